Source: an optimization exercise on an open RTL-to-GDS flow (aim: small area and a short achievable clock period). Production flows keep margins and buffers that such runs may drop.
Where RTL was checked, it was by simulation tests only, not by an equivalence proof against the original.
The runs stand in the order in which they began. Some may have run side by side, so a run need not build on the results above it, and the first need not be the original design.
Not every run is shown, and edits may drop behaviour that the tests do not exercise.
No functional check of the RTL was part of runs 1, 2, 13 and 14.

File: flow/design.v
module pic_core(
    input            clk,
    input            rst,
    input[31:0]      irq,
    output           exi,
    output[4:0]      exi_code,
    input            mgmt_req,
    input[31:0]      mgmt_adr,
    output reg       mgmt_ack,
    input            mgmt_rwn,
    input[1:0]       mgmt_wen,
    input[31:0]      mgmt_txd,
    output reg       mgmt_rxe,
    output[31:0]     mgmt_rxd
);
localparam LAT = 15;     
reg mgmt_fin, busy, issue;
always @(posedge clk or posedge rst)
begin
    if(rst)
    begin
        busy     <= 0;
        issue    <= 0;
        mgmt_fin <= 0;
    end else
    begin
        busy     <= !mgmt_fin && mgmt_req;
        issue    <= !busy     && mgmt_req;
        mgmt_fin <= issue;
    end
end
reg       rwn, wen, hit;
reg[4:0]  cfg_adr, cfg_din;
always @(posedge clk)
begin
    rwn     <= mgmt_rwn;
    wen     <= mgmt_wen[0];
    hit     <= mgmt_adr[15:5] == 11'd1;
    cfg_adr <= mgmt_adr[4:0];
    cfg_din <= mgmt_txd[4:0];
end
wire vld = issue && hit;
always @(posedge clk or posedge rst)
begin
    if(rst)
    begin
        mgmt_ack <= 0;
        mgmt_rxe <= 0;
    end else
    begin
        mgmt_ack <= vld;
        mgmt_rxe <= vld && rwn;
    end
end
reg[159:0] pri;
reg[4:0]   rd_adr;
reg[4:0]   rxd;
always @(posedge clk)
begin
    if(vld) rd_adr <= cfg_adr;
    rxd <= pri[rd_adr*5+:5];
end
genvar i;
generate
for(i = 0; i < 32; i = i + 1)
begin: g_pri
always @(posedge clk)
    if(vld && wen && cfg_adr == i) pri[i*5+:5] <= cfg_din;
end
endgenerate
assign mgmt_rxd = {27'd0, rxd};
reg[31:0]  nvld;         
reg[159:0] cnt;
generate
for(i = 0; i < 32; i = i + 1)
begin: g_line
always @(posedge clk)
    nvld[i] <= !irq[i];
always @(posedge clk or posedge rst)
begin
    if(rst) cnt[i*5+:5] <= 0;
    else    cnt[i*5+:5] <= cnt[i*5+:5] + (nvld[i] && irq[i] ? 5'd1 : 5'd0);
end
end
endgenerate
wire[10:0] key[0:31];
generate
for(i = 0; i < 32; i = i + 1)
begin: g_key
assign key[i] = {nvld[i], pri[i*5+:5], cnt[i*5+:5]};
end
endgenerate
reg[10:0] k1[0:7];
reg[1:0]  x1[0:7];
generate
for(i = 0; i < 8; i = i + 1)
begin: g_s1
wire[10:0] a = key[4*i], b = key[4*i+1], c = key[4*i+2], d = key[4*i+3];
wire ab = a <= b, ac = a <= c, ad = a <= d;
wire bc = b <= c, bd = b <= d, cd = c <= d;
wire wa = ab & ac & ad;
wire wb = !ab & bc & bd;
wire wc = !ac & !bc & cd;
wire wd = !ad & !bd & !cd;
always @(posedge clk)
begin
    k1[i] <= ({11{wa}} & a) | ({11{wb}} & b) | ({11{wc}} & c) | ({11{wd}} & d);
    x1[i] <= {wc | wd, wb | wd};
end
end
endgenerate
reg[10:0] k2[0:1];
reg[3:0]  x2[0:1];
generate
for(i = 0; i < 2; i = i + 1)
begin: g_s2
wire[10:0] a = k1[4*i], b = k1[4*i+1], c = k1[4*i+2], d = k1[4*i+3];
wire ab = a <= b, ac = a <= c, ad = a <= d;
wire bc = b <= c, bd = b <= d, cd = c <= d;
wire wa = ab & ac & ad;
wire wb = !ab & bc & bd;
wire wc = !ac & !bc & cd;
wire wd = !ad & !bd & !cd;
always @(posedge clk)
begin
    k2[i] <= ({11{wa}} & a) | ({11{wb}} & b) | ({11{wc}} & c) | ({11{wd}} & d);
    x2[i] <= {wc | wd, wb | wd,
              ({2{wa}} & x1[4*i]) | ({2{wb}} & x1[4*i+1]) |
              ({2{wc}} & x1[4*i+2]) | ({2{wd}} & x1[4*i+3])};
end
end
endgenerate
wire w0 = k2[0] <= k2[1];
wire[5:0] res = w0 ? {!k2[0][10], 1'b0, x2[0]} : {!k2[1][10], 1'b1, x2[1]};
reg[5:0] dly[3:LAT];
integer s;
always @(posedge clk)
begin
    dly[3] <= res;
    for(s = 4; s <= LAT; s = s + 1)
        dly[s] <= dly[s-1];
end
assign exi      = dly[LAT][5];
assign exi_code = dly[LAT][4:0];
endmodule
File: flow/run.sh
#!/bin/bash
# synth_recipe.tcl (not shown) runs the flow's synth.tcl, then flattens the netlist and writes it again
# the make line also repeats each setting of config.mk as NAME=value (left out here)
make -C /OpenROAD-flow-scripts/flow DESIGN_CONFIG=/design/flow/config.mk WORK_HOME=/design/flow/orfs CLKGATE_MAP_FILE= SYNTH_SCRIPT=/design/flow/synth_recipe.tcl finish
File: flow/config.mk
export PLATFORM = sky130hd
export DESIGN_NAME = pic_core
export DESIGN_NICKNAME = pic_core
export VERILOG_FILES = /design/flow/design.v
export SDC_FILE = /design/flow/constraint.sdc
export NUM_CORES = 4
export LEC_CHECK = 0
export CAP_MARGIN = 20
export CORE_MARGIN = 2
export CORE_UTILIZATION = 40
export SLEW_MARGIN = 20
File: flow/constraint.sdc
create_clock -name core_clock -period 5.0 [get_ports {clk}]
set_input_delay 1.0000 -clock core_clock [delete_from_list [all_inputs] [get_ports {clk}]]
set_output_delay 1.0000 -clock core_clock [all_outputs]
set_load 0.01 [all_outputs]
==> results of run 1 <==
==> per-layer routing <==
metal	up-vias	track usage [%]	part of all wire (%)
met2	841	34.1	45
met1	13419	30.5	47
met4	0	5.93	2.3
met5	-	0	0
li1	13564	-	-
met3	135	3.03	6.0
==> worst paths after layout <==
check,startpoint,to,slack (ns),cells past startpoint
setup / recovery,pri[22],k1[1][10],1.90,7
hold / removal,dly[13][1],dly[14][1],0.31,0
setup reg to reg,pri[22],k1[1][10],1.90,7
hold reg to reg,dly[13][1],dly[14][1],0.31,0
max in group asynchronous,rst,cnt[28],3.47,3
min in group asynchronous,rst,cnt[131],0.72,2
==> metrics by stage <==
stage / hold WS [ns] / util [%] / cells / setup slack (ns) / area (um2)
after floorplan: 0.310 / - / 3578 / 1.90 / 37500
after global placement: 0.312 / 42.5 / 4817 / 1.95 / 39500
after detailed placement: 0.312 / 42.5 / 4817 / 1.92 / 39500
after global routing: 0.325 / 45.1 / 4946 / 1.73 / 41900
final: 0.313 / 45.1 / 4946 / 1.90 / 41900
after CTS: 0.315 / 45.0 / 4945 / 1.91 / 41800
==> registers in the layout, summed over array words and instances (netlist names), 5 cells and up <==
register  cells
cfg_adr       5
cfg_din       5
k2           22
k1           88
rd_adr        5
x2            8
nvld         32
dly          78
cnt         160
rxd           5
pri         160
x1           16
==> logic make-up (layout without fill, tap and decap cells) <==
kind of cell	after synthesis	in the layout	share of synthesized area, %
and+or+nand+nor	677	677	10.1
muxes	60	60	3.31
xor gates and xnor gates	96	96	2.25
AOI/OAI and AO/OA	858	858	15.7
adders and majority gates	735	735	24.6
buffers and inverters	533	647	5.72
other	1	27	0.0100
DFF	592	592	38.3
==> Yosys cell counts, types with 51 or more instances <==
cell type / number
ha_1: 735
inv_1: 419
dfxtp_1: 262
a21oi_1: 247
nand3_1: 208
dfrtp_1: 165
edfxtp_1: 165
o21ai_0: 138
a221o_1: 113
o32ai_1: 113
nor2_1: 109
a21o_1: 96
nand2_1: 74
nand3b_1: 67
xnor2_1: 64
a211oi_1: 58
clkbuf_1: 57
nor4_1: 55
o22ai_1: 55
nor4b_1: 51
==> area by class of cell <==
class / instances / area [um2]
clock buffers: 91 / 1980
clock inverters: 37 / 369
fillers: 8749 / 51000
inverters: 419 / 1580
multi-input cells: 2453 / 21100
flip-flops and latches: 592 / 14300
well taps: 1254 / 1570
repair buffers: 100 / 951
==> placed cells by master, fill, tap and decap left out, types with 39 or more instances in the layout <==
cell | Yosys | layout
a221o_1 | 113 | 113
nand2_1 | 74 | 74
mux4_2 | 50 | 50
a21oi_1 | 247 | 247
inv_1 | 419 | 418
nand3_1 | 208 | 208
clkdlybuf4s50_1 | 0 | 70
a211oi_1 | 58 | 58
nor2_1 | 109 | 109
nand4_1 | 39 | 39
nand3b_1 | 67 | 67
nor4_1 | 55 | 55
edfxtp_1 | 165 | 165
o22ai_1 | 55 | 51
a21o_1 | 96 | 96
xnor2_1 | 64 | 64
clkbuf_16 | 0 | 74
o32ai_1 | 113 | 113
nor4b_1 | 51 | 44
ha_1 | 735 | 735
o21ai_0 | 138 | 138
dfxtp_1 | 262 | 262
dfrtp_1 | 165 | 165
==> results.yml, run 1 <==
die:
  rows: 112
  ios: 142
  dieArea_mm2: 0.0959
  core_mm2: 0.0929
  chipHeight_um: 310
  initial_core_util_pct: 40.2
  die_w_um: 310
final_layout:
  layout-drive-gt1-share_pct: 6.55
  fin_nets: 4473
  areaGrowthSynthToFinish_pct: 12.0
  diodes: 0
synth:
  synth_area_leaders: "ha_1 25%, dfxtp_1 14%, edfxtp_1 13%, dfrtp_1 11%, inv_1 4.2%"
  ys_seq_area_share_pct: 38.3
  synth_area_per_cell_um2: 10.5
  async_reset_ff_share_pct: 27.9
  synth-main-ff-cell: "dfxtp_1"
  yosysWarnings: 6
  synth_cell_types: 47
  yosysTopAreaCell: "ha_1"
  synth_top_area_share_pct: 24.6
  synth-seq-cells: 592
  synthCells: 3552
  syn_area_mm2: 0.0374
  synth_edf_count: 165
worst_setup_path:
  cp_max_fo: 11
  path_cells: "ha_1, nand3_1, a211oi_1, nor4b_1, o22ai_1, o32ai_1, a221o_1"
  crit_slowest_cell: "o22ai_1"
  crit_required_ns: 5.47
  cp-end-kind: "flip-flop"
  critPathTopFamily: "compound AO/OA/AOI/OAI gates"
  crit_arrival_ns: 3.57
  cp-start-kind: "flip-flop"
  slowest_delay_ns: 0.91
  path_buf_inv: 0
  crit_type: "flip-flop to flip-flop"
global_route:
  grt_pass1_vias: 27566
  grt_max_degree: 77
  antenna_found_initial: 2
  overflow: 0
  grt_pass1_wl_um: 160000
  grt_use_total_pct: 21.5
clock_network:
  cts_setup_buffers: 0
  cts-root-buf: "clkbuf_16"
  htreeDepth: 3
  cts.sinks: 592
  cts_resized: 0
  path_clk_slew_ns: 0.06
  cts-buffers-inserted: 70
  worstSkewPairLatency_ns: 0.63
  cts_tree: "built"
  clock_path_buffers: 3
  postCtsHoldBufs: 0
routing:
  routed_wl_um: 103000
  viasPerCell: 5.65
  avgRoutedWirePerCell_um: 20.8
  drtIter0Drc: 2188
  first_pass_iters: 8
  vias: 27959
  ant_nets: 0
  drc: 0
sta:
  fin_skew_ns: 0.0358
  fin_tns_setup_ns: 0
  slew_viol_final: 0
  tightest_slew_ns: 1.18
  fmax_mhz: 322
  setup_violations: 0
  final_hold_viol_count: 0
  rsz0062_at_grt: "no"
  min_period_over_period_pct: 62.1
  fin_crit_ns: 3.10
  relSlewSlack_pct: 21.6
placed_design:
  globalplace.congestion: 0.938
  dp_hpwl_um: 79200
  portBuffers: 70
worst_hold_path:
  hold_path.class: "flip-flop to flip-flop"
status:
  status: "complete, no violations"
job:
  cap_violations: 0
Power of run 1 is not shown: the default activity estimate is doubtful for this run.
==> inputs of run 2 (changes only) <==
--- a/flow/design.v
+++ b/flow/design.v
@@ -16,2 +16,22 @@
 localparam LAT = 15;     
+function le11(input[10:0] a, input[10:0] b);
+    reg[15:0] l, ng;
+    integer j, w;
+    begin
+        l  = 0;
+        ng = 16'hffff;
+        for(j = 0; j < 11; j = j + 1)
+        begin
+            l[j]  = !a[j] & b[j];
+            ng[j] = !a[j] | b[j];
+        end
+        for(w = 8; w >= 1; w = w / 2)
+            for(j = 0; j < w; j = j + 1)
+            begin
+                l[j]  = l[2*j+1] | (ng[2*j+1] & l[2*j]);
+                ng[j] = l[2*j+1] | (ng[2*j+1] & ng[2*j]);
+            end
+        le11 = ng[0];
+    end
+endfunction
 reg mgmt_fin, busy, issue;
@@ -98,4 +118,4 @@
 wire[10:0] a = key[4*i], b = key[4*i+1], c = key[4*i+2], d = key[4*i+3];
-wire ab = a <= b, ac = a <= c, ad = a <= d;
-wire bc = b <= c, bd = b <= d, cd = c <= d;
+wire ab = le11(a, b), ac = le11(a, c), ad = le11(a, d);
+wire bc = le11(b, c), bd = le11(b, d), cd = le11(c, d);
 wire wa = ab & ac & ad;
@@ -117,4 +137,4 @@
 wire[10:0] a = k1[4*i], b = k1[4*i+1], c = k1[4*i+2], d = k1[4*i+3];
-wire ab = a <= b, ac = a <= c, ad = a <= d;
-wire bc = b <= c, bd = b <= d, cd = c <= d;
+wire ab = le11(a, b), ac = le11(a, c), ad = le11(a, d);
+wire bc = le11(b, c), bd = le11(b, d), cd = le11(c, d);
 wire wa = ab & ac & ad;
@@ -132,3 +152,3 @@
 endgenerate
-wire w0 = k2[0] <= k2[1];
+wire w0 = le11(k2[0], k2[1]);
 wire[5:0] res = w0 ? {!k2[0][10], 1'b0, x2[0]} : {!k2[1][10], 1'b1, x2[1]};
--- a/flow/config.mk
+++ b/flow/config.mk
@@ -7,5 +7,7 @@
 export LEC_CHECK = 0
+export ABC_CLOCK_PERIOD_IN_PS = 1800
 export CAP_MARGIN = 20
 export CORE_MARGIN = 2
-export CORE_UTILIZATION = 40
+export CORE_UTILIZATION = 60
+export SETUP_SLACK_MARGIN = 3.2
 export SLEW_MARGIN = 20
==> run 2 against run 1 <==
Effect of this change: still clean on timing, DRC and antenna; sequential cell count is the same; clock-buffer cell count fell by 5; global-route usage is 16 points higher; cell area grew 5.5%; clock skew down 0.014 ns; worst hold slack better by 0.010 ns; critical path depth grew 5; routed wire length increased by 13%; cell count is 6.0% lower; synthesized area decreased by 10%; maximum frequency grew 1.6%; critical path type unchanged; critical endpoint is now k1[5][8]; highest routed layer is now met5.
==> results.yml, run 2 <==
status:
  status: "complete, no violations"
routing:
  drtIter0Drc: 4233
  routed_wl_um: 116000
  drc: 0
  first_pass_iters: 8
  avgRoutedWirePerCell_um: 24.9
  ant_nets: 0
  viasPerCell: 6.77
  vias: 31440
synth:
  synthCells: 3497
  synth_area_leaders: "dfxtp_1 16%, edfxtp_1 15%, dfrtp_1 12%, maj3_1 6.1%, inv_1 4.1%"
  yosysTopAreaCell: "dfxtp_1"
  synth_top_area_share_pct: 15.6
  synth_edf_count: 165
  syn_area_mm2: 0.0336
  yosys.area_share.simple_pct: 13.8
  synth_xor_area_share_pct: 2.50
  synth-main-ff-cell: "dfxtp_1"
  synth_cell_types: 101
  async_reset_ff_share_pct: 27.9
  synth_compound_area_share_pct: 21.0
  yosysWarnings: 6
  synth-seq-cells: 592
  ys_seq_area_share_pct: 42.7
  synthAdderAreaFrac_pct: 9.00
  synth_top_family_by_area: "compound AO/OA/AOI/OAI gates"
  synth.top_cells.by_count: "370 x inv_1, 262 x dfxtp_1, 204 x maj3_1"
  synth_area_per_cell_um2: 9.60
  synth.area.mux_share_pct: 3.95
  synth.most_common_cell: "inv_1"
die:
  rows: 86
  ios: 142
  chipHeight_um: 241
  dieArea_mm2: 0.0579
  die_w_um: 241
  core_mm2: 0.0552
  initial_core_util_pct: 60.8
final_layout:
  layout-drive-gt1-share_pct: 34.5
  final_cell_mix: "330 x inv_1, 306 x buf_4, 204 x dfxtp_1"
  top_regs: "cnt x160, pri x160, k1 x88"
  diodes: 0
  fin_nets: 4013
  final_common_cell: "inv_1"
  areaGrowthSynthToFinish_pct: 31.4
  num-fill-cells: 3265
clock_network:
  cts_tree: "built"
  cts-buffers-inserted: 66
  cts.sinks: 592
  clock_path_buffers: 3
  path_clk_slew_ns: 0.06
  worstSkewPairLatency_ns: 0.61
  cts-root-buf: "clkbuf_16"
  htreeDepth: 3
  postCtsHoldBufs: 0
global_route:
  antenna_found_initial: 7
  overflow: 0
  grt_pass1_wl_um: 169000
  grt_use_total_pct: 37.7
  grt_pass1_vias: 29736
  grt_max_degree: 91
worst_setup_path:
  critPathMostFrequentCell: "buf_4"
  path_buf_inv: 3
  crit_required_ns: 5.50
  r2r-end: "k1[5][8]"
  crit_type: "flip-flop to flip-flop"
  cp-end-kind: "flip-flop"
  ff2ff_path_depth: 12
  crit_cells: 12
  slowest_delay_ns: 0.53
  crit_path_end: "k1[5][8]"
  cp_max_fo: 7
  r2r_start: "pri[113]"
  r2r_setup_slack_ns: 1.94
  path_cells: "buf_4, nor2b_4, maj3_2, or4b_4, a21oi_4, nor3_2, o21a_1, a2111oi_4, buf_4, buf_12, a222oi_1, o21ai_1"
  crit_slowest_cell: "edfxtp_1"
  startpoint: "pri[113]"
  cp-start-kind: "flip-flop"
  critPathTopFamily: "compound AO/OA/AOI/OAI gates"
  crit_arrival_ns: 3.55
placed_design:
  dp_hpwl_um: 71900
  portBuffers: 70
  globalplace.congestion: 0.996
sta:
  fin_tns_setup_ns: 0
  final_hold_viol_count: 0
  relSlewSlack_pct: 37.8
  fmax_mhz: 327
  fin_skew_ns: 0.0218
  min_period_over_period_pct: 61.1
  fin_crit_ns: 3.06
  setup_violations: 0
  tightest_slew_ns: 0.933
  rsz0062_at_grt: "yes"
  slew_viol_final: 0
job:
  cap_violations: 0
worst_hold_path:
  hold_path.class: "flip-flop to flip-flop"
run 2: final cells by class:
cell class                 instances  area, um2  area share (%)
tap                              748        936            2.12
clock buffer                      86       1870            4.25
timing repair buffer             459       4260            9.66
clock inverter                    34        392           0.887
inverter                         371       1400            3.17
timing repair inverter             1       5.00          0.0113
sequential                       592      14500            32.9
multi-input combinational       2356      20700            47.0
run 2: per-stage QoR:
stage | instances | hold WS, ns | util (%) | worst slack [ns] | instance area [um2]
floorplan | 3523 | 0.310 | - | 1.90 | 34800
global placement | 4137 | 0.310 | 63.8 | 1.59 | 35200
detailed placement | 4138 | 0.312 | 63.8 | 1.47 | 35200
CTS | 4545 | 0.323 | 76.0 | 2.07 | 42000
global route | 4647 | 0.327 | 80.0 | 1.83 | 44100
finish | 4647 | 0.323 | 80.0 | 1.94 | 44100
run 2: kinds of logic (layout without fill, tap and decap cells):
family / Yosys count / after routing
other cells: 1 / 27
mux: 69 / 69
buf+inv: 587 / 951
simple gates: 915 / 924
fa+ha+maj: 284 / 284
xor+xnor: 96 / 96
flops: 592 / 592
compound gates: 953 / 956
run 2: worst min path at each step:
stage	to	depth (start not counted)	slack (ns)	from
6_report	dly[5][0]	0	0.32	dly[4][0]
5_1_grt	dly[5][1]	0	0.33	dly[4][1]
4_1_cts	dly[5][1]	0	0.32	dly[4][1]
3_5_place_dp	dly[5][1]	0	0.31	dly[4][1]
3_3_place_gp	dly[7][3]	0	0.31	dly[6][3]
2_1_floorplan	dly[10][0]	0	0.31	dly[9][0]
run 2: metal layers:
metal / vias up / track usage (%) / part of all wire (%)
met5: - / 0 / 0.054
met4: 10 / 15.9 / 4.4
met3: 447 / 9.56 / 11
met2: 2138 / 58.5 / 45
met1: 15207 / 50.5 / 39
li1: 13638 / - / -
run 2: timing repair:
action	in CTS	in global routing
endpoints found under the setup margin	392	455
resized for setup	611	298
pin swaps	179	149
cloned	23	3
setup buffers	264	99
Power of run 2 is not shown: the default activity estimate is doubtful for this run.
==> inputs of run 3 (changes only) <==
--- a/flow/design.v
+++ b/flow/design.v
@@ -112,45 +112,49 @@
 endgenerate
-reg[10:0] k1[0:7];
-reg[1:0]  x1[0:7];
+wire[32*11-1:0] lv0;
 generate
-for(i = 0; i < 8; i = i + 1)
-begin: g_s1
-wire[10:0] a = key[4*i], b = key[4*i+1], c = key[4*i+2], d = key[4*i+3];
-wire ab = le11(a, b), ac = le11(a, c), ad = le11(a, d);
-wire bc = le11(b, c), bd = le11(b, d), cd = le11(c, d);
-wire wa = ab & ac & ad;
-wire wb = !ab & bc & bd;
-wire wc = !ac & !bc & cd;
-wire wd = !ad & !bd & !cd;
-always @(posedge clk)
-begin
-    k1[i] <= ({11{wa}} & a) | ({11{wb}} & b) | ({11{wc}} & c) | ({11{wd}} & d);
-    x1[i] <= {wc | wd, wb | wd};
-end
+for(i = 0; i < 32; i = i + 1)
+begin: g_lv0
+assign lv0[i*11+:11] = key[i];
 end
 endgenerate
-reg[10:0] k2[0:1];
-reg[3:0]  x2[0:1];
+reg[16*12-1:0] lv1;
+reg[8*13-1:0]  lv2;
+reg[4*14-1:0]  lv3;
+reg[2*15-1:0]  lv4;
+reg[5:0]       lv5;
 generate
+for(i = 0; i < 16; i = i + 1)
+begin: g_l1
+    wire[10:0] a = lv0[(2*i)*11+:11], b = lv0[(2*i+1)*11+:11];
+    wire w = le11(a, b);
+    always @(posedge clk)
+        lv1[i*12+:12] <= w ? {a, 1'b0} : {b, 1'b1};
+end
+for(i = 0; i < 8; i = i + 1)
+begin: g_l2
+    wire[11:0] a = lv1[(2*i)*12+:12], b = lv1[(2*i+1)*12+:12];
+    wire w = le11(a[11:1], b[11:1]);
+    always @(posedge clk)
+        lv2[i*13+:13] <= w ? {a[11:1], 1'b0, a[0:0]} : {b[11:1], 1'b1, b[0:0]};
+end
+for(i = 0; i < 4; i = i + 1)
+begin: g_l3
+    wire[12:0] a = lv2[(2*i)*13+:13], b = lv2[(2*i+1)*13+:13];
+    wire w = le11(a[12:2], b[12:2]);
+    always @(posedge clk)
+        lv3[i*14+:14] <= w ? {a[12:2], 1'b0, a[1:0]} : {b[12:2], 1'b1, b[1:0]};
+end
 for(i = 0; i < 2; i = i + 1)
-begin: g_s2
-wire[10:0] a = k1[4*i], b = k1[4*i+1], c = k1[4*i+2], d = k1[4*i+3];
-wire ab = le11(a, b), ac = le11(a, c), ad = le11(a, d);
-wire bc = le11(b, c), bd = le11(b, d), cd = le11(c, d);
-wire wa = ab & ac & ad;
-wire wb = !ab & bc & bd;
-wire wc = !ac & !bc & cd;
-wire wd = !ad & !bd & !cd;
-always @(posedge clk)
-begin
-    k2[i] <= ({11{wa}} & a) | ({11{wb}} & b) | ({11{wc}} & c) | ({11{wd}} & d);
-    x2[i] <= {wc | wd, wb | wd,
-              ({2{wa}} & x1[4*i]) | ({2{wb}} & x1[4*i+1]) |
-              ({2{wc}} & x1[4*i+2]) | ({2{wd}} & x1[4*i+3])};
-end
+begin: g_l4
+    wire[13:0] a = lv3[(2*i)*14+:14], b = lv3[(2*i+1)*14+:14];
+    wire w = le11(a[13:3], b[13:3]);
+    always @(posedge clk)
+        lv4[i*15+:15] <= w ? {a[13:3], 1'b0, a[2:0]} : {b[13:3], 1'b1, b[2:0]};
 end
 endgenerate
-wire w0 = le11(k2[0], k2[1]);
-wire[5:0] res = w0 ? {!k2[0][10], 1'b0, x2[0]} : {!k2[1][10], 1'b1, x2[1]};
-reg[5:0] dly[3:LAT];
+wire[14:0] fa = lv4[14:0], fb = lv4[29:15];
+wire fw = le11(fa[14:4], fb[14:4]);
+always @(posedge clk)
+    lv5 <= fw ? {!fa[14], 1'b0, fa[3:0]} : {!fb[14], 1'b1, fb[3:0]};
+reg[5:0] dly[6:LAT];
 integer s;
@@ -158,4 +162,4 @@
 begin
-    dly[3] <= res;
-    for(s = 4; s <= LAT; s = s + 1)
+    dly[6] <= lv5;
+    for(s = 7; s <= LAT; s = s + 1)
         dly[s] <= dly[s-1];
==> run 3 against run 2 <==
Effect of this change: worst hold slack better by 0.0028 ns; first-iteration DRC count is 63% lower; utilization is 2.9 points lower; routed wire length is 33% lower; cell count is 14% lower; critical path depth is 7 lower; synthesized area is 0.87% higher; sequential share of layout area is 12 points higher; register-to-register slack better by 0.84 ns; sequential cell count is 236 higher; maximum frequency is 38% higher; critical path type unchanged.
==> results.yml, run 3 <==
status:
  status: "complete, no violations"
routing:
  ant_nets: 0
  routed_wl_um: 78000
  first_pass_iters: 6
  avgRoutedWirePerCell_um: 19.6
  drc: 0
  viasPerCell: 5.46
  drtIter0Drc: 1562
  vias: 21716
worst_setup_path:
  crit_type: "flip-flop to flip-flop"
  cp-end-kind: "flip-flop"
  cp_max_fo: 5
  crit_required_ns: 5.51
  crit_arrival_ns: 2.73
  cp-start-kind: "flip-flop"
synth:
  syn_area_mm2: 0.0339
  async_reset_ff_share_pct: 19.9
  ys_seq_area_share_pct: 56.2
  synthCells: 2743
  yosysWarnings: 2
  synth_edf_count: 165
  synth-seq-cells: 828
  yosysTopAreaCell: "dfxtp_1"
  synth_top_area_share_pct: 29.4
  synth.top_cells.by_count: "498 x dfxtp_1, 314 x inv_1, 260 x mux2_2"
  synth_cell_types: 53
  synth_area_leaders: "dfxtp_1 29%, edfxtp_1 15%, dfrtp_1 12%, mux2_2 8.6%, maj3_1 3.7%"
  synth.most_common_cell: "dfxtp_1"
  synth-main-ff-cell: "dfxtp_1"
  synth_area_per_cell_um2: 12.4
placed_design:
  portBuffers: 70
  dp_hpwl_um: 51400
  dp.cells: 3545
  globalplace.congestion: 0.851
  pre_cts_ws_ns: 2.30
sta:
  rsz0062_at_grt: "yes"
  fin_crit_ns: 2.22
  setup_violations: 0
  fin_skew_ns: 0.0198
  min_period_over_period_pct: 44.3
  slew_viol_final: 0
  fmax_mhz: 451
  final_hold_viol_count: 0
  relSlewSlack_pct: 38.4
  fin_tns_setup_ns: 0
  tightest_slew_ns: 0.923
  finalWorstSetupSlack_ns: 2.78
die:
  core_mm2: 0.0561
  ios: 142
  initial_core_util_pct: 60.4
  die_w_um: 242
  rows: 87
  dieArea_mm2: 0.0584
  chipHeight_um: 242
final_layout:
  top_regs: "lv1 x192, cnt x160, pri x160"
  final_cell_mix: "416 x dfxtp_1, 291 x mux2_4, 282 x inv_1"
  layout-drive-gt1-share_pct: 35.7
  final_cells: 3974
  areaGrowthSynthToFinish_pct: 27.5
  fin_nets: 3307
  largest_register_ffs: 192
  top_register: "lv1"
  final_common_cell: "dfxtp_1"
clock_network:
  worstSkewPairLatency_ns: 0.64
  cts-root-buf: "clkbuf_16"
  htreeDepth: 3
  postCtsHoldBufs: 0
  path_clk_slew_ns: 0.06
  cts_tree: "built"
  cts.sinks: 828
  clock_path_buffers: 3
  cts-buffers-inserted: 86
global_route:
  grt_max_degree: 166
  grt_pass1_wl_um: 119000
  overflow: 0
  grt_pass1_vias: 21931
  grt_use_total_pct: 26.0
  antenna_found_initial: 4
worst_hold_path:
  hold_path.class: "flip-flop to flip-flop"
job:
  cap_violations: 0
[run 3: logic make-up after synthesis]
logic type	synth area share, %
AO/OA/AOI/OAI	6.22
XOR/XNOR	2.48
adder cells (fa/ha/maj)	6.13
buffers and inverters	4.99
flip-flops	56.2
AND/OR/NAND/NOR	9.68
multiplexers	14.3
other	0.0111
[run 3: final timing paths]
kind | startpoint | to | slack, ns | depth (start not counted)
min reg2reg | dly[8][5] | dly[9][5] | 0.33 | 0
min | dly[8][5] | dly[9][5] | 0.33 | 0
max in group asynchronous | rst | cnt[84] | 3.52 | 3
max reg2reg | rd_adr[0] | rxd[3] | 2.78 | 5
max | rd_adr[0] | rxd[3] | 2.78 | 5
min in group asynchronous | rst | cnt[69] | 0.90 | 3
[run 3: final cells by class]
class                      instances  area [um2]
antenna                            4        10.0
clock buffer                     127        2640
clock inverter                    34         310
fill                            3490       12900
inverter                         314        1180
multi-input combinational       1557       15500
sequential                       828       19200
tap                              756         946
timing repair buffer             354        3450
[run 3: through the flow]
| step | hold WS (ns) | instance area, um2 | utilization, % |
|---|---|---|---|
| floorplan | 0.310 | 35200 | - |
| global placement | 0.313 | 36400 | 64.9 |
| detailed placement | 0.312 | 36400 | 64.9 |
| CTS | 0.326 | 42100 | 75.2 |
| global route | 0.335 | 43200 | 77.0 |
| finish | 0.325 | 43200 | 77.0 |
[run 3: worst max-delay path, cell delays in order, from the launching register on]
cell       delay [ns]
edfxtp_1         0.37
buf_6            0.16
clkbuf_16        0.18
mux4_2           0.56
mux4_2           0.49
mux2_2           0.31
[run 3: repair_timing]
action                                  4_1_cts  5_1_grt
resized for setup                           385      169
endpoints found under the setup margin      534      661
pin swaps                                    79       61
setup buffers                               185       62
gates cloned                                 15        2
hold endpoints to repair                      0        0
[run 3: per-layer routing]
metal / GRT usage, % / vias up / wire length, um
met2: 42.6 / 536 / 37000
met3: 3.95 / 151 / 3420
li1: - / 10350 / -
met4: 8.44 / 0 / 2310
met1: 35.7 / 10679 / 35300
met5: 0 / - / 0
Power of run 3 is not shown: the default activity estimate is doubtful for this run.
==> inputs of run 4 (changes only) <==
--- a/flow/design.v
+++ b/flow/design.v
@@ -34,2 +34,22 @@
         le11 = ng[0];
+    end
+endfunction
+function le_key(input[5:0] a, input[4:0] ca, input[5:0] b, input[4:0] cb, input z);
+    reg[7:0] l, ng;
+    integer j, w;
+    begin
+        l  = 0;
+        ng = 8'hff;
+        for(j = 0; j < 6; j = j + 1)
+        begin
+            l[j]  = !a[j] & b[j];
+            ng[j] = !a[j] | b[j];
+        end
+        for(w = 4; w >= 1; w = w / 2)
+            for(j = 0; j < w; j = j + 1)
+            begin
+                l[j]  = l[2*j+1] | (ng[2*j+1] & l[2*j]);
+                ng[j] = l[2*j+1] | (ng[2*j+1] & ng[2*j]);
+            end
+        le_key = l[0] | (ng[0] & (z | le11({6'd0, ca}, {6'd0, cb})));
     end
@@ -91,4 +111,10 @@
 assign mgmt_rxd = {27'd0, rxd};
+reg        rclr;
 reg[31:0]  nvld;         
 reg[159:0] cnt;
+always @(posedge clk or posedge rst)
+begin
+    if(rst) rclr <= 1;
+    else    rclr <= 0;
+end
 generate
@@ -97,7 +123,5 @@
 always @(posedge clk)
-    nvld[i] <= !irq[i];
-always @(posedge clk or posedge rst)
 begin
-    if(rst) cnt[i*5+:5] <= 0;
-    else    cnt[i*5+:5] <= cnt[i*5+:5] + (nvld[i] && irq[i] ? 5'd1 : 5'd0);
+    nvld[i]      <= !irq[i];
+    cnt[i*5+:5]  <= (rclr ? 5'd0 : cnt[i*5+:5]) + (nvld[i] && irq[i] ? 5'd1 : 5'd0);
 end
@@ -105,17 +129,4 @@
 endgenerate
-wire[10:0] key[0:31];
-generate
-for(i = 0; i < 32; i = i + 1)
-begin: g_key
-assign key[i] = {nvld[i], pri[i*5+:5], cnt[i*5+:5]};
-end
-endgenerate
-wire[32*11-1:0] lv0;
-generate
-for(i = 0; i < 32; i = i + 1)
-begin: g_lv0
-assign lv0[i*11+:11] = key[i];
-end
-endgenerate
-reg[16*12-1:0] lv1;
+reg[15:0]  v1, w1;
+reg[79:0]  p1;
 reg[8*13-1:0]  lv2;
@@ -127,6 +138,11 @@
 begin: g_l1
-    wire[10:0] a = lv0[(2*i)*11+:11], b = lv0[(2*i+1)*11+:11];
-    wire w = le11(a, b);
+    wire[5:0] a = {nvld[2*i], pri[(2*i)*5+:5]}, b = {nvld[2*i+1], pri[(2*i+1)*5+:5]};
+    wire[4:0] ca = cnt[(2*i)*5+:5], cb = cnt[(2*i+1)*5+:5];
+    wire w = !le_key(a, ca, b, cb, rclr);
     always @(posedge clk)
-        lv1[i*12+:12] <= w ? {a, 1'b0} : {b, 1'b1};
+    begin
+        v1[i] <= !(a[5] && b[5]);
+        w1[i] <= w;
+        p1[i*5+:5] <= w ? b[4:0] : a[4:0];
+    end
 end
@@ -134,3 +150,6 @@
 begin: g_l2
-    wire[11:0] a = lv1[(2*i)*12+:12], b = lv1[(2*i+1)*12+:12];
+    wire[4:0] ca = w1[2*i]   ? cnt[(4*i+1)*5+:5] : cnt[(4*i)*5+:5];
+    wire[4:0] cb = w1[2*i+1] ? cnt[(4*i+3)*5+:5] : cnt[(4*i+2)*5+:5];
+    wire[11:0] a = {!v1[2*i],   p1[(2*i)*5+:5],   ca, w1[2*i]};
+    wire[11:0] b = {!v1[2*i+1], p1[(2*i+1)*5+:5], cb, w1[2*i+1]};
     wire w = le11(a[11:1], b[11:1]);
==> run 4 against run 3 <==
Effect of this change: critical endpoint is now lv2[34]; via count is 4.3% higher; worst hold slack better by 0.00058 ns; clock-buffer cell count fell by 18; sequential cell count decreased by 79; cell count is 1.0% higher; synthesized area is 4.9% lower; sequential share of layout area shrank 5.7 points; routed wire length increased by 8.7%; non-clock buffer count down 5.
==> results.yml, run 4 <==
sta:
  fin_crit_ns: 2.52
  setup_violations: 0
  relSlewSlack_pct: 39.6
  tightest_slew_ns: 0.906
  final_hold_viol_count: 0
  fmax_mhz: 397
  rsz0062_at_grt: "yes"
  fin_skew_ns: 0.0221
  slew_viol_final: 0
  fin_tns_setup_ns: 0
  min_period_over_period_pct: 50.3
final_layout:
  diodes: 0
  layout-drive-gt1-share_pct: 38.9
  multiInputGateArea_mm2: 0.0180
  num-fill-cells: 2862
  top_regs: "cnt x160, pri x160, lv2 x104"
  fin_util_pct: 82.2
  final_cell_mix: "509 x dfxtp_1, 277 x inv_1, 165 x edfxtp_1"
  regArea_mm2: 0.0168
  final_common_cell: "dfxtp_1"
  fin_nets: 3430
  areaGrowthSynthToFinish_pct: 35.0
routing:
  viasPerCell: 5.64
  avgRoutedWirePerCell_um: 21.1
  routed_wl_um: 84800
  first_pass_iters: 5
  vias: 22655
  ant_nets: 0
  drtIter0Drc: 1522
  drc: 0
worst_setup_path:
  cp_max_fo: 5
  startpoint: "w1[4]"
  crit_type: "flip-flop to flip-flop"
  cp-start-kind: "flip-flop"
  r2r_start: "w1[4]"
  crit_arrival_ns: 3.01
  crit_required_ns: 5.50
  cp-end-kind: "flip-flop"
die:
  die_w_um: 236
  chipHeight_um: 236
  rows: 84
  dieArea_mm2: 0.0555
  initial_core_util_pct: 60.9
  ios: 142
  core_mm2: 0.0529
global_route:
  grt_pass1_wl_um: 126000
  grt_use_total_pct: 29.2
  overflow: 0
  antenna_found_initial: 1
  grt_max_degree: 33
  grt_pass1_vias: 23048
synth:
  synth.most_common_cell: "dfxtp_1"
  yosysTopAreaCell: "dfxtp_1"
  synth_top_area_share_pct: 35.9
  synth-main-ff-cell: "dfxtp_1"
  synth-seq-cells: 749
  synth_edf_count: 165
  synth.top_cells.by_count: "578 x dfxtp_1, 315 x inv_1, 223 x nor2_1"
  synth_cell_types: 75
  async_reset_ff_share_pct: 0.801
  syn_area_mm2: 0.0322
  ys_seq_area_share_pct: 51.8
  synth_area_leaders: "dfxtp_1 36%, edfxtp_1 15%, maj3_1 5.2%, mux2_2 3.9%, inv_1 3.7%"
  yosysWarnings: 2
  synth_area_per_cell_um2: 11.1
  synthCells: 2900
clock_network:
  cts.sinks: 749
  path_clk_slew_ns: 0.06
  cts_tree: "built"
  cts-root-buf: "clkbuf_16"
  clock_path_buffers: 3
  cts-buffers-inserted: 76
  htreeDepth: 3
  worstSkewPairLatency_ns: 0.62
placed_design:
  dp_hpwl_um: 53000
  globalplace.congestion: 0.863
  portBuffers: 70
worst_hold_path:
  hold_path.class: "flip-flop to flip-flop"
  holdCritStartpoint: "dly[6][5]"
status:
  status: "complete, no violations"
job:
  cap_violations: 0
## run 4: path summary, 6_finish.rpt
| path | endpoint | slack [ns] | cells after the start |
|---|---|---|---|
| max | lv2[34] | 2.48 | 9 |
| min | dly[7][5] | 0.33 | 0 |
| max reg2reg | lv2[34] | 2.48 | 9 |
| min reg2reg | dly[7][5] | 0.33 | 0 |
| max in group asynchronous | rclr | 4.15 | 2 |
| min in group asynchronous | mgmt_ack | 0.60 | 2 |
## run 4: stage by stage
step	area [um2]	instances	hold WS, ns	worst slack [ns]
after floorplan	34400	2927	0.310	2.61
after global routing	43500	4015	0.328	2.39
after global placement	35300	3605	0.312	2.00
after CTS	41700	3948	0.325	2.43
final	43500	4015	0.326	2.48
after detailed placement	35300	3606	0.312	1.95
## run 4: per-layer routing
metal / track usage [%] / vias to the layer above / routed length, um
met2: 50.1 / 635 / 41500
met1: 38.8 / 11187 / 36800
met5: 0 / - / 0
met3: 3.99 / 155 / 4000
met4: 8.18 / 0 / 2500
li1: - / 10678 / -
## run 4: layout make-up
class	instances	share of cell area, %
well taps	688	1.98
clock inverters	32	0.832
flip-flops and latches	749	38.7
inverters	315	3.02
multi-input cells	1773	41.4
repair buffers	349	9.06
clock buffers	109	4.97
## run 4: cells by family (layout without fill, tap and decap cells)
family          count (synthesis)  after routing  synth area share [%]
flops                         749            749                  51.8
mux                           336            336                  13.4
buf+inv                       409            805                  5.45
other cells                     1             28                0.0116
fa+ha+maj                     265            266                  8.86
xor+xnor                       96             96                  2.61
simple gates                  729            731                  11.1
compound gates                315            316                  6.78
## run 4: critical path: stages (launching register included)
cell,delay [ns]
dfxtp_4,0.38
mux2i_2,0.24
inv_1,0.09
maj3_2,0.34
maj3_2,0.33
maj3_2,0.33
nor3_4,0.15
nor2_4,0.09
buf_6,0.16
mux2_4,0.29
## run 4: repair_timing
item                       CTS  global route
gates cloned                16             2
gates resized for setup    567           247
pin swaps                  168           146
hold buffers                 0             0
setup buffers              185            65
setup endpoints to repair  590           567
Power of run 4 is not shown: the default activity estimate is doubtful for this run.
==> inputs of run 5 (changes only) <==
==> flow/design.v: back to that of run 3 <==
--- a/flow/config.mk
+++ b/flow/config.mk
@@ -7,7 +7,8 @@
 export LEC_CHECK = 0
-export ABC_CLOCK_PERIOD_IN_PS = 1800
 export CAP_MARGIN = 20
 export CORE_MARGIN = 2
-export CORE_UTILIZATION = 60
-export SETUP_SLACK_MARGIN = 3.2
+export CORE_UTILIZATION = 70
+export CTS_CLUSTER_DIAMETER = 60
+export CTS_CLUSTER_SIZE = 24
+export SETUP_SLACK_MARGIN = 3.4
 export SLEW_MARGIN = 20
==> run 5 against run 4 <==
Effect of this change: non-clock buffer count rose by 57; still clean on timing, DRC and antenna; global-route usage rose by 3.3 points; critical path depth fell by 2; worst hold slack improved by 0.0052 ns.
==> results.yml, run 5 <==
final_layout:
  final_cell_mix: "416 x dfxtp_1, 294 x mux2_4, 277 x inv_1"
  largest_register_ffs: 192
  top_regs: "lv1 x192, cnt x160, pri x160"
  design_area_mm2: 0.0431
  areaGrowthSynthToFinish_pct: 27.1
  fin_nets: 3321
  final_common_cell: "dfxtp_1"
  diodes: 0
  top_register: "lv1"
  layout-drive-gt1-share_pct: 39.0
sta:
  final_hold_viol_count: 0
  fin_skew_ns: 0.0297
  setup_violations: 0
  fin_crit_ns: 2.40
  tightest_slew_ns: 0.719
  fmax_mhz: 416
  rsz0062_at_grt: "yes"
  fin_tns_setup_ns: 0
  min_period_over_period_pct: 48.1
  slew_viol_final: 0
  relSlewSlack_pct: 51.9
worst_setup_path:
  critPathTopFamily: "simple AND/OR/NAND/NOR gates"
  path_cells: "inv_1, nand3_1, o21ai_0, or3_4, o211ai_1, buf_4, mux2_4"
  path_buf_inv: 2
  cp_max_fo: 6
  cp-end-kind: "flip-flop"
  slowest_delay_ns: 0.47
  crit_required_ns: 5.52
  cp-start-kind: "flip-flop"
  crit_arrival_ns: 2.93
  crit_type: "flip-flop to flip-flop"
  crit_slowest_cell: "edfxtp_1"
clock_network:
  cts-buffers-inserted: 48
  cts.sinks: 828
  postCtsHoldBufs: 0
  cts_tree: "built"
  htreeDepth: 2
  path_clk_slew_ns: 0.09
  cts-root-buf: "clkbuf_16"
  worstSkewPairLatency_ns: 0.64
  clock_path_buffers: 3
synth:
  synth_top_area_share_pct: 29.4
  synth.most_common_cell: "dfxtp_1"
  synth_cell_types: 53
  yosysWarnings: 2
  synth_area_per_cell_um2: 12.4
  synth-seq-cells: 828
  synth-main-ff-cell: "dfxtp_1"
  async_reset_ff_share_pct: 19.9
  synth_edf_count: 165
  yosysTopAreaCell: "dfxtp_1"
  syn_area_mm2: 0.0339
  synthCells: 2743
  synth_area_leaders: "dfxtp_1 29%, edfxtp_1 15%, dfrtp_1 12%, mux2_2 8.6%, maj3_1 3.7%"
  ys_seq_area_share_pct: 56.2
  synth.top_cells.by_count: "498 x dfxtp_1, 314 x inv_1, 260 x mux2_2"
global_route:
  grt_pass1_vias: 23003
  grt_max_degree: 84
  overflow: 0
  grt_pass1_wl_um: 126000
  antenna_found_initial: 8
  grt_use_total_pct: 32.5
die:
  ios: 142
  die_w_um: 224
  chipHeight_um: 224
  rows: 80
  initial_core_util_pct: 71.0
  core_mm2: 0.0477
  dieArea_mm2: 0.0502
status:
  status: "complete, no violations"
placed_design:
  globalplace.congestion: 0.872
  dp_hpwl_um: 51300
  postPlaceCellArea_mm2: 0.0369
  portBuffers: 70
routing:
  avgRoutedWirePerCell_um: 24.5
  viasPerCell: 6.23
  drtIter0Drc: 2343
  drc: 0
  ant_nets: 0
  routed_wl_um: 93400
  first_pass_iters: 5
  vias: 23693
worst_hold_path:
  hold_path.class: "flip-flop to flip-flop"
job:
  cap_violations: 0
-- run 5: cell count changes after synthesis, moves of 30 or more --
cell	delta
nor2_1	-156
o211ai_1	+32
nor2b_1	-32
mux2i_1	-87
and2_1	+42
nand2_1	-135
maj3_2	-30
mux2_2	+149
maj3_1	-44
dfrtp_1	+160
dfxtp_1	-80
-- run 5: stage by stage --
step / setup slack [ns] / utilization (%) / hold slack (ns) / cells
final: 2.60 / 90.2 / 0.331 / 3806
after global placement: 2.43 / 77.3 / 0.313 / 3407
after CTS: 2.80 / 87.3 / 0.333 / 3700
after floorplan: 1.90 / - / 0.310 / 2769
after detailed placement: 2.38 / 77.3 / 0.312 / 3407
after global routing: 2.57 / 90.2 / 0.341 / 3806
-- run 5: what timing repair did --
action	4_1_cts	5_1_grt
setup endpoints to repair	742	544
setup buffers	193	101
gates resized for setup	479	164
gates cloned	14	5
pin swaps	96	81
-- run 5: kinds of logic (layout without fill, tap and decap cells) --
family          after synthesis  after routing  share of synthesized area (%)
other cells                   1             27                         0.0111
compound gates              307            307                           6.22
fa+ha+maj                   191            191                           6.13
mux                         381            381                           14.3
simple gates                554            555                           9.68
xor+xnor                     96             96                           2.48
flops                       828            828                           56.2
buf+inv                     385            806                           4.99
-- run 5: worst reg2reg max path, delay by kind of cell, from the launching register on --
kind / cells / cell delay, ns
buf+inv: 2 / 0.38
mux: 1 / 0.32
flops: 1 / 0.47
compound gates: 2 / 0.54
simple gates: 2 / 0.60
-- run 5: final timing paths --
check                      startpoint          to  slack (ns)  cells past startpoint
setup / recovery              pri[46]     lv1[56]        2.60                      7
min in group asynchronous         rst    cnt[159]        0.79                      3
hold reg to reg            dly[12][2]  dly[13][2]        0.33                      0
max in group asynchronous         rst    cnt[139]        3.56                      3
hold / removal             dly[12][2]  dly[13][2]        0.33                      0
setup reg to reg              pri[46]     lv1[56]        2.60                      7
-- run 5: area by class of cell --
class | count | area, um2
Sequential cell | 828 | 19200
Multi-Input combinational cell | 1557 | 16400
Fill cell | 1883 | 4670
Timing Repair Buffer | 406 | 3870
Clock buffer | 64 | 1370
Inverter | 314 | 1180
Tap cell | 615 | 769
Clock inverter | 22 | 285
-- run 5: routing by layer --
metal | part of all wire (%) | vias to the layer above | track usage, %
met2 | 49 | 1178 | 55.0
met4 | 5.3 | 10 | 12.3
met5 | 0.073 | - | 0
li1 | - | 10352 | -
met3 | 7.5 | 356 | 5.02
met1 | 38 | 11797 | 42.5
Power of run 5 is not shown: the default activity estimate is doubtful for this run.
==> inputs of run 6 (changes only) <==
--- a/flow/config.mk
+++ b/flow/config.mk
@@ -9,6 +9,7 @@
 export CORE_MARGIN = 2
-export CORE_UTILIZATION = 70
-export CTS_CLUSTER_DIAMETER = 60
-export CTS_CLUSTER_SIZE = 24
-export SETUP_SLACK_MARGIN = 3.4
+export CORE_UTILIZATION = 60
+export CTS_BUF_LIST = sky130_fd_sc_hd__clkbuf_8 sky130_fd_sc_hd__clkbuf_16
+export CTS_CLUSTER_DIAMETER = 100
+export CTS_CLUSTER_SIZE = 30
+export SETUP_SLACK_MARGIN = 3.2
 export SLEW_MARGIN = 20
==> run 6 against run 5 <==
Effect of this change: sequential share of layout area grew 1.6 points; synthesized area is the same; clock-buffer cell count decreased by 26; via count is 9.7% lower; global-route usage fell by 6.9 points; maximum frequency up 4.6%; first-iteration DRC count decreased by 38%; cell area is 3.4% lower; clock skew shrank 0.0057 ns; synthesized cell count unchanged; register-to-register slack better by 0.11 ns; die area grew 16%.
==> results.yml, run 6 <==
clock_network:
  worstSkewPairLatency_ns: 0.60
  clock_path_buffers: 3
  cts-buffers-inserted: 35
  cts_tree: "built"
  htreeDepth: 2
  cts-root-buf: "clkbuf_16"
  path_clk_slew_ns: 0.11
  cts.sinks: 828
  postCtsHoldBufs: 0
final_layout:
  fin_nets: 3273
  final_cell_mix: "410 x dfxtp_1, 294 x inv_1, 292 x mux2_4"
  top_regs: "lv1 x192, cnt x160, pri x160"
  fin_util_pct: 74.2
  regArea_mm2: 0.0192
  final_common_cell: "dfxtp_1"
  areaGrowthSynthToFinish_pct: 22.8
  largest_register_ffs: 192
  multiInputGateArea_mm2: 0.0155
  top_register: "lv1"
  layout-drive-gt1-share_pct: 34.8
  num-fill-cells: 3746
die:
  core_mm2: 0.0561
  ios: 142
  initial_core_util_pct: 60.4
  dieArea_mm2: 0.0584
  rows: 87
  chipHeight_um: 242
  die_w_um: 242
global_route:
  grt_pass1_wl_um: 117000
  grt_pass1_vias: 21460
  grt_use_total_pct: 25.6
  overflow: 0
  antenna_found_initial: 1
  grt_max_degree: 166
routing:
  top_layer: "met4"
  ant_nets: 0
  vias: 21400
  wl_met2_um: 36700
  drtIter0Drc: 1461
  routed_wl_um: 76800
  first_pass_iters: 5
  viasPerCell: 5.50
  routedLengthMet1_um: 35200
  met3WireLength_um: 3210
  drc: 0
  avgRoutedWirePerCell_um: 19.8
synth:
  synth.top_cells.by_count: "498 x dfxtp_1, 314 x inv_1, 260 x mux2_2"
  async_reset_ff_share_pct: 19.9
  synth-main-ff-cell: "dfxtp_1"
  synth_cell_types: 53
  synth.most_common_cell: "dfxtp_1"
  synthCells: 2743
  ys_seq_area_share_pct: 56.2
  synth_top_area_share_pct: 29.4
  synth-seq-cells: 828
  synth_edf_count: 165
  yosysWarnings: 2
  yosysTopAreaCell: "dfxtp_1"
  synth_area_per_cell_um2: 12.4
  synth_area_leaders: "dfxtp_1 29%, edfxtp_1 15%, dfrtp_1 12%, mux2_2 8.6%, maj3_1 3.7%"
  syn_area_mm2: 0.0339
sta:
  fmax_mhz: 435
  rsz0062_at_grt: "yes"
  fin_tns_setup_ns: 0
  min_period_over_period_pct: 46.0
  relSlewSlack_pct: 40.8
  fin_skew_ns: 0.0240
  slew_viol_final: 0
  whs_ns: 0.327
  setup_violations: 0
  tightest_slew_ns: 0.887
  final_hold_viol_count: 0
  fin_crit_ns: 2.30
placed_design:
  globalplace.congestion: 0.851
  portBuffers: 70
  dp_hpwl_um: 51400
worst_setup_path:
  cp-start-kind: "flip-flop"
  r2r_start: "rd_adr[0]"
  cp-end-kind: "flip-flop"
  crit_arrival_ns: 2.78
  cp_max_fo: 5
  crit_required_ns: 5.48
  ff2ff_path_depth: 5
  r2r_setup_slack_ns: 2.70
  r2r-end: "rxd[0]"
  crit_type: "flip-flop to flip-flop"
worst_hold_path:
  holdCritStartpoint: "dly[12][2]"
  hold_path.class: "flip-flop to flip-flop"
  whs_endpoint: "dly[13][2]"
  hold-path-cell-count: 0
job:
  cap_violations: 0
status:
  status: "complete, no violations"
==> run 6: cell counts after synthesis <==
No cell type changed its count.
==> run 6: stage by stage <==
step / area, um2 / std cells / worst slack, ns
final: 41600 / 3889 / 2.70
after global routing: 41600 / 3887 / 2.70
after CTS: 40500 / 3817 / 2.78
after detailed placement: 36400 / 3545 / 2.30
after global placement: 36400 / 3545 / 2.40
after floorplan: 35200 / 2769 / 1.90
==> run 6: what timing repair did <==
| action | CTS | global route |
|---|---|---|
| pin swaps | 75 | 65 |
| setup endpoints to repair | 535 | 587 |
| gates resized for setup | 398 | 197 |
| gates cloned | 19 | 1 |
| setup buffers | 192 | 69 |
==> run 6: cell type report <==
| type | count | area share, % |
|---|---|---|
| multi-input cells | 1557 | 37.3 |
| repair buffers | 371 | 8.74 |
| diodes | 2 | 0.0120 |
| flip-flops and latches | 828 | 46.2 |
| inverters | 314 | 2.84 |
| clock buffers | 38 | 2.29 |
| well taps | 756 | 2.27 |
| clock inverters | 23 | 0.343 |
==> run 6: cell families after synthesis <==
| group | Yosys count | share of synthesized area, % |
|---|---|---|
| other cells | 1 | 0.0111 |
| simple gates | 554 | 9.68 |
| flops | 828 | 56.2 |
| fa+ha+maj | 191 | 6.13 |
| buf+inv | 385 | 4.99 |
| mux | 381 | 14.3 |
| compound gates | 307 | 6.22 |
| xor+xnor | 96 | 2.48 |
==> run 6: how the worst max path moves through the flow <==
stage               startpoint       end  cells past startpoint
floorplan                  rst      busy                      1
global placement     rd_adr[0]    rxd[0]                      4
detailed placement     pri[83]  lv1[103]                      7
CTS                  rd_adr[0]    rxd[0]                      5
global route         rd_adr[0]    rxd[0]                      5
finish               rd_adr[0]    rxd[0]                      5
==> run 6: routing by layer <==
layer / vias up / GRT usage, %
li1: 10218 / -
met1: 10590 / 35.9
met2: 475 / 42.8
met3: 117 / 3.20
met4: 0 / 6.08
met5: - / 0
==> run 6: worst max-delay path, stage by stage (launching register included) <==
cell      delay [ns]
edfxtp_1        0.44
buf_6           0.16
buf_12          0.15
mux4_2          0.58
mux4_2          0.52
mux2_4          0.32
Power of run 6 is not shown: the default activity estimate is doubtful for this run.
==> inputs of run 7 (changes only) <==
--- a/flow/config.mk
+++ b/flow/config.mk
@@ -12,4 +12,5 @@
 export CTS_CLUSTER_DIAMETER = 100
-export CTS_CLUSTER_SIZE = 30
+export CTS_CLUSTER_SIZE = 24
 export SETUP_SLACK_MARGIN = 3.2
 export SLEW_MARGIN = 20
+export TNS_END_PERCENT = 10
==> run 7 against run 6 <==
Effect of this change: synthesized cell count did not move; critical endpoint unchanged; cell count is 3.7% lower; critical path type unchanged; clock skew is 0.0049 ns lower; cell area decreased by 7.1%; sequential share of layout area rose by 3.3 points; utilization down 5.2 points.
==> results.yml, run 7 <==
clock_network:
  cts-root-buf: "clkbuf_16"
  postCtsHoldBufs: 0
  cts-buffers-inserted: 40
  cts.sinks: 828
  htreeDepth: 2
  worstSkewPairLatency_ns: 0.60
  clock_path_buffers: 3
  cts_tree: "built"
  path_clk_slew_ns: 0.09
worst_hold_path:
  hold-path-cell-count: 0
  hold_path.class: "flip-flop to flip-flop"
synth:
  synthAdderAreaFrac_pct: 6.13
  synthCells: 2743
  synth-seq-cells: 828
  yosysWarnings: 2
  syn_area_mm2: 0.0339
  ys_seq_area_share_pct: 56.2
  synth_top_area_share_pct: 29.4
  synth_edf_count: 165
  yosys.area_share.simple_pct: 9.68
  synth_area_per_cell_um2: 12.4
  synth_top_family_by_area: "multiplexers"
  synth_area_leaders: "dfxtp_1 29%, edfxtp_1 15%, dfrtp_1 12%, mux2_2 8.6%, maj3_1 3.7%"
  yosysTopAreaCell: "dfxtp_1"
  synth.top_cells.by_count: "498 x dfxtp_1, 314 x inv_1, 260 x mux2_2"
  synth.most_common_cell: "dfxtp_1"
  synth_cell_types: 53
  synth_xor_area_share_pct: 2.48
  synth.area.mux_share_pct: 14.3
  synth_compound_area_share_pct: 6.22
  synth-main-ff-cell: "dfxtp_1"
  async_reset_ff_share_pct: 19.9
final_layout:
  top_regs: "lv1 x192, cnt x160, pri x160"
  final_common_cell: "dfxtp_1"
  largest_register_ffs: 192
  fin_nets: 3125
  diodes: 0
  top_register: "lv1"
  layout-drive-gt1-share_pct: 22.5
  final_cell_mix: "453 x dfxtp_1, 343 x inv_1, 165 x edfxtp_1"
  areaGrowthSynthToFinish_pct: 14.1
  num-fill-cells: 4130
routing:
  drc: 0
  drtIter0Drc: 1315
  avgRoutedWirePerCell_um: 19.3
  vias: 20636
  viasPerCell: 5.51
  ant_nets: 0
  first_pass_iters: 5
  routed_wl_um: 72400
die:
  ios: 142
  core_mm2: 0.0561
  rows: 87
  die_w_um: 242
  chipHeight_um: 242
  dieArea_mm2: 0.0584
  initial_core_util_pct: 60.4
global_route:
  grt_use_total_pct: 24.1
  overflow: 0
  grt_pass1_vias: 20525
  grt_max_degree: 99
  grt_pass1_wl_um: 111000
  antenna_found_initial: 2
sta:
  final_hold_viol_count: 0
  tightest_slew_ns: 0.992
  fin_crit_ns: 2.31
  fin_skew_ns: 0.0191
  finalWorstSetupSlack_ns: 2.69
  fmax_mhz: 433
  setup_violations: 0
  min_period_over_period_pct: 46.2
  slew_viol_final: 0
  rsz0062_at_grt: "yes"
  relSlewSlack_pct: 33.9
  fin_tns_setup_ns: 0
worst_setup_path:
  cp-start-kind: "flip-flop"
  cp_max_fo: 7
  crit_required_ns: 5.48
  cp-end-kind: "flip-flop"
  crit_type: "flip-flop to flip-flop"
  ff2ff_path_depth: 5
  crit_arrival_ns: 2.78
job:
  cap_violations: 0
placed_design:
  globalplace.congestion: 0.879
  portBuffers: 70
  pre_cts_ws_ns: 2.22
  dp_hpwl_um: 49900
status:
  status: "complete, no violations"
## run 7: changes by cell type in the layout (fill, tap and decap cells not counted), sizes merged, moves of 2 or more
| cell | previous run | this run |
|---|---|---|
| inv | 334 | 343 |
| clkbuf | 41 | 45 |
| buf | 311 | 140 |
| clkdlybuf4s50 | 49 | 57 |
| o211ai | 59 | 64 |
| dlymetal6s2s | 7 | 0 |
| dlygate4sd2 | 1 | 13 |
| diode | 2 | 0 |
## run 7: kinds of logic after synthesis
| kind of cell | after synthesis |
|---|---|
| buf+inv | 385 |
| flops | 828 |
| mux | 381 |
| simple gates | 554 |
| fa+ha+maj | 191 |
| xor+xnor | 96 |
| other cells | 1 |
| compound gates | 307 |
## run 7: critical path: stages, from the launching register on
cell,delay (ns)
edfxtp_1,0.39
buf_12,0.18
clkbuf_16,0.20
mux4_2,0.56
mux4_2,0.52
mux2_4,0.32
## run 7: stage by stage
| stage | area (um2) | hold WS, ns | utilization, % | instances |
|---|---|---|---|---|
| after floorplan | 34000 | 0.310 | - | 2769 |
| after global placement | 35200 | 0.310 | 62.7 | 3529 |
| after detailed placement | 35200 | 0.312 | 62.8 | 3531 |
| after CTS | 37400 | 0.322 | 66.8 | 3687 |
| after global routing | 38700 | 0.329 | 69.0 | 3745 |
| final | 38700 | 0.326 | 69.0 | 3745 |
## run 7: area by class of cell
class	count	area (um2)	area share [%]
Sequential cell	828	19100	49.5
Multi-Input combinational cell	1561	14200	36.7
Timing Repair Buffer	214	2030	5.25
Inverter	314	1180	3.06
Clock buffer	41	1030	2.65
Tap cell	756	946	2.45
Clock inverter	31	129	0.333
## run 7: worst paths after layout
path | slack [ns] | from | to
max in group asynchronous | 3.26 | rst | cnt[94]
min in group asynchronous | 0.84 | rst | cnt[130]
setup / recovery | 2.69 | rd_adr[0] | rxd[0]
hold / removal | 0.33 | dly[12][5] | dly[13][5]
setup reg to reg | 2.69 | rd_adr[0] | rxd[0]
hold reg to reg | 0.33 | dly[12][5] | dly[13][5]
## run 7: timing repair
item	in CTS	in global routing
endpoints found under the setup margin	534	610
gates cloned	3	10
pin swaps	42	47
gates resized for setup	125	205
setup buffers	81	48
## run 7: per-layer routing
layer / track usage (%) / vias up / wire (um)
li1: - / 9940 / -
met1: 34.7 / 10114 / 33400
met2: 38.9 / 458 / 33800
met3: 2.82 / 122 / 3290
met4: 6.85 / 2 / 1900
met5: 0 / - / 12
Power of run 7 is not shown: the default activity estimate is doubtful for this run.
==> inputs of run 8 (changes only) <==
--- a/flow/config.mk
+++ b/flow/config.mk
@@ -13,4 +13,4 @@
 export CTS_CLUSTER_SIZE = 24
-export SETUP_SLACK_MARGIN = 3.2
+export SETUP_SLACK_MARGIN = 3.5
 export SLEW_MARGIN = 20
-export TNS_END_PERCENT = 10
+export TNS_END_PERCENT = 3
==> run 8 against run 7 <==
Effect of this change: still clean on timing, DRC and antenna; sequential cell count unchanged; first-iteration DRC count up 3.0%; sequential share of layout area up 1.3 points; global-route usage down 0.15 points; via count down 1.6%; die area unchanged; clock skew up 0.0023 ns; largest cell class unchanged.
==> results.yml, run 8 <==
synth:
  synth.top_cells.by_count: "498 x dfxtp_1, 314 x inv_1, 260 x mux2_2"
  synth-seq-cells: 828
  synth.most_common_cell: "dfxtp_1"
  yosysTopAreaCell: "dfxtp_1"
  synth_area_per_cell_um2: 12.4
  synth_cell_types: 53
  synth-main-ff-cell: "dfxtp_1"
  synth_edf_count: 165
  yosysWarnings: 2
  synth_area_leaders: "dfxtp_1 29%, edfxtp_1 15%, dfrtp_1 12%, mux2_2 8.6%, maj3_1 3.7%"
  ys_seq_area_share_pct: 56.2
  syn_area_mm2: 0.0339
  async_reset_ff_share_pct: 19.9
  synth_top_area_share_pct: 29.4
  synthCells: 2743
sta:
  relSlewSlack_pct: 34.7
  final_hold_viol_count: 0
  fin_skew_ns: 0.0213
  fin_crit_ns: 2.32
  min_period_over_period_pct: 46.5
  rsz0062_at_grt: "yes"
  slew_viol_final: 0
  setup_violations: 0
  fmax_mhz: 430
  fin_tns_setup_ns: 0
  tightest_slew_ns: 0.980
routing:
  first_pass_iters: 5
  ant_nets: 0
  drtIter0Drc: 1355
  routed_wl_um: 70700
  vias: 20312
  viasPerCell: 5.51
  avgRoutedWirePerCell_um: 19.2
  drc: 0
global_route:
  antenna_found_initial: 2
  grt_pass1_wl_um: 111000
  grt_max_degree: 99
  grt_pass1_vias: 20410
  grt_use_total_pct: 24.0
  overflow: 0
worst_setup_path:
  crit_arrival_ns: 2.79
  cp_max_fo: 7
  crit_required_ns: 5.47
  crit_type: "flip-flop to flip-flop"
  cp-end-kind: "flip-flop"
  cp-start-kind: "flip-flop"
final_layout:
  multiInputGateArea_mm2: 0.0137
  top_regs: "lv1 x192, cnt x160, pri x160"
  top_register: "lv1"
  num-fill-cells: 4246
  fin_nets: 3065
  largest_register_ffs: 192
  regArea_mm2: 0.0191
  layout-drive-gt1-share_pct: 17.7
  final_common_cell: "dfxtp_1"
  areaGrowthSynthToFinish_pct: 10.9
  diodes: 0
  final_cell_mix: "484 x dfxtp_1, 343 x inv_1, 217 x mux2_2"
worst_hold_path:
  hold_path.class: "flip-flop to flip-flop"
die:
  core_mm2: 0.0561
  dieArea_mm2: 0.0584
  die_w_um: 242
  rows: 87
  chipHeight_um: 242
  ios: 142
  initial_core_util_pct: 60.4
clock_network:
  path_clk_slew_ns: 0.09
  htreeDepth: 2
  cts_tree: "built"
  cts-buffers-inserted: 40
  worstSkewPairLatency_ns: 0.60
  postCtsHoldBufs: 0
  cts.sinks: 828
  cts-root-buf: "clkbuf_16"
  clock_path_buffers: 3
placed_design:
  globalplace.congestion: 0.879
  dp_hpwl_um: 49900
  portBuffers: 70
status:
  status: "complete, no violations"
job:
  cap_violations: 0
==> run 8: logic make-up (layout without fill, tap and decap cells) <==
family	count (synthesis)	after routing	share of synthesized area (%)
xor gates and xnor gates	96	96	2.48
adders and majority gates	191	191	6.13
muxes	381	381	14.3
DFF	828	828	56.2
and+or+nand+nor	554	554	9.68
buffers and inverters	385	542	4.99
other	1	27	0.0111
AOI/OAI and AO/OA	307	310	6.22
==> run 8: through the flow <==
step	hold WS, ns	setup WS [ns]	std cells	utilization, %	cell area, um2
final	0.324	2.68	3685	67.0	37600
after global routing	0.329	2.67	3685	67.0	37600
after CTS	0.322	2.70	3662	66.1	37100
after detailed placement	0.312	2.22	3531	62.8	35200
after global placement	0.310	2.25	3529	62.7	35200
after floorplan	0.310	1.90	2769	-	34000
==> run 8: what timing repair did <==
item | 4_1_cts | 5_1_grt
setup endpoints to repair | 708 | 731
pin swaps | 24 | 16
buffers inserted | 56 | 17
resized for setup | 70 | 70
gates cloned | 3 | 6
==> run 8: cell type report <==
class | instances | share of cell area [%]
Sequential cell | 828 | 50.8
Multi-Input combinational cell | 1559 | 36.5
Timing Repair Buffer | 156 | 4.02
Inverter | 314 | 3.15
Clock buffer | 41 | 2.73
Tap cell | 756 | 2.52
Clock inverter | 31 | 0.343
==> run 8: path summary, 6_finish.rpt <==
kind	from	to	slack (ns)	cells after the start
max	rd_adr[0]	rxd[0]	2.68	5
min	dly[12][5]	dly[13][5]	0.32	0
max reg2reg	rd_adr[0]	rxd[0]	2.68	5
min reg2reg	dly[12][5]	dly[13][5]	0.32	0
max in group asynchronous	rst	cnt[94]	3.26	3
min in group asynchronous	rst	cnt[130]	0.84	3
==> run 8: critical path, cell delays in order, from the launching register on <==
cell and delay (ns):
edfxtp_1 0.39, buf_12 0.18, clkbuf_16 0.20, mux4_2 0.57
mux4_2 0.52, mux2_2 0.34
==> run 8: layer usage <==
layer | track usage, % | part of all wire, % | wire length, um | vias to the layer above
met1 | 34.5 | 47 | 33100 | 9943
met4 | 6.89 | 2.5 | 1760 | 2
met2 | 38.5 | 46 | 32700 | 444
met3 | 2.86 | 4.4 | 3110 | 108
li1 | - | - | - | 9815
met5 | 0 | 0.017 | 12 | -
Power of run 8 is not shown: the default activity estimate is doubtful for this run.
==> inputs of run 9 (changes only) <==
--- a/flow/config.mk
+++ b/flow/config.mk
@@ -13,4 +13,4 @@
 export CTS_CLUSTER_SIZE = 24
-export SETUP_SLACK_MARGIN = 3.5
+export SETUP_SLACK_MARGIN = 4.0
 export SLEW_MARGIN = 20
-export TNS_END_PERCENT = 3
+export TNS_END_PERCENT = 1
==> run 9 against run 8 <==
Effect of this change: worst hold slack improved by 0.0016 ns; critical endpoint unchanged; non-clock buffer count down 2; critical path type unchanged; die area did not move; still clean.
==> results.yml, run 9 <==
synth:
  syn_area_mm2: 0.0339
  synth-main-ff-cell: "dfxtp_1"
  synth_top_area_share_pct: 29.4
  synth.top_cells.by_count: "498 x dfxtp_1, 314 x inv_1, 260 x mux2_2"
  synthCells: 2743
  async_reset_ff_share_pct: 19.9
  synth_area_leaders: "dfxtp_1 29%, edfxtp_1 15%, dfrtp_1 12%, mux2_2 8.6%, maj3_1 3.7%"
  synth_area_per_cell_um2: 12.4
  synth_cell_types: 53
  yosysWarnings: 2
  synth.most_common_cell: "dfxtp_1"
  synth_edf_count: 165
  yosysTopAreaCell: "dfxtp_1"
  ys_seq_area_share_pct: 56.2
  synth-seq-cells: 828
global_route:
  grt_pass1_vias: 20375
  overflow: 0
  grt_use_total_pct: 23.9
  grt_pass1_wl_um: 110000
  antenna_found_initial: 2
  grt_max_degree: 99
final_layout:
  largest_register_ffs: 192
  top_regs: "lv1 x192, cnt x160, pri x160"
  design_area_mm2: 0.0375
  layout-drive-gt1-share_pct: 17.6
  fin_nets: 3063
  top_register: "lv1"
  num-fill-cells: 4248
  final_cell_mix: "484 x dfxtp_1, 343 x inv_1, 239 x mux2_2"
  areaGrowthSynthToFinish_pct: 10.6
  diodes: 0
  final_common_cell: "dfxtp_1"
clock_network:
  htreeDepth: 2
  worstSkewPairLatency_ns: 0.60
  postCtsHoldBufs: 0
  cts-root-buf: "clkbuf_16"
  cts.sinks: 828
  path_clk_slew_ns: 0.09
  clock_path_buffers: 3
  cts_tree: "built"
  cts-buffers-inserted: 40
status:
  status: "complete, no violations"
worst_setup_path:
  crit_arrival_ns: 2.80
  cp-start-kind: "flip-flop"
  crit_required_ns: 5.47
  crit_path_end: "rxd[0]"
  startpoint: "rd_adr[0]"
  ff2ff_path_depth: 5
  crit_type: "flip-flop to flip-flop"
  cp-end-kind: "flip-flop"
  cp_max_fo: 7
  r2r-end: "rxd[0]"
  r2r_setup_slack_ns: 2.67
  r2r_start: "rd_adr[0]"
placed_design:
  globalplace.congestion: 0.879
  portBuffers: 70
  dp_hpwl_um: 49900
  postPlaceCellArea_mm2: 0.0352
sta:
  relSlewSlack_pct: 32.6
  fmax_mhz: 429
  final_hold_viol_count: 0
  fin_crit_ns: 2.33
  min_period_over_period_pct: 46.6
  fin_skew_ns: 0.0200
  rsz0062_at_grt: "yes"
  slew_viol_final: 0
  tightest_slew_ns: 1.01
  fin_tns_setup_ns: 0
  setup_violations: 0
routing:
  first_pass_iters: 5
  vias: 20264
  avgRoutedWirePerCell_um: 19.1
  viasPerCell: 5.50
  drtIter0Drc: 1264
  drc: 0
  ant_nets: 0
  routed_wl_um: 70500
job:
  cap_violations: 0
die:
  core_mm2: 0.0561
  dieArea_mm2: 0.0584
  chipHeight_um: 242
  rows: 87
  ios: 142
  die_w_um: 242
  initial_core_util_pct: 60.4
worst_hold_path:
  hold_path.class: "flip-flop to flip-flop"
## run 9: changes by cell type in the layout (fill, tap and decap cells not counted)
cell,previous run,this run
buf_6,3,2
mux2_4,48,25
buf_4,73,72
mux2_2,217,239
mux2_1,36,37
o211ai_2,1,2
o211ai_4,15,14
## run 9: how the worst min path moves through the flow
stage	to	start	cells after the start
2_1_floorplan	dly[10][0]	dly[9][0]	0
3_3_place_gp	dly[9][2]	dly[8][2]	0
3_5_place_dp	dly[9][2]	dly[8][2]	0
4_1_cts	dly[10][5]	dly[9][5]	0
5_1_grt	dly[13][5]	dly[12][5]	0
6_report	dly[13][5]	dly[12][5]	0
## run 9: critical path, stage by stage (launching register included)
cell and delay (ns):
edfxtp_1 0.39, buf_12 0.18, clkbuf_16 0.20, mux4_2 0.57
mux4_2 0.52, mux2_2 0.34
## run 9: final cells by class
type | count | area, um2 | area share [%]
well taps | 756 | 946 | 2.53
flip-flops and latches | 828 | 19100 | 50.9
clock buffers | 41 | 1030 | 2.74
inverters | 314 | 1180 | 3.16
multi-input cells | 1559 | 13600 | 36.3
repair buffers | 154 | 1490 | 3.98
clock inverters | 31 | 129 | 0.344
## run 9: stage by stage
stage	util (%)	hold slack [ns]	instances	setup WS, ns
2_1_floorplan	-	0.310	2769	1.90
3_3_place_gp	62.7	0.310	3529	2.25
3_5_place_dp	62.8	0.312	3531	2.22
4_1_cts	66.0	0.322	3661	2.70
5_1_grt	66.8	0.329	3683	2.67
6_report	66.8	0.326	3683	2.67
## run 9: layer usage
metal	vias up	wire length, um	GRT usage [%]	share of wire (%)
met2	431	32600	38.4	46
met5	-	12	0	0.017
li1	9812	-	-	-
met3	113	3080	2.87	4.4
met4	2	1740	6.91	2.5
met1	9906	33100	34.5	47
## run 9: cell families after synthesis
family	synth area share (%)
muxes	14.3
xor gates and xnor gates	2.48
and+or+nand+nor	9.68
buffers and inverters	4.99
other	0.0111
adders and majority gates	6.13
AOI/OAI and AO/OA	6.22
DFF	56.2
## run 9: what timing repair did
action / in CTS / in global routing
hold endpoints to repair: 0 / 0
cloned: 3 / 6
setup endpoints to repair: 999 / 1053
gates resized for setup: 58 / 57
setup buffers: 55 / 16
pin swaps: 24 / 16
Power of run 9 is not shown: the default activity estimate is doubtful for this run.
==> inputs of run 10 (changes only) <==
--- a/flow/config.mk
+++ b/flow/config.mk
@@ -13,4 +13,4 @@
 export CTS_CLUSTER_SIZE = 24
-export SETUP_SLACK_MARGIN = 4.0
+export SETUP_SLACK_MARGIN = 3.5
 export SLEW_MARGIN = 20
-export TNS_END_PERCENT = 1
+export TNS_END_PERCENT = 0
==> run 10 against run 9 <==
Effect of this change: first-iteration DRC count shrank 2.1%; non-clock buffer count shrank 21; die area is the same; critical endpoint unchanged; synthesized cell count is the same; register-to-register slack is essentially flat; still clean on timing, DRC and antenna; cell count shrank 0.65%; largest cell class unchanged; critical path depth is the same.
==> results.yml, run 10 <==
worst_hold_path:
  hold_path.class: "flip-flop to flip-flop"
sta:
  relSlewSlack_pct: 36.2
  slew_viol_final: 0
  fmax_mhz: 431
  fin_tns_setup_ns: 0
  setup_violations: 0
  fin_skew_ns: 0.0210
  final_hold_viol_count: 0
  finalWorstSetupSlack_ns: 2.68
  rsz0062_at_grt: "yes"
  min_period_over_period_pct: 46.4
  tightest_slew_ns: 0.958
  fin_crit_ns: 2.32
routing:
  drc: 0
  first_pass_iters: 5
  vias: 20205
  routed_wl_um: 69800
  viasPerCell: 5.52
  drtIter0Drc: 1238
  avgRoutedWirePerCell_um: 19.1
  ant_nets: 0
synth:
  synth_area_leaders: "dfxtp_1 29%, edfxtp_1 15%, dfrtp_1 12%, mux2_2 8.6%, maj3_1 3.7%"
  async_reset_ff_share_pct: 19.9
  synth-main-ff-cell: "dfxtp_1"
  synth-seq-cells: 828
  synthCells: 2743
  synth_edf_count: 165
  synth_cell_types: 53
  yosysWarnings: 2
  synth.top_cells.by_count: "498 x dfxtp_1, 314 x inv_1, 260 x mux2_2"
  synth.most_common_cell: "dfxtp_1"
  synth_area_per_cell_um2: 12.4
  synth_top_area_share_pct: 29.4
  ys_seq_area_share_pct: 56.2
  syn_area_mm2: 0.0339
  yosysTopAreaCell: "dfxtp_1"
die:
  rows: 87
  initial_core_util_pct: 60.4
  dieArea_mm2: 0.0584
  core_mm2: 0.0561
  chipHeight_um: 242
  ios: 142
  die_w_um: 242
worst_setup_path:
  cp-end-kind: "flip-flop"
  crit_type: "flip-flop to flip-flop"
  r2r_setup_slack_ns: 2.68
  crit_required_ns: 5.47
  cp-start-kind: "flip-flop"
  cp_max_fo: 7
  crit_arrival_ns: 2.79
clock_network:
  path_clk_slew_ns: 0.09
  cts-buffers-inserted: 40
  cts-root-buf: "clkbuf_16"
  postCtsHoldBufs: 0
  htreeDepth: 2
  clock_path_buffers: 3
  cts_tree: "built"
  worstSkewPairLatency_ns: 0.60
  cts.sinks: 828
status:
  status: "complete, no violations"
global_route:
  grt_pass1_vias: 20277
  grt_max_degree: 99
  antenna_found_initial: 2
  grt_pass1_wl_um: 110000
  grt_use_total_pct: 23.8
  overflow: 0
final_layout:
  fin_nets: 3039
  final_cells: 3659
  diodes: 0
  largest_register_ffs: 192
  top_register: "lv1"
  final_common_cell: "dfxtp_1"
  layout-drive-gt1-share_pct: 15.7
  final_cell_mix: "494 x dfxtp_1, 343 x inv_1, 256 x mux2_2"
  design_area_mm2: 0.0370
  areaGrowthSynthToFinish_pct: 9.35
  top_regs: "lv1 x192, cnt x160, pri x160"
job:
  cap_violations: 0
placed_design:
  dp_hpwl_um: 49900
  pre_cts_ws_ns: 2.22
  postPlaceCellArea_mm2: 0.0352
  portBuffers: 70
  globalplace.congestion: 0.879
  dp.cells: 3531
run 10: changes by cell type in the layout (fill, tap and decap cells not counted), sizes merged:
cell,delta
buf,-21
o211ai,-3
run 10: worst paths after layout:
kind | start | to | depth (start not counted)
worst max-delay path | rd_adr[0] | rxd[0] | 5
worst min-delay path | dly[12][5] | dly[13][5] | 0
worst max register to register | rd_adr[0] | rxd[0] | 5
worst min register to register | dly[12][5] | dly[13][5] | 0
max in group asynchronous | rst | cnt[7] | 3
min in group asynchronous | rst | cnt[130] | 3
run 10: cell families (layout without fill, tap and decap cells):
kind of cell / Yosys count / after routing / synth area share (%)
muxes: 381 / 381 / 14.3
DFF: 828 / 828 / 56.2
AOI/OAI and AO/OA: 307 / 307 / 6.22
other: 1 / 27 / 0.0111
adders and majority gates: 191 / 191 / 6.13
xor gates and xnor gates: 96 / 96 / 2.48
buffers and inverters: 385 / 519 / 4.99
and+or+nand+nor: 554 / 554 / 9.68
run 10: layout make-up:
cell class	instances	area (um2)
inverters	314	1180
repair buffers	133	1340
clock inverters	31	129
fillers	4289	19000
flip-flops and latches	828	19100
multi-input cells	1556	13400
well taps	756	946
clock buffers	41	1030
run 10: repair_timing:
| item | CTS | global route |
|---|---|---|
| buffers inserted | 35 | 15 |
| gates resized for setup | 34 | 13 |
| cloned | 3 | 3 |
| pin swaps | 16 | 2 |
| endpoints found under the setup margin | 708 | 731 |
run 10: metal layers:
metal,up-vias,GRT usage [%],part of all wire (%)
met2,469,38.1,46
li1,9755,-,-
met1,9871,34.4,47
met4,2,6.81,2.5
met5,-,0,0.017
met3,108,2.86,4.6
run 10: critical path: stages (launching register included):
cell	delay (ns)
edfxtp_1	0.39
buf_12	0.18
clkbuf_16	0.20
mux4_2	0.57
mux4_2	0.52
mux2_2	0.33
run 10: metrics by stage:
stage / hold WS (ns) / util, %
global route: 0.329 / 66.1
floorplan: 0.310 / -
CTS: 0.322 / 65.6
global placement: 0.310 / 62.7
detailed placement: 0.312 / 62.8
finish: 0.323 / 66.1
Power of run 10 is not shown: the default activity estimate is doubtful for this run.
==> inputs of run 11 (changes only) <==
==> flow/design.v: back to that of run 4 <==
==> run 11 against run 10 <==
Effect of this change: still clean; sequential cell count fell by 79; cell count rose by 1.3%; cell area fell by 4.5%; critical endpoint is now rxd[4].
==> results.yml, run 11 <==
synth:
  synthCells: 2900
  async_reset_ff_share_pct: 0.801
  synth_top_area_share_pct: 35.9
  synth_edf_count: 165
  synth_area_per_cell_um2: 11.1
  synth_compound_area_share_pct: 6.78
  synth-seq-cells: 749
  synth.most_common_cell: "dfxtp_1"
  yosysTopAreaCell: "dfxtp_1"
  synth.top_cells.by_count: "578 x dfxtp_1, 315 x inv_1, 223 x nor2_1"
  synth_area_leaders: "dfxtp_1 36%, edfxtp_1 15%, maj3_1 5.2%, mux2_2 3.9%, inv_1 3.7%"
  yosysWarnings: 2
  yosys.area_share.simple_pct: 11.1
  synth.area.mux_share_pct: 13.4
  synth_xor_area_share_pct: 2.61
  syn_area_mm2: 0.0322
  synth_top_family_by_area: "multiplexers"
  synthAdderAreaFrac_pct: 8.86
  ys_seq_area_share_pct: 51.8
  synth-main-ff-cell: "dfxtp_1"
  synth_cell_types: 75
worst_setup_path:
  r2r_setup_slack_ns: 2.42
  cp_max_fo: 30
  crit_required_ns: 5.47
  cp-end-kind: "flip-flop"
  r2r_start: "rd_adr[1]"
  crit_type: "flip-flop to flip-flop"
  r2r-end: "rxd[4]"
  slowest_delay_ns: 0.73
  startpoint: "rd_adr[1]"
  crit_slowest_cell: "edfxtp_1"
  crit_path_end: "rxd[4]"
  crit_arrival_ns: 3.05
  critPathMostFrequentCell: "mux4_2"
  path_cells: "buf_6, mux4_2, mux4_2, mux2_2"
  cp-start-kind: "flip-flop"
  ff2ff_path_depth: 4
final_layout:
  layout-drive-gt1-share_pct: 14.1
  diodes: 0
  multiInputGateArea_mm2: 0.0143
  areaGrowthSynthToFinish_pct: 9.86
  num-fill-cells: 4055
  final_common_cell: "dfxtp_1"
  regArea_mm2: 0.0167
  final_cell_mix: "559 x dfxtp_1, 333 x inv_1, 216 x nor2_1"
  top_regs: "cnt x160, pri x160, lv2 x104"
  fin_nets: 3162
global_route:
  met1_usage_pct: 31.3
  grtUsageMet2_pct: 42.8
  grt_max_degree: 61
  busiest_layer: "met2"
  antenna_found_initial: 1
  overflow: 0
  grt_use_total_pct: 24.3
  grt_pass1_vias: 20446
  grtUsageMet3_pct: 2.56
  grt_pass1_wl_um: 107000
clock_network:
  cts-root-buf: "clkbuf_16"
  path_clk_slew_ns: 0.09
  htreeDepth: 2
  cts.sinks: 749
  cts_tree: "built"
  postCtsHoldBufs: 0
  cts-buffers-inserted: 37
  worstSkewPairLatency_ns: 0.59
  clock_path_buffers: 3
status:
  status: "complete, no violations"
die:
  die_w_um: 236
  core_mm2: 0.0529
  rows: 84
  chipHeight_um: 236
  ios: 142
  dieArea_mm2: 0.0555
  initial_core_util_pct: 60.9
placed_design:
  globalplace.congestion: 0.854
  portBuffers: 70
  dp_hpwl_um: 50100
sta:
  relSlewSlack_pct: 42.1
  min_period_over_period_pct: 51.5
  fin_skew_ns: 0.0223
  fmax_mhz: 388
  slew_viol_final: 0
  fin_tns_setup_ns: 0
  rsz0062_at_grt: "yes"
  tightest_slew_ns: 0.868
  fin_crit_ns: 2.58
  final_hold_viol_count: 0
  setup_violations: 0
routing:
  vias: 20456
  drc: 0
  routed_wl_um: 68700
  first_pass_iters: 5
  avgRoutedWirePerCell_um: 18.5
  viasPerCell: 5.52
  ant_nets: 0
  drtIter0Drc: 1091
worst_hold_path:
  hold_path.class: "flip-flop to flip-flop"
job:
  cap_violations: 0
==> run 11: cell count changes after synthesis, moves of 29 or more <==
cell | before | now
and2_1 | 62 | 20
mux2_2 | 260 | 111
or3_1 | 29 | 0
maj3_2 | 3 | 33
mux2i_1 | 30 | 117
nand2_1 | 11 | 146
dfxtp_1 | 498 | 578
o211ai_1 | 46 | 14
nor2b_1 | 127 | 159
dfrtp_1 | 165 | 5
maj3_1 | 124 | 168
mux2_4 | 4 | 33
nor2_1 | 67 | 223
==> run 11: worst min path at each step <==
stage          slack [ns]  depth (start not counted)         end       start
2_1_floorplan        0.31                          0  dly[10][0]   dly[9][0]
3_3_place_gp         0.31                          0   dly[6][5]      lv5[5]
3_5_place_dp         0.31                          0  dly[14][2]  dly[13][2]
4_1_cts              0.33                          0  dly[12][3]  dly[11][3]
5_1_grt              0.34                          0   dly[7][2]   dly[6][2]
6_report             0.33                          0  dly[12][3]  dly[11][3]
==> run 11: layout make-up <==
class                   instances  share of cell area, %
clock buffers                  39                   2.76
multi-input cells            1770                   40.4
clock inverters                21                  0.283
inverters                     315                   3.35
repair buffers                123                   3.51
flip-flops and latches        749                   47.3
well taps                     688                   2.43
==> run 11: what timing repair did <==
| item | in CTS | in global routing |
|---|---|---|
| endpoints found under the setup margin | 605 | 606 |
| gates cloned | 1 | 1 |
| gates resized for setup | 47 | 78 |
| pin swaps | 11 | 32 |
| setup buffers | 26 | 14 |
==> run 11: logic make-up after synthesis <==
group                    Yosys count
flip-flops                       749
buffers and inverters            409
other                              1
AO/OA/AOI/OAI                    315
AND/OR/NAND/NOR                  729
multiplexers                     336
XOR/XNOR                          96
adder cells (fa/ha/maj)          265
==> run 11: routing by layer <==
layer  routed length [um]  share of wire, %
met3                 2350               3.4
met5                    0                 0
met1                30400                44
met4                 1890               2.8
met2                34000                50
==> run 11: through the flow <==
| stage | hold WS, ns | utilization [%] | cells | setup WS, ns | cell area, um2 |
|---|---|---|---|---|---|
| finish | 0.331 | 66.9 | 3705 | 2.42 | 35400 |
| global route | 0.339 | 66.9 | 3705 | 2.41 | 35400 |
| CTS | 0.327 | 66.1 | 3689 | 2.45 | 34900 |
| detailed placement | 0.312 | 63.2 | 3602 | 1.88 | 33400 |
| global placement | 0.311 | 63.2 | 3602 | 1.94 | 33400 |
| floorplan | 0.310 | - | 2927 | 2.60 | 32300 |
==> run 11: worst max-delay path: cells and delay by family (launching register included) <==
kind | cells | cell delay [ns]
buffers and inverters | 1 | 0.40
multiplexers | 3 | 1.30
flip-flops | 1 | 0.73
Power of run 11 is not shown: the default activity estimate is doubtful for this run.
==> inputs of run 12 (changes only) <==
==> flow/design.v: back to that of run 3 <==
==> flow/flow/run.sh (new file) <==
#!/bin/bash
# The standard layout, with plain buffers on the ports instead of the
# delay cells buffer_ports picks by default. Each ORFS step also keeps its
# own log under orfs/logs; make's output is kept in flow_make.log.
set -euo pipefail
bash standard.sh BUFFER_PORTS_ARGS="-buffer_cell sky130_fd_sc_hd__buf_2" finish > flow_make.log 2>&1
==> flow/standard.sh (new file) <==
#!/bin/bash
# synth_recipe.tcl (not shown) runs the flow's synth.tcl, then flattens the netlist and writes it again
# the make line also repeats each setting of config.mk as NAME=value (left out here)
make -C /OpenROAD-flow-scripts/flow DESIGN_CONFIG=/design/flow/config.mk WORK_HOME=/design/flow/orfs CLKGATE_MAP_FILE= SYNTH_SCRIPT=/design/flow/synth_recipe.tcl "${@:-finish}"
removed: flow/run.sh
==> run 12 against run 11 <==
Effect of this change: register-to-register slack gained 0.27 ns; synthesized area grew 5.2%; synthesized cell count is 5.4% lower; sequential share of layout area rose by 4.7 points; worst setup slack improved by 0.27 ns; utilization is 1.4 points lower; worst hold slack got worse by 0.0060 ns; critical path depth rose by 1; critical path type unchanged.
==> results.yml, run 12 <==
final_layout:
  largest_register_ffs: 192
  final_cell_mix: "494 x dfxtp_1, 342 x inv_1, 257 x mux2_2"
  fin_nets: 3045
  top_regs: "lv1 x192, cnt x160, pri x160"
  final_common_cell: "dfxtp_1"
  areaGrowthSynthToFinish_pct: 8.36
  design_area_mm2: 0.0367
  top_register: "lv1"
  layout-drive-gt1-share_pct: 18.4
  diodes: 0
die:
  dieArea_mm2: 0.0584
  core_mm2: 0.0561
  rows: 87
  chipHeight_um: 242
  die_w_um: 242
  ios: 142
  initial_core_util_pct: 60.4
clock_network:
  cts-root-buf: "clkbuf_16"
  worstSkewPairLatency_ns: 0.60
  clock_path_buffers: 3
  cts-buffers-inserted: 40
  cts_tree: "built"
  cts.sinks: 828
  path_clk_slew_ns: 0.10
  htreeDepth: 2
synth:
  synth-main-ff-cell: "dfxtp_1"
  yosysTopAreaCell: "dfxtp_1"
  synth_area_leaders: "dfxtp_1 29%, edfxtp_1 15%, dfrtp_1 12%, mux2_2 8.6%, maj3_1 3.7%"
  ys_seq_area_share_pct: 56.2
  synth_cell_types: 53
  syn_area_mm2: 0.0339
  synth.top_cells.by_count: "498 x dfxtp_1, 314 x inv_1, 260 x mux2_2"
  synth_edf_count: 165
  synth_top_area_share_pct: 29.4
  async_reset_ff_share_pct: 19.9
  synth_area_per_cell_um2: 12.4
  synthCells: 2743
  synth-seq-cells: 828
  yosysWarnings: 2
  synth.most_common_cell: "dfxtp_1"
routing:
  drc: 0
  first_pass_iters: 5
  routed_wl_um: 70100
  ant_nets: 0
  vias: 20155
  drtIter0Drc: 1277
  viasPerCell: 5.50
  avgRoutedWirePerCell_um: 19.1
worst_setup_path:
  cp_max_fo: 5
  crit_type: "flip-flop to flip-flop"
  path_buf_inv: 2
  slowest_delay_ns: 0.57
  crit_slowest_cell: "mux4_2"
  critPathTopFamily: "multiplexers"
  crit_required_ns: 5.47
  crit_arrival_ns: 2.78
  critPathMostFrequentCell: "mux4_2"
  cp-start-kind: "flip-flop"
  cp-end-kind: "flip-flop"
  path_cells: "buf_6, clkbuf_16, mux4_2, mux4_2, mux2_4"
sta:
  relSlewSlack_pct: 31.1
  rsz0062_at_grt: "yes"
  fin_skew_ns: 0.0197
  fmax_mhz: 434
  tightest_slew_ns: 1.03
  final_hold_viol_count: 0
  slew_viol_final: 0
  min_period_over_period_pct: 46.1
  fin_crit_ns: 2.31
  fin_tns_setup_ns: 0
  setup_violations: 0
worst_hold_path:
  hold_path.class: "flip-flop to flip-flop"
placed_design:
  portBuffers: 70
  globalplace.congestion: 0.864
  dp_hpwl_um: 49700
  postPlaceCellArea_mm2: 0.0348
global_route:
  antenna_found_initial: 4
  grt_pass1_vias: 20286
  grt_pass1_wl_um: 109000
  overflow: 0
  grt_max_degree: 99
  grt_use_total_pct: 23.7
job:
  cap_violations: 0
status:
  status: "complete, no violations"
## run 12: cell families after synthesis
family          count (synthesis)  synth area share [%]
buf+inv                       385                  4.99
xor+xnor                       96                  2.48
flops                         828                  56.2
mux                           381                  14.3
other cells                     1                0.0111
compound gates                307                  6.22
fa+ha+maj                     191                  6.13
simple gates                  554                  9.68
## run 12: worst reg2reg max path: cells and delay by family, from the launching register on
kind | cells | cell delay [ns]
buf+inv | 2 | 0.38
flops | 1 | 0.38
mux | 3 | 1.43
## run 12: final timing paths
path                                start         to  slack (ns)  cells past startpoint
worst min-delay path            dly[7][5]  dly[8][5]        0.32                      0
min in group asynchronous             rst   cnt[130]        0.49                      3
max in group asynchronous             rst     cnt[3]        3.64                      3
worst max register to register  rd_adr[0]     rxd[1]        2.69                      5
worst min register to register  dly[7][5]  dly[8][5]        0.32                      0
worst max-delay path            rd_adr[0]     rxd[1]        2.69                      5
## run 12: through the flow
step / cells / utilization, % / hold WS (ns) / setup slack [ns]
after global placement: 3529 / 62.1 / 0.310 / 2.26
after global routing: 3664 / 65.5 / 0.336 / 2.67
final: 3664 / 65.5 / 0.325 / 2.69
after detailed placement: 3532 / 62.2 / 0.312 / 2.21
after floorplan: 2769 / - / 0.310 / 1.90
after CTS: 3636 / 64.8 / 0.330 / 2.69
## run 12: area by class of cell
cell class              instances  area (um2)
clock inverters                30         120
multi-input cells            1559       13400
fillers                      4312       19300
clock buffers                  41        1030
inverters                     314        1180
repair buffers                136         973
well taps                     756         946
flip-flops and latches        828       19100
## run 12: repair_timing
action,CTS,global route
buffers inserted,32,21
endpoints found under the setup margin,535,546
gates cloned,1,7
pin swaps,16,4
hold buffers,0,0
gates resized for setup,15,18
## run 12: per-layer routing
layer  track usage [%]  routed length (um)  share of wire (%)
met1              34.4               33300                 47
met2              38.1               32200                 46
met5                 0                   0                  0
met3              2.45                2970                4.2
met4              6.39                1700                2.4
Power of run 12 is not shown: the default activity estimate is doubtful for this run.
==> inputs of run 13 (changes only) <==
--- a/flow/design.v
+++ b/flow/design.v
@@ -80,3 +80,11 @@
     if(vld) rd_adr <= cfg_adr;
-    rxd <= pri[rd_adr*5+:5];
+    rxd <= rd_data;
+end
+reg[4:0] rd_data;
+integer r;
+always @(*)
+begin
+    rd_data = 0;
+    for(r = 0; r < 32; r = r + 1)
+        rd_data = rd_data | ({5{rd_adr == r}} & pri[r*5+:5]);
 end
==> run 13 against run 12 <==
Effect of this change: still clean; maximum frequency rose by 1.6%; clock-buffer cell count is 1 higher; worst hold slack improved by 0.0015 ns; register-to-register slack improved by 0.04 ns; critical endpoint is now rxd[0].
==> results.yml, run 13 <==
status:
  status: "complete, no violations"
final_layout:
  fin_nets: 3162
  layout-drive-gt1-share_pct: 20.6
  largest_register_ffs: 192
  top_regs: "lv1 x192, cnt x160, pri x160"
  final_cell_mix: "493 x dfxtp_1, 309 x inv_1, 193 x mux2_2"
  diodes: 0
  areaGrowthSynthToFinish_pct: 12.6
  top_register: "lv1"
  final_common_cell: "dfxtp_1"
  final_cells: 3776
worst_hold_path:
  hold_path.class: "flip-flop to flip-flop"
  hold-path-cell-count: 0
worst_setup_path:
  cp-start-kind: "flip-flop"
  crit_required_ns: 5.48
  crit_type: "flip-flop to flip-flop"
  cp-end-kind: "flip-flop"
  cp_max_fo: 4
  ff2ff_path_depth: 6
  crit_arrival_ns: 2.75
synth:
  synth_edf_count: 165
  synth-seq-cells: 828
  ys_seq_area_share_pct: 56.8
  synth-main-ff-cell: "dfxtp_1"
  yosysWarnings: 2
  synth.most_common_cell: "dfxtp_1"
  synth_area_leaders: "dfxtp_1 30%, edfxtp_1 15%, dfrtp_1 12%, mux2_2 7.0%, inv_1 3.2%"
  synth.top_cells.by_count: "498 x dfxtp_1, 282 x inv_1, 208 x mux2_2"
  synth_top_area_share_pct: 29.7
  synth_cell_types: 67
  yosysTopAreaCell: "dfxtp_1"
  synthCells: 2791
  synth_area_per_cell_um2: 12.0
  async_reset_ff_share_pct: 19.9
  syn_area_mm2: 0.0335
die:
  die_w_um: 240
  chipHeight_um: 240
  core_mm2: 0.0552
  initial_core_util_pct: 60.8
  rows: 86
  dieArea_mm2: 0.0578
  ios: 142
routing:
  viasPerCell: 5.78
  drtIter0Drc: 1637
  vias: 21819
  drc: 0
  routed_wl_um: 83500
  routedLengthMet1_um: 35700
  avgRoutedWirePerCell_um: 22.1
  first_pass_iters: 5
  ant_nets: 0
  wl_met2_um: 40400
  top_layer: "met4"
  met3WireLength_um: 5180
global_route:
  grt_use_total_pct: 29.2
  grt_max_degree: 166
  grt_pass1_vias: 21868
  overflow: 0
  antenna_found_initial: 2
  grt_pass1_wl_um: 127000
clock_network:
  cts-root-buf: "clkbuf_16"
  path_clk_slew_ns: 0.10
  cts.sinks: 828
  cts_tree: "built"
  worstSkewPairLatency_ns: 0.61
  clock_path_buffers: 3
  postCtsHoldBufs: 0
  htreeDepth: 2
  cts-buffers-inserted: 40
sta:
  fin_skew_ns: 0.0244
  slew_viol_final: 0
  final_hold_viol_count: 0
  setup_violations: 0
  min_period_over_period_pct: 45.4
  fin_crit_ns: 2.27
  whs_ns: 0.326
  fin_tns_setup_ns: 0
  rsz0062_at_grt: "yes"
  relSlewSlack_pct: 36.9
  fmax_mhz: 441
  tightest_slew_ns: 0.947
job:
  cap_violations: 0
placed_design:
  portBuffers: 70
  globalplace.congestion: 0.939
  dp_hpwl_um: 60500
  dp.cells: 3583
-- run 13: changes by cell type after synthesis, moves of 38 or more --
cell      delta
a22oi_1     +48
maj3_1      -44
maj3_2      +38
mux2_1      +53
mux2_2      -52
mux4_2      -49
nand2_1     +84
o211ai_1    -45
o21ai_0     -49
o22ai_1     +66
-- run 13: metal layers --
layer  GRT usage, %  up-vias
met5              0        -
met4           8.19        0
met3           4.14      128
met2           49.6      634
met1           39.0    10895
li1               -    10162
-- run 13: cell type report --
cell class	instances	area [um2]
sequential	828	19100
fill	4077	17400
multi-input combinational	1638	13700
timing repair buffer	205	1800
inverter	283	1070
clock buffer	42	1040
tap	748	936
clock inverter	32	138
-- run 13: critical path, cell delays in order, from the launching register on --
cell	delay [ns]
edfxtp_1	0.54
buf_4	0.24
mux2i_1	0.35
o21ai_0	0.20
and3_1	0.26
a2111oi_4	0.42
nand4_1	0.15
-- run 13: timing repair --
| item | CTS | global route |
|---|---|---|
| cloned | 4 | 0 |
| setup buffers | 111 | 4 |
| gates resized for setup | 138 | 22 |
| pin swaps | 52 | 10 |
| endpoints found under the setup margin | 535 | 602 |
-- run 13: final timing paths --
path                            start    endpoint  slack, ns
setup reg to reg            rd_adr[3]      rxd[0]       2.73
setup / recovery            rd_adr[3]      rxd[0]       2.73
max in group asynchronous         rst     cnt[92]       3.64
hold reg to reg            dly[11][2]  dly[12][2]       0.33
hold / removal             dly[11][2]  dly[12][2]       0.33
min in group asynchronous         rst     cnt[35]       0.66
-- run 13: kinds of logic after synthesis --
kind of cell / share of synthesized area, %
adders and majority gates: 6.15
other: 0.0112
xor gates and xnor gates: 2.51
muxes: 10.6
DFF: 56.8
and+or+nand+nor: 8.96
buffers and inverters: 4.49
AOI/OAI and AO/OA: 10.5
-- run 13: stage by stage --
step	utilization [%]	cell area (um2)	setup slack, ns
final	68.4	37800	2.73
after floorplan	-	33600	1.90
after CTS	68.2	37600	2.86
after global routing	68.4	37800	2.77
after detailed placement	62.7	34600	2.11
after global placement	62.7	34600	2.17
Power of run 13 is not shown: the default activity estimate is doubtful for this run.
==> inputs of run 14 (changes only) <==
--- a/flow/config.mk
+++ b/flow/config.mk
@@ -7,2 +7,3 @@
 export LEC_CHECK = 0
+export ABC_AREA = 1
 export CAP_MARGIN = 20
==> run 14 against run 13 <==
Effect of this change: utilization decreased by 3.9 points; critical path type unchanged; non-clock buffer count decreased by 119; largest cell class unchanged; sequential cell count is the same; via count rose by 27%; sequential share of layout area decreased by 0.55 points; still clean.
==> results.yml, run 14 <==
status:
  status: "complete, no violations"
die:
  rows: 89
  ios: 142
  core_mm2: 0.0591
  chipHeight_um: 249
  initial_core_util_pct: 60.9
  die_w_um: 249
  dieArea_mm2: 0.0620
worst_setup_path:
  cp_max_fo: 5
  ff2ff_path_depth: 10
  crit_arrival_ns: 2.65
  crit_type: "flip-flop to flip-flop"
  cp-start-kind: "flip-flop"
  r2r_setup_slack_ns: 2.88
  startpoint: "rd_adr[0]"
  r2r_start: "rd_adr[0]"
  crit_required_ns: 5.53
  crit_path_end: "rxd[3]"
  r2r-end: "rxd[3]"
  cp-end-kind: "flip-flop"
routing:
  vias: 27682
  wl_met2_um: 37400
  routed_wl_um: 83000
  top_layer: "met4"
  routedLengthMet1_um: 38600
  met3WireLength_um: 4910
  ant_nets: 0
  drc: 0
  viasPerCell: 4.99
  drtIter0Drc: 2226
  avgRoutedWirePerCell_um: 15.0
  first_pass_iters: 5
synth:
  synth_top_area_share_pct: 27.7
  synth-main-ff-cell: "dfxtp_1"
  yosysWarnings: 2
  synth_cell_types: 30
  yosysTopAreaCell: "dfxtp_1"
  async_reset_ff_share_pct: 19.9
  synth_area_per_cell_um2: 7.64
  ys_seq_area_share_pct: 52.9
  synth-seq-cells: 828
  synth_area_leaders: "dfxtp_1 28%, nand2_1 21%, edfxtp_1 14%, dfrtp_1 11%, inv_1 7.1%"
  synth.top_cells.by_count: "2044 x nand2_1, 678 x inv_1, 498 x dfxtp_1"
  syn_area_mm2: 0.0360
  synthCells: 4709
  synth_edf_count: 165
  synth.most_common_cell: "nand2_1"
clock_network:
  cts-buffers-inserted: 40
  cts_tree: "built"
  postCtsHoldBufs: 0
  cts-root-buf: "clkbuf_16"
  clock_path_buffers: 3
  worstSkewPairLatency_ns: 0.62
  cts.sinks: 828
  path_clk_slew_ns: 0.09
  htreeDepth: 2
placed_design:
  globalplace.congestion: 0.960
  dp_hpwl_um: 64100
  portBuffers: 70
global_route:
  grt_pass1_wl_um: 133000
  grt_pass1_vias: 25376
  grt_use_total_pct: 27.0
  grt_max_degree: 85
  overflow: 0
  antenna_found_initial: 4
sta:
  slew_viol_final: 0
  fmax_mhz: 471
  whs_ns: 0.311
  fin_tns_setup_ns: 0
  fin_skew_ns: 0.0254
  relSlewSlack_pct: 54.0
  min_period_over_period_pct: 42.5
  fin_crit_ns: 2.12
  tightest_slew_ns: 0.690
  final_hold_viol_count: 0
  setup_violations: 0
  rsz0062_at_grt: "yes"
job:
  cap_violations: 0
worst_hold_path:
  hold_path.class: "input pin to asynchronous set/reset pin"
final_layout:
  final_cell_mix: "2024 x nand2_1, 702 x inv_1, 497 x dfxtp_1"
  layout-drive-gt1-share_pct: 4.30
  top_regs: "lv1 x192, cnt x160, pri x160"
  areaGrowthSynthToFinish_pct: 6.07
  top_register: "lv1"
  fin_util_pct: 64.6
  largest_register_ffs: 192
  fin_nets: 4907
  final_common_cell: "nand2_1"
run 14: cell types whose count changed after synthesis, moves of 99 or more:
cell      before   now
nand2b_1      99     0
mux2_2       208     0
nand2_1       95  2044
nor2_1       101   227
nor2b_1      109     0
nand3_1       90   429
inv_1        282   678
run 14: layout make-up:
class | count | area, um2
Clock inverter | 30 | 176
Multi-Input combinational cell | 3106 | 13900
Fill cell | 5224 | 21000
Antenna cell | 1 | 2.50
Clock buffer | 40 | 1000
Timing Repair Buffer | 86 | 483
Sequential cell | 828 | 19100
Tap cell | 773 | 967
Inverter | 679 | 2550
run 14: per-stage QoR:
step / std cells / cell area (um2) / worst slack [ns]
final: 5543 / 38200 / 2.88
after global routing: 5542 / 38200 / 2.83
after CTS: 5542 / 38100 / 2.84
after detailed placement: 5471 / 36900 / 2.67
after global placement: 5471 / 36900 / 2.68
after floorplan: 4735 / 36100 / 1.90
run 14: cells by family (layout without fill, tap and decap cells):
kind of cell,count (synthesis),count (layout),share of synthesized area (%)
adder cells (fa/ha/maj),64,64,2.23
XOR/XNOR,96,96,2.34
AND/OR/NAND/NOR,2747,2747,30.5
other,1,28,0.0104
buffers and inverters,801,835,8.88
AO/OA/AOI/OAI,172,172,3.12
flip-flops,828,828,52.9
run 14: repair_timing:
action                                  in CTS  in global routing
setup buffers                                1                  0
gates resized for setup                     11                 23
endpoints found under the setup margin     606                610
run 14: how the worst min path moves through the flow:
stage                     from          to  cells after the start  slack, ns
floorplan            dly[9][0]  dly[10][0]                      0       0.31
global placement    dly[10][5]  dly[11][5]                      0       0.31
detailed placement  dly[10][1]  dly[11][1]                      0       0.31
CTS                        rst    cnt[146]                      2       0.28
global route               rst    cnt[148]                      2       0.31
finish                     rst    cnt[140]                      2       0.31
run 14: per-layer routing:
layer | up-vias | GRT usage (%)
met5 | - | 0
met4 | 0 | 7.31
met3 | 106 | 3.61
met2 | 699 | 43.6
met1 | 12495 | 38.4
li1 | 14382 | -
run 14: worst max-delay path, stage by stage (launching register included):
cell and delay, ns:
edfxtp_1 0.48, inv_1 0.09, nor2_1 0.36, nand2_1 0.18, nor2_2 0.28, nand2_1 0.22, o21ai_0 0.12, nor2_1 0.06
nand2_1 0.06, nor2_1 0.04, nand2_1 0.16
Power of run 14 is not shown: the default activity estimate is doubtful for this run.
==> inputs of run 15 (changes only) <==
--- a/flow/design.v
+++ b/flow/design.v
@@ -80,11 +80,3 @@
     if(vld) rd_adr <= cfg_adr;
-    rxd <= rd_data;
-end
-reg[4:0] rd_data;
-integer r;
-always @(*)
-begin
-    rd_data = 0;
-    for(r = 0; r < 32; r = r + 1)
-        rd_data = rd_data | ({5{rd_adr == r}} & pri[r*5+:5]);
+    rxd <= pri[rd_adr*5+:5];
 end
==> run 15 against run 14 <==
Effect of this change: sequential share of layout area rose by 0.31 points; critical path type is now flip-flop to primary output; global-route usage fell by 1.3 points; clock skew is 0.0045 ns lower; critical path depth is 9 lower; still clean; critical endpoint is now mgmt_rxe; sequential cell count did not move; utilization decreased by 0.38 points; die area down 0.22%.
==> results.yml, run 15 <==
status:
  status: "complete, no violations"
global_route:
  grt_pass1_vias: 24253
  grt_use_total_pct: 25.7
  grt_pass1_wl_um: 127000
  antenna_found_initial: 3
  overflow: 0
  grt_max_degree: 83
synth:
  synth_top_area_share_pct: 27.8
  ys_seq_area_share_pct: 53.1
  synth.top_cells.by_count: "1844 x nand2_1, 571 x inv_1, 498 x dfxtp_1"
  yosysWarnings: 2
  synthCells: 4541
  synth-main-ff-cell: "dfxtp_1"
  synth-seq-cells: 828
  syn_area_mm2: 0.0359
  synth.most_common_cell: "nand2_1"
  synth_area_leaders: "dfxtp_1 28%, nand2_1 19%, edfxtp_1 14%, dfrtp_1 11%, nand3_1 6.6%"
  yosysTopAreaCell: "dfxtp_1"
  synth_cell_types: 31
  async_reset_ff_share_pct: 19.9
  synth_area_per_cell_um2: 7.91
  synth_edf_count: 165
final_layout:
  final_cells: 5348
  final_cell_mix: "1836 x nand2_1, 593 x inv_1, 493 x dfxtp_1"
  num-fill-cells: 5207
  top_register: "lv1"
  areaGrowthSynthToFinish_pct: 5.68
  largest_register_ffs: 192
  diodes: 0
  layout-drive-gt1-share_pct: 5.29
  final_common_cell: "nand2_1"
  fin_nets: 4713
  top_regs: "lv1 x192, cnt x160, pri x160"
routing:
  routed_wl_um: 79200
  vias: 26837
  drc: 0
  viasPerCell: 5.02
  ant_nets: 0
  avgRoutedWirePerCell_um: 14.8
  first_pass_iters: 22
  drtIter0Drc: 1910
clock_network:
  path_clk_slew_ns: 0.09
  htreeDepth: 2
  cts.sinks: 828
  clock_path_buffers: 3
  cts-root-buf: "clkbuf_16"
  postCtsHoldBufs: 0
  worstSkewPairLatency_ns: 0.61
  cts-buffers-inserted: 40
  cts_tree: "built"
die:
  initial_core_util_pct: 60.7
  core_mm2: 0.0591
  dieArea_mm2: 0.0618
  die_w_um: 249
  rows: 89
  ios: 142
  chipHeight_um: 249
sta:
  fin_crit_ns: 2.12
  tightest_slew_ns: 1.02
  min_period_over_period_pct: 42.3
  rsz0062_at_grt: "yes"
  setup_violations: 0
  final_hold_viol_count: 0
  fmax_mhz: 473
  fin_skew_ns: 0.0209
  relSlewSlack_pct: 31.9
  slew_viol_final: 0
  fin_tns_setup_ns: 0
worst_setup_path:
  crit_arrival_ns: 1.12
  startpoint: "mgmt_rxe"
  cp-start-kind: "flip-flop"
  crit_required_ns: 4.00
  crit_slowest_cell: "dfrtp_1"
  r2r-end: "rxd[0]"
  ff2ff_path_depth: 10
  path_cells: "buf_2"
  critPathTopFamily: "flip-flops"
  r2r_setup_slack_ns: 2.92
  cp_max_fo: 1
  slowest_delay_ns: 0.38
  cp-end-kind: "primary output"
  path_buf_inv: 1
  crit_type: "flip-flop to primary output"
  r2r_start: "rd_adr[0]"
worst_hold_path:
  hold-path-cell-count: 0
  hold_path.class: "flip-flop to flip-flop"
  holdCritStartpoint: "dly[9][0]"
  whs_endpoint: "dly[10][0]"
placed_design:
  dp_hpwl_um: 58000
  dp.cells: 5273
  portBuffers: 70
  globalplace.congestion: 0.872
job:
  cap_violations: 0
run 15: cell types whose count changed after synthesis, moves of 22 or more:
cell      delta
nand2_1    -200
nor2_1     -123
inv_1      -107
or2_1       +75
o21ai_0     +68
a21boi_0    -60
a31oi_1     +45
nand3_1     +41
a21oi_1     +31
clkinv_1    +27
buf_4       +24
nor3_1      -22
run 15: final cells by class:
class | instances | area (um2) | share of cell area, %
clock inverter | 29 | 128 | 0.336
inverter | 608 | 2290 | 6.04
clock buffer | 41 | 1030 | 2.70
sequential | 828 | 19100 | 50.2
multi-input combinational | 2981 | 13900 | 36.7
timing repair buffer | 88 | 551 | 1.45
tap | 773 | 967 | 2.55
run 15: kinds of logic (layout without fill, tap and decap cells):
logic type | count (synthesis) | count (layout) | share of synthesized area [%]
adder cells (fa/ha/maj) | 64 | 64 | 2.23
XOR/XNOR | 96 | 96 | 2.34
flip-flops | 828 | 828 | 53.1
AND/OR/NAND/NOR | 2535 | 2535 | 29.1
other | 1 | 27 | 0.0104
AO/OA/AOI/OAI | 259 | 259 | 4.29
buffers and inverters | 758 | 766 | 9.00
run 15: worst max-delay path by stage:
| stage | to | slack (ns) | cells past startpoint |
|---|---|---|---|
| after floorplan | busy | 1.90 | 1 |
| after global placement | rxd[0] | 2.28 | 10 |
| after detailed placement | rxd[0] | 2.27 | 10 |
| after CTS | mgmt_rxe | 2.85 | 1 |
| after global routing | mgmt_rxe | 2.85 | 1 |
| final | mgmt_rxe | 2.88 | 1 |
run 15: timing repair:
action | in CTS | in global routing
hold endpoints to repair | 0 | 0
setup endpoints to repair | 527 | 619
setup buffers | 1 | 3
cloned | 0 | 1
resized for setup | 20 | 48
run 15: routing by layer:
layer,global-route usage [%],wire [um]
met4,7.01,1890
met1,38.6,38400
met5,0,13
met2,39.5,34500
met3,2.89,4440
run 15: stage by stage:
step	setup WS (ns)	hold slack [ns]	utilization, %	cell area, um2
2_1_floorplan	1.90	0.310	-	36000
3_3_place_gp	2.28	0.310	61.7	36500
3_5_place_dp	2.27	0.312	61.7	36500
4_1_cts	2.85	0.330	63.9	37800
5_1_grt	2.85	0.334	64.2	37900
6_report	2.88	0.327	64.2	37900
Power of run 15 is not shown: the default activity estimate is doubtful for this run.
==> inputs of run 16 (changes only) <==
--- a/flow/config.mk
+++ b/flow/config.mk
@@ -14,3 +14,3 @@
 export CTS_CLUSTER_SIZE = 24
-export SETUP_SLACK_MARGIN = 3.5
+export SETUP_SLACK_MARGIN = 3.0
 export SLEW_MARGIN = 20
==> run 16 against run 15 <==
Effect of this change: still clean on timing, DRC and antenna; worst setup slack about the same; cell count unchanged; first-iteration DRC count increased by 0.84%; critical path depth unchanged; via count decreased by 0.17%; critical endpoint unchanged.
==> results.yml, run 16 <==
synth:
  synth_edf_count: 165
  synthCells: 4541
  ys_seq_area_share_pct: 53.1
  yosysTopAreaCell: "dfxtp_1"
  syn_area_mm2: 0.0359
  synth_xor_area_share_pct: 2.34
  synth.area.mux_share_pct: 0
  synth_top_family_by_area: "simple AND/OR/NAND/NOR gates"
  synth.top_cells.by_count: "1844 x nand2_1, 571 x inv_1, 498 x dfxtp_1"
  yosysWarnings: 2
  synth-seq-cells: 828
  synth-main-ff-cell: "dfxtp_1"
  async_reset_ff_share_pct: 19.9
  synth_area_leaders: "dfxtp_1 28%, nand2_1 19%, edfxtp_1 14%, dfrtp_1 11%, nand3_1 6.6%"
  synth_area_per_cell_um2: 7.91
  synthAdderAreaFrac_pct: 2.23
  synth_compound_area_share_pct: 4.29
  synth.most_common_cell: "nand2_1"
  synth_top_area_share_pct: 27.8
  synth_cell_types: 31
  yosys.area_share.simple_pct: 29.1
sta:
  final_hold_viol_count: 0
  whs_ns: 0.327
  fin_crit_ns: 2.12
  slew_viol_final: 0
  fin_tns_setup_ns: 0
  fmax_mhz: 473
  rsz0062_at_grt: "yes"
  fin_skew_ns: 0.0186
  min_period_over_period_pct: 42.3
  relSlewSlack_pct: 34.6
  setup_violations: 0
  tightest_slew_ns: 0.981
clock_network:
  htreeDepth: 2
  cts.sinks: 828
  cts-root-buf: "clkbuf_16"
  clock_path_buffers: 3
  cts_tree: "built"
  worstSkewPairLatency_ns: 0.61
  path_clk_slew_ns: 0.09
  postCtsHoldBufs: 0
  cts-buffers-inserted: 40
worst_setup_path:
  critPathTopFamily: "flip-flops"
  path_buf_inv: 1
  crit_required_ns: 4.00
  cp_max_fo: 1
  crit_slowest_cell: "dfrtp_1"
  path_cells: "buf_2"
  slowest_delay_ns: 0.38
  cp-start-kind: "flip-flop"
  crit_type: "flip-flop to primary output"
  crit_arrival_ns: 1.12
  cp-end-kind: "primary output"
final_layout:
  multiInputGateArea_mm2: 0.0138
  final_cells: 5348
  final_common_cell: "nand2_1"
  regArea_mm2: 0.0191
  final_cell_mix: "1840 x nand2_1, 593 x inv_1, 493 x dfxtp_1"
  top_regs: "lv1 x192, cnt x160, pri x160"
  layout-drive-gt1-share_pct: 4.61
  fin_nets: 4713
  top_register: "lv1"
  fin_util_pct: 64.0
  areaGrowthSynthToFinish_pct: 5.37
  num-fill-cells: 5223
  largest_register_ffs: 192
  diodes: 0
routing:
  vias: 26791
  routed_wl_um: 79100
  drc: 0
  avgRoutedWirePerCell_um: 14.8
  drtIter0Drc: 1926
  first_pass_iters: 22
  viasPerCell: 5.01
  ant_nets: 0
global_route:
  grt_pass1_vias: 24197
  grt_max_degree: 83
  grt_use_total_pct: 25.6
  antenna_found_initial: 3
  overflow: 0
  grt_pass1_wl_um: 127000
status:
  status: "complete, no violations"
die:
  dieArea_mm2: 0.0618
  chipHeight_um: 249
  die_w_um: 249
  rows: 89
  core_mm2: 0.0591
  ios: 142
  initial_core_util_pct: 60.7
worst_hold_path:
  hold_path.class: "flip-flop to flip-flop"
placed_design:
  portBuffers: 70
  globalplace.congestion: 0.872
  dp_hpwl_um: 58000
  dp.cells: 5273
job:
  cap_violations: 0
## run 16: cell types whose count changed in the layout (fill, tap and decap cells not counted), moves of 4 or more
cell	before	now
nor2_4	5	0
nor2_2	27	5
nor2_1	72	99
nand2_2	26	22
nand2_1	1836	1840
## run 16: what timing repair did
| action | CTS | global route |
|---|---|---|
| pin swaps | 0 | 0 |
| buffers inserted | 1 | 3 |
| cloned | 0 | 1 |
| resized for setup | 4 | 28 |
| setup endpoints to repair | 159 | 323 |
## run 16: cells by family (layout without fill, tap and decap cells)
| logic type | after synthesis | in the layout |
|---|---|---|
| compound gates | 259 | 259 |
| fa+ha+maj | 64 | 64 |
| other cells | 1 | 27 |
| simple gates | 2535 | 2535 |
| buf+inv | 758 | 766 |
| xor+xnor | 96 | 96 |
| flops | 828 | 828 |
## run 16: path summary, 6_finish.rpt
path	start	endpoint	slack (ns)	depth (start not counted)
setup / recovery	mgmt_rxe	mgmt_rxe	2.88	1
hold / removal	dly[9][0]	dly[10][0]	0.33	0
setup reg to reg	rd_adr[0]	rxd[3]	2.91	10
hold reg to reg	dly[9][0]	dly[10][0]	0.33	0
max in group asynchronous	rst	cnt[14]	3.61	3
min in group asynchronous	rst	cnt[140]	0.47	2
## run 16: metrics by stage
step | worst slack (ns) | instance area [um2]
after floorplan | 1.90 | 36000
after global placement | 2.28 | 36500
after detailed placement | 2.27 | 36500
after CTS | 2.65 | 37700
after global routing | 2.83 | 37800
final | 2.88 | 37800
## run 16: area by class of cell
class,count,share of cell area [%]
inverter,608,6.06
timing repair buffer,88,1.44
clock buffer,41,2.71
multi-input combinational,2981,36.5
sequential,828,50.4
clock inverter,29,0.337
tap,773,2.56
## run 16: metal layers
layer  share of wire [%]  track usage, %  wire [um]
met5              0.0089               0          7
met4                 2.3            6.89       1830
met3                 5.8            2.89       4600
met2                  43            39.4      34300
met1                  48            38.6      38400
Power of run 16 is not shown: the default activity estimate is doubtful for this run.
==> inputs of run 17 (changes only) <==
==> flow/run.sh (new file) <==
#!/bin/bash
# synth_recipe.tcl (not shown) runs the flow's synth.tcl, then flattens the netlist and writes it again
# the make line also repeats each setting of config.mk as NAME=value (left out here)
make -C /OpenROAD-flow-scripts/flow DESIGN_CONFIG=/design/flow/config.mk WORK_HOME=/design/flow/orfs CLKGATE_MAP_FILE= SYNTH_SCRIPT=/design/flow/synth_recipe.tcl finish
--- a/flow/config.mk
+++ b/flow/config.mk
@@ -14,3 +14,3 @@
 export CTS_CLUSTER_SIZE = 24
-export SETUP_SLACK_MARGIN = 3.0
+export SETUP_SLACK_MARGIN = 3.5
 export SLEW_MARGIN = 20
removed: flow/flow/run.sh
removed: flow/standard.sh
==> run 17 against run 16 <==
Effect of this change: still clean; utilization increased by 0.74 points; synthesized area is the same; non-clock buffer count fell by 2; worst hold slack hardly changed; maximum frequency rose by 1.4%; clock-buffer cell count stayed put; synthesized cell count is the same; register-to-register slack better by 0.10 ns; sequential cell count did not move; critical path type unchanged; largest cell class unchanged; highest routed layer is now met4.
==> results.yml, run 17 <==
global_route:
  grt_max_degree: 84
  grt_pass1_wl_um: 127000
  grt_pass1_vias: 24488
  antenna_found_initial: 1
  grt_use_total_pct: 25.6
  overflow: 0
final_layout:
  multiInputGateArea_mm2: 0.0139
  fin_nets: 4711
  final_cell_mix: "1833 x nand2_1, 594 x inv_1, 493 x dfxtp_1"
  largest_register_ffs: 192
  top_register: "lv1"
  layout-drive-gt1-share_pct: 4.09
  areaGrowthSynthToFinish_pct: 6.60
  regArea_mm2: 0.0191
  final_common_cell: "nand2_1"
  top_regs: "lv1 x192, cnt x160, pri x160"
  num-fill-cells: 5194
  diodes: 0
worst_setup_path:
  slowest_delay_ns: 0.38
  crit_required_ns: 4.00
  path_cells: "buf_6"
  cp_max_fo: 1
  cp-end-kind: "primary output"
  cp-start-kind: "flip-flop"
  ff2ff_path_depth: 10
  crit_cells: 1
  crit_arrival_ns: 1.09
  crit_slowest_cell: "dfrtp_1"
  critPathTopFamily: "flip-flops"
  path_buf_inv: 1
  crit_type: "flip-flop to primary output"
clock_network:
  cts.sinks: 828
  cts-root-buf: "clkbuf_16"
  clock_path_buffers: 3
  cts-buffers-inserted: 40
  worstSkewPairLatency_ns: 0.61
  cts_tree: "built"
  postCtsHoldBufs: 0
  htreeDepth: 2
  path_clk_slew_ns: 0.09
synth:
  synth_edf_count: 165
  yosysWarnings: 2
  synth_cell_types: 31
  synthCells: 4541
  synth.top_cells.by_count: "1844 x nand2_1, 571 x inv_1, 498 x dfxtp_1"
  synth_area_per_cell_um2: 7.91
  yosysTopAreaCell: "dfxtp_1"
  ys_seq_area_share_pct: 53.1
  synth-main-ff-cell: "dfxtp_1"
  synth.most_common_cell: "nand2_1"
  synth-seq-cells: 828
  syn_area_mm2: 0.0359
  synth_top_area_share_pct: 27.8
  synth_area_leaders: "dfxtp_1 28%, nand2_1 19%, edfxtp_1 14%, dfrtp_1 11%, nand3_1 6.6%"
  async_reset_ff_share_pct: 19.9
routing:
  avgRoutedWirePerCell_um: 14.8
  drc: 0
  first_pass_iters: 15
  drtIter0Drc: 1783
  routed_wl_um: 78900
  viasPerCell: 5.02
  vias: 26827
  ant_nets: 0
job:
  cap_violations: 0
placed_design:
  dp_hpwl_um: 57600
  globalplace.congestion: 0.870
  portBuffers: 70
sta:
  setup_violations: 0
  min_period_over_period_pct: 41.7
  tightest_slew_ns: 1.01
  relSlewSlack_pct: 32.6
  fmax_mhz: 479
  final_hold_viol_count: 0
  fin_crit_ns: 2.09
  rsz0062_at_grt: "yes"
  fin_tns_setup_ns: 0
  fin_skew_ns: 0.0338
  slew_viol_final: 0
die:
  core_mm2: 0.0591
  die_w_um: 249
  chipHeight_um: 249
  rows: 89
  dieArea_mm2: 0.0618
  initial_core_util_pct: 60.7
  ios: 142
worst_hold_path:
  hold_path.class: "flip-flop to flip-flop"
  hold-path-cell-count: 0
status:
  status: "complete, no violations"
-- run 17: path summary, 6_finish.rpt --
kind / from / endpoint / slack, ns
min in group asynchronous: rst / cnt[141] / 0.86
worst min-delay path: dly[11][5] / dly[12][5] / 0.33
worst max-delay path: mgmt_rxe / mgmt_rxe / 2.91
worst max register to register: rd_adr[0] / rxd[3] / 3.01
worst min register to register: dly[11][5] / dly[12][5] / 0.33
max in group asynchronous: rst / cnt[48] / 3.65
-- run 17: metal layers --
| layer | track usage, % | part of all wire, % |
|---|---|---|
| met1 | 37.9 | 48 |
| met2 | 40.9 | 44 |
| met3 | 2.93 | 6.0 |
| met4 | 5.00 | 1.5 |
| met5 | 0 | 0 |
-- run 17: what timing repair did --
item	4_1_cts	5_1_grt
buffers inserted	2	1
gates cloned	0	1
gates resized for setup	74	52
endpoints found under the setup margin	613	662
-- run 17: layout make-up --
cell class | instances | share of cell area, %
Clock buffer | 41 | 2.68
Clock inverter | 30 | 0.402
Inverter | 608 | 5.99
Multi-Input combinational cell | 2981 | 36.4
Sequential cell | 828 | 49.8
Tap cell | 773 | 2.53
Timing Repair Buffer | 86 | 2.17
-- run 17: metrics by stage --
step	setup WS [ns]	instances	area (um2)	utilization (%)	hold WS, ns
after floorplan	1.90	4567	36000	-	0.310
after global placement	2.42	5272	36800	62.3	0.311
after detailed placement	2.43	5272	36800	62.3	0.312
after CTS	2.88	5345	38100	64.4	0.332
after global routing	2.86	5347	38300	64.7	0.336
final	2.91	5347	38300	64.7	0.326
-- run 17: logic make-up (layout without fill, tap and decap cells) --
logic type / after synthesis / after routing / share of synthesized area (%)
AOI/OAI and AO/OA: 259 / 259 / 4.29
xor gates and xnor gates: 96 / 96 / 2.34
adders and majority gates: 64 / 64 / 2.23
buffers and inverters: 758 / 765 / 9.00
DFF: 828 / 828 / 53.1
other: 1 / 27 / 0.0104
and+or+nand+nor: 2535 / 2535 / 29.1
Power of run 17 is not shown: the default activity estimate is doubtful for this run.
==> inputs of run 18 (changes only) <==
--- a/flow/config.mk
+++ b/flow/config.mk
@@ -10,3 +10,3 @@
 export CORE_MARGIN = 2
-export CORE_UTILIZATION = 60
+export CORE_UTILIZATION = 72
 export CTS_BUF_LIST = sky130_fd_sc_hd__clkbuf_8 sky130_fd_sc_hd__clkbuf_16
==> run 18 against run 17 <==
Effect of this change: still clean; synthesized cell count stayed put; sequential cell count stayed put; first-iteration DRC count is 46% higher; cell area is 0.73% lower; global-route usage is 5.5 points higher; register-to-register slack worse by 0.04 ns; cell count is 2.1% lower; critical endpoint is now mgmt_ack.
==> results.yml, run 18 <==
synth:
  synth-main-ff-cell: "dfxtp_1"
  yosysTopAreaCell: "dfxtp_1"
  syn_area_mm2: 0.0359
  synthCells: 4541
  synth-seq-cells: 828
  yosysWarnings: 2
  synth.most_common_cell: "nand2_1"
  synth_cell_types: 31
  synth.top_cells.by_count: "1844 x nand2_1, 571 x inv_1, 498 x dfxtp_1"
  async_reset_ff_share_pct: 19.9
  synth_top_area_share_pct: 27.8
  ys_seq_area_share_pct: 53.1
  synth_area_leaders: "dfxtp_1 28%, nand2_1 19%, edfxtp_1 14%, dfrtp_1 11%, nand3_1 6.6%"
  synth_area_per_cell_um2: 7.91
  synth_edf_count: 165
worst_setup_path:
  crit_type: "flip-flop to primary output"
  ff2ff_path_depth: 4
  r2r_start: "issue"
  crit_required_ns: 4.00
  critPathTopFamily: "flip-flops"
  r2r_setup_slack_ns: 2.97
  crit_arrival_ns: 1.12
  cp_max_fo: 1
  crit_slowest_cell: "dfrtp_1"
  slowest_delay_ns: 0.39
  path_buf_inv: 1
  r2r-end: "pri[109]"
  path_cells: "buf_6"
  cp-start-kind: "flip-flop"
  cp-end-kind: "primary output"
final_layout:
  fin_nets: 4711
  top_register: "lv1"
  final_cell_mix: "1840 x nand2_1, 594 x inv_1, 491 x dfxtp_1"
  fin_util_pct: 77.5
  areaGrowthSynthToFinish_pct: 5.82
  layout-drive-gt1-share_pct: 3.32
  final_common_cell: "nand2_1"
  largest_register_ffs: 192
  diodes: 0
  num-fill-cells: 3620
  top_regs: "lv1 x192, cnt x160, pri x160"
clock_network:
  postCtsHoldBufs: 0
  cts-buffers-inserted: 40
  worstSkewPairLatency_ns: 0.60
  path_clk_slew_ns: 0.10
  htreeDepth: 2
  cts.sinks: 828
  cts_tree: "built"
  clock_path_buffers: 3
  cts-root-buf: "clkbuf_16"
sta:
  slew_viol_final: 0
  fin_crit_ns: 2.12
  fin_tns_setup_ns: 0
  relSlewSlack_pct: 33.8
  setup_violations: 0
  tightest_slew_ns: 0.993
  final_hold_viol_count: 0
  rsz0062_at_grt: "yes"
  min_period_over_period_pct: 42.4
  fin_skew_ns: 0.0175
  fmax_mhz: 471
worst_hold_path:
  whs_endpoint: "dly[15][3]"
  hold-path-cell-count: 0
  holdCritStartpoint: "dly[14][3]"
  hold_path.class: "flip-flop to flip-flop"
placed_design:
  globalplace.congestion: 0.924
  portBuffers: 70
  dp_hpwl_um: 57000
die:
  ios: 142
  rows: 81
  initial_core_util_pct: 73.2
  chipHeight_um: 227
  die_w_um: 227
  core_mm2: 0.0491
  dieArea_mm2: 0.0517
global_route:
  antenna_found_initial: 3
  grt_max_degree: 166
  grt_use_total_pct: 31.0
  grt_pass1_vias: 25374
  grt_pass1_wl_um: 125000
  overflow: 0
routing:
  avgRoutedWirePerCell_um: 15.1
  vias: 27791
  first_pass_iters: 5
  routed_wl_um: 79100
  drtIter0Drc: 2608
  drc: 0
  viasPerCell: 5.31
  ant_nets: 0
status:
  status: "complete, no violations"
job:
  cap_violations: 0
[run 18: cell counts after synthesis]
No cell type changed its count.
[run 18: metal layers]
layer | vias up | wire [um] | GRT usage (%)
met5 | - | 0 | 0
met4 | 0 | 2190 | 10.4
met3 | 129 | 6340 | 5.60
met2 | 898 | 35800 | 50.0
met1 | 12731 | 34800 | 42.7
li1 | 14033 | - | -
[run 18: per-stage QoR]
step                worst slack [ns]  hold WS (ns)  cells  cell area (um2)
floorplan                       1.90         0.310   4567            36000
global placement                2.48         0.311   5161            36700
detailed placement              2.46         0.312   5161            36700
CTS                             2.86         0.333   5235            37900
global route                    2.85         0.337   5237            38000
finish                          2.88         0.332   5237            38000
[run 18: timing repair]
item | 4_1_cts | 5_1_grt
resized for setup | 75 | 14
hold endpoints to repair | 0 | 0
cloned | 1 | 1
setup buffers | 3 | 1
endpoints found under the setup margin | 791 | 829
[run 18: cell families after synthesis]
group | synth area share (%)
flops | 53.1
simple gates | 29.1
buf+inv | 9.00
other cells | 0.0104
compound gates | 4.29
xor+xnor | 2.34
fa+ha+maj | 2.23
[run 18: layout make-up]
type	count	area [um2]	area share, %
timing repair buffer	85	821	2.16
timing repair inverter	1	7.51	0.0198
multi-input combinational	2981	13800	36.4
sequential	828	19100	50.2
clock buffer	41	1030	2.70
clock inverter	29	131	0.346
tap	664	831	2.19
inverter	608	2290	6.04
[run 18: how the worst max path moves through the flow]
stage                     startpoint  endpoint  slack (ns)  depth (start not counted)
after floorplan                  rst      busy        1.90                          1
after global placement     rd_adr[0]    rxd[0]        2.48                         10
after detailed placement   rd_adr[0]    rxd[3]        2.46                         11
after CTS                   mgmt_ack  mgmt_ack        2.86                          1
after global routing           issue  pri[107]        2.85                          4
final                       mgmt_ack  mgmt_ack        2.88                          1
Power of run 18 is not shown: the default activity estimate is doubtful for this run.
==> inputs of run 19 (changes only) <==
==> flow/design.v: back to that of run 4 <==
--- a/flow/config.mk
+++ b/flow/config.mk
@@ -10,3 +10,3 @@
 export CORE_MARGIN = 2
-export CORE_UTILIZATION = 72
+export CORE_UTILIZATION = 60
 export CTS_BUF_LIST = sky130_fd_sc_hd__clkbuf_8 sky130_fd_sc_hd__clkbuf_16
==> run 19 against run 18 <==
Effect of this change: utilization decreased by 10 points; sequential cell count decreased by 79; via count decreased by 5.7%; critical path type unchanged; routed wire length decreased by 4.5%; global-route usage decreased by 4.1 points; cell area decreased by 4.6%; still clean on timing, DRC and antenna; sequential share of layout area decreased by 4.1 points.
==> results.yml, run 19 <==
synth:
  synth_cell_types: 42
  yosysTopAreaCell: "dfxtp_1"
  synthCells: 4298
  synth_area_per_cell_um2: 7.65
  synth-main-ff-cell: "dfxtp_1"
  syn_area_mm2: 0.0329
  synth_compound_area_share_pct: 9.96
  yosysWarnings: 2
  synth_top_area_share_pct: 35.2
  synth_xor_area_share_pct: 1.30
  synth.top_cells.by_count: "1307 x nand2_1, 578 x dfxtp_1, 573 x inv_1"
  synth_top_family_by_area: "simple AND/OR/NAND/NOR gates"
  yosys.area_share.simple_pct: 26.3
  ys_seq_area_share_pct: 50.7
  async_reset_ff_share_pct: 0.801
  synth_edf_count: 165
  synth.most_common_cell: "nand2_1"
  synth.area.mux_share_pct: 0
  synthAdderAreaFrac_pct: 2.46
  synth_area_leaders: "dfxtp_1 35%, edfxtp_1 15%, nand2_1 15%, inv_1 6.5%, nand3_1 5.8%"
  synth-seq-cells: 749
job:
  cap_violations: 0
global_route:
  grt_use_total_pct: 26.9
  overflow: 0
  grt_pass1_wl_um: 122000
  antenna_found_initial: 5
  grt_pass1_vias: 23873
  grt_max_degree: 60
die:
  initial_core_util_pct: 60.9
  chipHeight_um: 238
  die_w_um: 238
  ios: 142
  rows: 85
  dieArea_mm2: 0.0567
  core_mm2: 0.0540
clock_network:
  htreeDepth: 2
  cts-buffers-inserted: 37
  clock_path_buffers: 3
  cts_tree: "built"
  worstSkewPairLatency_ns: 0.59
  cts-root-buf: "clkbuf_16"
  path_clk_slew_ns: 0.10
  cts.sinks: 749
final_layout:
  fin_nets: 4488
  layout-drive-gt1-share_pct: 8.71
  top_regs: "cnt x160, pri x160, lv2 x104"
  final_cell_mix: "1267 x nand2_1, 569 x dfxtp_1, 553 x inv_1"
  areaGrowthSynthToFinish_pct: 10.2
  multiInputGateArea_mm2: 0.0145
  num-fill-cells: 4673
  final_common_cell: "nand2_1"
  regArea_mm2: 0.0167
worst_setup_path:
  cp-end-kind: "primary output"
  cp_max_fo: 1
  critPathTopFamily: "flip-flops"
  path_buf_inv: 1
  crit_required_ns: 4.00
  r2r-end: "cnt[18]"
  path_cells: "buf_2"
  crit_type: "flip-flop to primary output"
  crit_slowest_cell: "dfxtp_2"
  cp-start-kind: "flip-flop"
  r2r_setup_slack_ns: 3.03
  ff2ff_path_depth: 4
  crit_arrival_ns: 1.11
  r2r_start: "rclr"
  slowest_delay_ns: 0.38
routing:
  avgRoutedWirePerCell_um: 15.0
  drc: 0
  drtIter0Drc: 1719
  vias: 26217
  viasPerCell: 5.21
  ant_nets: 0
  routed_wl_um: 75500
  first_pass_iters: 5
placed_design:
  globalplace.congestion: 0.877
  portBuffers: 70
  dp_hpwl_um: 55500
sta:
  fin_skew_ns: 0.0193
  fin_crit_ns: 2.11
  fin_tns_setup_ns: 0
  slew_viol_final: 0
  tightest_slew_ns: 0.830
  final_hold_viol_count: 0
  setup_violations: 0
  rsz0062_at_grt: "yes"
  relSlewSlack_pct: 44.6
  min_period_over_period_pct: 42.2
  fmax_mhz: 474
status:
  status: "complete, no violations"
worst_hold_path:
  holdCritStartpoint: "dly[6][5]"
  hold-path-cell-count: 0
  hold_path.class: "flip-flop to flip-flop"
  whs_endpoint: "dly[7][5]"
## run 19: cell count changes after synthesis, moves of 83 or more
cell,before,now
o21ai_0,92,239
nand3_1,470,384
nand2_1,1844,1307
a21oi_1,79,162
nor2_1,104,353
dfrtp_1,165,5
## run 19: cell type report
class	instances	area share, %
diodes	1	0.00690
repair buffers	93	2.47
inverters	591	6.13
clock buffers	40	2.73
well taps	696	2.40
flip-flops and latches	749	46.0
clock inverters	16	0.211
multi-input cells	2850	40.0
## run 19: per-stage QoR
stage | area, um2 | hold WS (ns) | worst slack [ns] | instances | util (%)
final | 36300 | 0.323 | 2.89 | 5036 | 67.1
after global routing | 36300 | 0.335 | 2.82 | 5035 | 67.1
after CTS | 36100 | 0.331 | 2.86 | 5033 | 66.8
after detailed placement | 35000 | 0.312 | 2.46 | 4975 | 64.8
after global placement | 35000 | 0.311 | 2.48 | 4975 | 64.8
after floorplan | 34100 | 0.310 | 3.33 | 4325 | -
## run 19: logic make-up (layout without fill, tap and decap cells)
family	Yosys count	in the layout
other	1	29
and+or+nand+nor	2126	2126
AOI/OAI and AO/OA	582	582
buffers and inverters	726	740
adders and majority gates	65	65
DFF	749	749
xor gates and xnor gates	49	49
## run 19: worst max path at each step
stage,start,end,slack (ns),cells past startpoint
6_report,rxd[3],mgmt_rxd[3],2.89,1
5_1_grt,lv2[100],lv3[45],2.82,11
4_1_cts,mgmt_ack,mgmt_ack,2.86,1
3_5_place_dp,rclr,cnt[19],2.46,4
3_3_place_gp,rclr,cnt[23],2.48,4
2_1_floorplan,irq[26],cnt[134],3.33,7
## run 19: repair_timing
item	4_1_cts	5_1_grt
buffers inserted	2	2
hold buffers	0	0
setup endpoints to repair	613	603
gates resized for setup	71	49
## run 19: routing by layer
layer	up-vias	track usage (%)	routed length, um
met3	96	3.57	4030
met4	0	7.16	1800
met2	575	45.5	35200
met5	-	0	0
met1	11834	36.5	34500
li1	13712	-	-
Power of run 19 is not shown: the default activity estimate is doubtful for this run.
==> inputs of run 20 (changes only) <==
==> flow/flow/run.sh (new file) <==
#!/bin/bash
# The standard layout, with plain buffers on the ports instead of the
# delay cells buffer_ports picks by default. Each ORFS step also keeps its
# own log under orfs/logs; make's output is kept in flow_make.log.
set -euo pipefail
bash standard.sh BUFFER_PORTS_ARGS="-buffer_cell sky130_fd_sc_hd__buf_2" finish > flow_make.log 2>&1
==> flow/standard.sh (new file) <==
#!/bin/bash
# synth_recipe.tcl (not shown) runs the flow's synth.tcl, then flattens the netlist and writes it again
# the make line also repeats each setting of config.mk as NAME=value (left out here)
make -C /OpenROAD-flow-scripts/flow DESIGN_CONFIG=/design/flow/config.mk WORK_HOME=/design/flow/orfs CLKGATE_MAP_FILE= SYNTH_SCRIPT=/design/flow/synth_recipe.tcl "${@:-finish}"
removed: flow/run.sh
==> run 20 against run 19 <==
Effect of this change: still clean; synthesized area did not move; cell count about the same; worst hold slack worse by 0.027 ns; critical path type unchanged; largest cell class unchanged.
==> results.yml, run 20 <==
worst_setup_path:
  crit_slowest_cell: "dfxtp_2"
  cp-start-kind: "flip-flop"
  critPathTopFamily: "flip-flops"
  cp_max_fo: 1
  cp-end-kind: "primary output"
  crit_arrival_ns: 1.11
  path_cells: "buf_2"
  slowest_delay_ns: 0.38
  crit_required_ns: 4.00
  crit_type: "flip-flop to primary output"
  path_buf_inv: 1
sta:
  fin_crit_ns: 2.11
  final_hold_viol_count: 0
  slew_viol_final: 0
  fmax_mhz: 473
  min_period_over_period_pct: 42.3
  tightest_slew_ns: 0.849
  finalWorstSetupSlack_ns: 2.89
  fin_tns_setup_ns: 0
  relSlewSlack_pct: 43.4
  rsz0062_at_grt: "yes"
  fin_skew_ns: 0.0260
  setup_violations: 0
global_route:
  grt_use_total_pct: 26.2
  grt_max_degree: 49
  antenna_found_initial: 4
  overflow: 0
  grt_pass1_vias: 23913
  grt_pass1_wl_um: 119000
final_layout:
  areaGrowthSynthToFinish_pct: 9.12
  top_regs: "cnt x160, pri x160, lv2 x104"
  final_cells: 5037
  layout-drive-gt1-share_pct: 10.0
  final_common_cell: "nand2_1"
  final_cell_mix: "1267 x nand2_1, 568 x dfxtp_1, 554 x inv_1"
  fin_nets: 4489
synth:
  synth_top_area_share_pct: 35.2
  synth_area_leaders: "dfxtp_1 35%, edfxtp_1 15%, nand2_1 15%, inv_1 6.5%, nand3_1 5.8%"
  yosysTopAreaCell: "dfxtp_1"
  synth.most_common_cell: "nand2_1"
  synth_edf_count: 165
  synthCells: 4298
  synth_cell_types: 42
  synth-main-ff-cell: "dfxtp_1"
  synth.top_cells.by_count: "1307 x nand2_1, 578 x dfxtp_1, 573 x inv_1"
  synth-seq-cells: 749
  ys_seq_area_share_pct: 50.7
  syn_area_mm2: 0.0329
  async_reset_ff_share_pct: 0.801
  synth_area_per_cell_um2: 7.65
  yosysWarnings: 2
placed_design:
  dp_hpwl_um: 55400
  pre_cts_ws_ns: 2.53
  globalplace.congestion: 0.889
  dp.cells: 4976
  portBuffers: 70
routing:
  drtIter0Drc: 1745
  ant_nets: 0
  vias: 26186
  drc: 0
  avgRoutedWirePerCell_um: 14.8
  routed_wl_um: 74600
  first_pass_iters: 6
  viasPerCell: 5.20
die:
  die_w_um: 238
  core_mm2: 0.0540
  rows: 85
  dieArea_mm2: 0.0567
  ios: 142
  chipHeight_um: 238
  initial_core_util_pct: 60.9
clock_network:
  cts-root-buf: "clkbuf_16"
  clock_path_buffers: 3
  postCtsHoldBufs: 0
  cts-buffers-inserted: 37
  htreeDepth: 2
  path_clk_slew_ns: 0.10
  cts.sinks: 749
  worstSkewPairLatency_ns: 0.60
  cts_tree: "built"
status:
  status: "complete, no violations"
worst_hold_path:
  hold_path.class: "input pin to asynchronous set/reset pin"
job:
  cap_violations: 0
## run 20: timing repair
action / 4_1_cts / 5_1_grt
setup endpoints to repair: 610 / 603
gates resized for setup: 18 / 53
buffers inserted: 3 / 1
## run 20: logic make-up after synthesis
logic type	share of synthesized area [%]
adder cells (fa/ha/maj)	2.46
flip-flops	50.7
XOR/XNOR	1.30
AND/OR/NAND/NOR	26.3
AO/OA/AOI/OAI	9.96
buffers and inverters	9.27
other	0.0114
## run 20: final cells by class
class / count / area (um2)
fillers: 4713 / 18100
flip-flops and latches: 749 / 16700
multi-input cells: 2850 / 14500
inverters: 591 / 2230
clock buffers: 38 / 951
well taps: 696 / 871
repair buffers: 94 / 576
clock inverters: 17 / 83.8
diodes: 2 / 5.00
## run 20: through the flow
step / instance area [um2] / utilization [%] / hold WS (ns)
finish: 35900 / 66.4 / 0.296
global route: 35900 / 66.4 / 0.308
CTS: 35700 / 66.2 / 0.279
detailed placement: 34600 / 64.1 / 0.312
global placement: 34600 / 64.1 / 0.310
floorplan: 34100 / - / 0.310
## run 20: worst paths after layout
kind                            start          end  slack (ns)  cells after the start
max                            rxd[1]  mgmt_rxd[1]        2.89                      1
min                               rst         busy        0.30                      2
max reg2reg                 rd_adr[0]       rxd[4]        2.95                      9
min reg2reg                dly[13][0]   dly[14][0]        0.33                      0
max in group asynchronous         rst         rclr        4.46                      2
min in group core_clock    dly[13][0]   dly[14][0]        0.33                      0
## run 20: per-layer routing
metal	wire, um	track usage [%]
met1	34300	36.0
met2	34300	44.4
met3	3910	2.42
met4	2120	7.67
met5	0	0
Power of run 20 is not shown: the default activity estimate is doubtful for this run.
==> inputs of run 21 (changes only) <==
==> flow/run.sh (new file) <==
#!/bin/bash
# synth_recipe.tcl (not shown) runs the flow's synth.tcl, then flattens the netlist and writes it again
# the make line also repeats each setting of config.mk as NAME=value (left out here)
make -C /OpenROAD-flow-scripts/flow DESIGN_CONFIG=/design/flow/config.mk WORK_HOME=/design/flow/orfs CLKGATE_MAP_FILE= SYNTH_SCRIPT=/design/flow/synth_recipe.tcl finish
--- a/flow/config.mk
+++ b/flow/config.mk
@@ -14,3 +14,3 @@
 export CTS_CLUSTER_SIZE = 24
-export SETUP_SLACK_MARGIN = 3.5
+export SETUP_SLACK_MARGIN = 3.2
 export SLEW_MARGIN = 20
removed: flow/flow/run.sh
removed: flow/standard.sh
==> run 21 against run 20 <==
Effect of this change: sequential share of layout area up 1.1 points; global-route usage down 0.36 points; critical path depth unchanged; cell area down 2.3%; routed wire length down 1.5%; clock skew down 0.0031 ns; sequential cell count unchanged; die area unchanged; via count down 0.31%; worst setup slack worse by 0.00056 ns; cell count up 0.22%; utilization down 1.5 points.
==> results.yml, run 21 <==
final_layout:
  areaGrowthSynthToFinish_pct: 6.66
  final_cell_mix: "1299 x nand2_1, 587 x inv_1, 568 x dfxtp_1"
  final_common_cell: "nand2_1"
  top_regs: "cnt x160, pri x160, lv2 x104"
  fin_nets: 4498
  layout-drive-gt1-share_pct: 4.48
  diodes: 0
clock_network:
  clock_path_buffers: 3
  cts-root-buf: "clkbuf_16"
  worstSkewPairLatency_ns: 0.61
  cts-buffers-inserted: 37
  postCtsHoldBufs: 0
  path_clk_slew_ns: 0.10
  cts.sinks: 749
  cts_tree: "built"
  htreeDepth: 2
sta:
  slew_viol_final: 0
  rsz0062_at_grt: "yes"
  fmax_mhz: 473
  tightest_slew_ns: 0.808
  relSlewSlack_pct: 46.2
  min_period_over_period_pct: 42.3
  setup_violations: 0
  fin_tns_setup_ns: 0
  fin_skew_ns: 0.0230
  fin_crit_ns: 2.11
  final_hold_viol_count: 0
worst_setup_path:
  path_buf_inv: 1
  crit_slowest_cell: "dfxtp_2"
  cp-start-kind: "flip-flop"
  crit_path_end: "mgmt_rxd[0]"
  cp-end-kind: "primary output"
  crit_required_ns: 4.00
  cp_max_fo: 1
  critPathTopFamily: "flip-flops"
  r2r_setup_slack_ns: 2.96
  ff2ff_path_depth: 9
  startpoint: "rxd[0]"
  slowest_delay_ns: 0.37
  r2r-end: "rxd[4]"
  r2r_start: "rd_adr[1]"
  crit_type: "flip-flop to primary output"
  path_cells: "buf_2"
  crit_arrival_ns: 1.11
  crit_cells: 1
synth:
  synth_area_leaders: "dfxtp_1 35%, edfxtp_1 15%, nand2_1 15%, inv_1 6.5%, nand3_1 5.8%"
  synth-seq-cells: 749
  syn_area_mm2: 0.0329
  async_reset_ff_share_pct: 0.801
  synth_area_per_cell_um2: 7.65
  yosysTopAreaCell: "dfxtp_1"
  ys_seq_area_share_pct: 50.7
  synth.most_common_cell: "nand2_1"
  synthCells: 4298
  synth-main-ff-cell: "dfxtp_1"
  synth_edf_count: 165
  synth_cell_types: 42
  yosysWarnings: 2
  synth.top_cells.by_count: "1307 x nand2_1, 578 x dfxtp_1, 573 x inv_1"
  synth_top_area_share_pct: 35.2
routing:
  first_pass_iters: 5
  drc: 0
  viasPerCell: 5.17
  vias: 26105
  avgRoutedWirePerCell_um: 14.6
  routed_wl_um: 73500
  ant_nets: 0
  drtIter0Drc: 2082
global_route:
  antenna_found_initial: 0
  grt_pass1_wl_um: 118000
  overflow: 0
  grt_use_total_pct: 25.9
  grt_max_degree: 63
  grt_pass1_vias: 23662
placed_design:
  dp_hpwl_um: 53900
  portBuffers: 70
  globalplace.congestion: 0.877
worst_hold_path:
  holdCritStartpoint: "dly[13][2]"
  hold_path.class: "flip-flop to flip-flop"
die:
  initial_core_util_pct: 60.9
  rows: 85
  core_mm2: 0.0540
  die_w_um: 238
  dieArea_mm2: 0.0567
  chipHeight_um: 238
  ios: 142
job:
  cap_violations: 0
status:
  status: "complete, no violations"
run 21: cell counts after synthesis:
No cell type changed its count.
run 21: what timing repair did:
| action | 4_1_cts | 5_1_grt |
|---|---|---|
| endpoints found under the hold margin | 0 | 0 |
| endpoints found under the setup margin | 461 | 561 |
| pin swaps | 0 | 0 |
| buffers inserted | 5 | 3 |
| cloned | 2 | 0 |
| gates resized for setup | 64 | 18 |
run 21: area by class of cell:
type	instances	area, um2
clock inverter	20	92.6
timing repair buffer	101	906
sequential	749	16700
clock buffer	39	976
tap	696	871
inverter	591	2230
multi-input combinational	2850	13300
timing repair inverter	2	15.0
fill	4780	18900
run 21: worst min-delay path by stage:
stage	cells past startpoint	end
detailed placement	0	dly[7][0]
CTS	0	dly[8][5]
global placement	0	dly[8][5]
floorplan	0	dly[10][0]
global route	0	dly[8][5]
finish	0	dly[14][2]
run 21: metal layers:
| metal | routed length [um] | share of wire [%] | up-vias | GRT usage [%] |
|---|---|---|---|---|
| li1 | - | - | 13712 | - |
| met1 | 35100 | 48 | 11650 | 36.7 |
| met2 | 32200 | 44 | 643 | 41.2 |
| met4 | 1850 | 2.5 | 0 | 7.73 |
| met3 | 4360 | 5.9 | 100 | 3.77 |
| met5 | 0 | 0 | - | 0 |
run 21: logic make-up (layout without fill, tap and decap cells):
kind of cell,after synthesis,count (layout),share of synthesized area (%)
buf+inv,726,753,9.27
fa+ha+maj,65,65,2.46
compound gates,582,582,9.96
other cells,1,28,0.0114
xor+xnor,49,49,1.30
simple gates,2126,2126,26.3
flops,749,749,50.7
run 21: through the flow:
stage          worst slack (ns)  util [%]  instances  hold slack, ns  area (um2)
6_report                   2.89      64.9       5048           0.332       35100
5_1_grt                    2.85      64.9       5048           0.340       35100
4_1_cts                    2.87      64.8       5045           0.330       35000
3_5_place_dp               2.43      62.8       4979           0.312       33900
3_3_place_gp               2.45      62.8       4979           0.310       33900
2_1_floorplan              3.21         -       4325           0.310       33000
Power of run 21 is not shown: the default activity estimate is doubtful for this run.
==> inputs of run 22 (changes only) <==
--- a/flow/config.mk
+++ b/flow/config.mk
@@ -14,3 +14,3 @@
 export CTS_CLUSTER_SIZE = 24
-export SETUP_SLACK_MARGIN = 3.2
+export SETUP_SLACK_MARGIN = 2.9
 export SLEW_MARGIN = 20
==> run 22 against run 21 <==
Effect of this change: still clean on timing, DRC and antenna; synthesized cell count stayed put; sequential cell count stayed put; utilization is 0.081 points lower; cell area is 0.12% lower.
==> results.yml, run 22 <==
status:
  status: "complete, no violations"
die:
  core_mm2: 0.0540
  dieArea_mm2: 0.0567
  initial_core_util_pct: 60.9
  chipHeight_um: 238
  ios: 142
  rows: 85
  die_w_um: 238
clock_network:
  cts_tree: "built"
  postCtsHoldBufs: 0
  path_clk_slew_ns: 0.10
  cts-buffers-inserted: 37
  clock_path_buffers: 3
  cts.sinks: 749
  worstSkewPairLatency_ns: 0.59
  htreeDepth: 2
  cts-root-buf: "clkbuf_16"
worst_setup_path:
  crit_arrival_ns: 2.76
  r2r_setup_slack_ns: 2.75
  crit_type: "flip-flop to flip-flop"
  r2r_start: "rd_adr[1]"
  r2r-end: "rxd[0]"
  cp_max_fo: 31
  ff2ff_path_depth: 8
  crit_required_ns: 5.50
  cp-end-kind: "flip-flop"
  cp-start-kind: "flip-flop"
worst_hold_path:
  holdCritStartpoint: "dly[11][1]"
  whs_endpoint: "dly[12][1]"
  hold-path-cell-count: 0
  hold_path.class: "flip-flop to flip-flop"
global_route:
  grt_use_total_pct: 25.8
  antenna_found_initial: 1
  grt_pass1_vias: 23786
  grt_max_degree: 63
  grt_pass1_wl_um: 118000
  overflow: 0
sta:
  final_hold_viol_count: 0
  relSlewSlack_pct: 52.1
  fin_skew_ns: 0.0204
  fin_tns_setup_ns: 0
  min_period_over_period_pct: 45.1
  slew_viol_final: 0
  rsz0062_at_grt: "yes"
  fmax_mhz: 444
  tightest_slew_ns: 0.718
  setup_violations: 0
  fin_crit_ns: 2.25
synth:
  yosysWarnings: 2
  ys_seq_area_share_pct: 50.7
  async_reset_ff_share_pct: 0.801
  synth_xor_area_share_pct: 1.30
  synth-seq-cells: 749
  synth_cell_types: 42
  synth.top_cells.by_count: "1307 x nand2_1, 578 x dfxtp_1, 573 x inv_1"
  synth_edf_count: 165
  synth.most_common_cell: "nand2_1"
  synth.area.mux_share_pct: 0
  syn_area_mm2: 0.0329
  synth_area_per_cell_um2: 7.65
  synth_compound_area_share_pct: 9.96
  synth_top_area_share_pct: 35.2
  synth_area_leaders: "dfxtp_1 35%, edfxtp_1 15%, nand2_1 15%, inv_1 6.5%, nand3_1 5.8%"
  yosys.area_share.simple_pct: 26.3
  synth_top_family_by_area: "simple AND/OR/NAND/NOR gates"
  yosysTopAreaCell: "dfxtp_1"
  synth-main-ff-cell: "dfxtp_1"
  synthAdderAreaFrac_pct: 2.46
  synthCells: 4298
final_layout:
  layout-drive-gt1-share_pct: 3.89
  areaGrowthSynthToFinish_pct: 6.52
  diodes: 0
  fin_nets: 4492
  final_cell_mix: "1306 x nand2_1, 585 x inv_1, 574 x dfxtp_1"
  final_common_cell: "nand2_1"
  top_regs: "cnt x160, pri x160, lv2 x104"
routing:
  first_pass_iters: 5
  avgRoutedWirePerCell_um: 14.5
  drc: 0
  vias: 26040
  routed_wl_um: 72900
  ant_nets: 0
  drtIter0Drc: 1962
  viasPerCell: 5.17
job:
  cap_violations: 0
placed_design:
  globalplace.congestion: 0.897
  portBuffers: 70
  dp_hpwl_um: 54100
## run 22: per-stage QoR
| stage | setup slack [ns] | cell area (um2) | hold slack [ns] | instances | utilization [%] |
|---|---|---|---|---|---|
| final | 2.75 | 35000 | 0.330 | 5040 | 64.9 |
| after global routing | 2.66 | 35000 | 0.337 | 5040 | 64.9 |
| after CTS | 2.81 | 35000 | 0.332 | 5040 | 64.8 |
| after detailed placement | 2.47 | 33900 | 0.312 | 4980 | 62.8 |
| after global placement | 2.47 | 33900 | 0.311 | 4980 | 62.8 |
| after floorplan | 2.92 | 33000 | 0.310 | 4325 | - |
## run 22: worst max path at each step
stage | from | depth (start not counted) | slack [ns] | end
after floorplan | rclr | 10 | 2.92 | cnt[129]
after detailed placement | rd_adr[1] | 8 | 2.47 | rxd[2]
after CTS | dly[15][5] | 1 | 2.81 | exi
after global routing | lv2[33] | 10 | 2.66 | lv3[21]
final | rd_adr[1] | 8 | 2.75 | rxd[0]
after global placement | rd_adr[1] | 8 | 2.47 | rxd[2]
## run 22: metal layers
layer / track usage, % / up-vias / part of all wire, %
li1: - / 13705 / -
met5: 0 / - / 0.016
met2: 41.9 / 634 / 44
met4: 6.82 / 2 / 2.3
met1: 36.4 / 11595 / 48
met3: 3.35 / 104 / 5.8
## run 22: area by class of cell
class | instances | area, um2
Multi-Input combinational cell | 2850 | 13300
Timing Repair inverter | 2 | 12.5
Timing Repair Buffer | 95 | 868
Sequential cell | 749 | 16700
Clock inverter | 17 | 108
Clock buffer | 40 | 990
Fill cell | 4780 | 19000
Inverter | 591 | 2230
Tap cell | 696 | 871
## run 22: kinds of logic (layout without fill, tap and decap cells)
kind of cell,Yosys count,after routing
AND/OR/NAND/NOR,2126,2126
flip-flops,749,749
buffers and inverters,726,745
AO/OA/AOI/OAI,582,582
adder cells (fa/ha/maj),65,65
XOR/XNOR,49,49
other,1,28
## run 22: what timing repair did
action	4_1_cts	5_1_grt
pin swaps	0	0
gates cloned	2	0
endpoints found under the setup margin	104	231
gates resized for setup	45	3
buffers inserted	1	0
## run 22: critical path, stage by stage (launching register included)
cell and delay (ns):
edfxtp_1 0.52, clkinvlp_4 0.41, buf_6 0.32, o21ai_0 0.11
o21ai_0 0.13, o21ai_0 0.43, nand2_1 0.11, nand2_1 0.08
nand2_1 0.05
Power of run 22 is not shown: the default activity estimate is doubtful for this run.
==> inputs of run 23 (changes only) <==
--- a/flow/config.mk
+++ b/flow/config.mk
@@ -14,3 +14,3 @@
 export CTS_CLUSTER_SIZE = 24
-export SETUP_SLACK_MARGIN = 2.9
+export SETUP_SLACK_MARGIN = 2.6
 export SLEW_MARGIN = 20
==> run 23 against run 22 <==
Effect of this change: still clean on timing, DRC and antenna; die area is the same; maximum frequency shrank 12%; synthesized cell count is the same; critical path depth shrank 7; cell count is essentially flat; utilization is essentially flat; clock skew grew 0.0041 ns; largest cell class unchanged.
==> results.yml, run 23 <==
status:
  status: "complete, no violations"
worst_setup_path:
  crit_required_ns: 4.00
  path_cells: "clkdlybuf4s50_1"
  cp_max_fo: 1
  cp-start-kind: "flip-flop"
  cp-end-kind: "primary output"
  crit_type: "flip-flop to primary output"
  crit_slowest_cell: "clkdlybuf4s50_1"
  ff2ff_path_depth: 8
  critPathTopFamily: "buffers and inverters"
  path_buf_inv: 1
  slowest_delay_ns: 0.57
  crit_arrival_ns: 1.57
  crit_cells: 1
sta:
  tightest_slew_ns: 1.06
  min_period_over_period_pct: 51.5
  finalWorstSetupSlack_ns: 2.43
  fin_crit_ns: 2.57
  fmax_mhz: 388
  setup_violations: 0
  fin_tns_setup_ns: 0
  final_hold_viol_count: 0
  fin_skew_ns: 0.0245
  relSlewSlack_pct: 29.2
  slew_viol_final: 0
  rsz0062_at_grt: "yes"
global_route:
  grt_pass1_wl_um: 117000
  overflow: 0
  grt_pass1_vias: 23736
  antenna_found_initial: 1
  grt_use_total_pct: 25.6
  grt_max_degree: 63
die:
  dieArea_mm2: 0.0567
  initial_core_util_pct: 60.9
  chipHeight_um: 238
  rows: 85
  core_mm2: 0.0540
  ios: 142
  die_w_um: 238
worst_hold_path:
  hold-path-cell-count: 0
  hold_path.class: "flip-flop to flip-flop"
routing:
  routed_wl_um: 72800
  ant_nets: 0
  drc: 0
  viasPerCell: 5.16
  drtIter0Drc: 1905
  avgRoutedWirePerCell_um: 14.4
  vias: 25989
  first_pass_iters: 8
clock_network:
  worstSkewPairLatency_ns: 0.60
  htreeDepth: 2
  cts_tree: "built"
  cts-root-buf: "clkbuf_16"
  path_clk_slew_ns: 0.10
  cts.sinks: 749
  clock_path_buffers: 3
  postCtsHoldBufs: 0
  cts-buffers-inserted: 37
synth:
  synth_top_area_share_pct: 35.2
  synth_cell_types: 42
  yosysWarnings: 2
  synth_area_per_cell_um2: 7.65
  yosysTopAreaCell: "dfxtp_1"
  async_reset_ff_share_pct: 0.801
  synth.most_common_cell: "nand2_1"
  synth-main-ff-cell: "dfxtp_1"
  synth.top_cells.by_count: "1307 x nand2_1, 578 x dfxtp_1, 573 x inv_1"
  ys_seq_area_share_pct: 50.7
  synth-seq-cells: 749
  syn_area_mm2: 0.0329
  synthCells: 4298
  synth_edf_count: 165
  synth_area_leaders: "dfxtp_1 35%, edfxtp_1 15%, nand2_1 15%, inv_1 6.5%, nand3_1 5.8%"
final_layout:
  diodes: 0
  final_cell_mix: "1307 x nand2_1, 586 x inv_1, 578 x dfxtp_1"
  final_common_cell: "nand2_1"
  areaGrowthSynthToFinish_pct: 6.54
  fin_nets: 4490
  top_regs: "cnt x160, pri x160, lv2 x104"
  layout-drive-gt1-share_pct: 3.52
placed_design:
  pre_cts_ws_ns: 2.47
  dp_hpwl_um: 54100
  portBuffers: 70
  globalplace.congestion: 0.897
job:
  cap_violations: 0
==> run 23: cell count changes in the layout (fill, tap and decap cells not counted), sizes merged <==
cell and delta:
buf -7, clkdlybuf4s15 -2, dlymetal6s2s +1, dlygate4sd2 -4, clkinvlp -3, clkdlybuf4s50 +12
inv +1
==> run 23: worst paths after layout <==
| path | startpoint | end | slack (ns) |
|---|---|---|---|
| hold reg to reg | dly[11][1] | dly[12][1] | 0.33 |
| max in group asynchronous | rst | rclr | 4.16 |
| setup reg to reg | rd_adr[1] | rxd[2] | 2.67 |
| setup / recovery | rxd[3] | mgmt_rxd[3] | 2.43 |
| min in group asynchronous | rst | issue | 0.60 |
| hold / removal | dly[11][1] | dly[12][1] | 0.33 |
==> run 23: kinds of logic (layout without fill, tap and decap cells) <==
group                    Yosys count  after routing  synth area share (%)
AND/OR/NAND/NOR                 2126           2126                  26.3
other                              1             28                0.0114
adder cells (fa/ha/maj)           65             65                  2.46
AO/OA/AOI/OAI                    582            582                  9.96
XOR/XNOR                          49             49                  1.30
buffers and inverters            726            743                  9.27
flip-flops                       749            749                  50.7
==> run 23: what timing repair did <==
item | CTS | global route
endpoints found under the setup margin | 17 | 31
buffers inserted | 0 | 1
gates resized for setup | 1 | 1
==> run 23: per-layer routing <==
layer / vias to the layer above / part of all wire (%) / global-route usage, % / wire length, um
met4: 2 / 2.3 / 6.74 / 1650
met3: 106 / 5.6 / 3.22 / 4100
met1: 11526 / 48 / 36.3 / 34700
li1: 13691 / - / - / -
met5: - / 0.016 / 0 / 12
met2: 664 / 44 / 41.7 / 32300
==> run 23: metrics by stage <==
stage	hold WS, ns	std cells	cell area, um2	utilization, %
global route	0.337	5038	35000	64.9
floorplan	0.310	4325	33000	-
CTS	0.332	5037	35000	64.9
detailed placement	0.312	4980	33900	62.8
finish	0.330	5038	35000	64.9
global placement	0.311	4980	33900	62.8
==> run 23: area by class of cell <==
type                       instances  area (um2)
clock buffer                      40         990
multi-input combinational       2850       13300
clock inverter                    17         108
inverter                         591        2220
tap                              696         871
sequential                       749       16700
fill                            4774       19000
timing repair buffer              95         903
Power of run 23 is not shown: the default activity estimate is doubtful for this run.
==> inputs of run 24 (changes only) <==
--- a/flow/config.mk
+++ b/flow/config.mk
@@ -14,3 +14,3 @@
 export CTS_CLUSTER_SIZE = 24
-export SETUP_SLACK_MARGIN = 2.6
+export SETUP_SLACK_MARGIN = 3.35
 export SLEW_MARGIN = 20
==> run 24 against run 23 <==
Effect of this change: routed wire length up 3.8%; worst setup slack better by 0.46 ns; worst hold slack worse by 0.0070 ns; maximum frequency up 22%; first-iteration DRC count down 9.8%; global-route usage up 1.3 points; via count up 0.88%; sequential share of layout area down 1.6 points; clock-buffer cell count unchanged; cell area up 3.4%; non-clock buffer count down 2; clock skew down 0.0053 ns; critical endpoint unchanged; highest routed layer is now met4.
==> results.yml, run 24 <==
worst_setup_path:
  r2r-end: "cnt[18]"
  crit_type: "flip-flop to primary output"
  r2r_setup_slack_ns: 3.03
  path_buf_inv: 1
  cp-end-kind: "primary output"
  crit_slowest_cell: "dfxtp_2"
  critPathTopFamily: "flip-flops"
  slowest_delay_ns: 0.38
  r2r_start: "rclr"
  path_cells: "buf_2"
  crit_arrival_ns: 1.11
  cp_max_fo: 1
  ff2ff_path_depth: 4
  cp-start-kind: "flip-flop"
  crit_required_ns: 4.00
routing:
  avgRoutedWirePerCell_um: 15.0
  drc: 0
  first_pass_iters: 5
  routed_wl_um: 75500
  ant_nets: 0
  viasPerCell: 5.21
  drtIter0Drc: 1719
  vias: 26217
clock_network:
  cts-root-buf: "clkbuf_16"
  cts-buffers-inserted: 37
  postCtsHoldBufs: 0
  cts.sinks: 749
  worstSkewPairLatency_ns: 0.59
  cts_tree: "built"
  path_clk_slew_ns: 0.10
  clock_path_buffers: 3
  htreeDepth: 2
sta:
  final_hold_viol_count: 0
  fin_crit_ns: 2.11
  setup_violations: 0
  tightest_slew_ns: 0.830
  fin_skew_ns: 0.0193
  rsz0062_at_grt: "yes"
  relSlewSlack_pct: 44.6
  slew_viol_final: 0
  min_period_over_period_pct: 42.2
  fin_tns_setup_ns: 0
  fmax_mhz: 474
synth:
  synth-main-ff-cell: "dfxtp_1"
  synth_area_per_cell_um2: 7.65
  async_reset_ff_share_pct: 0.801
  synth_cell_types: 42
  synth.most_common_cell: "nand2_1"
  synth_area_leaders: "dfxtp_1 35%, edfxtp_1 15%, nand2_1 15%, inv_1 6.5%, nand3_1 5.8%"
  yosysWarnings: 2
  synth_edf_count: 165
  yosysTopAreaCell: "dfxtp_1"
  synth-seq-cells: 749
  synth.top_cells.by_count: "1307 x nand2_1, 578 x dfxtp_1, 573 x inv_1"
  syn_area_mm2: 0.0329
  synthCells: 4298
  synth_top_area_share_pct: 35.2
  ys_seq_area_share_pct: 50.7
global_route:
  grt_max_degree: 60
  antenna_found_initial: 5
  grt_use_total_pct: 26.9
  grt_pass1_vias: 23873
  grt_pass1_wl_um: 122000
  overflow: 0
die:
  dieArea_mm2: 0.0567
  initial_core_util_pct: 60.9
  chipHeight_um: 238
  core_mm2: 0.0540
  rows: 85
  die_w_um: 238
  ios: 142
final_layout:
  fin_nets: 4488
  layout-drive-gt1-share_pct: 8.71
  num-fill-cells: 4673
  final_common_cell: "nand2_1"
  final_cell_mix: "1267 x nand2_1, 569 x dfxtp_1, 553 x inv_1"
  top_regs: "cnt x160, pri x160, lv2 x104"
  areaGrowthSynthToFinish_pct: 10.2
worst_hold_path:
  hold_path.class: "flip-flop to flip-flop"
  holdCritStartpoint: "dly[6][5]"
  hold-path-cell-count: 0
  whs_endpoint: "dly[7][5]"
placed_design:
  dp_hpwl_um: 55500
  portBuffers: 70
  globalplace.congestion: 0.877
status:
  status: "complete, no violations"
job:
  cap_violations: 0
==> run 24: worst max-delay path by stage <==
| stage | start | to | cells past startpoint |
|---|---|---|---|
| 2_1_floorplan | irq[26] | cnt[134] | 7 |
| 3_3_place_gp | rclr | cnt[23] | 4 |
| 3_5_place_dp | rclr | cnt[19] | 4 |
| 4_1_cts | mgmt_ack | mgmt_ack | 1 |
| 5_1_grt | lv2[100] | lv3[45] | 11 |
| 6_report | rxd[3] | mgmt_rxd[3] | 1 |
==> run 24: kinds of logic after synthesis <==
group | after synthesis | synth area share [%]
AOI/OAI and AO/OA | 582 | 9.96
xor gates and xnor gates | 49 | 1.30
adders and majority gates | 65 | 2.46
buffers and inverters | 726 | 9.27
DFF | 749 | 50.7
other | 1 | 0.0114
and+or+nand+nor | 2126 | 26.3
==> run 24: per-stage QoR <==
step                cell area (um2)  std cells  hold slack (ns)  utilization, %  worst slack (ns)
finish                        36300       5036            0.323            67.1              2.89
global route                  36300       5035            0.335            67.1              2.82
CTS                           36100       5033            0.331            66.8              2.86
detailed placement            35000       4975            0.312            64.8              2.46
global placement              35000       4975            0.311            64.8              2.48
floorplan                     34100       4325            0.310               -              3.33
==> run 24: layout make-up <==
| cell class | count | area (um2) | share of cell area, % |
|---|---|---|---|
| well taps | 696 | 871 | 2.40 |
| repair buffers | 93 | 897 | 2.47 |
| flip-flops and latches | 749 | 16700 | 46.0 |
| multi-input cells | 2850 | 14500 | 40.0 |
| diodes | 1 | 2.50 | 0.00690 |
| clock buffers | 40 | 990 | 2.73 |
| inverters | 591 | 2220 | 6.13 |
| clock inverters | 16 | 76.3 | 0.211 |
==> run 24: timing repair <==
item | CTS | global route
setup buffers | 2 | 2
resized for setup | 71 | 49
endpoints found under the setup margin | 610 | 599
hold endpoints to repair | 0 | 0
==> run 24: routing by layer <==
layer / wire length, um / global-route usage, % / vias to the layer above / part of all wire [%]
met5: 0 / 0 / - / 0
met4: 1800 / 7.16 / 0 / 2.4
met3: 4030 / 3.57 / 96 / 5.3
met2: 35200 / 45.5 / 575 / 47
met1: 34500 / 36.5 / 11834 / 46
li1: - / - / 13712 / -
Power of run 24 is not shown: the default activity estimate is doubtful for this run.
==> inputs of run 25 (changes only) <==
==> flow/flow/run.sh (new file) <==
#!/bin/bash
# The standard layout, with plain buffers on the ports instead of the
# delay cells buffer_ports picks by default. Each ORFS step also keeps its
# own log under orfs/logs; make's output is kept in flow_make.log.
set -euo pipefail
bash standard.sh BUFFER_PORTS_ARGS="-buffer_cell sky130_fd_sc_hd__buf_2" finish > flow_make.log 2>&1
==> flow/standard.sh (new file) <==
#!/bin/bash
# synth_recipe.tcl (not shown) runs the flow's synth.tcl, then flattens the netlist and writes it again
# the make line also repeats each setting of config.mk as NAME=value (left out here)
make -C /OpenROAD-flow-scripts/flow DESIGN_CONFIG=/design/flow/config.mk WORK_HOME=/design/flow/orfs CLKGATE_MAP_FILE= SYNTH_SCRIPT=/design/flow/synth_recipe.tcl "${@:-finish}"
--- a/flow/config.mk
+++ b/flow/config.mk
@@ -14,3 +14,3 @@
 export CTS_CLUSTER_SIZE = 24
-export SETUP_SLACK_MARGIN = 3.35
+export SETUP_SLACK_MARGIN = 3.2
 export SLEW_MARGIN = 20
removed: flow/run.sh
==> run 25 against run 24 <==
Effect of this change: via count fell by 0.34%; still clean on timing, DRC and antenna; non-clock buffer count is 8 higher; highest routed layer unchanged; largest cell class unchanged; clock skew is 0.013 ns higher.
==> results.yml, run 25 <==
status:
  status: "complete, no violations"
synth:
  synth.most_common_cell: "nand2_1"
  yosysTopAreaCell: "dfxtp_1"
  synth_area_per_cell_um2: 7.65
  synth_edf_count: 165
  synth_area_leaders: "dfxtp_1 35%, edfxtp_1 15%, nand2_1 15%, inv_1 6.5%, nand3_1 5.8%"
  synth-seq-cells: 749
  yosysWarnings: 2
  synth-main-ff-cell: "dfxtp_1"
  synth.top_cells.by_count: "1307 x nand2_1, 578 x dfxtp_1, 573 x inv_1"
  synth_top_area_share_pct: 35.2
  async_reset_ff_share_pct: 0.801
  synthCells: 4298
  ys_seq_area_share_pct: 50.7
  synth_cell_types: 42
  syn_area_mm2: 0.0329
worst_setup_path:
  crit_slowest_cell: "dfrtp_1"
  path_buf_inv: 1
  slowest_delay_ns: 0.38
  path_cells: "buf_2"
  crit_type: "flip-flop to primary output"
  cp_max_fo: 1
  crit_arrival_ns: 1.10
  cp-start-kind: "flip-flop"
  cp-end-kind: "primary output"
  crit_required_ns: 4.00
  critPathTopFamily: "flip-flops"
routing:
  ant_nets: 0
  routed_wl_um: 74400
  vias: 26127
  drtIter0Drc: 1947
  avgRoutedWirePerCell_um: 14.7
  drc: 0
  viasPerCell: 5.18
  first_pass_iters: 6
placed_design:
  globalplace.congestion: 0.889
  portBuffers: 70
  postPlaceCellArea_mm2: 0.0336
  dp_hpwl_um: 54100
  pre_cts_ws_ns: 2.48
sta:
  fin_skew_ns: 0.0321
  min_period_over_period_pct: 41.9
  fin_tns_setup_ns: 0
  fmax_mhz: 477
  final_hold_viol_count: 0
  finalWorstSetupSlack_ns: 2.90
  slew_viol_final: 0
  fin_crit_ns: 2.10
  tightest_slew_ns: 0.820
  setup_violations: 0
  relSlewSlack_pct: 45.4
  rsz0062_at_grt: "yes"
global_route:
  antenna_found_initial: 1
  grt_pass1_vias: 23489
  grt_max_degree: 64
  overflow: 0
  grt_use_total_pct: 26.1
  grt_pass1_wl_um: 119000
clock_network:
  cts-root-buf: "clkbuf_16"
  htreeDepth: 2
  postCtsHoldBufs: 0
  cts.sinks: 749
  cts-buffers-inserted: 37
  clock_path_buffers: 3
  worstSkewPairLatency_ns: 0.61
  path_clk_slew_ns: 0.08
  cts_tree: "built"
die:
  core_mm2: 0.0540
  ios: 142
  dieArea_mm2: 0.0567
  die_w_um: 238
  chipHeight_um: 238
  rows: 85
  initial_core_util_pct: 60.9
final_layout:
  fin_nets: 4497
  areaGrowthSynthToFinish_pct: 5.91
  top_regs: "cnt x160, pri x160, lv2 x104"
  layout-drive-gt1-share_pct: 5.66
  design_area_mm2: 0.0348
  final_cell_mix: "1300 x nand2_1, 586 x inv_1, 571 x dfxtp_1"
  final_common_cell: "nand2_1"
  diodes: 0
job:
  cap_violations: 0
worst_hold_path:
  hold_path.class: "input pin to asynchronous set/reset pin"
run 25: cell counts after synthesis:
No cell type changed its count.
run 25: cell type report:
cell class                 instances  area [um2]
multi-input combinational       2850       13300
tap                              696         871
inverter                         591        2240
clock buffer                      37         926
clock inverter                    19         120
timing repair buffer             101         673
timing repair inverter             1        7.51
sequential                       749       16700
fill                            4858       19200
run 25: timing repair:
item,4_1_cts,5_1_grt
setup endpoints to repair,442,549
gates resized for setup,16,23
buffers inserted,5,4
cloned,1,0
pin swaps,0,0
run 25: worst paths after layout:
path                                start         end  slack (ns)  cells past startpoint
worst min-delay path                  rst    mgmt_rxe        0.31                      2
min in group core_clock         dly[9][3]  dly[10][3]        0.33                      0
max in group asynchronous             rst        rclr        4.45                      2
worst max register to register       rclr    cnt[129]        3.01                      7
worst min register to register  dly[9][3]  dly[10][3]        0.33                      0
worst max-delay path             mgmt_rxe    mgmt_rxe        2.90                      1
run 25: metal layers:
| layer | track usage (%) | part of all wire, % |
|---|---|---|
| met1 | 37.2 | 47 |
| met2 | 42.0 | 44 |
| met3 | 3.19 | 6.2 |
| met4 | 6.91 | 2.6 |
| met5 | 0 | 0 |
run 25: kinds of logic after synthesis:
family / after synthesis / synth area share [%]
and+or+nand+nor: 2126 / 26.3
DFF: 749 / 50.7
xor gates and xnor gates: 49 / 1.30
other: 1 / 0.0114
adders and majority gates: 65 / 2.46
AOI/OAI and AO/OA: 582 / 9.96
buffers and inverters: 726 / 9.27
run 25: through the flow:
step	cells	utilization, %	hold slack, ns
5_1_grt	5044	64.5	0.313
2_1_floorplan	4325	-	0.310
4_1_cts	5040	64.3	0.287
3_3_place_gp	4978	62.1	0.310
6_report	5044	64.5	0.308
3_5_place_dp	4978	62.1	0.312
Power of run 25 is not shown: the default activity estimate is doubtful for this run.
==> inputs of run 26 (changes only) <==
--- a/flow/config.mk
+++ b/flow/config.mk
@@ -10,3 +10,3 @@
 export CORE_MARGIN = 2
-export CORE_UTILIZATION = 60
+export CORE_UTILIZATION = 66
 export CTS_BUF_LIST = sky130_fd_sc_hd__clkbuf_8 sky130_fd_sc_hd__clkbuf_16
==> run 26 against run 25 <==
Effect of this change: still clean; first-iteration DRC count increased by 8.3%; die area decreased by 8.9%; clock skew decreased by 0.0081 ns; highest routed layer unchanged.
==> results.yml, run 26 <==
synth:
  synth_edf_count: 165
  async_reset_ff_share_pct: 0.801
  synthAdderAreaFrac_pct: 2.46
  ys_seq_area_share_pct: 50.7
  yosys.area_share.simple_pct: 26.3
  synth_top_area_share_pct: 35.2
  synth.area.mux_share_pct: 0
  synth-seq-cells: 749
  synth-main-ff-cell: "dfxtp_1"
  synth.top_cells.by_count: "1307 x nand2_1, 578 x dfxtp_1, 573 x inv_1"
  synth_area_per_cell_um2: 7.65
  yosysWarnings: 2
  synth_compound_area_share_pct: 9.96
  syn_area_mm2: 0.0329
  synth_cell_types: 42
  synth_top_family_by_area: "simple AND/OR/NAND/NOR gates"
  synth_area_leaders: "dfxtp_1 35%, edfxtp_1 15%, nand2_1 15%, inv_1 6.5%, nand3_1 5.8%"
  synthCells: 4298
  synth_xor_area_share_pct: 1.30
  synth.most_common_cell: "nand2_1"
  yosysTopAreaCell: "dfxtp_1"
sta:
  fin_tns_setup_ns: 0
  fin_crit_ns: 2.11
  setup_violations: 0
  fin_skew_ns: 0.0240
  min_period_over_period_pct: 42.2
  fmax_mhz: 474
  relSlewSlack_pct: 44.8
  slew_viol_final: 0
  rsz0062_at_grt: "yes"
  tightest_slew_ns: 0.829
  final_hold_viol_count: 0
clock_network:
  worstSkewPairLatency_ns: 0.60
  htreeDepth: 2
  cts_tree: "built"
  postCtsHoldBufs: 0
  cts-buffers-inserted: 37
  cts.sinks: 749
  path_clk_slew_ns: 0.09
  cts-root-buf: "clkbuf_16"
  clock_path_buffers: 3
die:
  ios: 142
  core_mm2: 0.0491
  die_w_um: 227
  chipHeight_um: 227
  dieArea_mm2: 0.0516
  initial_core_util_pct: 67.1
  rows: 81
worst_setup_path:
  cp_max_fo: 1
  crit_arrival_ns: 1.11
  crit_type: "flip-flop to primary output"
  cp-end-kind: "primary output"
  crit_slowest_cell: "dfxtp_1"
  crit_required_ns: 4.00
  startpoint: "rxd[1]"
  path_cells: "buf_2"
  path_buf_inv: 1
  critPathTopFamily: "flip-flops"
  r2r_start: "rd_adr[0]"
  slowest_delay_ns: 0.38
  cp-start-kind: "flip-flop"
global_route:
  grt_pass1_vias: 23863
  antenna_found_initial: 0
  grt_max_degree: 60
  grt_pass1_wl_um: 119000
  overflow: 0
  grt_use_total_pct: 28.9
worst_hold_path:
  hold_path.class: "input pin to asynchronous set/reset pin"
final_layout:
  final_cell_mix: "1302 x nand2_1, 585 x inv_1, 572 x dfxtp_1"
  diodes: 0
  layout-drive-gt1-share_pct: 5.68
  areaGrowthSynthToFinish_pct: 5.82
  fin_nets: 4499
  multiInputGateArea_mm2: 0.0133
  num-fill-cells: 4099
  regArea_mm2: 0.0167
  final_common_cell: "nand2_1"
  top_regs: "cnt x160, pri x160, lv2 x104"
status:
  status: "complete, no violations"
routing:
  vias: 26547
  drc: 0
  ant_nets: 0
  viasPerCell: 5.29
  first_pass_iters: 6
  routed_wl_um: 73900
  drtIter0Drc: 2109
  avgRoutedWirePerCell_um: 14.7
placed_design:
  portBuffers: 70
  globalplace.congestion: 0.910
  dp_hpwl_um: 53500
job:
  cap_violations: 0
run 26: worst paths after layout:
check | end | slack (ns) | cells after the start
max | mgmt_rxd[1] | 2.89 | 1
min | mgmt_fin | 0.30 | 2
max reg2reg | rxd[2] | 2.99 | 9
min reg2reg | dly[9][3] | 0.32 | 0
max in group asynchronous | rclr | 4.46 | 2
min in group core_clock | dly[9][3] | 0.32 | 0
run 26: cell families (layout without fill, tap and decap cells):
logic type | count (synthesis) | in the layout
flops | 749 | 749
buf+inv | 726 | 752
other cells | 1 | 28
simple gates | 2126 | 2126
xor+xnor | 49 | 49
compound gates | 582 | 582
fa+ha+maj | 65 | 65
run 26: layer usage:
layer  routed length [um]  GRT usage, %  part of all wire (%)  vias up
li1                     -             -                     -    13713
met1                33600          40.7                    45    11902
met2                33400          47.4                    45      820
met3                 5170          3.36                   7.0      112
met4                 1740          7.65                   2.4        0
met5                    0             0                     0        -
run 26: area by class of cell:
class | instances | area share, %
clock inverters | 18 | 0.255
inverters | 591 | 6.42
repair inverters | 1 | 0.0216
multi-input cells | 2850 | 38.2
well taps | 664 | 2.39
clock buffers | 39 | 2.80
flip-flops and latches | 749 | 47.9
repair buffers | 103 | 1.96
run 26: metrics by stage:
| step | setup slack, ns | instance area, um2 | hold WS (ns) | utilization [%] | instances |
|---|---|---|---|---|---|
| 3_3_place_gp | 2.06 | 33500 | 0.310 | 68.3 | 4944 |
| 6_report | 2.89 | 34800 | 0.299 | 71.0 | 5015 |
| 3_5_place_dp | 2.04 | 33500 | 0.312 | 68.3 | 4944 |
| 5_1_grt | 2.87 | 34800 | 0.294 | 71.0 | 5015 |
| 4_1_cts | 2.88 | 34800 | 0.282 | 70.8 | 5012 |
| 2_1_floorplan | 3.21 | 33000 | 0.310 | - | 4325 |
run 26: what timing repair did:
action                                 in CTS  in global routing
endpoints found under the hold margin       0                  0
gates resized for setup                    21                 15
setup endpoints to repair                 479                538
cloned                                      1                  0
setup buffers                              10                  3
Power of run 26 is not shown: the default activity estimate is doubtful for this run.

-- port drivers added, routing unchanged --
How much do the figures lean on ideal ports? The routed layouts below were timed once more, with nothing changed but the port constraints.
Step 1: set_driving_cell puts a clkbuf_16 on clk and a buf_2 on each other input, an assumption about the parent block.
Step 2 times the ports against the registers' clock, not the clock port: input delays grow and output delays shrink by t, the midpoint of the rising clock arrivals with the driver on.
a / b / c = ideal / step 1 / step 2; a / b = the first two.
| run | t, ns | slack for setup (ns) | hold slack, ns | worst setup path at the end |
|---|---|---|---|---|
| run 1 | 0.683 | 1.896 / 1.896 / 1.896 | 0.313 / 0.313 / 0.313 | register to register |
| run 2 | 0.666 | 1.943 / 1.943 / 1.943 | 0.323 / 0.323 / 0.323 | register to register |
| run 3 | 0.689 | 2.784 / 2.784 / 2.592 | 0.325 / 0.325 / 0.325 | input to register |
| run 4 | 0.676 | 2.484 / 2.484 / 2.434 | 0.326 / 0.326 / 0.326 | input to register |
| run 5 | 0.684 | 2.595 / 2.595 / 2.595 | 0.331 / 0.331 / 0.331 | register to register |
| run 6 | 0.657 | 2.702 / 2.702 / 2.578 | 0.327 / 0.327 / 0.327 | input to register |
| run 7 | 0.648 | 2.692 / 2.692 / 2.562 | 0.326 / 0.326 / 0.326 | input to register |
| run 8 | 0.646 | 2.676 / 2.676 / 2.560 | 0.324 / 0.324 / 0.324 | input to register |
| run 9 | 0.646 | 2.670 / 2.670 / 2.565 | 0.326 / 0.326 / 0.326 | input to register |
| run 10 | 0.649 | 2.682 / 2.682 / 2.556 | 0.323 / 0.323 / 0.323 | input to register |
| run 11 | 0.645 | 2.424 / 2.424 / 2.382 | 0.331 / 0.331 / 0.331 | input to register |
| run 12 | 0.646 | 2.694 / 2.694 / 2.694 | 0.325 / 0.325 / 0.325 | register to register |
| run 13 | 0.657 | 2.731 / 2.731 / 2.731 | 0.326 / 0.326 / 0.326 | register to register |
| run 14 | 0.661 | 2.876 / 2.818 / 2.754 | 0.311 / 0.268 / 0.330 | input, reset recovery |
| run 15 | 0.661 | 2.885 / 2.821 / 2.919 | 0.327 / 0.327 / 0.327 | register to register |
| run 16 | 0.663 | 2.885 / 2.820 / 2.915 | 0.327 / 0.327 / 0.327 | register to register |
| run 17 | 0.657 | 2.913 / 2.851 / 2.462 | 0.326 / 0.326 / 0.326 | input to register |
| run 18 | 0.662 | 2.878 / 2.812 / 2.491 | 0.332 / 0.332 / 0.332 | input to register |
| run 19 | 0.645 | 2.890 / 2.827 / 2.681 | 0.323 / 0.323 / 0.323 | input to register |
| run 20 | 0.645 | 2.887 / 2.825 / 2.946 | 0.296 / 0.257 / 0.328 | register to register |
| run 21 | 0.654 | 2.886 / 2.826 / 2.557 | 0.332 / 0.332 / 0.332 | input to register |
| run 22 | 0.643 | 2.745 / 2.745 / 2.574 | 0.330 / 0.330 / 0.330 | input to register |
| run 23 | 0.643 | 2.426 / 2.368 / 2.575 | 0.330 / 0.330 / 0.330 | input to register |
| run 24 | 0.645 | 2.890 / 2.827 / 2.681 | 0.323 / 0.323 / 0.323 | input to register |
| run 25 | 0.649 | 2.905 / 2.847 / 2.909 | 0.308 / 0.268 / 0.328 | input to register |
| run 26 | 0.645 | 2.890 / 2.829 / 2.922 | 0.299 / 0.257 / 0.324 | input to register |
After both steps setup and hold are still met in every run listed. The setup slack of run 17, which loses most, moves by -0.062 ns with the drivers and by -0.451 ns with both steps. Setup slack includes reset recovery checks.
